From an optimization exercise on the open Yosys and OpenROAD flow, aimed at small area; shortcuts taken in it are not production practice. Where RTL was checked, it was by simulation tests only, not by an equivalence proof against the original. The runs stand in the order in which they began. Some may have run side by side, so a run need not build on the results above it, and the first need not be the original design. The series may have gaps, and a smaller design here may also do less where the tests do not look. For runs 1, 4 and 5, only the layout was checked, not whether the RTL still works. Power figures rest on the tool's default switching activity, not on a simulated workload.

==> flow/design.v <==
module fixed_pri_arbiter_linear #(
    parameter N = 32
) (
    input  logic [N-1:0] req,
    output logic [N-1:0] gnt
);
  logic [N-1:0] higher_pri_req;
  assign higher_pri_req[0] = 1'b0;   
  generate
    for (genvar i = 0; i < N - 1; i++) begin : gen_prefix
      assign higher_pri_req[i+1] = higher_pri_req[i] | req[i];
    end
  endgenerate
  assign gnt = req & ~higher_pri_req;
endmodule
module rr_arbiter_linear_scan #(
    parameter int N = 32
) (
    input logic clk,
    input logic rst_n,
    input  logic [N-1:0] req,
    output logic [N-1:0] gnt    
);
  logic [$clog2(N)-1:0] last_grant;
  logic [$clog2(N)-1:0] grant_idx;
  logic                 grant_found;
  always_ff @(posedge clk) begin
    if (!rst_n) begin
      last_grant <= '0;
    end else if (grant_found) begin
      last_grant <= grant_idx;
    end
  end
  always_comb begin
    gnt         = '0;
    grant_idx   = last_grant;
    grant_found = 1'b0;
    for (int i = 0; i < N; i++) begin
      int idx;
      idx = (last_grant + 1 + i) % N;
      if (!grant_found && req[idx]) begin
        gnt[idx]    = 1'b1;
        grant_idx   = idx[$clog2(N)-1:0];
        grant_found = 1'b1;
      end
    end
  end
endmodule
module axi4_mux_r_arb #(
    parameter int RR_PRIO_NUMBER = 4,
    parameter int FIXED_PRIO_NUMBER = 1,
    localparam int INPUT_NUMBER = RR_PRIO_NUMBER + FIXED_PRIO_NUMBER
) (
    input logic clk,
    input logic rst_n,
    input logic [INPUT_NUMBER-1:0] in_ar_valid,
    input logic out_ar_ready,
    input logic out_r_last,
    input logic out_r_valid,
    input logic out_r_ready,
    output logic [INPUT_NUMBER-1:0] sel
);
  typedef enum logic [1:0] {
    IDLE,
    BUSY
  } state_t;
  state_t state_r, state_n;
  logic [INPUT_NUMBER-1:0] sel_r, sel_n;
  logic [RR_PRIO_NUMBER-1:0] rr_req, rr_gnt;
  logic [FIXED_PRIO_NUMBER-1:0] fixed_req, fixed_gnt;
  logic rr_has_req, fixed_has_req;
  logic [INPUT_NUMBER-1:0] grant_comb;
  always_ff @(posedge clk) begin
    if (!rst_n) begin
      state_r <= IDLE;
      sel_r   <= '0;
    end else begin
      state_r <= state_n;
      sel_r   <= sel_n;
    end
  end
  assign {rr_req, fixed_req} = in_ar_valid & {INPUT_NUMBER{out_ar_ready}};
  assign rr_has_req = |rr_req;
  assign fixed_has_req = |fixed_req;
  assign sel = sel_r;
  always_comb begin
    state_n = state_r;
    sel_n   = '0;
    grant_comb = '0;
    unique case (state_r)
      IDLE: begin
        grant_comb = rr_has_req ? {rr_gnt, {FIXED_PRIO_NUMBER{1'b0}}} :
          fixed_has_req ? {{RR_PRIO_NUMBER{1'b0}}, fixed_gnt} :
          '0;
        if (grant_comb != '0) begin
          sel_n   = grant_comb;
          state_n = BUSY;
        end
      end
      BUSY: begin
        if (out_r_valid && out_r_ready && out_r_last) begin
          state_n = IDLE;
        end else begin
          sel_n = sel_r;
        end
      end
    endcase
  end
  fixed_pri_arbiter_linear #(
      .N(FIXED_PRIO_NUMBER)
  ) fixed_pri_arbiter (
      .req(fixed_req),
      .gnt(fixed_gnt)
  );
  rr_arbiter_linear_scan #(
      .N(RR_PRIO_NUMBER)
  ) rr_arbiter (
      .clk  (clk),
      .rst_n(rst_n),
      .req(rr_req),
      .gnt(rr_gnt)
  );
endmodule
module axi4_mux_r #(
    parameter int AW = 32,
    parameter int AXI_ID_WIDTH = 8,
    parameter int AXI_DATA_WIDTH = 256,
    parameter int RR_PRIO_NUMBER = 4,
    parameter int FIXED_PRIO_NUMBER = 1,
    localparam int INPUT_NUMBER = RR_PRIO_NUMBER + FIXED_PRIO_NUMBER
) (
    input logic [INPUT_NUMBER-1:0] sel,
    input  logic [INPUT_NUMBER-1:0][AXI_ID_WIDTH-1:0] in_ar_id,
    input  logic [INPUT_NUMBER-1:0][          AW-1:0] in_ar_addr,
    input  logic [INPUT_NUMBER-1:0][             7:0] in_ar_len,
    input  logic [INPUT_NUMBER-1:0][             2:0] in_ar_size,
    input  logic [INPUT_NUMBER-1:0][             1:0] in_ar_burst,
    input  logic [INPUT_NUMBER-1:0]                   in_ar_valid,
    output logic [INPUT_NUMBER-1:0]                   in_ar_ready,
    output logic [INPUT_NUMBER-1:0][  AXI_ID_WIDTH-1:0] in_r_id,
    output logic [INPUT_NUMBER-1:0][AXI_DATA_WIDTH-1:0] in_r_data,
    output logic [INPUT_NUMBER-1:0][               1:0] in_r_resp,
    output logic [INPUT_NUMBER-1:0]                     in_r_last,
    output logic [INPUT_NUMBER-1:0]                     in_r_valid,
    input  logic [INPUT_NUMBER-1:0]                     in_r_ready,
    output logic [AXI_ID_WIDTH-1:0] out_ar_id,
    output logic [          AW-1:0] out_ar_addr,
    output logic [             7:0] out_ar_len,
    output logic [             2:0] out_ar_size,
    output logic [             1:0] out_ar_burst,
    output logic                    out_ar_valid,
    input  logic                    out_ar_ready,
    input  logic [  AXI_ID_WIDTH-1:0] out_r_id,
    input  logic [AXI_DATA_WIDTH-1:0] out_r_data,
    input  logic [               1:0] out_r_resp,
    input  logic                      out_r_last,
    input  logic                      out_r_valid,
    output logic                      out_r_ready
);
  always_comb begin
    in_ar_ready  = '0;
    in_r_id      = '0;
    in_r_data    = '0;
    in_r_resp    = '0;
    in_r_last    = '0;
    in_r_valid   = '0;
    out_ar_id    = '0;
    out_ar_addr  = '0;
    out_ar_len   = '0;
    out_ar_size  = '0;
    out_ar_burst = '0;
    out_ar_valid = '0;
    out_r_ready  = '0;
    for (int i = 0; i < INPUT_NUMBER; i++) begin
      if (sel[i]) begin
        in_ar_ready[i] = out_ar_ready;
        in_r_id[i]    = out_r_id;
        in_r_data[i]  = out_r_data;
        in_r_resp[i]  = out_r_resp;
        in_r_last[i]  = out_r_last;
        in_r_valid[i] = out_r_valid;
        out_ar_id    = in_ar_id[i];
        out_ar_addr  = in_ar_addr[i];
        out_ar_len   = in_ar_len[i];
        out_ar_size  = in_ar_size[i];
        out_ar_burst = in_ar_burst[i];
        out_ar_valid = in_ar_valid[i];
        out_r_ready = in_r_ready[i];
      end
    end
  end
endmodule
module axi4_mux_w_arb #(
    parameter int RR_PRIO_NUMBER = 4,
    parameter int FIXED_PRIO_NUMBER = 1,
    localparam int INPUT_NUMBER = RR_PRIO_NUMBER + FIXED_PRIO_NUMBER
) (
    input logic clk,
    input logic rst_n,
    input logic [INPUT_NUMBER-1:0] in_aw_valid,
    input logic out_aw_ready,
    input logic out_b_valid,
    input logic out_b_ready,
    output logic [INPUT_NUMBER-1:0] sel
);
  typedef enum logic [1:0] {
    IDLE,
    BUSY
  } state_t;
  state_t state_r, state_n;
  logic [INPUT_NUMBER-1:0] sel_r, sel_n;
  logic [RR_PRIO_NUMBER-1:0] rr_req, rr_gnt;
  logic [FIXED_PRIO_NUMBER-1:0] fixed_req, fixed_gnt;
  logic rr_has_req, fixed_has_req;
  logic [INPUT_NUMBER-1:0] grant_comb;
  always_ff @(posedge clk) begin
    if (!rst_n) begin
      state_r <= IDLE;
      sel_r   <= '0;
    end else begin
      state_r <= state_n;
      sel_r   <= sel_n;
    end
  end
  assign {rr_req, fixed_req} = in_aw_valid & {INPUT_NUMBER{out_aw_ready}};
  assign rr_has_req = |rr_req;
  assign fixed_has_req = |fixed_req;
  assign sel = sel_r;
  always_comb begin
    state_n = state_r;
    sel_n   = '0;
    grant_comb = '0;
    unique case (state_r)
      IDLE: begin
        grant_comb = rr_has_req ? {rr_gnt, {FIXED_PRIO_NUMBER{1'b0}}} :
          fixed_has_req ? {{RR_PRIO_NUMBER{1'b0}}, fixed_gnt} :
          '0;
        if (grant_comb != '0) begin
          sel_n   = grant_comb;
          state_n = BUSY;
        end
      end
      BUSY: begin
        if (out_b_valid && out_b_ready) begin
          state_n = IDLE;
        end else begin
          sel_n = sel_r;
        end
      end
    endcase
  end
  fixed_pri_arbiter_linear #(
      .N(FIXED_PRIO_NUMBER)
  ) fixed_pri_arbiter (
      .req(fixed_req),
      .gnt(fixed_gnt)
  );
  rr_arbiter_linear_scan #(
      .N(RR_PRIO_NUMBER)
  ) rr_arbiter (
      .clk  (clk),
      .rst_n(rst_n),
      .req(rr_req),
      .gnt(rr_gnt)
  );
endmodule
module axi4_mux_w #(
    parameter int AW = 32,
    parameter int AXI_ID_WIDTH = 8,
    parameter int AXI_DATA_WIDTH = 256,
    parameter int RR_PRIO_NUMBER = 4,
    parameter int FIXED_PRIO_NUMBER = 1,
    localparam int INPUT_NUMBER = RR_PRIO_NUMBER + FIXED_PRIO_NUMBER
) (
    input logic [INPUT_NUMBER-1:0] sel,
    input  logic [INPUT_NUMBER-1:0][AXI_ID_WIDTH-1:0] in_aw_id,
    input  logic [INPUT_NUMBER-1:0][          AW-1:0] in_aw_addr,
    input  logic [INPUT_NUMBER-1:0][             7:0] in_aw_len,
    input  logic [INPUT_NUMBER-1:0][             2:0] in_aw_size,
    input  logic [INPUT_NUMBER-1:0][             1:0] in_aw_burst,
    input  logic [INPUT_NUMBER-1:0]                   in_aw_valid,
    output logic [INPUT_NUMBER-1:0]                   in_aw_ready,
    input  logic [INPUT_NUMBER-1:0][    AXI_DATA_WIDTH-1:0] in_w_data,
    input  logic [INPUT_NUMBER-1:0][(AXI_DATA_WIDTH/8)-1:0] in_w_strb,
    input  logic [INPUT_NUMBER-1:0]                         in_w_last,
    input  logic [INPUT_NUMBER-1:0]                         in_w_valid,
    output logic [INPUT_NUMBER-1:0]                         in_w_ready,
    output logic [INPUT_NUMBER-1:0][AXI_ID_WIDTH-1:0] in_b_id,
    output logic [INPUT_NUMBER-1:0][             1:0] in_b_resp,
    output logic [INPUT_NUMBER-1:0]                   in_b_valid,
    input  logic [INPUT_NUMBER-1:0]                   in_b_ready,
    output logic [AXI_ID_WIDTH-1:0] out_aw_id,
    output logic [          AW-1:0] out_aw_addr,
    output logic [             7:0] out_aw_len,
    output logic [             2:0] out_aw_size,
    output logic [             1:0] out_aw_burst,
    output logic                    out_aw_valid,
    input  logic                    out_aw_ready,
    output logic [    AXI_DATA_WIDTH-1:0] out_w_data,
    output logic [(AXI_DATA_WIDTH/8)-1:0] out_w_strb,
    output logic                          out_w_last,
    output logic                          out_w_valid,
    input  logic                          out_w_ready,
    input  logic [AXI_ID_WIDTH-1:0] out_b_id,
    input  logic [             1:0] out_b_resp,
    input  logic                    out_b_valid,
    output logic                    out_b_ready
);
  always_comb begin
    in_aw_ready  = '0;
    in_w_ready   = '0;
    in_b_id      = '0;
    in_b_resp    = '0;
    in_b_valid   = '0;
    out_aw_id    = '0;
    out_aw_addr  = '0;
    out_aw_len   = '0;
    out_aw_size  = '0;
    out_aw_burst = '0;
    out_aw_valid = '0;
    out_w_data   = '0;
    out_w_strb   = '0;
    out_w_last   = '0;
    out_w_valid  = '0;
    out_b_ready  = '0;
    for (int i = 0; i < INPUT_NUMBER; i++) begin
      if (sel[i]) begin
        in_aw_ready[i] = out_aw_ready;
        in_w_ready[i]  = out_w_ready;
        in_b_id[i]     = out_b_id;
        in_b_resp[i]   = out_b_resp;
        in_b_valid[i]  = out_b_valid;
        out_aw_id      = in_aw_id[i];
        out_aw_addr    = in_aw_addr[i];
        out_aw_len     = in_aw_len[i];
        out_aw_size    = in_aw_size[i];
        out_aw_burst   = in_aw_burst[i];
        out_aw_valid   = in_aw_valid[i];
        out_w_data     = in_w_data[i];
        out_w_strb     = in_w_strb[i];
        out_w_last     = in_w_last[i];
        out_w_valid    = in_w_valid[i];
        out_b_ready    = in_b_ready[i];
      end
    end
  end
endmodule
module axi4_mux #(
    parameter int AW = 16,
    parameter int AXI_ID_WIDTH = 4,
    parameter int AXI_DATA_WIDTH = 32,
    parameter int RR_PRIO_NUMBER = 4,
    parameter int FIXED_PRIO_NUMBER = 2,
    localparam int INPUT_NUMBER = RR_PRIO_NUMBER + FIXED_PRIO_NUMBER
) (
    input logic clk,
    input logic rst_n,
    input  logic [INPUT_NUMBER-1:0][AXI_ID_WIDTH-1:0] in_aw_id,
    input  logic [INPUT_NUMBER-1:0][          AW-1:0] in_aw_addr,
    input  logic [INPUT_NUMBER-1:0][             7:0] in_aw_len,
    input  logic [INPUT_NUMBER-1:0][             2:0] in_aw_size,
    input  logic [INPUT_NUMBER-1:0][             1:0] in_aw_burst,
    input  logic [INPUT_NUMBER-1:0]                   in_aw_valid,
    output logic [INPUT_NUMBER-1:0]                   in_aw_ready,
    input  logic [INPUT_NUMBER-1:0][    AXI_DATA_WIDTH-1:0] in_w_data,
    input  logic [INPUT_NUMBER-1:0][(AXI_DATA_WIDTH/8)-1:0] in_w_strb,
    input  logic [INPUT_NUMBER-1:0]                         in_w_last,
    input  logic [INPUT_NUMBER-1:0]                         in_w_valid,
    output logic [INPUT_NUMBER-1:0]                         in_w_ready,
    output logic [INPUT_NUMBER-1:0][AXI_ID_WIDTH-1:0] in_b_id,
    output logic [INPUT_NUMBER-1:0][             1:0] in_b_resp,
    output logic [INPUT_NUMBER-1:0]                   in_b_valid,
    input  logic [INPUT_NUMBER-1:0]                   in_b_ready,
    input  logic [INPUT_NUMBER-1:0][AXI_ID_WIDTH-1:0] in_ar_id,
    input  logic [INPUT_NUMBER-1:0][          AW-1:0] in_ar_addr,
    input  logic [INPUT_NUMBER-1:0][             7:0] in_ar_len,
    input  logic [INPUT_NUMBER-1:0][             2:0] in_ar_size,
    input  logic [INPUT_NUMBER-1:0][             1:0] in_ar_burst,
    input  logic [INPUT_NUMBER-1:0]                   in_ar_valid,
    output logic [INPUT_NUMBER-1:0]                   in_ar_ready,
    output logic [INPUT_NUMBER-1:0][  AXI_ID_WIDTH-1:0] in_r_id,
    output logic [INPUT_NUMBER-1:0][AXI_DATA_WIDTH-1:0] in_r_data,
    output logic [INPUT_NUMBER-1:0][               1:0] in_r_resp,
    output logic [INPUT_NUMBER-1:0]                     in_r_last,
    output logic [INPUT_NUMBER-1:0]                     in_r_valid,
    input  logic [INPUT_NUMBER-1:0]                     in_r_ready,
    output logic [AXI_ID_WIDTH-1:0] out_aw_id,
    output logic [          AW-1:0] out_aw_addr,
    output logic [             7:0] out_aw_len,
    output logic [             2:0] out_aw_size,
    output logic [             1:0] out_aw_burst,
    output logic                    out_aw_valid,
    input  logic                    out_aw_ready,
    output logic [    AXI_DATA_WIDTH-1:0] out_w_data,
    output logic [(AXI_DATA_WIDTH/8)-1:0] out_w_strb,
    output logic                          out_w_last,
    output logic                          out_w_valid,
    input  logic                          out_w_ready,
    input  logic [AXI_ID_WIDTH-1:0] out_b_id,
    input  logic [             1:0] out_b_resp,
    input  logic                    out_b_valid,
    output logic                    out_b_ready,
    output logic [AXI_ID_WIDTH-1:0] out_ar_id,
    output logic [          AW-1:0] out_ar_addr,
    output logic [             7:0] out_ar_len,
    output logic [             2:0] out_ar_size,
    output logic [             1:0] out_ar_burst,
    output logic                    out_ar_valid,
    input  logic                    out_ar_ready,
    input  logic [  AXI_ID_WIDTH-1:0] out_r_id,
    input  logic [AXI_DATA_WIDTH-1:0] out_r_data,
    input  logic [               1:0] out_r_resp,
    input  logic                      out_r_last,
    input  logic                      out_r_valid,
    output logic                      out_r_ready
);
  logic [INPUT_NUMBER-1:0] sel_r, sel_w;
  axi4_mux_r_arb #(
      .RR_PRIO_NUMBER(RR_PRIO_NUMBER),
      .FIXED_PRIO_NUMBER(FIXED_PRIO_NUMBER)
  ) arb_r (
      .clk  (clk),
      .rst_n(rst_n),
      .in_ar_valid (in_ar_valid),
      .out_ar_ready(out_ar_ready),
      .out_r_last (out_r_last),
      .out_r_valid(out_r_valid),
      .out_r_ready(out_r_ready),
      .sel(sel_r)
  );
  axi4_mux_r #(
      .AW(AW),
      .AXI_ID_WIDTH(AXI_ID_WIDTH),
      .AXI_DATA_WIDTH(AXI_DATA_WIDTH),
      .RR_PRIO_NUMBER(RR_PRIO_NUMBER),
      .FIXED_PRIO_NUMBER(FIXED_PRIO_NUMBER)
  ) mux_r (
      .sel(sel_r),
      .in_ar_id(in_ar_id),
      .in_ar_addr(in_ar_addr),
      .in_ar_len(in_ar_len),
      .in_ar_size(in_ar_size),
      .in_ar_burst(in_ar_burst),
      .in_ar_valid(in_ar_valid),
      .in_ar_ready(in_ar_ready),
      .in_r_id(in_r_id),
      .in_r_data(in_r_data),
      .in_r_resp(in_r_resp),
      .in_r_last(in_r_last),
      .in_r_valid(in_r_valid),
      .in_r_ready(in_r_ready),
      .out_ar_id(out_ar_id),
      .out_ar_addr(out_ar_addr),
      .out_ar_len(out_ar_len),
      .out_ar_size(out_ar_size),
      .out_ar_burst(out_ar_burst),
      .out_ar_valid(out_ar_valid),
      .out_ar_ready(out_ar_ready),
      .out_r_id(out_r_id),
      .out_r_data(out_r_data),
      .out_r_resp(out_r_resp),
      .out_r_last(out_r_last),
      .out_r_valid(out_r_valid),
      .out_r_ready(out_r_ready)
  );
  axi4_mux_w_arb #(
      .RR_PRIO_NUMBER(RR_PRIO_NUMBER),
      .FIXED_PRIO_NUMBER(FIXED_PRIO_NUMBER)
  ) arb_w (
      .clk  (clk),
      .rst_n(rst_n),
      .in_aw_valid (in_aw_valid),
      .out_aw_ready(out_aw_ready),
      .out_b_valid(out_b_valid),
      .out_b_ready(out_b_ready),
      .sel(sel_w)
  );
  axi4_mux_w #(
      .AW(AW),
      .AXI_ID_WIDTH(AXI_ID_WIDTH),
      .AXI_DATA_WIDTH(AXI_DATA_WIDTH),
      .RR_PRIO_NUMBER(RR_PRIO_NUMBER),
      .FIXED_PRIO_NUMBER(FIXED_PRIO_NUMBER)
  ) mux_w (
      .sel(sel_w),
      .in_aw_id   (in_aw_id),
      .in_aw_addr (in_aw_addr),
      .in_aw_len  (in_aw_len),
      .in_aw_size (in_aw_size),
      .in_aw_burst(in_aw_burst),
      .in_aw_valid(in_aw_valid),
      .in_aw_ready(in_aw_ready),
      .in_w_data (in_w_data),
      .in_w_strb (in_w_strb),
      .in_w_last (in_w_last),
      .in_w_valid(in_w_valid),
      .in_w_ready(in_w_ready),
      .in_b_id   (in_b_id),
      .in_b_resp (in_b_resp),
      .in_b_valid(in_b_valid),
      .in_b_ready(in_b_ready),
      .out_aw_id   (out_aw_id),
      .out_aw_addr (out_aw_addr),
      .out_aw_len  (out_aw_len),
      .out_aw_size (out_aw_size),
      .out_aw_burst(out_aw_burst),
      .out_aw_valid(out_aw_valid),
      .out_aw_ready(out_aw_ready),
      .out_w_data (out_w_data),
      .out_w_strb (out_w_strb),
      .out_w_last (out_w_last),
      .out_w_valid(out_w_valid),
      .out_w_ready(out_w_ready),
      .out_b_id   (out_b_id),
      .out_b_resp (out_b_resp),
      .out_b_valid(out_b_valid),
      .out_b_ready(out_b_ready)
  );
endmodule
==> flow/run.sh <==
#!/bin/bash
# synth_recipe.tcl (not shown) runs the flow's synth.tcl, then flattens the netlist and writes it again
# the make line also repeats each setting of config.mk as NAME=value (left out here)
make -C /OpenROAD-flow-scripts/flow DESIGN_CONFIG=/design/flow/config.mk WORK_HOME=/design/flow/orfs CLKGATE_MAP_FILE= SYNTH_SCRIPT=/design/flow/synth_recipe.tcl finish
==> flow/config.mk <==
export PLATFORM = sky130hd
export DESIGN_NAME = axi4_mux
export DESIGN_NICKNAME = axi4_mux
export VERILOG_FILES = /design/flow/design.v
export SDC_FILE = /design/flow/constraint.sdc
export NUM_CORES = 4
export LEC_CHECK = 0
export CAP_MARGIN = 20
export CORE_AREA = 5 5 435 435
export DIE_AREA = 0 0 440 440
export SLEW_MARGIN = 20
==> flow/constraint.sdc <==
create_clock -name core_clock -period 6.0 [get_ports {clk}]
set_input_delay 1.2000 -clock core_clock [delete_from_list [all_inputs] [get_ports {clk}]]
set_output_delay 1.2000 -clock core_clock [all_outputs]
set_load 0.01 [all_outputs]
==> impl_metrics.py, run 1 <==
metrics = {
    "floorplan": {
        "core_area_um2": 183000,
        "die_y_um": 440,
        "die-area_um2": 194000,
        "pin_count": 1108,
        "die_w_um": 440,
        "start_util": 0.0483,
        "row_count": 157,
    },
    "placement": {
        "dpl.hpwl_um": 104000,
        "io_buffers": 1107,
        "dpl.cell_count": 4977,
        "gp_congestion": 0.926,
    },
    "sta": {
        "fin_skew_ps": 2.29,
        "setup_viol": 0,
        "fmax_mhz": 203,
        "slew-limit-headroom": 0.319,
        "setup_tns_ps": 0,
        "period_share": 0.823,
        "rsz0062_at_grt": "false",
        "drv_slew": 0,
        "hold_viol_final": 0,
        "layout_min_cycle_time_ps": 4940,
        "worst_slew_pin_slew_ps": 1020,
    },
    "route": {
        "wl_per_cell_um": 23.2,
        "drtIter0Drc": 1010,
        "drt_wl_total_um": 116000,
        "viasPerCell": 3.16,
        "first_pass_iters": 5,
        "route.detailed.drc": 0,
        "ant_nets": 0,
        "vias": 15800,
    },
    "layout": {
        "post_layout_nonfiller_instances": 4996,
        "fin_util": 0.125,
        "nets": 3234,
        "layout_common_cells": "1106 x clkdlybuf4s50_1, 306 x and2_1, 228 x a21oi_1, 118 x nor2_1",
        "drive_gt1_frac": 0.0314,
        "syn_to_final_growth_pct": 158,
        "layout_commonest_cell": "clkdlybuf4s50_1",
    },
    "logic_synthesis": {
        "synth_fa_ha_area_frac": 0.0226,
        "avgSynthCellArea_um2": 5.79,
        "syn_nets": 2245,
        "synthSimpleGateAreaFrac": 0.488,
        "synth_cell_types": 66,
        "yosys.area_share.xor_xnor": 0.000989,
        "ys_seq_area_frac": 0.0407,
        "synth-compound-area-share": 0.354,
        "synthCells": 1529,
        "ys_ff_latch": 18,
        "synth_ff_type": "dfxtp_1",
        "syn_area_um2": 8860,
        "yosys_warnings": 5,
        "synth_edf_count": 0,
        "async_flop_share": 0,
        "muxShareOfSynthArea": 0.00975,
        "synth_top_family_by_area": "simple AND/OR/NAND/NOR gates",
    },
    "worst_setup_path": {
        "crit_path_end_kind": "output pin",
        "crit_type": "primary input to output pin",
        "cp_max_fo": 9,
        "arrival_ps": 3740,
        "crit_chain": "clkdlybuf4s50_1 > inv_1 > a211oi_1 > a21oi_1 > nor2_1 > a21oi_1 > o21ai_1 > clkdlybuf4s50_1",
        "required_ps": 4800,
        "r2r_slack_ps": 2760,
        "critPathSlowestCell": "clkdlybuf4s50_1",
        "critPathLaunchType": "primary input",
        "max_stage_delay_ps": 820,
    },
    "clock_network": {
        "post_cts_buffers": 0,
        "clock_path_buffers": 2,
        "h-tree-depth": 1,
        "ctsResizeCount": 0,
        "clkLatencyLatePin_ps": 260,
        "cts_made_buffers": 3,
        "clk_pin_slew_ps": 50,
        "cts_hold_buf": 0,
        "cts_tree": "yes",
        "cts_root_buf": "clkbuf_16",
        "cts_sinks": 18,
    },
    "worst_hold_path": {
        "worstHoldPathType": "flip-flop to flip-flop",
    },
    "job": {
        "drv_cap": 0,
    },
    "grt": {
        "grt.total_usage": 0.111,
        "antenna_found_initial": 52,
        "grt_max_degree": 89,
        "grt_pass1_wl_um": 145000,
        "overflow": 0,
        "grt_pass1_vias": 15500,
    },
    "power_and_ir_drop": {
        "worst_ir_drop_vdd_v": 0.000124,
        "finalPower_mw": 5.14,
        "leakagePower_nw": 7.47,
        "powerDensity_nw_per_um2": 224,
    },
    "run_status": {
        "status": "finished clean",
    },
}
-- cell type report --
class | instances | area (µm²)
fill | 21500 | 161000
timing repair buffer | 1151 | 11400
multi-input combinational | 1326 | 7770
tap | 2464 | 3080
sequential | 18 | 399
clock buffer | 3 | 75.1
inverter | 18 | 67.6
antenna | 16 | 40.0
-- per-layer routing --
layer  track usage  wire length, µm
met3        0.0179             6510
met4        0.0588             6620
met5             0              109
met2         0.223            65700
met1         0.107            36900
-- critical path: cells and delay by family --
family | cells | cell delay (ps)
AOI/OAI and AO/OA | 4 | 780
buffers and inverters | 3 | 1610
and+or+nand+nor | 1 | 130
-- power breakdown --
part,switching (mW),internal (mW)
logic,2.56,2.01
registers,0.273,0.151
clock network,0.0516,0.0881
total,2.89,2.25
-- flip-flops by register name (all words and copies together) (netlist names) --
| name | flops |
|---|---|
| arb_w.sel_r | 6 |
| arb_r.sel_r | 6 |
| arb_r.rr_arbiter.last_grant | 2 |
| arb_r.state_r | 1 |
| arb_w.rr_arbiter.last_grant | 2 |
| arb_w.state_r | 1 |
-- cells in the mapped netlist, types with 3 or more instances --
master     number  area share
and2_1        306        0.22
a21oi_1       228        0.13
clkbuf_1      137       0.058
nor2_1        118       0.050
nor2b_1       118       0.083
nand2_1       116       0.049
a221oi_1      109        0.11
nor3_1        107       0.060
o21ai_1       103       0.058
dfxtp_1        18       0.041
ha_1           16       0.023
inv_1          16      0.0068
buf_1          15      0.0064
a31oi_1         9      0.0064
a22oi_1         7      0.0059
buf_2           7      0.0040
nand3_1         7      0.0040
o21ai_0         7      0.0040
a22o_1          5      0.0049
buf_4           5      0.0042
a211oi_1        4      0.0034
a311oi_1        4      0.0040
and3_1          4      0.0028
o2bb2ai_1       4      0.0040
a32oi_1         3      0.0030
buf_6           3      0.0038
mux2i_1         3      0.0034
nand4_1         3      0.0021
-- path summary, 6_finish.rpt --
kind                                  start               end  cells after the start
max                          in_ar_valid[2]      out_ar_valid                      8
min                        arb_r.state_r[0]    arb_r.sel_r[5]                      2
max reg2reg  arb_w.rr_arbiter.last_grant[0]  arb_w.state_r[0]                      8
min reg2reg                arb_r.state_r[0]    arb_r.sel_r[5]                      2
-- stage by stage --
step	instance area (µm²)	hold slack (ps)	setup slack, ps
detailed placement	22800	582	848
global placement	22800	597	471
finish	22900	611	1060
CTS	22800	606	844
global route	22900	643	828
floorplan	8860	544	2880
-- cells by family (layout without fill, tap and decap cells) --
family / count (synthesis) / in the layout
simple gates: 800 / 800
mux: 6 / 6
other cells: 0 / 16
flops: 18 / 18
compound gates: 503 / 503
fa+ha+maj: 16 / 16
buf+inv: 185 / 1172
xor+xnor: 1 / 1
==> inputs of run 2 (changes only) <==
--- a/flow/design.v
+++ b/flow/design.v
@@ -23,28 +23,32 @@
 );
   logic [$clog2(N)-1:0] last_grant;
   logic [$clog2(N)-1:0] grant_idx;
-  logic                 grant_found;
+  logic [N-1:0] gnt_q[N];
   always_ff @(posedge clk) begin
     if (!rst_n) begin
       last_grant <= '0;
-    end else if (grant_found) begin
+    end else if (|req) begin
       last_grant <= grant_idx;
     end
   end
   always_comb begin
-    gnt         = '0;
-    grant_idx   = last_grant;
-    grant_found = 1'b0;
-    for (int i = 0; i < N; i++) begin
-      int idx;
-      idx = (last_grant + 1 + i) % N;
-      if (!grant_found && req[idx]) begin
-        gnt[idx]    = 1'b1;
-        grant_idx   = idx[$clog2(N)-1:0];
-        grant_found = 1'b1;
+    for (int q = 0; q < N; q++) begin
+      logic found;
+      found = 1'b0;
+      gnt_q[q] = '0;
+      for (int i = 0; i < N; i++) begin
+        if (!found && req[(q+1+i)%N]) begin
+          gnt_q[q][(q+1+i)%N] = 1'b1;
+          found = 1'b1;
+        end
       end
     end
   end
+  assign gnt = gnt_q[last_grant];
+  always_comb begin
+    grant_idx = '0;
+    for (int i = 0; i < N; i++) if (gnt[i]) grant_idx |= i[$clog2(N)-1:0];
+  end
 endmodule
 module axi4_mux_r_arb #(
     parameter int RR_PRIO_NUMBER = 4,
@@ -60,52 +64,26 @@
     input logic out_r_ready,
     output logic [INPUT_NUMBER-1:0] sel
 );
-  typedef enum logic [1:0] {
-    IDLE,
-    BUSY
-  } state_t;
-  state_t state_r, state_n;
-  logic [INPUT_NUMBER-1:0] sel_r, sel_n;
+  logic [INPUT_NUMBER-1:0] sel_r;
   logic [RR_PRIO_NUMBER-1:0] rr_req, rr_gnt;
   logic [FIXED_PRIO_NUMBER-1:0] fixed_req, fixed_gnt;
-  logic rr_has_req, fixed_has_req;
+  logic busy, done;
   logic [INPUT_NUMBER-1:0] grant_comb;
   always_ff @(posedge clk) begin
     if (!rst_n) begin
-      state_r <= IDLE;
-      sel_r   <= '0;
+      sel_r <= '0;
+    end else if (busy) begin
+      if (done) sel_r <= '0;
     end else begin
-      state_r <= state_n;
-      sel_r   <= sel_n;
+      sel_r <= grant_comb;
     end
   end
   assign {rr_req, fixed_req} = in_ar_valid & {INPUT_NUMBER{out_ar_ready}};
-  assign rr_has_req = |rr_req;
-  assign fixed_has_req = |fixed_req;
+  assign busy = |sel_r;
+  assign done = out_r_valid & out_r_ready & out_r_last;
+  assign grant_comb = (|rr_req) ? {rr_gnt, {FIXED_PRIO_NUMBER{1'b0}}} :
+                                  {{RR_PRIO_NUMBER{1'b0}}, fixed_gnt};
   assign sel = sel_r;
-  always_comb begin
-    state_n = state_r;
-    sel_n   = '0;
-    grant_comb = '0;
-    unique case (state_r)
-      IDLE: begin
-        grant_comb = rr_has_req ? {rr_gnt, {FIXED_PRIO_NUMBER{1'b0}}} :
-          fixed_has_req ? {{RR_PRIO_NUMBER{1'b0}}, fixed_gnt} :
-          '0;
-        if (grant_comb != '0) begin
-          sel_n   = grant_comb;
-          state_n = BUSY;
-        end
-      end
-      BUSY: begin
-        if (out_r_valid && out_r_ready && out_r_last) begin
-          state_n = IDLE;
-        end else begin
-          sel_n = sel_r;
-        end
-      end
-    endcase
-  end
   fixed_pri_arbiter_linear #(
       .N(FIXED_PRIO_NUMBER)
   ) fixed_pri_arbiter (
@@ -117,8 +95,8 @@
   ) rr_arbiter (
       .clk  (clk),
       .rst_n(rst_n),
-      .req(rr_req),
-      .gnt(rr_gnt)
+      .req  (rr_req),
+      .gnt  (rr_gnt)
   );
 endmodule
 module axi4_mux_r #(
@@ -158,12 +136,16 @@
     output logic                      out_r_ready
 );
   always_comb begin
-    in_ar_ready  = '0;
-    in_r_id      = '0;
-    in_r_data    = '0;
-    in_r_resp    = '0;
-    in_r_last    = '0;
-    in_r_valid   = '0;
+    for (int i = 0; i < INPUT_NUMBER; i++) begin
+      in_r_id[i]   = out_r_id;
+      in_r_data[i] = out_r_data;
+      in_r_resp[i] = out_r_resp;
+      in_r_last[i] = out_r_last;
+    end
+  end
+  assign in_ar_ready = sel & {INPUT_NUMBER{out_ar_ready}};
+  assign in_r_valid  = sel & {INPUT_NUMBER{out_r_valid}};
+  always_comb begin
     out_ar_id    = '0;
     out_ar_addr  = '0;
     out_ar_len   = '0;
@@ -172,21 +154,13 @@
     out_ar_valid = '0;
     out_r_ready  = '0;
     for (int i = 0; i < INPUT_NUMBER; i++) begin
-      if (sel[i]) begin
-        in_ar_ready[i] = out_ar_ready;
-        in_r_id[i]    = out_r_id;
-        in_r_data[i]  = out_r_data;
-        in_r_resp[i]  = out_r_resp;
-        in_r_last[i]  = out_r_last;
-        in_r_valid[i] = out_r_valid;
-        out_ar_id    = in_ar_id[i];
-        out_ar_addr  = in_ar_addr[i];
-        out_ar_len   = in_ar_len[i];
-        out_ar_size  = in_ar_size[i];
-        out_ar_burst = in_ar_burst[i];
-        out_ar_valid = in_ar_valid[i];
-        out_r_ready = in_r_ready[i];
-      end
+      out_ar_id    |= {AXI_ID_WIDTH{sel[i]}} & in_ar_id[i];
+      out_ar_addr  |= {AW{sel[i]}} & in_ar_addr[i];
+      out_ar_len   |= {8{sel[i]}} & in_ar_len[i];
+      out_ar_size  |= {3{sel[i]}} & in_ar_size[i];
+      out_ar_burst |= {2{sel[i]}} & in_ar_burst[i];
+      out_ar_valid |= sel[i] & in_ar_valid[i];
+      out_r_ready  |= sel[i] & in_r_ready[i];
     end
   end
 endmodule
@@ -203,52 +177,26 @@
     input logic out_b_ready,
     output logic [INPUT_NUMBER-1:0] sel
 );
-  typedef enum logic [1:0] {
-    IDLE,
-    BUSY
-  } state_t;
-  state_t state_r, state_n;
-  logic [INPUT_NUMBER-1:0] sel_r, sel_n;
+  logic [INPUT_NUMBER-1:0] sel_r;
   logic [RR_PRIO_NUMBER-1:0] rr_req, rr_gnt;
   logic [FIXED_PRIO_NUMBER-1:0] fixed_req, fixed_gnt;
-  logic rr_has_req, fixed_has_req;
+  logic busy, done;
   logic [INPUT_NUMBER-1:0] grant_comb;
   always_ff @(posedge clk) begin
     if (!rst_n) begin
-      state_r <= IDLE;
-      sel_r   <= '0;
+      sel_r <= '0;
+    end else if (busy) begin
+      if (done) sel_r <= '0;
     end else begin
-      state_r <= state_n;
-      sel_r   <= sel_n;
+      sel_r <= grant_comb;
     end
   end
   assign {rr_req, fixed_req} = in_aw_valid & {INPUT_NUMBER{out_aw_ready}};
-  assign rr_has_req = |rr_req;
-  assign fixed_has_req = |fixed_req;
+  assign busy = |sel_r;
+  assign done = out_b_valid & out_b_ready;
+  assign grant_comb = (|rr_req) ? {rr_gnt, {FIXED_PRIO_NUMBER{1'b0}}} :
+                                  {{RR_PRIO_NUMBER{1'b0}}, fixed_gnt};
   assign sel = sel_r;
-  always_comb begin
-    state_n = state_r;
-    sel_n   = '0;
-    grant_comb = '0;
-    unique case (state_r)
-      IDLE: begin
-        grant_comb = rr_has_req ? {rr_gnt, {FIXED_PRIO_NUMBER{1'b0}}} :
-          fixed_has_req ? {{RR_PRIO_NUMBER{1'b0}}, fixed_gnt} :
-          '0;
-        if (grant_comb != '0) begin
-          sel_n   = grant_comb;
-          state_n = BUSY;
-        end
-      end
-      BUSY: begin
-        if (out_b_valid && out_b_ready) begin
-          state_n = IDLE;
-        end else begin
-          sel_n = sel_r;
-        end
-      end
-    endcase
-  end
   fixed_pri_arbiter_linear #(
       .N(FIXED_PRIO_NUMBER)
   ) fixed_pri_arbiter (
@@ -260,8 +208,8 @@
   ) rr_arbiter (
       .clk  (clk),
       .rst_n(rst_n),
-      .req(rr_req),
-      .gnt(rr_gnt)
+      .req  (rr_req),
+      .gnt  (rr_gnt)
   );
 endmodule
 module axi4_mux_w #(
@@ -307,11 +255,15 @@
     output logic                    out_b_ready
 );
   always_comb begin
-    in_aw_ready  = '0;
-    in_w_ready   = '0;
-    in_b_id      = '0;
-    in_b_resp    = '0;
-    in_b_valid   = '0;
+    for (int i = 0; i < INPUT_NUMBER; i++) begin
+      in_b_id[i]   = out_b_id;
+      in_b_resp[i] = out_b_resp;
+    end
+  end
+  assign in_aw_ready = sel & {INPUT_NUMBER{out_aw_ready}};
+  assign in_w_ready  = sel & {INPUT_NUMBER{out_w_ready}};
+  assign in_b_valid  = sel & {INPUT_NUMBER{out_b_valid}};
+  always_comb begin
     out_aw_id    = '0;
     out_aw_addr  = '0;
     out_aw_len   = '0;
@@ -324,24 +276,17 @@
     out_w_valid  = '0;
     out_b_ready  = '0;
     for (int i = 0; i < INPUT_NUMBER; i++) begin
-      if (sel[i]) begin
-        in_aw_ready[i] = out_aw_ready;
-        in_w_ready[i]  = out_w_ready;
-        in_b_id[i]     = out_b_id;
-        in_b_resp[i]   = out_b_resp;
-        in_b_valid[i]  = out_b_valid;
-        out_aw_id      = in_aw_id[i];
-        out_aw_addr    = in_aw_addr[i];
-        out_aw_len     = in_aw_len[i];
-        out_aw_size    = in_aw_size[i];
-        out_aw_burst   = in_aw_burst[i];
-        out_aw_valid   = in_aw_valid[i];
-        out_w_data     = in_w_data[i];
-        out_w_strb     = in_w_strb[i];
-        out_w_last     = in_w_last[i];
-        out_w_valid    = in_w_valid[i];
-        out_b_ready    = in_b_ready[i];
-      end
+      out_aw_id    |= {AXI_ID_WIDTH{sel[i]}} & in_aw_id[i];
+      out_aw_addr  |= {AW{sel[i]}} & in_aw_addr[i];
+      out_aw_len   |= {8{sel[i]}} & in_aw_len[i];
+      out_aw_size  |= {3{sel[i]}} & in_aw_size[i];
+      out_aw_burst |= {2{sel[i]}} & in_aw_burst[i];
+      out_aw_valid |= sel[i] & in_aw_valid[i];
+      out_w_data   |= {AXI_DATA_WIDTH{sel[i]}} & in_w_data[i];
+      out_w_strb   |= {(AXI_DATA_WIDTH/8){sel[i]}} & in_w_strb[i];
+      out_w_last   |= sel[i] & in_w_last[i];
+      out_w_valid  |= sel[i] & in_w_valid[i];
+      out_b_ready  |= sel[i] & in_b_ready[i];
     end
   end
 endmodule
==> run 2 against run 1 <==
Net effect: register-to-register slack gained 1100 ps; sequential power shrank 62%; hold slack lost 120 ps; still clean on timing, DRC and antenna; synthesized area shrank 28%; clock-buffer cell count grew 1; fmax grew 4.2%; critical path depth shrank 4; non-clock buffer count shrank 329; wire length shrank 24%; critical path type unchanged.
==> impl_metrics.py, run 2 <==
metrics = {
    "route": {
        "ant_nets": 0,
        "wl_per_cell_um": 22.8,
        "vias": 9557,
        "wl_met3_um": 15800,
        "first_pass_iters": 5,
        "highest_layer": "met5",
        "drt_wl_total_um": 87900,
        "viasPerCell": 2.48,
        "met1_length_um": 26800,
        "routed-wl-met2_um": 43900,
        "drtIter0Drc": 761,
        "route.detailed.drc": 0,
    },
    "worst_setup_path": {
        "crit_type": "primary input to output pin",
        "cp_max_fo": 1,
        "required_ps": 4800,
        "crit_path_end_kind": "output pin",
        "arrival_ps": 3540,
        "critPathLaunchType": "primary input",
    },
    "layout": {
        "layout_common_cells": "797 x clkdlybuf4s50_1, 318 x a22oi_1, 110 x nand3_1, 31 x and2_1, 20 x buf_4",
        "reg_top3": "arb_r.sel_r: 6 flops, arb_w.sel_r: 6 flops",
        "post_layout_nonfiller_instances": 3855,
        "syn_to_final_growth_pct": 142,
        "nFillCells": 21500,
        "nets": 2085,
        "drive_gt1_frac": 0.0325,
        "layout_commonest_cell": "clkdlybuf4s50_1",
    },
    "clock_network": {
        "cts_made_buffers": 3,
        "cts_hold_buf": 0,
        "cts_root_buf": "clkbuf_16",
        "cts_sinks": 16,
        "clock_path_buffers": 2,
        "h-tree-depth": 1,
        "cts_tree": "yes",
        "ctsResizeCount": 0,
        "clkLatencyLatePin_ps": 270,
        "post_cts_buffers": 0,
        "clk_pin_slew_ps": 50,
    },
    "grt": {
        "grt_max_degree": 41,
        "overflow": 0,
        "grt.total_usage": 0.0843,
        "antenna_found_initial": 35,
        "grt_pass1_wl_um": 106000,
        "grt_pass1_vias": 9788,
    },
    "placement": {
        "pre_cts_slack_ps": 1250,
        "gp_congestion": 0.905,
        "io_buffers": 799,
        "dpl.hpwl_um": 78800,
        "dpl.cell_count": 3844,
    },
    "sta": {
        "period_share": 0.790,
        "layout_min_cycle_time_ps": 4740,
        "fin_skew_ps": 0.683,
        "worst_slew_pin_slew_ps": 1160,
        "drv_slew": 0,
        "fmax_mhz": 211,
        "setup_tns_ps": 0,
        "slew-limit-headroom": 0.224,
        "finalWorstSetupSlack_ps": 1260,
        "rsz0062_at_grt": "false",
        "setup_viol": 0,
        "hold_viol_final": 0,
    },
    "logic_synthesis": {
        "syn_nets": 1611,
        "ys_seq_area_frac": 0.0503,
        "synth_cell_types": 43,
        "syn_area_um2": 6370,
        "synth_ff_type": "dfxtp_1",
        "synthCells": 911,
        "avgSynthCellArea_um2": 6.99,
        "ys_ff_latch": 16,
        "synth_top_area_cell": "a22oi_1",
        "synth_top_area_frac": 0.375,
        "async_flop_share": 0,
        "synth_edf_count": 0,
        "yosysMostFrequentCell": "a22oi_1",
        "synth_commonest_cells": "318 x a22oi_1, 270 x buf_4, 110 x nand3_1",
        "ys_top_cells_by_area": "a22oi_1 37%, buf_4 32%, nand3_1 8.6%",
        "yosys_warnings": 6,
    },
    "floorplan": {
        "start_util": 0.0347,
        "pin_count": 1108,
        "core_area_um2": 183000,
        "die_w_um": 440,
        "die-area_um2": 194000,
        "die_y_um": 440,
        "row_count": 157,
    },
    "run_status": {
        "status": "finished clean",
    },
    "power_and_ir_drop": {
        "powerDensity_nw_per_um2": 113,
        "worst_ir_drop_vdd_v": 0.0000648,
        "finalPower_mw": 1.75,
        "leakagePower_nw": 4.51,
    },
    "worst_hold_path": {
        "worstHoldPathType": "flip-flop to flip-flop",
    },
    "job": {
        "drv_cap": 0,
    },
}
## run 2: cell count changes in the layout (fill, tap and decap cells not counted), moves of 22 or more
cell / before / now
nor2b_1: 116 / 2
buf_4: 42 / 20
a22oi_1: 7 / 318
and2_1: 306 / 31
a21oi_1: 228 / 10
nor3_1: 106 / 0
o21ai_1: 104 / 4
clkdlybuf4s50_1: 1106 / 797
nand3_1: 7 / 110
nor2_1: 118 / 4
nand2_1: 116 / 6
a221oi_1: 109 / 0
## run 2: path summary, 6_finish.rpt
kind / startpoint / endpoint / slack [ps] / cells after the start
max: in_w_data[23] / out_w_data[23] / 1260 / 4
min: arb_r.sel_r[4] / arb_r.sel_r[4] / 500 / 1
max reg2reg: arb_w.sel_r[1] / arb_w.sel_r[1] / 3860 / 5
min reg2reg: arb_r.sel_r[4] / arb_r.sel_r[4] / 500 / 1
## run 2: cells by family after synthesis
| kind of cell | count (synthesis) | share of synthesized area |
|---|---|---|
| DFF | 16 | 0.0503 |
| AOI/OAI and AO/OA | 368 | 0.433 |
| buffers and inverters | 357 | 0.372 |
| and+or+nand+nor | 170 | 0.145 |
## run 2: worst max-delay path, cell delays in order
cell and delay [ps]:
clkdlybuf4s50_1 400, a22oi_1 900, nand3_1 340, clkdlybuf4s50_1 690
## run 2: through the flow
step	instance area (µm²)	hold WS (ps)	util
global route	15400	507	0.0841
global placement	15300	484	0.0835
finish	15400	495	0.0841
CTS	15400	498	0.0840
floorplan	6370	525	-
detailed placement	15300	487	0.0836
## run 2: power by group
group	internal (mW)	leakage [nW]	switching (mW)
clock	0.0908	0.0382	0.0567
combinational	0.732	4.33	0.709
sequential	0.114	0.138	0.0493
total	0.936	4.51	0.815
## run 2: layout make-up
type	instances	area, µm²	area share
Antenna cell	7	17.5	0.00113
Clock buffer	4	78.8	0.00511
Inverter	4	15.0	0.000973
Multi-Input combinational cell	538	3680	0.238
Sequential cell	16	350	0.0227
Tap cell	2464	3080	0.200
Timing Repair Buffer	822	8210	0.532
## run 2: routing by layer
metal  up-vias  track usage
met5         -            0
met4        30       0.0165
met3       108       0.0672
met2       661        0.146
met1      4564       0.0784
li1       4194            -
==> inputs of run 3 (changes only) <==
--- a/flow/design.v
+++ b/flow/design.v
@@ -145,24 +145,21 @@
   end
   assign in_ar_ready = sel & {INPUT_NUMBER{out_ar_ready}};
   assign in_r_valid  = sel & {INPUT_NUMBER{out_r_valid}};
+  localparam int MW = AXI_ID_WIDTH + AW + 8 + 3 + 2 + 1 + 1;
+  logic [INPUT_NUMBER-1:0][MW-1:0] mux_d;
   always_comb begin
-    out_ar_id    = '0;
-    out_ar_addr  = '0;
-    out_ar_len   = '0;
-    out_ar_size  = '0;
-    out_ar_burst = '0;
-    out_ar_valid = '0;
-    out_r_ready  = '0;
     for (int i = 0; i < INPUT_NUMBER; i++) begin
-      out_ar_id    |= {AXI_ID_WIDTH{sel[i]}} & in_ar_id[i];
-      out_ar_addr  |= {AW{sel[i]}} & in_ar_addr[i];
-      out_ar_len   |= {8{sel[i]}} & in_ar_len[i];
-      out_ar_size  |= {3{sel[i]}} & in_ar_size[i];
-      out_ar_burst |= {2{sel[i]}} & in_ar_burst[i];
-      out_ar_valid |= sel[i] & in_ar_valid[i];
-      out_r_ready  |= sel[i] & in_r_ready[i];
+      mux_d[i] = {in_r_ready[i], in_ar_valid[i], in_ar_burst[i], in_ar_size[i], in_ar_len[i], in_ar_addr[i], in_ar_id[i]};
     end
   end
+  axi4_mux_onehot #(
+      .N(INPUT_NUMBER),
+      .W(MW)
+  ) mux (
+      .sel(sel),
+      .d  (mux_d),
+      .y  ({out_r_ready, out_ar_valid, out_ar_burst, out_ar_size, out_ar_len, out_ar_addr, out_ar_id})
+  );
 endmodule
 module axi4_mux_w_arb #(
     parameter int RR_PRIO_NUMBER = 4,
@@ -263,32 +260,23 @@
   assign in_aw_ready = sel & {INPUT_NUMBER{out_aw_ready}};
   assign in_w_ready  = sel & {INPUT_NUMBER{out_w_ready}};
   assign in_b_valid  = sel & {INPUT_NUMBER{out_b_valid}};
+  localparam int MW = AXI_ID_WIDTH + AW + 8 + 3 + 2 + 1 + AXI_DATA_WIDTH + AXI_DATA_WIDTH / 8 + 1 + 1 + 1;
+  logic [INPUT_NUMBER-1:0][MW-1:0] mux_d;
   always_comb begin
-    out_aw_id    = '0;
-    out_aw_addr  = '0;
-    out_aw_len   = '0;
-    out_aw_size  = '0;
-    out_aw_burst = '0;
-    out_aw_valid = '0;
-    out_w_data   = '0;
-    out_w_strb   = '0;
-    out_w_last   = '0;
-    out_w_valid  = '0;
-    out_b_ready  = '0;
     for (int i = 0; i < INPUT_NUMBER; i++) begin
-      out_aw_id    |= {AXI_ID_WIDTH{sel[i]}} & in_aw_id[i];
-      out_aw_addr  |= {AW{sel[i]}} & in_aw_addr[i];
-      out_aw_len   |= {8{sel[i]}} & in_aw_len[i];
-      out_aw_size  |= {3{sel[i]}} & in_aw_size[i];
-      out_aw_burst |= {2{sel[i]}} & in_aw_burst[i];
-      out_aw_valid |= sel[i] & in_aw_valid[i];
-      out_w_data   |= {AXI_DATA_WIDTH{sel[i]}} & in_w_data[i];
-      out_w_strb   |= {(AXI_DATA_WIDTH/8){sel[i]}} & in_w_strb[i];
-      out_w_last   |= sel[i] & in_w_last[i];
-      out_w_valid  |= sel[i] & in_w_valid[i];
-      out_b_ready  |= sel[i] & in_b_ready[i];
+      mux_d[i] = {in_b_ready[i], in_w_valid[i], in_w_last[i], in_w_strb[i], in_w_data[i],
+                in_aw_valid[i], in_aw_burst[i], in_aw_size[i], in_aw_len[i], in_aw_addr[i], in_aw_id[i]};
     end
   end
+  axi4_mux_onehot #(
+      .N(INPUT_NUMBER),
+      .W(MW)
+  ) mux (
+      .sel(sel),
+      .d  (mux_d),
+      .y  ({out_b_ready, out_w_valid, out_w_last, out_w_strb, out_w_data,
+            out_aw_valid, out_aw_burst, out_aw_size, out_aw_len, out_aw_addr, out_aw_id})
+  );
 endmodule
 module axi4_mux #(
     parameter int AW = 16,
@@ -462,3 +450,41 @@
       .out_b_ready(out_b_ready)
   );
 endmodule
+module axi4_mux_onehot #(
+    parameter int N = 6,
+    parameter int W = 1
+) (
+    input  logic [N-1:0]        sel,
+    input  logic [N-1:0][W-1:0] d,
+    output logic [W-1:0]        y
+);
+  localparam int G = (N + 2) / 3;
+  logic [G*3-1:0] sel_p;
+  assign sel_p = (G * 3)'(sel);
+  for (genvar b = 0; b < W; b++) begin : gen_bit
+    logic [G*3-1:0] d_p;
+    logic [G-1:0] grp_n;
+    for (genvar i = 0; i < G * 3; i++) begin : gen_in
+      if (i < N) begin : gen_d
+        assign d_p[i] = d[i][b];
+      end else begin : gen_z
+        assign d_p[i] = 1'b0;
+      end
+    end
+    for (genvar g = 0; g < G; g++) begin : gen_grp
+      axi4_mux_aoi3 aoi (
+          .s(sel_p[g*3+:3]),
+          .d(d_p[g*3+:3]),
+          .y(grp_n[g])
+      );
+    end
+    assign y[b] = ~&grp_n;
+  end
+endmodule
+module axi4_mux_aoi3 (
+    input  logic [2:0] s,
+    input  logic [2:0] d,
+    output logic       y
+);
+  assign y = ~|(s & d);
+endmodule
==> flow/flow/run.sh (new file) <==
#!/bin/bash
# The standard layout, with the smallest buffer cell on the ports.
set -euo pipefail
export BUFFER_PORTS_ARGS="-buffer_cell sky130_fd_sc_hd__buf_1"
bash standard.sh finish > standard_finish.log 2>&1
==> flow/standard.sh (new file) <==
#!/bin/bash
# synth_recipe.tcl (not shown) runs the flow's synth.tcl, then flattens the netlist and writes it again
# the make line also repeats each setting of config.mk as NAME=value (left out here)
make -C /OpenROAD-flow-scripts/flow DESIGN_CONFIG=/design/flow/config.mk WORK_HOME=/design/flow/orfs CLKGATE_MAP_FILE= SYNTH_SCRIPT=/design/flow/synth_recipe.tcl "${@:-finish}"
--- a/flow/config.mk
+++ b/flow/config.mk
@@ -9,3 +9,5 @@
 export CORE_AREA = 5 5 435 435
 export DIE_AREA = 0 0 440 440
 export SLEW_MARGIN = 20
+export SYNTH_HIERARCHICAL = 1
+export SYNTH_MINIMUM_KEEP_SIZE = 0
removed: flow/run.sh
==> run 3 against run 2 <==
Net effect: clock-buffer cell count stayed put; global-route usage is 1.2 points higher; flip-flop and latch count stayed put; total power is 17% lower; clock skew is 0.82 ps higher; largest power group unchanged.
==> impl_metrics.py, run 3 <==
metrics = {
    "run_status": {
        "status": "finished clean",
    },
    "route": {
        "vias": 10500,
        "wl_met3_um": 14000,
        "met1_length_um": 39000,
        "viasPerCell": 2.77,
        "highest_layer": "met5",
        "drtIter0Drc": 2615,
        "drt_wl_total_um": 102000,
        "ant_nets": 0,
        "wl_per_cell_um": 26.9,
        "route.detailed.drc": 0,
        "routed-wl-met2_um": 45100,
        "first_pass_iters": 10,
    },
    "logic_synthesis": {
        "ys_seq_area_frac": 0.0546,
        "yosys_warnings": 12,
        "async_flop_share": 0,
        "synth_cell_types": 38,
        "ys_top_cells_by_area": "a222oi_1 37%, buf_4 35%, nand2_1 7.0%",
        "synthCells": 743,
        "avgSynthCellArea_um2": 7.89,
        "synth_ff_type": "dfxtp_1",
        "synth_commonest_cells": "272 x buf_4, 216 x a222oi_1, 110 x nand2_1",
        "syn_nets": 1443,
        "syn_area_um2": 5860,
        "synth_top_area_cell": "a222oi_1",
        "synth_top_area_frac": 0.369,
        "ys_ff_latch": 16,
        "synth_edf_count": 0,
        "yosysMostFrequentCell": "buf_4",
    },
    "layout": {
        "post_layout_nonfiller_instances": 3794,
        "reg_top3": "arb_r.sel_r: 6 flops, arb_w.sel_r: 6 flops",
        "layout_common_cells": "795 x buf_1, 216 x a222oi_1, 110 x nand2_1, 43 x and2_1, 32 x buf_4",
        "drive_gt1_frac": 0.0478,
        "fin_area_um2": 10300,
        "layout_commonest_cell": "buf_1",
        "nets": 1998,
        "fin_util": 0.0560,
        "nFillCells": 22000,
        "syn_to_final_growth_pct": 75.4,
    },
    "placement": {
        "placed_area_um2": 10100,
        "dpl.cell_count": 3757,
        "gp_congestion": 1.02,
        "dpl.hpwl_um": 93700,
        "pre_cts_slack_ps": 2120,
        "io_buffers": 799,
    },
    "floorplan": {
        "die_y_um": 440,
        "die-area_um2": 194000,
        "row_count": 157,
        "pin_count": 1108,
        "core_area_um2": 183000,
        "start_util": 0.0320,
        "die_w_um": 440,
    },
    "worst_setup_path": {
        "worstReg2RegEnd": "arb_w.sel_r[2]",
        "critPathLaunchType": "flip-flop",
        "cp_max_fo": 41,
        "required_ps": 4800,
        "reg2reg_depth": 4,
        "arrival_ps": 2880,
        "r2r_slack_ps": 3630,
        "max_stage_delay_ps": 820,
        "critPathSlowestCell": "buf_1",
        "crit_type": "flip-flop to output pin",
        "crit_path_end_kind": "output pin",
        "r2r-start": "arb_w.sel_r[3]",
        "crit_chain": "buf_4 > a222oi_1 > nand2_1 > buf_1",
    },
    "clock_network": {
        "clkLatencyLatePin_ps": 270,
        "clock_path_buffers": 2,
        "cts_made_buffers": 3,
        "cts_root_buf": "clkbuf_16",
        "cts_tree": "yes",
        "clk_pin_slew_ps": 70,
        "ctsResizeCount": 0,
        "h-tree-depth": 1,
        "post_cts_buffers": 0,
        "cts_hold_buf": 0,
        "cts_sinks": 16,
    },
    "job": {
        "drv_cap": 0,
    },
    "power_and_ir_drop": {
        "worst_ir_drop_vdd_v": 0.0000719,
        "finalPower_mw": 1.46,
        "leakagePower_nw": 2.64,
        "powerDensity_nw_per_um2": 142,
    },
    "sta": {
        "rsz0062_at_grt": "false",
        "holdWs_ps": 582,
        "finalWorstSetupSlack_ps": 1920,
        "period_share": 0.680,
        "layout_min_cycle_time_ps": 4080,
        "fin_skew_ps": 1.50,
        "drv_slew": 0,
        "fmax_mhz": 245,
        "slew-limit-headroom": 0.165,
        "setup_viol": 0,
        "setup_tns_ps": 0,
        "worst_slew_pin_slew_ps": 1250,
        "hold_viol_final": 0,
    },
    "grt": {
        "grt_pass1_vias": 8847,
        "grt_max_degree": 73,
        "grt_pass1_wl_um": 117000,
        "grt.total_usage": 0.0964,
        "antenna_found_initial": 100,
        "overflow": 0,
    },
    "worst_hold_path": {
        "min_path_cells": 1,
        "hp-start": "arb_r.sel_r[0]",
        "hold_end": "arb_r.sel_r[0]",
        "worstHoldPathType": "flip-flop to flip-flop",
    },
}
run 3: cell types whose count changed in the layout (fill, tap and decap cells not counted), moves of 26 or more:
cell | before | now
diode_2 | 7 | 33
a222oi_1 | 0 | 216
buf_1 | 0 | 795
clkdlybuf4s50_1 | 797 | 0
a22oi_1 | 318 | 0
nand3_1 | 110 | 0
nand2_1 | 6 | 110
run 3: worst max-delay path by stage:
stage / from / to / slack [ps] / cells after the start
2_1_floorplan: arb_w.sel_r[0] / out_b_ready / 2760 / 2
3_3_place_gp: in_w_data[118] / out_w_data[22] / 1900 / 4
3_5_place_dp: in_w_data[3] / out_w_data[3] / 2120 / 4
4_1_cts: arb_w.sel_r[5] / out_aw_len[5] / 1960 / 4
5_1_grt: arb_w.sel_r[5] / out_aw_len[5] / 1940 / 4
6_report: arb_w.sel_r[5] / out_w_strb[3] / 1920 / 4
run 3: power by group:
group	internal (mW)	total, mW	switching [mW]	leakage (nW)
Clock	0.0910	0.151	0.0598	0.0384
Combinational	0.325	1.12	0.790	2.47
Sequential	0.115	0.190	0.0751	0.138
run 3: critical path: cells and delay by family, from the launching register on:
kind	cells	cell delay [ps]
flip-flops	1	760
buffers and inverters	2	1390
AND/OR/NAND/NOR	1	110
AO/OA/AOI/OAI	1	180
run 3: kinds of logic after synthesis:
logic type / synth area share
and+or+nand+nor: 0.151
DFF: 0.0546
buffers and inverters: 0.359
AOI/OAI and AO/OA: 0.433
muxes: 0.00341
run 3: final cells by class:
cell class | instances | area, µm² | area share
diodes | 33 | 82.6 | 0.00803
well taps | 2464 | 3080 | 0.300
flip-flops and latches | 16 | 350 | 0.0341
repair buffers | 828 | 3230 | 0.314
clock buffers | 4 | 78.8 | 0.00767
inverters | 5 | 18.8 | 0.00183
multi-input cells | 444 | 3440 | 0.335
run 3: metal layers:
metal / up-vias / track usage
met1: 4939 / 0.115
met2: 1125 / 0.151
met3: 308 / 0.0517
met5: - / 0.00479
li1: 4077 / -
met4: 52 / 0.0227
==> inputs of run 4 (changes only) <==
--- a/flow/design.v
+++ b/flow/design.v
@@ -1,55 +1,3 @@
-module fixed_pri_arbiter_linear #(
-    parameter N = 32
-) (
-    input  logic [N-1:0] req,
-    output logic [N-1:0] gnt
-);
-  logic [N-1:0] higher_pri_req;
-  assign higher_pri_req[0] = 1'b0;   
-  generate
-    for (genvar i = 0; i < N - 1; i++) begin : gen_prefix
-      assign higher_pri_req[i+1] = higher_pri_req[i] | req[i];
-    end
-  endgenerate
-  assign gnt = req & ~higher_pri_req;
-endmodule
-module rr_arbiter_linear_scan #(
-    parameter int N = 32
-) (
-    input logic clk,
-    input logic rst_n,
-    input  logic [N-1:0] req,
-    output logic [N-1:0] gnt    
-);
-  logic [$clog2(N)-1:0] last_grant;
-  logic [$clog2(N)-1:0] grant_idx;
-  logic [N-1:0] gnt_q[N];
-  always_ff @(posedge clk) begin
-    if (!rst_n) begin
-      last_grant <= '0;
-    end else if (|req) begin
-      last_grant <= grant_idx;
-    end
-  end
-  always_comb begin
-    for (int q = 0; q < N; q++) begin
-      logic found;
-      found = 1'b0;
-      gnt_q[q] = '0;
-      for (int i = 0; i < N; i++) begin
-        if (!found && req[(q+1+i)%N]) begin
-          gnt_q[q][(q+1+i)%N] = 1'b1;
-          found = 1'b1;
-        end
-      end
-    end
-  end
-  assign gnt = gnt_q[last_grant];
-  always_comb begin
-    grant_idx = '0;
-    for (int i = 0; i < N; i++) if (gnt[i]) grant_idx |= i[$clog2(N)-1:0];
-  end
-endmodule
 module axi4_mux_r_arb #(
     parameter int RR_PRIO_NUMBER = 4,
     parameter int FIXED_PRIO_NUMBER = 1,
@@ -64,40 +12,77 @@
     input logic out_r_ready,
     output logic [INPUT_NUMBER-1:0] sel
 );
+  logic done;
+  assign done = out_r_valid & out_r_ready & out_r_last;
+  axi4_mux_arb_core #(
+      .RR_PRIO_NUMBER(RR_PRIO_NUMBER),
+      .FIXED_PRIO_NUMBER(FIXED_PRIO_NUMBER)
+  ) core (
+      .clk  (clk),
+      .rst_n(rst_n),
+      .valid(in_ar_valid),
+      .ready(out_ar_ready),
+      .done (done),
+      .sel  (sel)
+  );
+endmodule
+module axi4_mux_arb_core #(
+    parameter int RR_PRIO_NUMBER = 4,
+    parameter int FIXED_PRIO_NUMBER = 1,
+    localparam int INPUT_NUMBER = RR_PRIO_NUMBER + FIXED_PRIO_NUMBER
+) (
+    input logic clk,
+    input logic rst_n,
+    input logic [INPUT_NUMBER-1:0] valid,
+    input logic                    ready,
+    input logic                    done,
+    output logic [INPUT_NUMBER-1:0] sel
+);
+  localparam int PW = $clog2(RR_PRIO_NUMBER);
   logic [INPUT_NUMBER-1:0] sel_r;
-  logic [RR_PRIO_NUMBER-1:0] rr_req, rr_gnt;
-  logic [FIXED_PRIO_NUMBER-1:0] fixed_req, fixed_gnt;
-  logic busy, done;
+  logic [PW-1:0] last_grant;
+  logic [RR_PRIO_NUMBER-1:0] rr_v, rr_gnt;
+  logic [FIXED_PRIO_NUMBER-1:0] fixed_v, fixed_gnt;
+  logic [PW-1:0] rr_idx;
+  logic rr_any, busy, keep, load, step;
   logic [INPUT_NUMBER-1:0] grant_comb;
-  always_ff @(posedge clk) begin
-    if (!rst_n) begin
-      sel_r <= '0;
-    end else if (busy) begin
-      if (done) sel_r <= '0;
-    end else begin
-      sel_r <= grant_comb;
+  assign {rr_v, fixed_v} = valid;
+  assign rr_any = |rr_v;
+  assign busy = |sel_r;
+  always_comb begin
+    rr_gnt = '0;
+    rr_idx = '0;
+    for (int q = 0; q < RR_PRIO_NUMBER; q++) begin
+      if (last_grant == q[PW-1:0]) begin
+        for (int i = RR_PRIO_NUMBER; i >= 1; i--) begin
+          if (rr_v[(q+i)%RR_PRIO_NUMBER]) begin
+            rr_gnt = '0;
+            rr_gnt[(q+i)%RR_PRIO_NUMBER] = 1'b1;
+            rr_idx = PW'((q + i) % RR_PRIO_NUMBER);
+          end
+        end
+      end
     end
   end
-  assign {rr_req, fixed_req} = in_ar_valid & {INPUT_NUMBER{out_ar_ready}};
-  assign busy = |sel_r;
-  assign done = out_r_valid & out_r_ready & out_r_last;
-  assign grant_comb = (|rr_req) ? {rr_gnt, {FIXED_PRIO_NUMBER{1'b0}}} :
-                                  {{RR_PRIO_NUMBER{1'b0}}, fixed_gnt};
+  always_comb begin
+    fixed_gnt = '0;
+    for (int i = FIXED_PRIO_NUMBER - 1; i >= 0; i--) begin
+      if (fixed_v[i]) begin
+        fixed_gnt = '0;
+        fixed_gnt[i] = 1'b1;
+      end
+    end
+  end
+  assign grant_comb = rr_any ? {rr_gnt, {FIXED_PRIO_NUMBER{1'b0}}} :
+                               {{RR_PRIO_NUMBER{1'b0}}, fixed_gnt};
+  assign keep = rst_n & ~done;
+  assign load = rst_n & ~busy & ready;
+  assign step = ready & rr_any;
+  always_ff @(posedge clk) begin
+    sel_r      <= (sel_r & {INPUT_NUMBER{keep}}) | (grant_comb & {INPUT_NUMBER{load}});
+    last_grant <= {PW{rst_n}} & (step ? rr_idx : last_grant);
+  end
   assign sel = sel_r;
-  fixed_pri_arbiter_linear #(
-      .N(FIXED_PRIO_NUMBER)
-  ) fixed_pri_arbiter (
-      .req(fixed_req),
-      .gnt(fixed_gnt)
-  );
-  rr_arbiter_linear_scan #(
-      .N(RR_PRIO_NUMBER)
-  ) rr_arbiter (
-      .clk  (clk),
-      .rst_n(rst_n),
-      .req  (rr_req),
-      .gnt  (rr_gnt)
-  );
 endmodule
 module axi4_mux_r #(
     parameter int AW = 32,
@@ -174,39 +159,16 @@
     input logic out_b_ready,
     output logic [INPUT_NUMBER-1:0] sel
 );
-  logic [INPUT_NUMBER-1:0] sel_r;
-  logic [RR_PRIO_NUMBER-1:0] rr_req, rr_gnt;
-  logic [FIXED_PRIO_NUMBER-1:0] fixed_req, fixed_gnt;
-  logic busy, done;
-  logic [INPUT_NUMBER-1:0] grant_comb;
-  always_ff @(posedge clk) begin
-    if (!rst_n) begin
-      sel_r <= '0;
-    end else if (busy) begin
-      if (done) sel_r <= '0;
-    end else begin
-      sel_r <= grant_comb;
-    end
-  end
-  assign {rr_req, fixed_req} = in_aw_valid & {INPUT_NUMBER{out_aw_ready}};
-  assign busy = |sel_r;
-  assign done = out_b_valid & out_b_ready;
-  assign grant_comb = (|rr_req) ? {rr_gnt, {FIXED_PRIO_NUMBER{1'b0}}} :
-                                  {{RR_PRIO_NUMBER{1'b0}}, fixed_gnt};
-  assign sel = sel_r;
-  fixed_pri_arbiter_linear #(
-      .N(FIXED_PRIO_NUMBER)
-  ) fixed_pri_arbiter (
-      .req(fixed_req),
-      .gnt(fixed_gnt)
-  );
-  rr_arbiter_linear_scan #(
-      .N(RR_PRIO_NUMBER)
-  ) rr_arbiter (
+  axi4_mux_arb_core #(
+      .RR_PRIO_NUMBER(RR_PRIO_NUMBER),
+      .FIXED_PRIO_NUMBER(FIXED_PRIO_NUMBER)
+  ) core (
       .clk  (clk),
       .rst_n(rst_n),
-      .req  (rr_req),
-      .gnt  (rr_gnt)
+      .valid(in_aw_valid),
+      .ready(out_aw_ready),
+      .done (out_b_valid & out_b_ready),
+      .sel  (sel)
   );
 endmodule
 module axi4_mux_w #(
--- a/flow/config.mk
+++ b/flow/config.mk
@@ -6,8 +6,9 @@
 export NUM_CORES = 4
 export LEC_CHECK = 0
 export CAP_MARGIN = 20
-export CORE_AREA = 5 5 435 435
-export DIE_AREA = 0 0 440 440
+export CORE_AREA = 5 5 295 295
+export CTS_BUF_LIST = sky130_fd_sc_hd__clkbuf_2 sky130_fd_sc_hd__clkbuf_4
+export DIE_AREA = 0 0 300 300
 export SLEW_MARGIN = 20
 export SYNTH_HIERARCHICAL = 1
 export SYNTH_MINIMUM_KEEP_SIZE = 0
==> run 4 against run 3 <==
Net effect: the run now fails in I/O pin placement; synthesized cell count down 0.67%; synthesized area down 0.68%.
==> impl_metrics.py, run 4 <==
metrics = {
    "logic_synthesis": {
        "synthCells": 738,
        "synth_top_area_cell": "a222oi_1",
        "ys_ff_latch": 16,
        "synth_edf_count": 0,
        "yosysMostFrequentCell": "buf_4",
        "ys_top_cells_by_area": "a222oi_1 37%, buf_4 35%, nand2_1 7.3%",
        "synth_ff_type": "dfxtp_1",
        "ys_seq_area_frac": 0.0550,
        "async_flop_share": 0,
        "syn_nets": 1438,
        "avgSynthCellArea_um2": 7.89,
        "syn_area_um2": 5820,
        "synth_top_area_frac": 0.371,
        "synth_cell_types": 30,
        "yosys_warnings": 9,
        "synth_commonest_cells": "270 x buf_4, 216 x a222oi_1, 114 x nand2_1",
    },
    "floorplan": {
        "die_y_um": 300,
        "die_w_um": 300,
        "start_util": 0.0697,
        "row_count": 106,
    },
    "run_status": {
        "status": "stopped before the end",
        "firstError": "[ERROR PPL-0024] Number of IO pins (1108) exceeds maximum number of available positions (1082). Increase the die perimeter from 1200.00um to 1506.88um.",
        "haltStage": "I/O pin placement",
    },
}
## run 4: cell families after synthesis
logic type             count (synthesis)  synth area share
buffers and inverters                282             0.356
XOR/XNOR                               2           0.00301
AND/OR/NAND/NOR                      176             0.147
multiplexers                           4           0.00688
AO/OA/AOI/OAI                        258             0.432
flip-flops                            16            0.0550
==> inputs of run 5 (changes only) <==
--- a/flow/design.v
+++ b/flow/design.v
@@ -78,12 +78,31 @@
   assign keep = rst_n & ~done;
   assign load = rst_n & ~busy & ready;
   assign step = ready & rr_any;
+  logic [INPUT_NUMBER-1:0] sel_n;
+  for (genvar i = 0; i < INPUT_NUMBER; i++) begin : gen_sel
+    axi4_mux_ao22 next (
+        .a(sel_r[i]),
+        .b(keep),
+        .c(grant_comb[i]),
+        .d(load),
+        .y(sel_n[i])
+    );
+  end
   always_ff @(posedge clk) begin
-    sel_r      <= (sel_r & {INPUT_NUMBER{keep}}) | (grant_comb & {INPUT_NUMBER{load}});
+    sel_r      <= sel_n;
     last_grant <= {PW{rst_n}} & (step ? rr_idx : last_grant);
   end
   assign sel = sel_r;
 endmodule
+module axi4_mux_ao22 (
+    input  logic a,
+    input  logic b,
+    input  logic c,
+    input  logic d,
+    output logic y
+);
+  assign y = (a & b) | (c & d);
+endmodule
 module axi4_mux_r #(
     parameter int AW = 32,
     parameter int AXI_ID_WIDTH = 8,
==> flow/config.mk (replaced) <==
export PLATFORM = sky130hd
export DESIGN_NAME = axi4_mux
export DESIGN_NICKNAME = axi4_mux
export VERILOG_FILES = /design/flow/design.v
export SDC_FILE = /design/flow/constraint.sdc
export NUM_CORES = 4
export LEC_CHECK = 0
export CAP_MARGIN = 20
export CORE_AREA = 5 5 380 380
export CTS_BUF_LIST = sky130_fd_sc_hd__clkbuf_4 sky130_fd_sc_hd__clkbuf_8
export DIE_AREA = 0 0 385 385
export SLEW_MARGIN = 20
export SYNTH_HIERARCHICAL = 1
export SYNTH_MINIMUM_KEEP_SIZE = 0
==> run 5 against run 4 <==
Net effect: the run now finishes clean; synthesized area is 2.2% lower; synthesized cell count is the same.
==> impl_metrics.py, run 5 <==
metrics = {
    "layout": {
        "layout_commonest_cell": "buf_1",
        "syn_to_final_growth_pct": 63.8,
        "drive_gt1_frac": 0.0302,
        "regArea_um2": 343,
        "multi_input_area_um2": 3310,
        "nFillCells": 16600,
        "layout_common_cells": "797 x buf_1, 216 x a222oi_1, 126 x nand2_1, 31 x and2_1, 21 x buf_4",
        "nets": 1994,
        "reg_top3": "arb_r.core.sel_r: 6 flops, arb_w.core.sel_r: 6 flops",
    },
    "floorplan": {
        "start_util": 0.0408,
        "row_count": 137,
        "die_w_um": 385,
        "die-area_um2": 148000,
        "core_area_um2": 140000,
        "pin_count": 1108,
        "die_y_um": 385,
    },
    "sta": {
        "worst_slew_pin_slew_ps": 1190,
        "rsz0062_at_grt": "false",
        "setup_tns_ps": 0,
        "drv_slew": 0,
        "slew-limit-headroom": 0.204,
        "hold_viol_final": 0,
        "fmax_mhz": 250,
        "layout_min_cycle_time_ps": 4000,
        "setup_viol": 0,
        "fin_skew_ps": 6.18,
        "period_share": 0.667,
        "finalWorstSetupSlack_ps": 2000,
    },
    "clock_network": {
        "clock_path_buffers": 2,
        "post_cts_buffers": 0,
        "clkLatencyLatePin_ps": 260,
        "ctsResizeCount": 0,
        "cts_made_buffers": 3,
        "cts_sinks": 16,
        "cts_tree": "yes",
        "h-tree-depth": 1,
        "cts_root_buf": "clkbuf_8",
        "clk_pin_slew_ps": 70,
        "cts_hold_buf": 0,
    },
    "logic_synthesis": {
        "synth_ff_type": "dfxtp_1",
        "avgSynthCellArea_um2": 7.71,
        "synth_edf_count": 0,
        "ys_seq_area_frac": 0.0563,
        "synth_commonest_cells": "272 x buf_4, 216 x a222oi_1, 126 x nand2_1",
        "syn_area_um2": 5690,
        "synth_cell_types": 22,
        "yosys_warnings": 9,
        "syn_nets": 1438,
        "ys_top_cells_by_area": "a222oi_1 38%, buf_4 36%, nand2_1 8.3%",
        "ys_ff_latch": 16,
        "synthCells": 738,
        "synth_top_area_frac": 0.380,
        "synth_top_area_cell": "a222oi_1",
        "yosysMostFrequentCell": "buf_4",
        "async_flop_share": 0,
    },
    "route": {
        "first_pass_iters": 12,
        "drt_wl_total_um": 82500,
        "vias": 9900,
        "ant_nets": 0,
        "route.detailed.drc": 0,
        "viasPerCell": 3.10,
        "drtIter0Drc": 1726,
        "wl_per_cell_um": 25.8,
    },
    "worst_setup_path": {
        "r2r_slack_ps": 3310,
        "crit_path_end_kind": "output pin",
        "cp_max_fo": 68,
        "reg2reg_depth": 4,
        "critPathLaunchType": "flip-flop",
        "crit_type": "flip-flop to output pin",
        "arrival_ps": 2800,
        "required_ps": 4800,
    },
    "power_and_ir_drop": {
        "seq_power_share": 0.122,
        "swShare": 0.629,
        "combPwrFrac": 0.801,
        "p_switching_uw": 735,
        "powerDensity_nw_per_um2": 125,
        "worst_ir_drop_vdd_v": 0.0000657,
        "p_int_uw": 434,
        "clkPwrFrac": 0.076,
        "leakagePower_nw": 2.60,
    },
    "grt": {
        "overflow": 0,
        "antenna_found_initial": 49,
        "grt_max_degree": 69,
        "grt.total_usage": 0.100,
        "grt_pass1_wl_um": 95100,
        "grt_pass1_vias": 9087,
    },
    "placement": {
        "io_buffers": 799,
        "dpl.hpwl_um": 75200,
        "pre_cts_slack_ps": 2220,
        "gp_congestion": 0.943,
    },
    "worst_hold_path": {
        "worstHoldPathType": "flip-flop to flip-flop",
        "min_path_cells": 2,
    },
    "run_status": {
        "status": "finished clean",
    },
    "job": {
        "drv_cap": 0,
    },
}
-- run 5: changes by cell type after synthesis, sizes merged, moves of 6 or more --
cell	delta
a21oi	+6
a22o	+12
a32o	-10
clkbuf	-10
inv	+6
nand2	+12
nor2	+10
nor2b	-12
-- run 5: kinds of logic after synthesis --
| kind of cell | Yosys count | share of synthesized area |
|---|---|---|
| AO/OA/AOI/OAI | 250 | 0.425 |
| flip-flops | 16 | 0.0563 |
| AND/OR/NAND/NOR | 194 | 0.156 |
| buffers and inverters | 278 | 0.363 |
-- run 5: per-layer routing --
layer	routed length, µm	part of all wire	track usage	vias up
met1	30800	0.37	0.111	4616
met4	2280	0.028	0.0342	14
met3	9920	0.12	0.0476	128
met5	289	0.0035	0.0103	-
met2	39200	0.47	0.167	1112
li1	-	-	-	4030
-- run 5: critical path: stages, from the launching register on --
cell and delay, ps:
dfxtp_4 450, buf_4 610, a222oi_1 340, nand2_1 200
buf_1 740
-- run 5: cell type report --
type | count | area share
clock buffer | 3 | 0.00443
clock inverter | 1 | 0.000402
inverter | 6 | 0.00241
timing repair buffer | 823 | 0.343
sequential | 16 | 0.0368
tap | 1876 | 0.252
antenna | 26 | 0.00698
multi-input combinational | 444 | 0.355
-- run 5: final timing paths --
path	start	to
setup / recovery	arb_w.core.sel_r[0]	out_aw_len[2]
hold / removal	arb_r.core.last_grant[0]	arb_r.core.last_grant[0]
setup reg to reg	arb_r.core.sel_r[0]	arb_r.core.sel_r[0]
hold reg to reg	arb_r.core.last_grant[0]	arb_r.core.last_grant[0]
-- run 5: power groups by stage --
stage                     Combinational, mW  Clock (mW)  Sequential, mW
after floorplan                       0.434           0           0.163
after global placement                0.944           0           0.145
after detailed placement              0.954           0           0.145
after CTS                             0.957      0.0922           0.143
after global routing                  0.999      0.0986           0.144
final                                 0.937      0.0891           0.143
-- run 5: through the flow --
step           hold slack (ps)    util  area [µm²]  std cells  power [mW]
4_1_cts                    540  0.0661        9240       3165        1.19
2_1_floorplan              496       -        5690        738       0.597
5_1_grt                    568  0.0667        9320       3190        1.24
3_5_place_dp               531  0.0658        9190       3161        1.10
3_3_place_gp               523  0.0658        9190       3161        1.09
6_report                   539  0.0668        9330       3195        1.17
-- run 5: modules after synthesis, one instance, submodules excluded, a selection --
module | area [µm²] | cells inside | flops+latches | times used
axi4_mux_ao22 | 8.76 | 1 | 0 | 12
axi4_mux_aoi3 | 10.0 | 1 | 0 | 216
==> inputs of run 6 (changes only) <==
--- a/flow/design.v
+++ b/flow/design.v
@@ -49,20 +49,15 @@
   assign {rr_v, fixed_v} = valid;
   assign rr_any = |rr_v;
   assign busy = |sel_r;
+  logic [RR_PRIO_NUMBER-1:0] rr_mask, rr_hi, rr_hi_gnt, rr_lo_gnt;
   always_comb begin
-    rr_gnt = '0;
+    for (int k = 0; k < RR_PRIO_NUMBER; k++) rr_mask[k] = (k > last_grant);
+    rr_hi = rr_v & rr_mask;
+    rr_hi_gnt = rr_hi & ~(rr_hi - 1'b1);
+    rr_lo_gnt = rr_v & ~(rr_v - 1'b1);
+    rr_gnt = (|rr_hi) ? rr_hi_gnt : rr_lo_gnt;
     rr_idx = '0;
-    for (int q = 0; q < RR_PRIO_NUMBER; q++) begin
-      if (last_grant == q[PW-1:0]) begin
-        for (int i = RR_PRIO_NUMBER; i >= 1; i--) begin
-          if (rr_v[(q+i)%RR_PRIO_NUMBER]) begin
-            rr_gnt = '0;
-            rr_gnt[(q+i)%RR_PRIO_NUMBER] = 1'b1;
-            rr_idx = PW'((q + i) % RR_PRIO_NUMBER);
-          end
-        end
-      end
-    end
+    for (int k = 0; k < RR_PRIO_NUMBER; k++) if (rr_gnt[k]) rr_idx |= PW'(k);
   end
   always_comb begin
     fixed_gnt = '0;
--- a/flow/config.mk
+++ b/flow/config.mk
@@ -5,10 +5,10 @@
 export SDC_FILE = /design/flow/constraint.sdc
 export NUM_CORES = 4
 export LEC_CHECK = 0
-export CAP_MARGIN = 20
+export CAP_MARGIN = 10
 export CORE_AREA = 5 5 380 380
 export CTS_BUF_LIST = sky130_fd_sc_hd__clkbuf_4 sky130_fd_sc_hd__clkbuf_8
 export DIE_AREA = 0 0 385 385
-export SLEW_MARGIN = 20
+export SLEW_MARGIN = 10
 export SYNTH_HIERARCHICAL = 1
 export SYNTH_MINIMUM_KEEP_SIZE = 0
==> run 6 against run 5 <==
Net effect: sequential power is 5% higher; die area stayed put; total power is 3.7% lower; synthesized cell count is 2.4% lower; design area is 0.59% lower; utilization hardly changed; via count is 1.4% higher; critical path type unchanged; largest cell class unchanged; largest power group unchanged; highest routed layer unchanged.
==> impl_metrics.py, run 6 <==
metrics = {
    "logic_synthesis": {
        "ys_top_cells_by_area": "a222oi_1 38%, buf_4 36%, nand2_1 7.3%",
        "yosysMostFrequentCell": "buf_4",
        "synth_cell_types": 26,
        "synth_top_area_cell": "a222oi_1",
        "synth_commonest_cells": "270 x buf_4, 216 x a222oi_1, 110 x nand2_1",
        "synth_edf_count": 0,
        "syn_area_um2": 5660,
        "avgSynthCellArea_um2": 7.86,
        "async_flop_share": 0,
        "syn_nets": 1420,
        "ys_ff_latch": 16,
        "ys_seq_area_frac": 0.0566,
        "synth_top_area_frac": 0.382,
        "synth_ff_type": "dfxtp_1",
        "synthCells": 720,
        "yosys_warnings": 9,
    },
    "grt": {
        "grt_pass1_wl_um": 96900,
        "grt.total_usage": 0.101,
        "antenna_found_initial": 52,
        "grt_max_degree": 63,
        "grt_pass1_vias": 9125,
        "overflow": 0,
    },
    "worst_setup_path": {
        "cp_max_fo": 54,
        "crit_chain": "buf_4 > a222oi_1 > nand2_1 > buf_1",
        "cp_top_family": "buffers and inverters",
        "required_ps": 4800,
        "critPathSlowestCell": "dfxtp_4",
        "crit_path_end_kind": "output pin",
        "arrival_ps": 2530,
        "path_buf_inv": 2,
        "crit_type": "flip-flop to output pin",
        "critPathLaunchType": "flip-flop",
        "max_stage_delay_ps": 860,
    },
    "sta": {
        "worst_slew_pin_slew_ps": 946,
        "slew-limit-headroom": 0.369,
        "hold_viol_final": 0,
        "layout_min_cycle_time_ps": 3730,
        "fmax_mhz": 268,
        "setup_viol": 0,
        "fin_skew_ps": 0.678,
        "drv_slew": 0,
        "setup_tns_ps": 0,
        "period_share": 0.622,
        "rsz0062_at_grt": "false",
    },
    "run_status": {
        "status": "finished clean",
    },
    "power_and_ir_drop": {
        "worst_ir_drop_vdd_v": 0.0000602,
        "swShare": 0.612,
        "finalPower_mw": 1.13,
        "combPwrFrac": 0.791,
        "powerDensity_nw_per_um2": 121,
        "p_int_uw": 437,
        "p_switching_uw": 689,
        "leakagePower_nw": 2.50,
        "clkPwrFrac": 0.076,
        "seq_power_share": 0.133,
    },
    "clock_network": {
        "cts_hold_buf": 0,
        "cts_made_buffers": 3,
        "ctsResizeCount": 0,
        "h-tree-depth": 1,
        "post_cts_buffers": 0,
        "clock_path_buffers": 2,
        "clk_pin_slew_ps": 60,
        "clkLatencyLatePin_ps": 240,
        "cts_root_buf": "clkbuf_8",
        "cts_sinks": 16,
        "cts_tree": "yes",
    },
    "placement": {
        "gp_congestion": 0.960,
        "io_buffers": 799,
        "dpl.cell_count": 3138,
        "dpl.hpwl_um": 74700,
    },
    "route": {
        "ant_nets": 0,
        "first_pass_iters": 10,
        "vias": 10000,
        "route.detailed.drc": 0,
        "drt_wl_total_um": 83000,
        "wl_per_cell_um": 26.2,
        "viasPerCell": 3.16,
        "drtIter0Drc": 1851,
    },
    "layout": {
        "layout_common_cells": "799 x buf_1, 216 x a222oi_1, 110 x nand2_1, 33 x and2_1",
        "nets": 1967,
        "post_layout_nonfiller_instances": 3174,
        "syn_to_final_growth_pct": 63.9,
        "drive_gt1_frac": 0.0300,
        "reg_top3": "arb_r.core.sel_r: 6 flops, arb_w.core.sel_r: 6 flops",
        "layout_commonest_cell": "buf_1",
    },
    "floorplan": {
        "die_w_um": 385,
        "pin_count": 1108,
        "die_y_um": 385,
        "start_util": 0.0405,
        "die-area_um2": 148000,
        "core_area_um2": 140000,
        "row_count": 137,
    },
    "worst_hold_path": {
        "worstHoldPathType": "flip-flop to flip-flop",
    },
    "job": {
        "drv_cap": 0,
    },
}
[run 6: changes by cell type in the layout (fill, tap and decap cells not counted), moves of 4 or more]
cell	before	now
nand2_1	126	110
buf_4	21	12
diode_2	26	32
nor2_1	12	6
nor3_1	0	6
inv_1	6	2
nand4_1	4	0
nor2b_1	0	4
o211a_1	4	0
o21a_1	4	0
o221a_1	0	4
o221a_2	0	4
[run 6: worst paths after layout]
path,start,endpoint,slack (ps),cells after the start
setup / recovery,arb_w.core.sel_r[0],out_w_data[10],2270,4
hold / removal,arb_r.core.sel_r[4],arb_r.core.sel_r[4],600,1
setup reg to reg,arb_w.core.sel_r[5],arb_w.core.sel_r[1],3930,3
hold reg to reg,arb_r.core.sel_r[4],arb_r.core.sel_r[4],600,1
[run 6: metrics by stage]
step             util  hold slack [ps]  instance area, µm²  worst slack [ps]
2_1_floorplan       -              580                5660              2830
3_3_place_gp   0.0655              577                9140              2260
3_5_place_dp   0.0655              586                9140              2290
4_1_cts        0.0658              599                9190              2220
5_1_grt        0.0663              619                9260              2160
6_report       0.0664              600                9270              2270
[run 6: kinds of logic after synthesis]
logic type / after synthesis / share of synthesized area
buffers and inverters: 274 / 0.361
AOI/OAI and AO/OA: 250 / 0.431
and+or+nand+nor: 180 / 0.151
DFF: 16 / 0.0566
[run 6: power groups by stage]
stage | Combinational [mW] | Clock (mW) | Sequential [mW]
6_report | 0.890 | 0.0859 | 0.150
5_1_grt | 0.962 | 0.0929 | 0.153
3_3_place_gp | 0.914 | 0 | 0.151
4_1_cts | 0.927 | 0.0881 | 0.150
2_1_floorplan | 0.441 | 0 | 0.164
3_5_place_dp | 0.924 | 0 | 0.153
[run 6: area by class of cell]
cell class	count	area [µm²]
Fill cell	16600	130000
Multi-Input combinational cell	430	3290
Timing Repair Buffer	814	3150
Tap cell	1876	2350
Sequential cell	16	347
Antenna cell	32	80.1
Clock buffer	4	48.8
Inverter	2	7.51
[run 6: per-module statistics from Yosys (local to each module, per instance), a selection]
module | times used | cell area, µm² | flops+latches | cells inside
axi4_mux_aoi3 | 216 | 10.0 | 0 | 1
axi4_mux_ao22 | 12 | 8.76 | 0 | 1
[run 6: routing by layer]
layer / track usage / part of all wire / up-vias
met5: 0.0155 / 0.0019 / -
met4: 0.0424 / 0.050 / 12
met3: 0.0530 / 0.14 / 171
met2: 0.166 / 0.46 / 1253
met1: 0.106 / 0.34 / 4628
li1: - / - / 3977
==> inputs of run 7 (changes only) <==
--- a/flow/config.mk
+++ b/flow/config.mk
@@ -8,7 +8,10 @@
 export CAP_MARGIN = 10
 export CORE_AREA = 5 5 380 380
 export CTS_BUF_LIST = sky130_fd_sc_hd__clkbuf_4 sky130_fd_sc_hd__clkbuf_8
+export CTS_CLUSTER_DIAMETER = 400
+export CTS_CLUSTER_SIZE = 20
 export DIE_AREA = 0 0 385 385
+export PLACE_DENSITY = 0.8
 export SLEW_MARGIN = 10
 export SYNTH_HIERARCHICAL = 1
 export SYNTH_MINIMUM_KEEP_SIZE = 0
==> run 7 against run 6 <==
Net effect: fmax decreased by 9.8%; die area did not move; register-to-register slack lost 390 ps; synthesized area is the same; global-route usage up 0.46 points; largest cell class unchanged; flip-flop and latch count unchanged; sequential power is 7% higher; clock power increased by 2%; critical endpoint is now out_ar_id[3].
==> impl_metrics.py, run 7 <==
metrics = {
    "clock_network": {
        "h-tree-depth": 1,
        "cts_root_buf": "clkbuf_8",
        "clkLatencyLatePin_ps": 240,
        "ctsResizeCount": 0,
        "cts_tree": "yes",
        "cts_hold_buf": 0,
        "cts_made_buffers": 3,
        "clock_path_buffers": 2,
        "cts_sinks": 16,
        "clk_pin_slew_ps": 60,
        "post_cts_buffers": 0,
    },
    "worst_setup_path": {
        "critPathLaunchType": "primary input",
        "cp_max_fo": 1,
        "crit_chain": "buf_1 > a222oi_1 > nand2_1 > buf_1",
        "arrival_ps": 2940,
        "crit_path_end_kind": "output pin",
        "critPathSlowestCell": "a222oi_1",
        "max_stage_delay_ps": 980,
        "cp_common_cell": "buf_1",
        "cp_top_family": "compound AO/OA/AOI/OAI gates",
        "crit_type": "primary input to output pin",
        "path_buf_inv": 2,
        "required_ps": 4800,
    },
    "logic_synthesis": {
        "synth_ff_type": "dfxtp_1",
        "synth_top_area_frac": 0.382,
        "synth_commonest_cells": "270 x buf_4, 216 x a222oi_1, 110 x nand2_1",
        "synth_cell_types": 26,
        "syn_nets": 1420,
        "syn_area_um2": 5660,
        "synthCells": 720,
        "synth_top_area_cell": "a222oi_1",
        "async_flop_share": 0,
        "ys_top_cells_by_area": "a222oi_1 38%, buf_4 36%, nand2_1 7.3%",
        "yosysMostFrequentCell": "buf_4",
        "synth_edf_count": 0,
        "ys_seq_area_frac": 0.0566,
        "ys_ff_latch": 16,
        "yosys_warnings": 9,
        "avgSynthCellArea_um2": 7.86,
    },
    "layout": {
        "drive_gt1_frac": 0.0347,
        "reg_top3": "arb_r.core.sel_r: 6 flops, arb_w.core.sel_r: 6 flops",
        "layout_commonest_cell": "buf_1",
        "syn_to_final_growth_pct": 63.9,
        "nets": 1969,
        "layout_common_cells": "797 x buf_1, 216 x a222oi_1, 110 x nand2_1, 33 x and2_1, 19 x buf_4",
        "nFillCells": 16500,
    },
    "sta": {
        "slew-limit-headroom": 0.201,
        "period_share": 0.689,
        "setup_tns_ps": 0,
        "rsz0062_at_grt": "false",
        "fmax_mhz": 242,
        "hold_viol_final": 0,
        "fin_skew_ps": 1.16,
        "setup_viol": 0,
        "drv_slew": 0,
        "layout_min_cycle_time_ps": 4140,
        "worst_slew_pin_slew_ps": 1200,
    },
    "grt": {
        "grt_pass1_vias": 8989,
        "grt.total_usage": 0.105,
        "overflow": 0,
        "grt_max_degree": 58,
        "grt_pass1_wl_um": 99600,
        "antenna_found_initial": 69,
    },
    "route": {
        "vias": 9877,
        "ant_nets": 0,
        "first_pass_iters": 10,
        "drtIter0Drc": 1546,
        "viasPerCell": 3.10,
        "wl_per_cell_um": 27.2,
        "route.detailed.drc": 0,
        "drt_wl_total_um": 86500,
    },
    "floorplan": {
        "core_area_um2": 140000,
        "die_y_um": 385,
        "die_w_um": 385,
        "start_util": 0.0405,
        "pin_count": 1108,
        "die-area_um2": 148000,
        "row_count": 137,
    },
    "power_and_ir_drop": {
        "powerDensity_nw_per_um2": 123,
        "finalPower_mw": 1.14,
        "leakagePower_nw": 2.51,
        "worst_ir_drop_vdd_v": 0.0000723,
    },
    "run_status": {
        "status": "finished clean",
    },
    "placement": {
        "gp_congestion": 1.00,
        "dpl.hpwl_um": 78300,
        "io_buffers": 799,
    },
    "job": {
        "drv_cap": 0,
    },
    "worst_hold_path": {
        "worstHoldPathType": "flip-flop to flip-flop",
    },
}
## run 7: cell count changes in the layout (fill, tap and decap cells not counted), sizes merged
cell	delta
buf	+2
diode	+5
## run 7: final timing paths
path	start	to	slack (ps)	depth (start not counted)
max reg2reg	arb_w.core.sel_r[2]	arb_w.core.sel_r[3]	3540	4
min	arb_r.core.sel_r[1]	arb_r.core.sel_r[1]	560	1
max	in_ar_id[3]	out_ar_id[3]	1860	4
min reg2reg	arb_r.core.sel_r[1]	arb_r.core.sel_r[1]	560	1
## run 7: kinds of logic (layout without fill, tap and decap cells)
logic type / after synthesis / count (layout) / synth area share
buf+inv: 274 / 822 / 0.361
compound gates: 250 / 250 / 0.431
flops: 16 / 16 / 0.0566
simple gates: 180 / 180 / 0.151
other cells: 0 / 37 / 0
## run 7: layout make-up
type,instances,area (µm²),area share
multi-input combinational,430,3290,0.355
tap,1876,2350,0.253
clock buffer,4,48.8,0.00526
antenna,37,92.6,0.00999
sequential,16,349,0.0376
timing repair buffer,816,3130,0.338
inverter,2,7.51,0.000810
## run 7: per-stage QoR
stage               cell area [µm²]  worst slack (ps)  utilization  hold slack, ps  cells
finish                         9270              1860       0.0664             556   3181
global route                   9260              1770       0.0663             587   3176
CTS                            9180              1650       0.0657             546   3144
detailed placement             9130              1650       0.0654             532   3140
global placement               9130              1610       0.0654             528   3140
floorplan                      5660              2830            -             580    720
## run 7: routing by layer
layer	global-route usage	vias to the layer above	wire length, µm
li1	-	3988	-
met1	0.113	4536	30700
met2	0.174	1154	40700
met3	0.0492	189	10800
met4	0.0502	10	4240
met5	0.0106	-	132
## run 7: power breakdown
group | leakage (nW) | total, mW | switching, mW | internal [mW]
combinational | 2.35 | 0.889 | 0.614 | 0.275
sequential | 0.138 | 0.160 | 0.0474 | 0.113
clock | 0.0264 | 0.0877 | 0.0362 | 0.0515
total | 2.51 | 1.14 | 0.697 | 0.439
## run 7: per-module statistics from Yosys (local to each module, per instance), excerpt
module | copies in the design | area, µm² | cells
axi4_mux_ao22 | 12 | 8.76 | 1
axi4_mux_aoi3 | 216 | 10.0 | 1
==> inputs of run 8 (changes only) <==
==> flow/config.mk (replaced) <==
export PLATFORM = sky130hd
export DESIGN_NAME = axi4_mux
export DESIGN_NICKNAME = axi4_mux
export VERILOG_FILES = /design/flow/design.v
export SDC_FILE = /design/flow/constraint.sdc
export NUM_CORES = 4
export LEC_CHECK = 0
export CAP_MARGIN = 0
export CORE_AREA = 5 5 380 380
export CTS_BUF_LIST = sky130_fd_sc_hd__clkbuf_4 sky130_fd_sc_hd__clkbuf_8
export DIE_AREA = 0 0 385 385
export PLACE_DENSITY = 0.8
export SLEW_MARGIN = 0
export SYNTH_HIERARCHICAL = 1
export SYNTH_MINIMUM_KEEP_SIZE = 0
==> run 8 against run 7 <==
Net effect: final cell count did not move; sequential power barely moved; critical endpoint unchanged; sequential share of layout area did not move; combinational power barely moved; clock power barely moved; flip-flop and latch count did not move; synthesized cell count did not move; clock-buffer cell count did not move.
==> impl_metrics.py, run 8 <==
metrics = {
    "logic_synthesis": {
        "syn_area_um2": 5660,
        "synth_commonest_cells": "270 x buf_4, 216 x a222oi_1, 110 x nand2_1",
        "async_flop_share": 0,
        "synthCells": 720,
        "ys_seq_area_frac": 0.0566,
        "synth_top_area_cell": "a222oi_1",
        "ys_ff_latch": 16,
        "ys_top_cells_by_area": "a222oi_1 38%, buf_4 36%, nand2_1 7.3%",
        "synth_cell_types": 26,
        "synth_ff_type": "dfxtp_1",
        "synth_edf_count": 0,
        "yosys_warnings": 9,
        "syn_nets": 1420,
        "avgSynthCellArea_um2": 7.86,
        "yosysMostFrequentCell": "buf_4",
        "synth_top_area_frac": 0.382,
    },
    "sta": {
        "worst_slew_pin_slew_ps": 1200,
        "hold_viol_final": 0,
        "period_share": 0.689,
        "fin_skew_ps": 1.16,
        "fmax_mhz": 242,
        "rsz0062_at_grt": "false",
        "layout_min_cycle_time_ps": 4140,
        "drv_slew": 0,
        "setup_tns_ps": 0,
        "slew-limit-headroom": 0.201,
        "setup_viol": 0,
        "finalWorstSetupSlack_ps": 1860,
    },
    "clock_network": {
        "ctsResizeCount": 0,
        "cts_sinks": 16,
        "cts_hold_buf": 0,
        "cts_tree": "yes",
        "cts_root_buf": "clkbuf_8",
        "post_cts_buffers": 0,
        "cts_made_buffers": 3,
        "clk_pin_slew_ps": 60,
        "h-tree-depth": 1,
        "clkLatencyLatePin_ps": 240,
        "clock_path_buffers": 2,
    },
    "route": {
        "vias": 9877,
        "wl_per_cell_um": 27.2,
        "drtIter0Drc": 1546,
        "route.detailed.drc": 0,
        "viasPerCell": 3.10,
        "drt_wl_total_um": 86500,
        "ant_nets": 0,
        "first_pass_iters": 10,
    },
    "layout": {
        "regArea_um2": 349,
        "drive_gt1_frac": 0.0347,
        "nets": 1969,
        "multi_input_area_um2": 3290,
        "nFillCells": 16500,
        "layout_common_cells": "797 x buf_1, 216 x a222oi_1, 110 x nand2_1, 33 x and2_1, 19 x buf_4",
        "reg_top3": "arb_r.core.sel_r: 6 flops, arb_w.core.sel_r: 6 flops",
        "syn_to_final_growth_pct": 63.9,
        "layout_commonest_cell": "buf_1",
        "fin_area_um2": 9270,
    },
    "grt": {
        "antenna_found_initial": 69,
        "grt_max_degree": 58,
        "overflow": 0,
        "grt_pass1_vias": 8989,
        "grt_pass1_wl_um": 99600,
        "grt.total_usage": 0.105,
    },
    "placement": {
        "gp_congestion": 1.00,
        "io_buffers": 799,
        "dpl.hpwl_um": 78300,
        "placed_area_um2": 9130,
        "pre_cts_slack_ps": 1650,
    },
    "power_and_ir_drop": {
        "leakagePower_nw": 2.51,
        "worst_ir_drop_vdd_v": 0.0000723,
        "powerDensity_nw_per_um2": 123,
    },
    "worst_setup_path": {
        "cp_common_cell": "buf_1",
        "crit_chain": "buf_1 > a222oi_1 > nand2_1 > buf_1",
        "critPathSlowestCell": "a222oi_1",
        "critPathLaunchType": "primary input",
        "r2r-start": "arb_w.core.sel_r[2]",
        "arrival_ps": 2940,
        "cp_max_fo": 1,
        "required_ps": 4800,
        "timing.critical_path.from": "in_ar_id[3]",
        "crit_type": "primary input to output pin",
        "crit_path_end_kind": "output pin",
        "max_stage_delay_ps": 980,
    },
    "floorplan": {
        "pin_count": 1108,
        "core_area_um2": 140000,
        "die_w_um": 385,
        "die_y_um": 385,
        "die-area_um2": 148000,
        "row_count": 137,
        "start_util": 0.0405,
    },
    "worst_hold_path": {
        "hp-start": "arb_r.core.sel_r[1]",
        "worstHoldPathType": "flip-flop to flip-flop",
    },
    "job": {
        "drv_cap": 0,
    },
    "run_status": {
        "status": "finished clean",
    },
}
-- run 8: modules after synthesis, one instance, submodules excluded, a selection --
module	cells inside	times used
axi4_mux_aoi3	1	216
axi4_mux_ao22	1	12
-- run 8: cell families after synthesis --
family | Yosys count | synth area share
flip-flops | 16 | 0.0566
AND/OR/NAND/NOR | 180 | 0.151
AO/OA/AOI/OAI | 250 | 0.431
buffers and inverters | 274 | 0.361
-- run 8: cell type report --
cell class              count  share of cell area
inverters                   2            0.000810
well taps                1876               0.253
clock buffers               4             0.00526
repair buffers            816               0.338
diodes                     37             0.00999
flip-flops and latches     16              0.0376
multi-input cells         430               0.355
-- run 8: final timing paths --
check,end,slack [ps],depth (start not counted)
worst max-delay path,out_ar_id[3],1860,4
worst min-delay path,arb_r.core.sel_r[1],560,1
worst max register to register,arb_w.core.sel_r[3],3540,4
worst min register to register,arb_r.core.sel_r[1],560,1
-- run 8: routing by layer --
metal | vias up | track usage | wire length, µm
met5 | - | 0.0106 | 132
met4 | 10 | 0.0502 | 4240
met3 | 189 | 0.0492 | 10800
met2 | 1154 | 0.174 | 40700
met1 | 4536 | 0.113 | 30700
li1 | 3988 | - | -
-- run 8: worst max-delay path: cells and delay by family --
family	cells	cell delay [ps]
buf+inv	2	350
compound gates	1	980
simple gates	1	400
-- run 8: metrics by stage --
step | util | total power, mW | instances | hold WS, ps
2_1_floorplan | - | 0.606 | 720 | 580
3_3_place_gp | 0.0654 | 1.08 | 3140 | 528
3_5_place_dp | 0.0654 | 1.08 | 3140 | 532
4_1_cts | 0.0657 | 1.17 | 3144 | 546
5_1_grt | 0.0663 | 1.22 | 3176 | 587
6_report | 0.0664 | 1.14 | 3181 | 556
-- run 8: where the power goes --
| group | switching, mW | internal [mW] | total [mW] |
|---|---|---|---|
| registers | 0.0474 | 0.113 | 0.160 |
| logic | 0.614 | 0.275 | 0.889 |
| clock network | 0.0362 | 0.0515 | 0.0877 |
| total | 0.697 | 0.439 | 1.14 |
==> inputs of run 9 (changes only) <==
--- a/flow/config.mk
+++ b/flow/config.mk
@@ -5,11 +5,11 @@
 export SDC_FILE = /design/flow/constraint.sdc
 export NUM_CORES = 4
 export LEC_CHECK = 0
-export CAP_MARGIN = 0
+export CAP_MARGIN = 10
 export CORE_AREA = 5 5 380 380
 export CTS_BUF_LIST = sky130_fd_sc_hd__clkbuf_4 sky130_fd_sc_hd__clkbuf_8
 export DIE_AREA = 0 0 385 385
 export PLACE_DENSITY = 0.8
-export SLEW_MARGIN = 0
+export SLEW_MARGIN = 10
 export SYNTH_HIERARCHICAL = 1
 export SYNTH_MINIMUM_KEEP_SIZE = 0
==> run 9 against run 8 <==
Net effect: global-route usage unchanged; clock-buffer cell count unchanged; worst setup slack unchanged; critical path type unchanged.
==> impl_metrics.py, run 9 <==
metrics = {
    "run_status": {
        "status": "finished clean",
    },
    "floorplan": {
        "row_count": 137,
        "die-area_um2": 148000,
        "core_area_um2": 140000,
        "start_util": 0.0405,
        "pin_count": 1108,
        "die_y_um": 385,
        "die_w_um": 385,
    },
    "route": {
        "wl_per_cell_um": 27.2,
        "route.detailed.drc": 0,
        "drt_wl_total_um": 86500,
        "vias": 9877,
        "first_pass_iters": 10,
        "viasPerCell": 3.10,
        "ant_nets": 0,
        "drtIter0Drc": 1546,
    },
    "worst_setup_path": {
        "worstReg2RegEnd": "arb_w.core.sel_r[3]",
        "arrival_ps": 2940,
        "reg2reg_depth": 4,
        "cp_max_fo": 1,
        "critPathSlowestCell": "a222oi_1",
        "cp_common_cell": "buf_1",
        "path_buf_inv": 2,
        "r2r_slack_ps": 3540,
        "required_ps": 4800,
        "cp.depth": 4,
        "r2r-start": "arb_w.core.sel_r[2]",
        "crit_path_end_kind": "output pin",
        "critPathLaunchType": "primary input",
        "cp_top_family": "compound AO/OA/AOI/OAI gates",
        "crit_chain": "buf_1 > a222oi_1 > nand2_1 > buf_1",
        "max_stage_delay_ps": 980,
        "crit_type": "primary input to output pin",
    },
    "logic_synthesis": {
        "ys_ff_latch": 16,
        "synth_edf_count": 0,
        "synthCells": 720,
        "async_flop_share": 0,
        "ys_top_cells_by_area": "a222oi_1 38%, buf_4 36%, nand2_1 7.3%",
        "synth_commonest_cells": "270 x buf_4, 216 x a222oi_1, 110 x nand2_1",
        "synth_ff_type": "dfxtp_1",
        "avgSynthCellArea_um2": 7.86,
        "ys_seq_area_frac": 0.0566,
        "syn_nets": 1420,
        "synth_top_area_frac": 0.382,
        "yosys_warnings": 9,
        "synth_cell_types": 26,
        "yosysMostFrequentCell": "buf_4",
        "synth_top_area_cell": "a222oi_1",
        "syn_area_um2": 5660,
    },
    "sta": {
        "drv_slew": 0,
        "hold_viol_final": 0,
        "worst_slew_pin_slew_ps": 1200,
        "layout_min_cycle_time_ps": 4140,
        "fin_skew_ps": 1.16,
        "slew-limit-headroom": 0.201,
        "fmax_mhz": 242,
        "setup_tns_ps": 0,
        "period_share": 0.689,
        "setup_viol": 0,
        "rsz0062_at_grt": "false",
    },
    "clock_network": {
        "post_cts_buffers": 0,
        "clk_pin_slew_ps": 60,
        "cts_tree": "yes",
        "cts_hold_buf": 0,
        "clock_path_buffers": 2,
        "cts_sinks": 16,
        "ctsResizeCount": 0,
        "h-tree-depth": 1,
        "clkLatencyLatePin_ps": 240,
        "cts_made_buffers": 3,
        "cts_root_buf": "clkbuf_8",
    },
    "layout": {
        "layout_common_cells": "797 x buf_1, 216 x a222oi_1, 110 x nand2_1, 33 x and2_1, 19 x buf_4",
        "multi_input_area_um2": 3290,
        "drive_gt1_frac": 0.0347,
        "regArea_um2": 349,
        "nFillCells": 16500,
        "nets": 1969,
        "fin_area_um2": 9270,
        "reg_top3": "arb_r.core.sel_r: 6 flops, arb_w.core.sel_r: 6 flops",
        "layout_commonest_cell": "buf_1",
        "syn_to_final_growth_pct": 63.9,
    },
    "grt": {
        "grt_max_degree": 58,
        "grt.total_usage": 0.105,
        "grt_pass1_vias": 8989,
        "grt_pass1_wl_um": 99600,
        "overflow": 0,
        "antenna_found_initial": 69,
    },
    "power_and_ir_drop": {
        "worst_ir_drop_vdd_v": 0.0000723,
        "leakagePower_nw": 2.51,
        "powerDensity_nw_per_um2": 123,
    },
    "placement": {
        "placed_area_um2": 9130,
        "dpl.hpwl_um": 78300,
        "io_buffers": 799,
        "gp_congestion": 1.00,
    },
    "job": {
        "drv_cap": 0,
    },
    "worst_hold_path": {
        "hold_end": "arb_r.core.sel_r[1]",
        "worstHoldPathType": "flip-flop to flip-flop",
        "min_path_cells": 1,
        "hp-start": "arb_r.core.sel_r[1]",
    },
}
==> run 9: layout make-up <==
type | instances | share of cell area
multi-input combinational | 430 | 0.355
timing repair buffer | 816 | 0.338
tap | 1876 | 0.253
sequential | 16 | 0.0376
antenna | 37 | 0.00999
clock buffer | 4 | 0.00526
inverter | 2 | 0.000810
==> run 9: report_power, final <==
| group | internal (mW) | switching [mW] |
|---|---|---|
| sequential | 0.113 | 0.0474 |
| clock | 0.0515 | 0.0362 |
| combinational | 0.275 | 0.614 |
==> run 9: worst max-delay path by stage <==
stage                     slack [ps]           end                start
after global placement          1610  out_ar_id[3]          in_ar_id[3]
after floorplan                 2830   out_b_ready  arb_w.core.sel_r[0]
after CTS                       1650  out_ar_id[3]          in_ar_id[3]
after global routing            1770  out_ar_id[3]          in_ar_id[3]
final                           1860  out_ar_id[3]          in_ar_id[3]
after detailed placement        1650  out_ar_id[3]          in_ar_id[3]
==> run 9: modules after synthesis, one instance, submodules excluded, a selection <==
module,flops+latches,cells,times used
axi4_mux_aoi3,0,1,216
axi4_mux_ao22,0,1,12
==> run 9: cells by family after synthesis <==
family          after synthesis  synth area share
simple gates                180             0.151
compound gates              250             0.431
buf+inv                     274             0.361
flops                        16            0.0566
==> run 9: per-layer routing <==
layer,GRT usage,wire length (µm),part of all wire,vias to the layer above
met2,0.174,40700,0.47,1154
met5,0.0106,132,0.0015,-
li1,-,-,-,3988
met4,0.0502,4240,0.049,10
met3,0.0492,10800,0.12,189
met1,0.113,30700,0.35,4536
==> run 9: per-stage QoR <==
step / hold WS [ps] / worst slack (ps) / total power, mW / std cells / util
after CTS: 546 / 1650 / 1.17 / 3144 / 0.0657
after global routing: 587 / 1770 / 1.22 / 3176 / 0.0663
after global placement: 528 / 1610 / 1.08 / 3140 / 0.0654
after detailed placement: 532 / 1650 / 1.08 / 3140 / 0.0654
after floorplan: 580 / 2830 / 0.606 / 720 / -
final: 556 / 1860 / 1.14 / 3181 / 0.0664
==> inputs of run 10 (changes only) <==
--- a/flow/design.v
+++ b/flow/design.v
@@ -39,16 +39,17 @@
     output logic [INPUT_NUMBER-1:0] sel
 );
   localparam int PW = $clog2(RR_PRIO_NUMBER);
-  logic [INPUT_NUMBER-1:0] sel_r;
+  localparam int RR_BASE = 2 ** $clog2(FIXED_PRIO_NUMBER + 1);
+  localparam int CW = $clog2(RR_BASE + RR_PRIO_NUMBER);
+  logic [CW-1:0] code_r, code_n, grant_code;
   logic [PW-1:0] last_grant;
   logic [RR_PRIO_NUMBER-1:0] rr_v, rr_gnt;
-  logic [FIXED_PRIO_NUMBER-1:0] fixed_v, fixed_gnt;
+  logic [FIXED_PRIO_NUMBER-1:0] fixed_v;
   logic [PW-1:0] rr_idx;
   logic rr_any, busy, keep, load, step;
-  logic [INPUT_NUMBER-1:0] grant_comb;
   assign {rr_v, fixed_v} = valid;
   assign rr_any = |rr_v;
-  assign busy = |sel_r;
+  assign busy = |code_r;
   logic [RR_PRIO_NUMBER-1:0] rr_mask, rr_hi, rr_hi_gnt, rr_lo_gnt;
   always_comb begin
     for (int k = 0; k < RR_PRIO_NUMBER; k++) rr_mask[k] = (k > last_grant);
@@ -60,34 +61,32 @@
     for (int k = 0; k < RR_PRIO_NUMBER; k++) if (rr_gnt[k]) rr_idx |= PW'(k);
   end
   always_comb begin
-    fixed_gnt = '0;
-    for (int i = FIXED_PRIO_NUMBER - 1; i >= 0; i--) begin
-      if (fixed_v[i]) begin
-        fixed_gnt = '0;
-        fixed_gnt[i] = 1'b1;
-      end
-    end
+    grant_code = '0;
+    for (int i = FIXED_PRIO_NUMBER - 1; i >= 0; i--) if (fixed_v[i]) grant_code = CW'(i + 1);
+    if (rr_any) grant_code = CW'(RR_BASE) | CW'(rr_idx);
   end
-  assign grant_comb = rr_any ? {rr_gnt, {FIXED_PRIO_NUMBER{1'b0}}} :
-                               {{RR_PRIO_NUMBER{1'b0}}, fixed_gnt};
   assign keep = rst_n & ~done;
   assign load = rst_n & ~busy & ready;
   assign step = ready & rr_any;
-  logic [INPUT_NUMBER-1:0] sel_n;
-  for (genvar i = 0; i < INPUT_NUMBER; i++) begin : gen_sel
+  for (genvar b = 0; b < CW; b++) begin : gen_code
     axi4_mux_ao22 next (
-        .a(sel_r[i]),
+        .a(code_r[b]),
         .b(keep),
-        .c(grant_comb[i]),
+        .c(grant_code[b]),
         .d(load),
-        .y(sel_n[i])
+        .y(code_n[b])
     );
   end
   always_ff @(posedge clk) begin
-    sel_r      <= sel_n;
+    code_r     <= code_n;
     last_grant <= {PW{rst_n}} & (step ? rr_idx : last_grant);
   end
-  assign sel = sel_r;
+  always_comb begin
+    for (int i = 0; i < INPUT_NUMBER; i++) begin
+      if (i < FIXED_PRIO_NUMBER) sel[i] = (code_r == CW'(i + 1));
+      else sel[i] = (code_r == CW'(RR_BASE + i - FIXED_PRIO_NUMBER));
+    end
+  end
 endmodule
 module axi4_mux_ao22 (
     input  logic a,
==> run 10 against run 9 <==
Net effect: the layout now fails its checks (max-slew violations); sequential power decreased by 39%; register-to-register slack got worse by 1100 ps; utilization decreased by 0.14 points; largest cell class unchanged; largest power group unchanged; highest routed layer unchanged.
==> impl_metrics.py, run 10 <==
metrics = {
    "run_status": {
        "status": "failed layout checks",
        "so_faults": "max-slew violations",
    },
    "placement": {
        "gp_congestion": 1.04,
        "dpl.hpwl_um": 66800,
        "io_buffers": 799,
    },
    "clock_network": {
        "cts_sinks": 10,
        "cts_root_buf": "clkbuf_8",
        "cts_made_buffers": 3,
        "cts_tree": "yes",
        "h-tree-depth": 1,
        "cts_hold_buf": 0,
        "clk_pin_slew_ps": 70,
        "ctsResizeCount": 0,
        "post_cts_buffers": 0,
        "clkLatencyLatePin_ps": 290,
        "clock_path_buffers": 2,
    },
    "route": {
        "routed-wl-met2_um": 32600,
        "route.detailed.drc": 0,
        "met1_length_um": 24700,
        "drt_wl_total_um": 75100,
        "viasPerCell": 3.19,
        "first_pass_iters": 13,
        "wl_met3_um": 14900,
        "drtIter0Drc": 1989,
        "wl_per_cell_um": 23.9,
        "ant_nets": 0,
        "highest_layer": "met5",
        "vias": 10000,
    },
    "sta": {
        "rsz0062_at_grt": "false",
        "worst_slew_pin_slew_ps": 1520,
        "fin_skew_ps": 0.556,
        "fmax_mhz": 235,
        "setup_tns_ps": 0,
        "drv_slew": 1,
        "setup_viol": 0,
        "layout_min_cycle_time_ps": 4260,
        "period_share": 0.710,
        "slew-limit-headroom": -0.0148,
        "hold_viol_final": 0,
    },
    "logic_synthesis": {
        "ys_seq_area_frac": 0.0368,
        "async_flop_share": 0,
        "yosysMostFrequentCell": "buf_4",
        "syn_area_um2": 5440,
        "ys_top_cells_by_area": "a222oi_1 40%, buf_4 37%, nand2_1 7.9%",
        "yosys_warnings": 9,
        "synth_ff_type": "dfxtp_1",
        "synth_commonest_cells": "270 x buf_4, 216 x a222oi_1, 114 x nand2_1",
        "ys_ff_latch": 10,
        "synth_cell_types": 25,
        "avgSynthCellArea_um2": 7.77,
        "syn_nets": 1400,
        "synth_edf_count": 0,
        "synthCells": 700,
        "synth_top_area_cell": "a222oi_1",
        "synth_top_area_frac": 0.397,
    },
    "floorplan": {
        "start_util": 0.0389,
        "die_w_um": 385,
        "row_count": 137,
        "pin_count": 1108,
        "core_area_um2": 140000,
        "die_y_um": 385,
        "die-area_um2": 148000,
    },
    "worst_hold_path": {
        "worstHoldPathType": "flip-flop to flip-flop",
        "hp-start": "arb_r.core.last_grant[1]",
        "hold_end": "arb_r.core.last_grant[1]",
        "min_path_cells": 2,
    },
    "layout": {
        "nFillCells": 16600,
        "reg_top3": "arb_r.core.code_r: 3 flops, arb_w.core.code_r: 3 flops",
        "layout_commonest_cell": "buf_1",
        "nets": 1948,
        "layout_common_cells": "799 x buf_1, 216 x a222oi_1, 114 x nand2_1, 31 x and2_1",
        "drive_gt1_frac": 0.0265,
        "syn_to_final_growth_pct": 67.0,
        "fin_util": 0.0650,
    },
    "grt": {
        "grt_pass1_vias": 8796,
        "antenna_found_initial": 48,
        "grt.total_usage": 0.0914,
        "grt_max_degree": 77,
        "grt_pass1_wl_um": 89100,
        "overflow": 0,
    },
    "power_and_ir_drop": {
        "p_int_uw": 554,
        "p_switching_mw": 1.04,
        "clkPwrFrac": 0.059,
        "combPwrFrac": 0.880,
        "leakagePower_nw": 2.39,
        "powerDensity_nw_per_um2": 176,
        "worst_ir_drop_vdd_v": 0.000122,
        "seq_power_share": 0.061,
        "swShare": 0.653,
    },
    "job": {
        "drv_cap": 0,
    },
    "worst_setup_path": {
        "cp_max_fo": 44,
        "worstReg2RegEnd": "arb_w.core.code_r[1]",
        "critPathLaunchType": "flip-flop",
        "required_ps": 4800,
        "crit_path_end_kind": "output pin",
        "crit_type": "flip-flop to output pin",
        "r2r_slack_ps": 2470,
        "r2r-start": "arb_w.core.code_r[1]",
        "arrival_ps": 3060,
        "reg2reg_depth": 7,
    },
}
[run 10: changes by cell type in the layout (fill, tap and decap cells not counted), sizes merged, moves of 4 or more]
cell	previous run	this run
diode	37	22
a22o	12	6
dfxtp	16	10
nor3b	2	6
o21ai	2	6
and2	35	31
o221a	8	0
a21oi	6	0
nand2b	6	2
nor3	6	0
nand2	110	114
[run 10: power by group through the flow]
stage	Sequential, mW	Clock (mW)	Combinational [mW]
2_1_floorplan	0.0901	0	0.743
3_3_place_gp	0.0984	0	1.41
3_5_place_dp	0.0996	0	1.42
4_1_cts	0.0978	0.115	1.43
5_1_grt	0.100	0.116	1.50
6_report	0.0979	0.0937	1.41
[run 10: layer usage]
layer	GRT usage	vias to the layer above
met5	0.00893	-
met4	0.0279	42
met3	0.0750	186
met2	0.138	1252
met1	0.0953	4655
li1	-	3887
[run 10: modules after synthesis (local to each module, per instance), excerpt]
module         cell area (µm²)  copies in the design  flip-flops and latches  cells
axi4_mux_aoi3             10.0                   216                       0      1
axi4_mux_ao22             8.76                     6                       0      1
[run 10: area by class of cell]
type / instances / area [µm²] / area share
diodes: 22 / 55.1 / 0.00606
multi-input cells: 420 / 3290 / 0.362
well taps: 1876 / 2350 / 0.258
clock buffers: 3 / 41.3 / 0.00455
repair buffers: 813 / 3150 / 0.347
flip-flops and latches: 10 / 200 / 0.0220
[run 10: cells by family (layout without fill, tap and decap cells)]
group | after synthesis | in the layout | synth area share
buf+inv | 270 | 816 | 0.373
flops | 10 | 10 | 0.0368
simple gates | 178 | 178 | 0.157
compound gates | 242 | 242 | 0.434
other cells | 0 | 22 | 0
[run 10: worst max-delay path by stage]
stage | from | endpoint | slack, ps | cells after the start
after global placement | arb_w.core.code_r[0] | out_w_data[14] | 2130 | 6
after floorplan | arb_w.core.code_r[0] | out_b_ready | 1450 | 4
after CTS | arb_w.core.code_r[2] | out_w_data[14] | 1730 | 6
after detailed placement | arb_w.core.code_r[2] | out_w_data[14] | 2090 | 6
after global routing | arb_w.core.code_r[1] | out_aw_id[0] | 1690 | 5
final | arb_w.core.code_r[1] | out_aw_addr[9] | 1740 | 5
[run 10: critical path, stage by stage, from the launching register on]
cell	delay (ps)
dfxtp_1	580
and3_4	750
buf_4	430
a222oi_1	150
nand2_1	230
buf_1	510
[run 10: stage by stage]
| stage | cells | worst slack [ps] | cell area, µm² | total power, mW | hold slack, ps |
|---|---|---|---|---|---|
| after floorplan | 700 | 1450 | 5460 | 0.833 | 480 |
| final | 3144 | 1740 | 9080 | 1.60 | 528 |
| after detailed placement | 3119 | 2090 | 8990 | 1.52 | 516 |
| after global placement | 3119 | 2130 | 8990 | 1.51 | 506 |
| after CTS | 3122 | 1730 | 9030 | 1.64 | 529 |
| after global routing | 3133 | 1690 | 9060 | 1.71 | 557 |
==> inputs of run 11 (changes only) <==
--- a/flow/design.v
+++ b/flow/design.v
@@ -39,7 +39,7 @@
     output logic [INPUT_NUMBER-1:0] sel
 );
   localparam int PW = $clog2(RR_PRIO_NUMBER);
-  localparam int RR_BASE = 2 ** $clog2(FIXED_PRIO_NUMBER + 1);
+  localparam int RR_BASE = 2 ** FIXED_PRIO_NUMBER;
   localparam int CW = $clog2(RR_BASE + RR_PRIO_NUMBER);
   logic [CW-1:0] code_r, code_n, grant_code;
   logic [PW-1:0] last_grant;
@@ -62,7 +62,7 @@
   end
   always_comb begin
     grant_code = '0;
-    for (int i = FIXED_PRIO_NUMBER - 1; i >= 0; i--) if (fixed_v[i]) grant_code = CW'(i + 1);
+    for (int i = FIXED_PRIO_NUMBER - 1; i >= 0; i--) if (fixed_v[i]) grant_code = CW'(1 << i);
     if (rr_any) grant_code = CW'(RR_BASE) | CW'(rr_idx);
   end
   assign keep = rst_n & ~done;
@@ -83,8 +83,8 @@
   end
   always_comb begin
     for (int i = 0; i < INPUT_NUMBER; i++) begin
-      if (i < FIXED_PRIO_NUMBER) sel[i] = (code_r == CW'(i + 1));
-      else sel[i] = (code_r == CW'(RR_BASE + i - FIXED_PRIO_NUMBER));
+      if (i < FIXED_PRIO_NUMBER) sel[i] = ~code_r[CW-1] & code_r[i];
+      else sel[i] = code_r[CW-1] & (code_r[PW-1:0] == PW'(i - FIXED_PRIO_NUMBER));
     end
   end
 endmodule
--- a/flow/config.mk
+++ b/flow/config.mk
@@ -5,11 +5,11 @@
 export SDC_FILE = /design/flow/constraint.sdc
 export NUM_CORES = 4
 export LEC_CHECK = 0
-export CAP_MARGIN = 10
+export CAP_MARGIN = 20
 export CORE_AREA = 5 5 380 380
 export CTS_BUF_LIST = sky130_fd_sc_hd__clkbuf_4 sky130_fd_sc_hd__clkbuf_8
 export DIE_AREA = 0 0 385 385
 export PLACE_DENSITY = 0.8
-export SLEW_MARGIN = 10
+export SLEW_MARGIN = 30
 export SYNTH_HIERARCHICAL = 1
 export SYNTH_MINIMUM_KEEP_SIZE = 0
==> run 11 against run 10 <==
Net effect: now clean on timing, DRC and antenna; hold slack got worse by 5.0 ps; first-iteration DRC count grew 3.5%; sequential power is 1% lower; flip-flop and latch count is the same; total power increased by 8.7%; critical path depth stayed put; highest routed layer unchanged.
==> impl_metrics.py, run 11 <==
metrics = {
    "power_and_ir_drop": {
        "combPwrFrac": 0.895,
        "worst_ir_drop_vdd_v": 0.0000731,
        "p_switching_mw": 1.17,
        "p_int_uw": 565,
        "clkPwrFrac": 0.049,
        "swShare": 0.675,
        "finalPower_mw": 1.74,
        "leakagePower_nw": 2.44,
        "powerDensity_nw_per_um2": 191,
        "seq_power_share": 0.056,
    },
    "route": {
        "viasPerCell": 3.20,
        "vias": 10100,
        "route.detailed.drc": 0,
        "first_pass_iters": 10,
        "ant_nets": 0,
        "wl_per_cell_um": 26.8,
        "drt_wl_total_um": 84500,
        "drtIter0Drc": 2058,
    },
    "logic_synthesis": {
        "synth_ff_type": "dfxtp_1",
        "ys_ff_latch": 10,
        "ys_seq_area_frac": 0.0369,
        "synth_top_area_cell": "a222oi_1",
        "synth_edf_count": 0,
        "yosys_warnings": 9,
        "yosysMostFrequentCell": "buf_4",
        "syn_nets": 1406,
        "ys_top_cells_by_area": "a222oi_1 40%, buf_4 37%, nand2_1 8.0%",
        "async_flop_share": 0,
        "avgSynthCellArea_um2": 7.68,
        "synth_commonest_cells": "270 x buf_4, 216 x a222oi_1, 116 x nand2_1",
        "synthCells": 706,
        "synth_cell_types": 24,
        "syn_area_um2": 5420,
        "synth_top_area_frac": 0.399,
    },
    "placement": {
        "dpl.hpwl_um": 76400,
        "placed_area_um2": 9000,
        "pre_cts_slack_ps": 1960,
        "gp_congestion": 0.952,
        "io_buffers": 799,
    },
    "sta": {
        "drv_slew": 0,
        "slew-limit-headroom": 0.286,
        "fmax_mhz": 240,
        "fin_skew_ps": 0.556,
        "period_share": 0.693,
        "worst_slew_pin_slew_ps": 1070,
        "layout_min_cycle_time_ps": 4160,
        "setup_viol": 0,
        "hold_viol_final": 0,
        "rsz0062_at_grt": "false",
        "setup_tns_ps": 0,
        "finalWorstSetupSlack_ps": 1840,
    },
    "floorplan": {
        "die-area_um2": 148000,
        "die_w_um": 385,
        "row_count": 137,
        "core_area_um2": 140000,
        "die_y_um": 385,
        "start_util": 0.0388,
        "pin_count": 1108,
    },
    "clock_network": {
        "cts_sinks": 10,
        "cts_hold_buf": 0,
        "h-tree-depth": 1,
        "clkLatencyLatePin_ps": 270,
        "clk_pin_slew_ps": 60,
        "cts_root_buf": "clkbuf_8",
        "clock_path_buffers": 2,
        "ctsResizeCount": 0,
        "cts_tree": "yes",
        "post_cts_buffers": 0,
        "cts_made_buffers": 3,
    },
    "worst_setup_path": {
        "critPathLaunchType": "flip-flop",
        "crit_chain": "and3b_4 > buf_4 > a222oi_1 > nand2_1 > buf_1",
        "timing.critical_path.from": "arb_w.core.code_r[2]",
        "r2r-start": "arb_r.core.code_r[1]",
        "crit_path_end_kind": "output pin",
        "arrival_ps": 2960,
        "max_stage_delay_ps": 890,
        "critPathSlowestCell": "and3b_4",
        "required_ps": 4800,
        "cp_max_fo": 56,
        "crit_type": "flip-flop to output pin",
    },
    "layout": {
        "layout_common_cells": "799 x buf_1, 216 x a222oi_1, 116 x nand2_1, 31 x and2_1, 16 x buf_4",
        "syn_to_final_growth_pct": 68.1,
        "reg_top3": "arb_r.core.code_r: 3 flops, arb_w.core.code_r: 3 flops",
        "fin_area_um2": 9110,
        "layout_commonest_cell": "buf_1",
        "drive_gt1_frac": 0.0310,
        "nets": 1960,
    },
    "grt": {
        "grt_pass1_wl_um": 98900,
        "grt_max_degree": 60,
        "antenna_found_initial": 48,
        "overflow": 0,
        "grt.total_usage": 0.103,
        "grt_pass1_vias": 9109,
    },
    "run_status": {
        "status": "finished clean",
    },
    "job": {
        "drv_cap": 0,
    },
    "worst_hold_path": {
        "hp-start": "arb_r.core.last_grant[1]",
        "worstHoldPathType": "flip-flop to flip-flop",
    },
}
run 11: cell count changes after synthesis, sizes merged, moves of 4 or more:
cell	previous run	this run
nor3b	6	2
inv	0	4
a21oi	0	4
nor2	6	12
run 11: layout make-up:
| cell class | instances | area, µm² |
|---|---|---|
| Sequential cell | 10 | 200 |
| Fill cell | 16600 | 131000 |
| Antenna cell | 17 | 42.5 |
| Inverter | 4 | 15.0 |
| Timing Repair Buffer | 819 | 3210 |
| Tap cell | 1876 | 2350 |
| Clock buffer | 3 | 41.3 |
| Multi-Input combinational cell | 422 | 3250 |
run 11: worst paths after layout:
kind              cells past startpoint  slack (ps)                        to
hold reg to reg                       2         520  arb_r.core.last_grant[1]
setup / recovery                      5        1840            out_w_data[24]
setup reg to reg                      7        3150      arb_r.core.code_r[1]
hold / removal                        2         520  arb_r.core.last_grant[1]
run 11: cell families after synthesis:
| kind of cell | count (synthesis) | synth area share |
|---|---|---|
| flops | 10 | 0.0369 |
| buf+inv | 274 | 0.377 |
| compound gates | 238 | 0.428 |
| simple gates | 184 | 0.158 |
run 11: routing by layer:
layer | track usage | up-vias | part of all wire
met3 | 0.0632 | 187 | 0.16
met2 | 0.171 | 1227 | 0.46
met1 | 0.105 | 4750 | 0.32
met5 | 0.0126 | - | 0.0042
li1 | - | 3897 | -
met4 | 0.0409 | 34 | 0.047
run 11: power by group through the flow:
stage          clock network [mW]  registers (mW)  logic [mW]
2_1_floorplan                   0          0.0887       0.742
3_3_place_gp                    0          0.0976        1.63
3_5_place_dp                    0          0.0981        1.64
4_1_cts                    0.0887          0.0967        1.65
5_1_grt                    0.0903          0.0986        1.68
6_report                   0.0847          0.0969        1.55
run 11: Yosys stat by module, one instance, submodules excluded, excerpt:
module | flops+latches | cells | cell area [µm²]
axi4_mux_ao22 | 0 | 1 | 8.76
axi4_mux_aoi3 | 0 | 1 | 10.0
run 11: worst max-delay path, delay by kind of cell (launching register included):
kind	cells	cell delay, ps
AO/OA/AOI/OAI	1	120
AND/OR/NAND/NOR	2	1110
flip-flops	1	530
buffers and inverters	2	820
run 11: stage by stage:
| stage | hold slack, ps | util | instances |
|---|---|---|---|
| global placement | 514 | 0.0642 | 3129 |
| floorplan | 475 | - | 706 |
| detailed placement | 505 | 0.0644 | 3130 |
| CTS | 520 | 0.0647 | 3133 |
| finish | 523 | 0.0652 | 3151 |
| global route | 537 | 0.0652 | 3148 |
==> inputs of run 12 (changes only) <==
--- a/flow/design.v
+++ b/flow/design.v
@@ -39,7 +39,7 @@
     output logic [INPUT_NUMBER-1:0] sel
 );
   localparam int PW = $clog2(RR_PRIO_NUMBER);
-  localparam int RR_BASE = 2 ** FIXED_PRIO_NUMBER;
+  localparam int RR_BASE = 2 ** $clog2(FIXED_PRIO_NUMBER + 1);
   localparam int CW = $clog2(RR_BASE + RR_PRIO_NUMBER);
   logic [CW-1:0] code_r, code_n, grant_code;
   logic [PW-1:0] last_grant;
@@ -62,7 +62,7 @@
   end
   always_comb begin
     grant_code = '0;
-    for (int i = FIXED_PRIO_NUMBER - 1; i >= 0; i--) if (fixed_v[i]) grant_code = CW'(1 << i);
+    for (int i = FIXED_PRIO_NUMBER - 1; i >= 0; i--) if (fixed_v[i]) grant_code = CW'(i + 1);
     if (rr_any) grant_code = CW'(RR_BASE) | CW'(rr_idx);
   end
   assign keep = rst_n & ~done;
@@ -83,8 +83,8 @@
   end
   always_comb begin
     for (int i = 0; i < INPUT_NUMBER; i++) begin
-      if (i < FIXED_PRIO_NUMBER) sel[i] = ~code_r[CW-1] & code_r[i];
-      else sel[i] = code_r[CW-1] & (code_r[PW-1:0] == PW'(i - FIXED_PRIO_NUMBER));
+      if (i < FIXED_PRIO_NUMBER) sel[i] = (code_r == CW'(i + 1));
+      else sel[i] = (code_r == CW'(RR_BASE + i - FIXED_PRIO_NUMBER));
     end
   end
 endmodule
==> run 12 against run 11 <==
Net effect: synthesized cell count down 0.85%; fmax is 5.1% lower; non-clock buffer count fell by 4; still clean on timing, DRC and antenna; design area about the same; clock-buffer cell count unchanged; utilization hardly changed; clock skew hardly changed; flip-flop and latch count did not move; sequential power increased by 2%.
==> impl_metrics.py, run 12 <==
metrics = {
    "sta": {
        "worst_slew_pin_slew_ps": 1010,
        "slew-limit-headroom": 0.324,
        "fmax_mhz": 228,
        "rsz0062_at_grt": "false",
        "setup_tns_ps": 0,
        "drv_slew": 0,
        "fin_skew_ps": 0.564,
        "setup_viol": 0,
        "layout_min_cycle_time_ps": 4380,
        "hold_viol_final": 0,
        "period_share": 0.730,
    },
    "worst_setup_path": {
        "arrival_ps": 3180,
        "required_ps": 4800,
        "crit_type": "flip-flop to output pin",
        "cp_max_fo": 76,
        "critPathLaunchType": "flip-flop",
        "crit_path_end_kind": "output pin",
    },
    "route": {
        "vias": 10000,
        "route.detailed.drc": 0,
        "wl_met3_um": 15000,
        "ant_nets": 0,
        "routed-wl-met2_um": 33100,
        "drt_wl_total_um": 75100,
        "highest_layer": "met5",
        "met1_length_um": 24700,
        "viasPerCell": 3.19,
        "first_pass_iters": 10,
        "wl_per_cell_um": 23.9,
        "drtIter0Drc": 2173,
    },
    "logic_synthesis": {
        "yosysMostFrequentCell": "buf_4",
        "yosys_warnings": 9,
        "synth_top_area_cell": "a222oi_1",
        "syn_nets": 1400,
        "ys_ff_latch": 10,
        "ys_seq_area_frac": 0.0368,
        "synth_cell_types": 25,
        "synth_edf_count": 0,
        "synthCells": 700,
        "synth_top_area_frac": 0.397,
        "synth_ff_type": "dfxtp_1",
        "async_flop_share": 0,
        "avgSynthCellArea_um2": 7.77,
        "ys_top_cells_by_area": "a222oi_1 40%, buf_4 37%, nand2_1 7.9%",
        "syn_area_um2": 5440,
        "synth_commonest_cells": "270 x buf_4, 216 x a222oi_1, 114 x nand2_1",
    },
    "clock_network": {
        "clkLatencyLatePin_ps": 290,
        "cts_tree": "yes",
        "cts_hold_buf": 0,
        "clk_pin_slew_ps": 70,
        "cts_sinks": 10,
        "h-tree-depth": 1,
        "cts_root_buf": "clkbuf_8",
        "cts_made_buffers": 3,
        "clock_path_buffers": 2,
        "ctsResizeCount": 0,
        "post_cts_buffers": 0,
    },
    "power_and_ir_drop": {
        "powerDensity_nw_per_um2": 176,
        "leakagePower_nw": 2.40,
        "worst_ir_drop_vdd_v": 0.0000992,
    },
    "floorplan": {
        "core_area_um2": 140000,
        "row_count": 137,
        "die_y_um": 385,
        "pin_count": 1108,
        "start_util": 0.0389,
        "die_w_um": 385,
        "die-area_um2": 148000,
    },
    "placement": {
        "dpl.cell_count": 3120,
        "gp_congestion": 1.04,
        "io_buffers": 799,
        "dpl.hpwl_um": 66700,
    },
    "layout": {
        "layout_common_cells": "799 x buf_1, 216 x a222oi_1, 114 x nand2_1, 31 x and2_1",
        "nFillCells": 16500,
        "reg_top3": "arb_r.core.code_r: 3 flops, arb_w.core.code_r: 3 flops",
        "post_layout_nonfiller_instances": 3142,
        "nets": 1950,
        "layout_commonest_cell": "buf_1",
        "drive_gt1_frac": 0.0288,
        "syn_to_final_growth_pct": 67.4,
    },
    "run_status": {
        "status": "finished clean",
    },
    "grt": {
        "grt.total_usage": 0.0911,
        "grt_pass1_wl_um": 88700,
        "overflow": 0,
        "grt_pass1_vias": 8650,
        "antenna_found_initial": 50,
        "grt_max_degree": 77,
    },
    "worst_hold_path": {
        "worstHoldPathType": "flip-flop to flip-flop",
    },
    "job": {
        "drv_cap": 0,
    },
}
run 12: logic make-up (layout without fill, tap and decap cells):
group	count (synthesis)	after routing	share of synthesized area
AOI/OAI and AO/OA	242	242	0.434
buffers and inverters	270	818	0.373
DFF	10	10	0.0368
other	0	18	0
and+or+nand+nor	178	178	0.157
run 12: power by group:
part	total, mW	leakage (nW)	switching (mW)	internal, mW
registers	0.0984	0.0827	0.0221	0.0763
logic	1.41	2.30	0.975	0.436
clock network	0.0935	0.0217	0.0485	0.0450
run 12: path summary, 6_finish.rpt:
| path | cells after the start | start | end | slack, ps |
|---|---|---|---|---|
| worst max register to register | 7 | arb_w.core.code_r[1] | arb_w.core.code_r[1] | 2830 |
| worst max-delay path | 5 | arb_w.core.code_r[1] | out_aw_id[0] | 1620 |
| worst min-delay path | 2 | arb_r.core.last_grant[1] | arb_r.core.last_grant[1] | 530 |
| worst min register to register | 2 | arb_r.core.last_grant[1] | arb_r.core.last_grant[1] | 530 |
run 12: through the flow:
step	power (mW)	setup WS, ps	util	instance area, µm²	hold WS [ps]
floorplan	0.833	1450	-	5460	480
global placement	1.51	2130	0.0643	8990	506
detailed placement	1.52	2090	0.0644	8990	515
CTS	1.64	1730	0.0647	9040	526
global route	1.72	1670	0.0651	9090	559
finish	1.60	1620	0.0652	9110	531
run 12: area by class of cell:
class / instances / area (µm²) / share of cell area
diodes: 18 / 45.0 / 0.00495
clock buffers: 3 / 41.3 / 0.00453
multi-input cells: 420 / 3290 / 0.361
repair buffers: 815 / 3190 / 0.350
flip-flops and latches: 10 / 200 / 0.0220
well taps: 1876 / 2350 / 0.258
run 12: worst max-delay path, cell delays in order (launching register included):
cell,delay (ps)
dfxtp_1,600
nor3b_4,90
buf_12,210
a222oi_1,970
nand2_1,440
buf_1,370
run 12: per-layer routing:
layer,track usage,vias up
met5,0.00893,-
met4,0.0226,48
met3,0.0749,161
met2,0.139,1289
met1,0.0952,4625
li1,-,3891
run 12: modules after synthesis, one instance, submodules excluded, a selection:
module | cells | cell area, µm² | flip-flops and latches
axi4_mux_ao22 | 1 | 8.76 | 0
axi4_mux_aoi3 | 1 | 10.0 | 0
==> inputs of run 13 (changes only) <==
--- a/flow/config.mk
+++ b/flow/config.mk
@@ -7,9 +7,9 @@
 export LEC_CHECK = 0
 export CAP_MARGIN = 20
 export CORE_AREA = 5 5 380 380
-export CTS_BUF_LIST = sky130_fd_sc_hd__clkbuf_4 sky130_fd_sc_hd__clkbuf_8
+export CTS_BUF_LIST = sky130_fd_sc_hd__clkbuf_2 sky130_fd_sc_hd__clkbuf_4 sky130_fd_sc_hd__clkbuf_8
 export DIE_AREA = 0 0 385 385
-export PLACE_DENSITY = 0.8
+export PLACE_DENSITY = 0.95
 export SLEW_MARGIN = 30
 export SYNTH_HIERARCHICAL = 1
 export SYNTH_MINIMUM_KEEP_SIZE = 0
==> run 13 against run 12 <==
Net effect: critical path depth did not move; synthesized area unchanged; clock skew about the same; non-clock buffer count up 11; fmax grew 3.6%; sequential share of layout area about the same; via count up 1.6%; clock power decreased by 7.6%; largest power group unchanged; global-route usage is 1.2 points higher; total power is 2.8% higher; highest routed layer unchanged; clock-buffer cell count unchanged; first-iteration DRC count shrank 14%; still clean.
==> impl_metrics.py, run 13 <==
metrics = {
    "clock_network": {
        "h-tree-depth": 1,
        "clock_path_buffers": 2,
        "cts_hold_buf": 0,
        "ctsResizeCount": 0,
        "cts_tree": "yes",
        "cts_root_buf": "clkbuf_8",
        "post_cts_buffers": 0,
        "clkLatencyLatePin_ps": 280,
        "cts_sinks": 10,
        "cts_made_buffers": 3,
        "clk_pin_slew_ps": 80,
    },
    "sta": {
        "hold_viol_final": 0,
        "period_share": 0.705,
        "holdWs_ps": 527,
        "fin_skew_ps": 0.473,
        "setup_viol": 0,
        "layout_min_cycle_time_ps": 4230,
        "setup_tns_ps": 0,
        "drv_slew": 0,
        "worst_slew_pin_slew_ps": 989,
        "fmax_mhz": 236,
        "slew-limit-headroom": 0.340,
        "rsz0062_at_grt": "false",
    },
    "worst_setup_path": {
        "r2r-start": "arb_w.core.code_r[0]",
        "crit_chain": "and3_4 > buf_4 > a222oi_1 > nand2_1 > buf_1",
        "critPathSlowestCell": "and3_4",
        "cp_max_fo": 52,
        "crit_type": "flip-flop to output pin",
        "path_buf_inv": 2,
        "cp_top_family": "simple AND/OR/NAND/NOR gates",
        "critPathLaunchType": "flip-flop",
        "required_ps": 4800,
        "max_stage_delay_ps": 900,
        "crit_path_end_kind": "output pin",
        "arrival_ps": 3030,
        "timing.critical_path.from": "arb_w.core.code_r[1]",
    },
    "layout": {
        "layout_commonest_cell": "buf_1",
        "drive_gt1_frac": 0.0365,
        "syn_to_final_growth_pct": 68.2,
        "layout_common_cells": "799 x buf_1, 216 x a222oi_1, 114 x nand2_1, 31 x and2_1, 27 x buf_4",
        "reg_top3": "arb_r.core.code_r: 3 flops, arb_w.core.code_r: 3 flops",
        "nets": 1961,
    },
    "route": {
        "vias": 10200,
        "first_pass_iters": 11,
        "route.detailed.drc": 0,
        "wl_per_cell_um": 26.5,
        "ant_nets": 0,
        "drtIter0Drc": 1879,
        "drt_wl_total_um": 84000,
        "viasPerCell": 3.22,
    },
    "logic_synthesis": {
        "yosys_warnings": 9,
        "synth_fa_ha_area_frac": 0,
        "async_flop_share": 0,
        "ys_seq_area_frac": 0.0368,
        "ys_top_cells_by_area": "a222oi_1 40%, buf_4 37%, nand2_1 7.9%",
        "yosysMostFrequentCell": "buf_4",
        "muxShareOfSynthArea": 0,
        "syn_nets": 1400,
        "synthCells": 700,
        "synth-compound-area-share": 0.434,
        "synth_commonest_cells": "270 x buf_4, 216 x a222oi_1, 114 x nand2_1",
        "avgSynthCellArea_um2": 7.77,
        "synth_top_area_frac": 0.397,
        "yosys.area_share.xor_xnor": 0,
        "synth_ff_type": "dfxtp_1",
        "syn_area_um2": 5440,
        "synth_top_area_cell": "a222oi_1",
        "synth_edf_count": 0,
        "ys_ff_latch": 10,
        "synth_top_family_by_area": "compound AO/OA/AOI/OAI gates",
        "synth_cell_types": 25,
        "synthSimpleGateAreaFrac": 0.157,
    },
    "floorplan": {
        "start_util": 0.0389,
        "core_area_um2": 140000,
        "die_y_um": 385,
        "die-area_um2": 148000,
        "row_count": 137,
        "die_w_um": 385,
        "pin_count": 1108,
    },
    "power_and_ir_drop": {
        "worst_ir_drop_vdd_v": 0.0000850,
        "clkPwrFrac": 0.052,
        "p_int_uw": 564,
        "p_switching_mw": 1.08,
        "powerDensity_nw_per_um2": 180,
        "combPwrFrac": 0.888,
        "finalPower_mw": 1.65,
        "leakagePower_nw": 2.44,
        "seq_power_share": 0.060,
        "swShare": 0.658,
    },
    "placement": {
        "gp_congestion": 0.957,
        "dpl.hpwl_um": 75300,
        "io_buffers": 799,
    },
    "grt": {
        "grt_pass1_vias": 9093,
        "overflow": 0,
        "grt.total_usage": 0.103,
        "grt_max_degree": 53,
        "antenna_found_initial": 78,
        "grt_pass1_wl_um": 97900,
    },
    "worst_hold_path": {
        "worstHoldPathType": "flip-flop to flip-flop",
        "hp-start": "arb_r.core.last_grant[1]",
    },
    "job": {
        "drv_cap": 0,
    },
    "run_status": {
        "status": "finished clean",
    },
}
==> run 13: cell types whose count changed in the layout (fill, tap and decap cells not counted), sizes merged <==
cell	delta
buf	+11
diode	+11
==> run 13: worst min-delay path, stage by stage (launching register included) <==
cell	delay, ps
dfxtp_1	330
nand2_1	70
o32ai_1	70
==> run 13: metal layers <==
metal	vias up	GRT usage	wire length, µm
met5	-	0.0179	614
met4	58	0.0369	3540
met3	221	0.0757	15400
met2	1219	0.169	38900
met1	4757	0.0983	25500
li1	3924	-	-
==> run 13: area by class of cell <==
cell class,instances,area (µm²)
tap,1876,2350
sequential,10,200
antenna,29,72.6
multi-input combinational,420,3290
fill,16500,131000
timing repair buffer,826,3200
clock buffer,3,41.3
==> run 13: final timing paths <==
kind	cells past startpoint	slack, ps	to
max reg2reg	7	3270	arb_w.core.code_r[2]
min	2	530	arb_r.core.last_grant[1]
max	5	1770	out_aw_len[2]
min reg2reg	2	530	arb_r.core.last_grant[1]
==> run 13: kinds of logic (layout without fill, tap and decap cells) <==
group / after synthesis / in the layout
other: 0 / 29
buffers and inverters: 270 / 829
and+or+nand+nor: 178 / 178
AOI/OAI and AO/OA: 242 / 242
DFF: 10 / 10
==> run 13: metrics by stage <==
step | instance area (µm²) | util | instances | setup WS [ps]
after floorplan | 5460 | - | 700 | 1450
after global placement | 9030 | 0.0647 | 3132 | 2020
after detailed placement | 9030 | 0.0647 | 3132 | 1990
after CTS | 9080 | 0.0650 | 3135 | 1640
after global routing | 9130 | 0.0653 | 3156 | 1580
final | 9150 | 0.0655 | 3164 | 1770
==> run 13: power by group through the flow <==
stage,sequential [mW],clock (mW),combinational (mW)
after floorplan,0.0901,0,0.743
after CTS,0.0984,0.103,1.51
after global routing,0.101,0.105,1.57
after detailed placement,0.100,0,1.51
after global placement,0.0984,0,1.50
final,0.0985,0.0864,1.46
==> run 13: Yosys stat by module (local to each module, per instance), a selection <==
module         cells inside  flip-flops and latches  copies in the design  area, µm²
axi4_mux_ao22             1                       0                     6       8.76
axi4_mux_aoi3             1                       0                   216       10.0

## what the ideal ports hide
The results above use ideal ports. As a check the final layouts listed here were re-extracted and re-timed, cells and wires unchanged.
Step 1 assumes that a clkbuf_16 drives the clock port and a buf_2 every other input.
Step 2 also shifts input and output timing later by t, the mid clock arrival at the registers, as if the neighbouring blocks saw the same clock.
a / b / c = ideal / step 1 / step 2; a / b = the first two.
run	t, ns	setup slack, ns	worst data-port slew with drivers (ns)	cell pins on the clock port's net
run 1	0.310	1.062 / 1.003 / 1.003	0.29	1
run 2	0.326	1.260 / 1.234 / 1.234	0.57	1
run 3	0.301	1.921 / 1.886 / 2.068	0.73	1
run 5	0.323	1.997 / 1.935 / 2.096	0.69	1
run 6	0.285	2.267 / 2.226 / 2.231	0.64	1
run 7	0.291	1.863 / 1.841 / 1.841	0.70	1
run 8	0.291	1.863 / 1.841 / 1.841	0.70	1
run 9	0.291	1.863 / 1.841 / 1.841	0.70	1
run 10	0.351	1.737 / 1.669 / 1.958	0.63	1
run 11	0.313	1.840 / 1.792 / 2.059	0.65	1
run 12	0.345	1.619 / 1.556 / 1.746	0.61	1
run 13	0.331	1.770 / 1.705 / 2.036	0.56	1
For run 1, which loses most, drivers alone change the setup slack by -0.059 ns; drivers and shift together by -0.059 ns.
